Context: an optimization exercise on an open-source flow, tuned for small area, a short achievable clock period and few clock cycles. The choices shown serve that exercise and are no tape-out recipe.
Function was checked by simulation only, so behaviour that the tests miss may differ from the original.
Runs are listed by start time; runs that overlapped did not see each other's results, and the first one shown may already differ from the original design.
Some runs may be left out. An edit can pass the tests and still lose a function that they never use.
The clock cells of run 18 come from the design's own scripts or RTL, not from TritonCTS.
The clock port is modelled as an ideal driver, which makes a skipped or thinned clock tree look cheaper than it is; a real chip needs a root buffer or a tree.
Power is estimated from default activity; no workload was simulated.

## flow/config.mk

```make
export PLATFORM = sky130hd
export DESIGN_NAME = dna_vt_consensus
export DESIGN_NICKNAME = dna_vt_consensus
export VERILOG_FILES = /design/flow/design.v
export SDC_FILE = /design/flow/constraint.sdc
export NUM_CORES = 4
export LEC_CHECK = 0
export CAP_MARGIN = 20
export CORE_MARGIN = 2
export CORE_UTILIZATION = 50
export CTS_BUF_LIST = sky130_fd_sc_hd__clkbuf_4 sky130_fd_sc_hd__clkbuf_8 sky130_fd_sc_hd__clkbuf_16
export CTS_CLUSTER_DIAMETER = 30
export CTS_CLUSTER_SIZE = 6
export PLACE_DENSITY = 0.6
export SETUP_SLACK_MARGIN = 3
export SLEW_MARGIN = 20
```

## flow/constraint.sdc

```tcl
create_clock -name core_clock -period 62.0 [get_ports {clk}]
set_input_delay 12.4000 -clock core_clock [delete_from_list [all_inputs] [get_ports {clk}]]
set_output_delay 12.4000 -clock core_clock [all_outputs]
set_load 0.01 [all_outputs]
```

## flow/design.v

```verilog
module hard_decoder #(
    parameter DATA_WIDTH = 32
)(
    input logic[31:0] received,
    input logic [31:0] N,
    input logic [31:0] n,
    input logic [31:0] a,
    output logic [127:0] out
);
    localparam W = DATA_WIDTH;
    logic [W:0] r_ext;                  
    assign r_ext = {1'b0, received[W-1:0]};
    logic [31:0] ds_c [0:W];            
    logic [31:0] sy_c [0:W];            
    assign ds_c[0] = 32'd0;
    assign sy_c[0] = 32'd0;
    genvar g;
    generate
        for (g = 0; g < W; g++) begin : sums
            wire in_n = (32'(g) < N);
            assign ds_c[g+1] = ds_c[g] + ((in_n && received[g]) ? 32'd1 : 32'd0);
            assign sy_c[g+1] = sy_c[g] + ((in_n && received[g]) ? 32'(g+1) : 32'd0);
        end
    endgenerate
    logic [31:0] digit_sum, syndrome, diff, temp;
    assign digit_sum = ds_c[W];
    assign syndrome  = sy_c[W];
    assign diff = (syndrome > a) ? syndrome - a : a - syndrome;
    assign temp = (n > N) ? n - N : N - n;
    logic valid_in, is_ins, is_del, is_sub;
    assign valid_in = (temp <= 1) && (diff <= n + 1);
    assign is_ins = valid_in && (N == n + 1);
    assign is_del = valid_in && (N == n - 1);
    assign is_sub = valid_in && (N == n);
    logic [31:0] xi_c [0:W], ci_i_c [0:W];    
    logic [31:0] xd_c [0:W], ci_d_c [0:W];    
    assign xi_c[0] = diff - digit_sum;
    assign ci_i_c[0] = 32'd0;
    assign xd_c[0] = diff - (digit_sum + 1);
    assign ci_d_c[0] = 32'd0;
    logic [31:0] xr_c [0:W], ci_r_c [0:W];
    assign xr_c[W] = diff;
    assign ci_r_c[W] = N - 1;
    generate
        for (g = 0; g < W; g++) begin : scans
            wire in_n = (32'(g) < N);
            wire step_i = in_n && (xi_c[g] > 0);
            assign xi_c[g+1]   = (step_i && !received[g]) ? xi_c[g] - 1 : xi_c[g];
            assign ci_i_c[g+1] = step_i ? ci_i_c[g] + 1 : ci_i_c[g];
            wire step_d = in_n && (xd_c[g] > 0);
            assign xd_c[g+1]   = (step_d && received[g]) ? xd_c[g] - 1 : xd_c[g];
            assign ci_d_c[g+1] = step_d ? ci_d_c[g] + 1 : ci_d_c[g];
            wire step_r = in_n && (xr_c[g+1] > 0);
            assign xr_c[g]   = (step_r && received[g]) ? xr_c[g+1] - 1 : xr_c[g+1];
            assign ci_r_c[g] = step_r ? ci_r_c[g+1] - 1 : ci_r_c[g+1];
        end
    endgenerate
    logic [31:0] ci_ins, ci_del;
    logic deleted_bit;
    always_comb begin
        if (diff > digit_sum)      ci_ins = ci_i_c[W];    
        else if (diff < digit_sum) ci_ins = ci_r_c[0];    
        else                       ci_ins = 32'd0;        
        deleted_bit = (diff > digit_sum);
        if (diff > digit_sum)      ci_del = ci_d_c[W];    
        else if (diff == 0)        ci_del = N;            
        else if (diff < digit_sum) ci_del = ci_r_c[0];    
        else                       ci_del = 32'd0;        
    end
    logic [31:0] flip_idx;
    assign flip_idx = diff - 1;
    generate
        for (g = 0; g <= W; g++) begin : outs
            wire [31:0] gi = 32'(g);
            wire r_g  = r_ext[g];
            wire r_up = (g < W) ? r_ext[g+1] : 1'b0;
            wire r_dn = (g > 0) ? r_ext[g-1] : 1'b0;
            wire o_ins = (g < W && gi < N && gi >= ci_ins) ? r_up : r_g;
            wire o_del = (gi <= N) ? ((gi == ci_del) ? deleted_bit : ((gi > ci_del) ? r_dn : r_g)) : r_g;
            wire o_sub = (flip_idx == gi) ? !r_g : r_g;
            assign out[g] = is_ins ? o_ins : (is_del ? o_del : (is_sub ? o_sub : r_g));
        end
    endgenerate
    assign out[127:W+1] = '0;
endmodule
module vt_decode #(
	parameter k = 5,                 
	parameter n = find_n(k),         
	parameter SYNDROME_VAL = 0       
)(
	input wire [n-1:0] data_in,      
	output reg [k-1:0] recovered,     
	output reg good_syndrome         
);
	function integer find_n(input integer k);
		integer n_guess;
		begin
			n_guess = k;
			while (k > (n_guess - $clog2(n_guess) - 1)) begin
				n_guess = n_guess + 1;
			end
			find_n = n_guess;
		end
	endfunction
	integer i;
	integer sum;
	integer parity_sum;
	integer m;
	integer index;
	reg [n-1:0] parity_index;
	integer temp;
	integer j;
	reg [n-1:0] is_parity;
	integer num_data_bits;
	always @(*) begin
		sum = 0;
		j = 0;
		recovered = '0;
		for (i = 0; i < n; i = i + 1) begin
			sum = sum + ((i+1) * data_in[i]);
			if (j < k && (((i + 1) & i) != 0)) begin
				recovered[j] = data_in[i];
				j = j+1;
			end
		end
		good_syndrome = (sum % (2 * n + 1)) == SYNDROME_VAL;
	end
endmodule
module dna_vt_consensus #(
	parameter int n = 10,
	parameter int a = 5,
	parameter int k = 5
)(
	input  logic         clk,
	input  logic         rst_n,
	input  logic         in_valid,
	output logic         in_ready,
	input  logic [31:0]  in_strand,
	input  logic [5:0]   in_len,
	input  logic         in_last,
	output logic         out_valid,
	output logic [n-1:0] out_codeword,
	output logic [k-1:0] out_data,
	output logic         out_syndrome_ok
);
	assign in_ready = 1'b1;
	logic        s_valid, s_last;
	logic [31:0] s_strand;
	logic [5:0]  s_len;
	always_ff @(posedge clk or negedge rst_n) begin
		if (!rst_n) begin
			s_valid  <= 1'b0;
			s_last   <= 1'b0;
			s_strand <= '0;
			s_len    <= '0;
		end else begin
			s_valid <= in_valid;
			if (in_valid) begin
				s_last   <= in_last;
				s_strand <= in_strand;
				s_len    <= in_len;
			end
		end
	end
	logic [127:0] temp_out;
	hard_decoder hard (
		.received(s_strand),
		.N({26'd0, s_len}),
		.n(32'(n)),
		.a(32'(a)),
		.out(temp_out)
	);
	logic signed [31:0] data_out [n-1:0];
	always_comb begin
		for (int i = 0; i < n; i++) begin
			if (32'(i) < {26'd0, s_len})
				data_out[i] = temp_out[i] ? -(32'sd1 <<< 23) : (32'sd1 <<< 23);
			else
				data_out[i] = 32'sd0;
		end
	end
	logic signed [31:0] sum_L [n-1:0];
	logic [n-1:0] bit_out;
	always_ff @(posedge clk or negedge rst_n) begin
		if (!rst_n) begin
			for (int i = 0; i < n; i++)
				sum_L[i] <= 32'sd0;
			bit_out   <= '0;
			out_valid <= 1'b0;
		end else begin
			out_valid <= 1'b0;
			if (s_valid) begin
				if (s_last) begin
					for (int i = 0; i < n; i++) begin
						bit_out[i] <= ((sum_L[i] + data_out[i]) > 0) ? 1'b0 : 1'b1;
						sum_L[i]   <= 32'sd0;
					end
					out_valid <= 1'b1;
				end else begin
					for (int i = 0; i < n; i++)
						sum_L[i] <= sum_L[i] + data_out[i];
				end
			end
		end
	end
	assign out_codeword = bit_out;
	vt_decode #(
		.k            (k),
		.n            (n),
		.SYNDROME_VAL (a)
	) u_vt_decode (
		.data_in      (bit_out),
		.recovered    (out_data),
		.good_syndrome(out_syndrome_ok)
	);
endmodule
```

## flow/run.sh

```bash
#!/bin/bash
# synth_recipe.tcl (not shown) runs the flow's synth.tcl, then flattens the netlist and writes it again
# the make line also repeats each setting of config.mk as NAME=value (left out here)
make -C /OpenROAD-flow-scripts/flow DESIGN_CONFIG=/design/flow/config.mk WORK_HOME=/design/flow/orfs CLKGATE_MAP_FILE= SYNTH_SCRIPT=/design/flow/synth_recipe.tcl finish
```

==> out/results.ini, run 1 <==
[cts]
clockRootBuffer=clkbuf_16
hold_buffers=0
cts_tree=yes
clockBufferDepth=2
cts.sinks=141
cts_buffers=17
clock_latency_ps=570
htreeDepth=4
clkTransAtPathRegs_ps=120

[floorplan]
die_w_microns=483
core_sq_um=227000
die_y_microns=483
core.rowCount=175
boundaryPins=60
initial_core_util_pct=50.3
die_area_sq_um=233000

[run_status]
status=complete, no violations

[setup_path]
cp-start-kind=flop
reg2reg_to=bit_out[5]$_DFFE_PN0P_
r2r_slack_ps=5120
rr_worst_depth=221
endpoint=bit_out[5]$_DFFE_PN0P_
cpMostUsedCell=inv_1
end_kind=flop
worstSetupPathType=flop to flop
cp.arrival_ps=57310
r2r_start=s_len[2]$_DFFE_PN0P_
crit_required_ps=62430
cpPeakStageDelay_ps=740
cp_slowest_cell=xnor2_1
startpoint=s_len[2]$_DFFE_PN0P_
crit_fanout=22

[cells_and_area]
final_cell_mix=nand2_1, nor2_1, xnor2_1
syn2layout_area_growth_pct=9.45
final_common_cell=nand2_1
fin_nets=16700
layout-drive-gt1-share_pct=20.0

[synthesis]
syn_area_sq_um=115000
syn_nets=16300
yosysSeqAreaShare_pct=3.08
synth-seq-cells=141
synth_edf_count=0
ys.flop_type=dfrtp_1
postSynthCellCount=15700
ys_async_sr_fraction_pct=100
synth_cell_type_count=236
ys_warn_count=13
synth_area_per_cell_sq_um=7.28

[global_route]
grt_pass1_vias=114000
grt-ovfl-total=0
grt_pass1_wl_microns=698000
antenna_found_initial=17
grt_usage_pct=37.4
grt_max_degree=81

[sta]
drv_slew=0
clock_skew_ps=50.3
setup_tns_ps=0
hold_violations=0
finalSetupViolCount=0
clock.fmax_mhz=17.6
fin_crit_sh_pct=91.7
worstMarginPinSlew_ps=1210
rsz0062_at_grt=no
fin_ws_ps=5120
relSlewSlack_pct=18.5
layout_min_cycle_time_ps=56880

[job]
cap_violations=0

[detailed_routing]
viasPerCell=6.77
ant_nets=0
drcViolationCount=0
wl_per_cell_microns=24.3
num_vias=130000
wl_microns=466000
firstDrtPassIters=8
drt_iter0_drc=15600

[placed_design]
place_ws_ps=-3650
hpwl_microns=379000
port_buffers=58
place.gp.congestion=1.07

[hold_path]
hp-class=flop to flop

-- stage by stage --
| stage | instance area, sq um | hold WS, ps | cells | utilization (%) |
|---|---|---|---|---|
| floorplan | 115000 | 461 | 15700 | - |
| global placement | 120000 | 478 | 18900 | 52.6 |
| detailed placement | 120000 | 480 | 18900 | 52.6 |
| CTS | 122000 | 498 | 19000 | 53.5 |
| global route | 125000 | 507 | 19200 | 55.1 |
| finish | 125000 | 495 | 19200 | 55.1 |
-- Yosys cell counts (73+ instances only) --
cell | n | share of area [%]
fa_1 | 103 | 1.8
or3_1 | 197 | 1.1
buf_2 | 88 | 0.38
inv_1 | 595 | 1.9
o21bai_1 | 84 | 0.55
or4_1 | 94 | 0.62
and3_1 | 237 | 1.3
a31oi_1 | 284 | 1.6
and2_1 | 175 | 0.96
xnor2_1 | 1215 | 9.3
a21oi_1 | 667 | 2.9
nor4_1 | 276 | 1.5
xor2_1 | 627 | 4.8
nand3b_1 | 107 | 0.70
o2111ai_1 | 114 | 0.87
clkbuf_1 | 142 | 0.47
dfrtp_1 | 141 | 3.1
nand2_1 | 1434 | 4.7
nand4_1 | 319 | 1.7
buf_6 | 128 | 1.3
nand2b_1 | 143 | 0.78
clkbuf_8 | 76 | 0.91
nor3_1 | 635 | 2.8
or2_2 | 197 | 1.1
nor4b_1 | 73 | 0.56
mux2i_1 | 196 | 1.7
a41oi_1 | 83 | 0.63
and2_2 | 75 | 0.49
a311oi_1 | 87 | 0.67
o21ai_1 | 83 | 0.36
mux2_2 | 250 | 2.5
o211ai_1 | 194 | 1.3
nor2_1 | 1403 | 4.6
o21ai_0 | 528 | 2.3
a21o_1 | 99 | 0.65
nor3b_1 | 115 | 0.75
o21a_1 | 125 | 0.82
o31ai_1 | 144 | 0.94
ha_1 | 368 | 4.0
nor2b_1 | 106 | 0.58
and4_1 | 101 | 0.77
nand3_1 | 666 | 2.9
a211oi_1 | 178 | 1.2
-- how the worst min path moves through the flow --
stage | endpoint | start | depth (start not counted) | slack [ps]
finish | sum_L[0][26]$_DFFE_PN0P_ | sum_L[0][26]$_DFFE_PN0P_ | 1 | 500
global route | sum_L[0][26]$_DFFE_PN0P_ | sum_L[0][26]$_DFFE_PN0P_ | 1 | 510
global placement | sum_L[8][28]$_DFFE_PN0P_ | sum_L[8][28]$_DFFE_PN0P_ | 1 | 480
CTS | sum_L[8][28]$_DFFE_PN0P_ | sum_L[8][28]$_DFFE_PN0P_ | 1 | 500
detailed placement | sum_L[3][28]$_DFFE_PN0P_ | sum_L[3][28]$_DFFE_PN0P_ | 1 | 480
floorplan | sum_L[8][26]$_DFFE_PN0P_ | sum_L[8][26]$_DFFE_PN0P_ | 1 | 460
-- layer usage --
metal / vias up / GRT usage, % / part of all wire, %
li1: 61100 / - / -
met2: 6269 / 54.0 / 41
met5: - / 0 / 0.013
met3: 885 / 6.27 / 9.4
met4: 8 / 12.9 / 3.9
met1: 61600 / 55.2 / 46
-- logic make-up after synthesis --
| kind of cell | count (synthesis) | synth area share (%) |
|---|---|---|
| AND/OR/NAND/NOR | 7195 | 35.2 |
| AO/OA/AOI/OAI | 4390 | 30.4 |
| XOR/XNOR | 1893 | 15.0 |
| buffers and inverters | 1172 | 5.92 |
| multiplexers | 474 | 4.53 |
| adder cells (fa/ha/maj) | 473 | 5.84 |
| flip-flops | 141 | 3.08 |
| other | 1 | 0.00327 |
-- worst max-delay path, delay by kind of cell, from the launching register on --
family	cells	cell delay (ps)
AO/OA/AOI/OAI	74	18180
XOR/XNOR	12	2810
adder cells (fa/ha/maj)	29	9250
buffers and inverters	30	4880
flip-flops	1	370
multiplexers	9	3330
AND/OR/NAND/NOR	67	17750
-- sequential cells by signal (all words and copies together), names as in the netlist --
name / flops
bit_out: 10
s_strand: 32
out_valid: 1
s_valid: 1
sum_L: 90
s_len: 6
s_last: 1
-- repair_timing --
item	4_1_cts	5_1_grt
gates resized for setup	194	361
cloned	2	1
endpoints found under the setup margin	90	90
pin swaps	38	127
buffers inserted	56	204
-- area by class of cell --
type,count,area [sq um]
Multi-Input combinational cell,14400,108000
Fill cell,22600,102000
Timing Repair Buffer,953,7370
Tap cell,3009,3760
Sequential cell,141,3530
Inverter,611,2320
Clock buffer,17,425
Clock inverter,15,168
Antenna cell,8,20.0
Testbench counts, summed over its fixed seeds: cycles 13,845.
Power of run 1 is not shown: default switching activity piles up to over one toggle a cycle in this logic, so the estimate is an artifact.
==> inputs of run 2 (changes only) <==
==> flow/design.v (replaced) <==
module hard_decoder (
	input  logic [10:0] r,
	input  logic [5:0]  N,
	output logic [9:0]  c
);
	wire k0, k1;    
	assign k0 = (N[5:2] == 4'b0010) & N[0];
	assign k1 = (N[5:2] == 4'b0010) & N[1];
wire new_n24, new_n25, new_n26, new_n27, new_n28, new_n29, new_n30, new_n31, new_n32, new_n33, new_n34, new_n35, new_n36, new_n37, new_n38, new_n39, new_n40, new_n41, new_n42, new_n43, new_n44, new_n45, new_n46, new_n47, new_n48, new_n49, new_n50, new_n51, new_n52, new_n53, new_n54, new_n55, new_n56, new_n57, new_n58, new_n59, new_n60, new_n61, new_n62, new_n63, new_n64, new_n65, new_n66, new_n67, new_n68, new_n69, new_n70, new_n71, new_n72, new_n73, new_n74, new_n75, new_n76, new_n77, new_n78, new_n79, new_n80, new_n81, new_n82, new_n83, new_n84, new_n85, new_n86, new_n87, new_n88, new_n89, new_n90, new_n91, new_n92, new_n94, new_n95, new_n96, new_n97, new_n98, new_n99, new_n100, new_n101, new_n102, new_n103, new_n104, new_n105, new_n106, new_n107, new_n108, new_n109, new_n110, new_n111, new_n112, new_n113, new_n114, new_n115, new_n116, new_n117, new_n118, new_n119, new_n120, new_n121, new_n122, new_n123, new_n124, new_n125, new_n126, new_n127, new_n128, new_n129, new_n130, new_n131, new_n132, new_n133, new_n134, new_n135, new_n136, new_n137, new_n139, new_n140, new_n141, new_n142, new_n143, new_n144, new_n145, new_n146, new_n147, new_n148, new_n149, new_n150, new_n151, new_n152, new_n153, new_n154, new_n155, new_n156, new_n157, new_n158, new_n159, new_n160, new_n161, new_n162, new_n163, new_n164, new_n165, new_n166, new_n167, new_n168, new_n169, new_n170, new_n171, new_n172, new_n173, new_n174, new_n175, new_n176, new_n177, new_n178, new_n179, new_n180, new_n181, new_n182, new_n183, new_n184, new_n185, new_n186, new_n187, new_n188, new_n189, new_n191, new_n192, new_n193, new_n194, new_n195, new_n196, new_n197, new_n198, new_n199, new_n200, new_n201, new_n202, new_n203, new_n204, new_n205, new_n206, new_n207, new_n208, new_n209, new_n210, new_n211, new_n212, new_n213, new_n214, new_n215, new_n216, new_n217, new_n218, new_n219, new_n220, new_n221, new_n222, new_n223, new_n224, new_n225, new_n226, new_n227, new_n228, new_n229, new_n230, new_n231, new_n232, new_n233, new_n234, new_n235, new_n236, new_n237, new_n238, new_n239, new_n240, new_n241, new_n242, new_n243, new_n244, new_n245, new_n247, new_n248, new_n249, new_n250, new_n251, new_n252, new_n253, new_n254, new_n255, new_n256, new_n257, new_n258, new_n259, new_n260, new_n261, new_n262, new_n263, new_n264, new_n265, new_n266, new_n267, new_n268, new_n269, new_n270, new_n271, new_n272, new_n273, new_n274, new_n275, new_n276, new_n277, new_n278, new_n279, new_n280, new_n281, new_n282, new_n283, new_n284, new_n285, new_n287, new_n288, new_n289, new_n290, new_n291, new_n292, new_n293, new_n294, new_n295, new_n296, new_n297, new_n298, new_n299, new_n300, new_n301, new_n302, new_n303, new_n304, new_n305, new_n306, new_n307, new_n308, new_n309, new_n310, new_n311, new_n312, new_n313, new_n314, new_n315, new_n316, new_n317, new_n318, new_n319, new_n320, new_n321, new_n322, new_n323, new_n324, new_n326, new_n327, new_n328, new_n329, new_n330, new_n331, new_n332, new_n333, new_n334, new_n335, new_n336, new_n337, new_n338, new_n339, new_n340, new_n341, new_n342, new_n343, new_n344, new_n345, new_n346, new_n347, new_n348, new_n349, new_n350, new_n351, new_n352, new_n353, new_n354, new_n355, new_n356, new_n357, new_n358, new_n360, new_n361, new_n362, new_n363, new_n364, new_n365, new_n366, new_n367, new_n368, new_n369, new_n370, new_n371, new_n372, new_n373, new_n374, new_n375, new_n376, new_n377, new_n378, new_n379, new_n380, new_n381, new_n382, new_n383, new_n384, new_n385, new_n386, new_n387, new_n388, new_n390, new_n391, new_n392, new_n393, new_n394, new_n395, new_n396, new_n397, new_n398, new_n399, new_n400, new_n401, new_n402, new_n403, new_n404, new_n405, new_n406, new_n407, new_n408, new_n409, new_n410, new_n411, new_n412, new_n413, new_n415, new_n416, new_n417, new_n418, new_n419, new_n420, new_n421, new_n422, new_n423, new_n424, new_n425, new_n426, new_n427, new_n428, new_n429, new_n430, new_n431, new_n432, new_n433, new_n434, new_n435, new_n436, new_n437, new_n438, new_n439, new_n440, new_n441, new_n442, new_n443, new_n444, new_n445;
assign new_n24 = ~r[6] & ~r[7];
assign new_n25 = ~r[8] & new_n24;
assign new_n26 = k0 & ~k1;
assign new_n27 = r[2] & new_n26;
assign new_n28 = ~r[4] & new_n26;
assign new_n29 = ~r[3] & r[5];
assign new_n30 = new_n28 & new_n29;
assign new_n31 = ~new_n27 & ~new_n30;
assign new_n32 = r[3] & ~r[4];
assign new_n33 = ~r[5] & new_n32;
assign new_n34 = ~r[0] & r[1];
assign new_n35 = r[2] & new_n34;
assign new_n36 = ~new_n33 & new_n35;
assign new_n37 = r[2] & r[3];
assign new_n38 = ~r[5] & ~new_n37;
assign new_n39 = ~r[1] & ~new_n38;
assign new_n40 = ~new_n36 & ~new_n39;
assign new_n41 = ~new_n31 & new_n40;
assign new_n42 = ~r[3] & ~r[5];
assign new_n43 = k0 & new_n42;
assign new_n44 = r[1] & r[4];
assign new_n45 = new_n43 & new_n44;
assign new_n46 = r[4] & r[5];
assign new_n47 = ~r[1] & ~new_n46;
assign new_n48 = new_n29 & new_n47;
assign new_n49 = ~new_n33 & ~new_n48;
assign new_n50 = ~k0 & ~new_n49;
assign new_n51 = ~new_n45 & ~new_n50;
assign new_n52 = r[10] & k0;
assign new_n53 = k1 & ~new_n52;
assign new_n54 = ~r[9] & new_n53;
assign new_n55 = ~r[2] & new_n54;
assign new_n56 = ~new_n51 & new_n55;
assign new_n57 = ~new_n41 & ~new_n56;
assign new_n58 = new_n25 & ~new_n57;
assign new_n59 = ~new_n26 & ~new_n54;
assign new_n60 = new_n25 & ~new_n59;
assign new_n61 = ~r[0] & r[2];
assign new_n62 = new_n28 & ~new_n61;
assign new_n63 = new_n42 & new_n62;
assign new_n64 = ~r[7] & ~r[8];
assign new_n65 = new_n63 & new_n64;
assign new_n66 = ~new_n60 & new_n65;
assign new_n67 = ~r[0] & ~new_n66;
assign new_n68 = r[3] & r[4];
assign new_n69 = ~r[2] & ~new_n68;
assign new_n70 = ~r[3] & r[4];
assign new_n71 = r[2] & ~new_n32;
assign new_n72 = ~new_n70 & new_n71;
assign new_n73 = ~new_n69 & ~new_n72;
assign new_n74 = ~r[2] & ~k0;
assign new_n75 = new_n42 & ~new_n74;
assign new_n76 = ~new_n73 & new_n75;
assign new_n77 = ~r[2] & ~r[5];
assign new_n78 = new_n70 & new_n77;
assign new_n79 = ~r[1] & new_n78;
assign new_n80 = ~r[4] & k0;
assign new_n81 = ~r[2] & ~r[3];
assign new_n82 = r[5] & ~new_n81;
assign new_n83 = new_n80 & ~new_n82;
assign new_n84 = ~new_n79 & ~new_n83;
assign new_n85 = ~new_n76 & new_n84;
assign new_n86 = r[0] & ~new_n60;
assign new_n87 = r[1] & new_n26;
assign new_n88 = k0 & ~new_n87;
assign new_n89 = ~new_n39 & new_n88;
assign new_n90 = ~new_n86 & ~new_n89;
assign new_n91 = ~new_n85 & new_n90;
assign new_n92 = ~new_n67 & ~new_n91;
assign c[0] = new_n58 | new_n92;
assign new_n94 = ~r[0] & new_n38;
assign new_n95 = new_n80 & ~new_n94;
assign new_n96 = r[0] & ~r[5];
assign new_n97 = ~r[2] & new_n96;
assign new_n98 = ~new_n78 & ~new_n97;
assign new_n99 = ~new_n95 & new_n98;
assign new_n100 = ~r[3] & k0;
assign new_n101 = r[4] & ~new_n100;
assign new_n102 = ~r[5] & k1;
assign new_n103 = ~new_n101 & new_n102;
assign new_n104 = r[0] & ~r[2];
assign new_n105 = ~new_n103 & new_n104;
assign new_n106 = ~new_n82 & ~new_n105;
assign new_n107 = new_n60 & new_n106;
assign new_n108 = ~new_n99 & new_n107;
assign new_n109 = r[1] & ~new_n108;
assign new_n110 = ~k0 & k1;
assign new_n111 = ~r[9] & new_n110;
assign new_n112 = ~r[2] & ~r[4];
assign new_n113 = new_n111 & new_n112;
assign new_n114 = ~new_n28 & ~new_n113;
assign new_n115 = r[0] & new_n29;
assign new_n116 = ~new_n114 & new_n115;
assign new_n117 = r[0] & ~new_n80;
assign new_n118 = r[2] & ~new_n117;
assign new_n119 = new_n103 & new_n118;
assign new_n120 = new_n26 & new_n96;
assign new_n121 = new_n73 & new_n120;
assign new_n122 = ~new_n119 & ~new_n121;
assign new_n123 = ~new_n116 & new_n122;
assign new_n124 = new_n60 & ~new_n123;
assign new_n125 = ~r[7] & new_n111;
assign new_n126 = ~r[0] & ~new_n125;
assign new_n127 = ~r[4] & new_n81;
assign new_n128 = ~r[6] & r[7];
assign new_n129 = r[6] & ~r[7];
assign new_n130 = ~new_n128 & ~new_n129;
assign new_n131 = ~r[5] & ~r[8];
assign new_n132 = ~new_n130 & new_n131;
assign new_n133 = new_n127 & new_n132;
assign new_n134 = r[0] & ~new_n26;
assign new_n135 = new_n133 & ~new_n134;
assign new_n136 = ~new_n126 & new_n135;
assign new_n137 = ~new_n124 & ~new_n136;
assign c[1] = new_n109 | ~new_n137;
assign new_n139 = ~r[6] & new_n111;
assign new_n140 = ~r[7] & new_n34;
assign new_n141 = ~r[0] & ~r[1];
assign new_n142 = ~r[5] & new_n141;
assign new_n143 = r[7] & new_n142;
assign new_n144 = ~new_n140 & ~new_n143;
assign new_n145 = new_n139 & ~new_n144;
assign new_n146 = r[0] & ~r[1];
assign new_n147 = r[6] & new_n111;
assign new_n148 = new_n146 & new_n147;
assign new_n149 = ~new_n87 & ~new_n148;
assign new_n150 = r[5] & ~new_n24;
assign new_n151 = ~r[7] & ~new_n150;
assign new_n152 = ~r[6] & new_n96;
assign new_n153 = ~new_n151 & ~new_n152;
assign new_n154 = ~new_n149 & ~new_n153;
assign new_n155 = ~new_n145 & ~new_n154;
assign new_n156 = ~r[3] & ~r[4];
assign new_n157 = ~r[8] & new_n156;
assign new_n158 = ~new_n155 & new_n157;
assign new_n159 = r[0] & new_n32;
assign new_n160 = ~new_n80 & ~new_n159;
assign new_n161 = k0 & k1;
assign new_n162 = ~r[5] & ~new_n161;
assign new_n163 = ~new_n160 & new_n162;
assign new_n164 = ~r[0] & ~r[4];
assign new_n165 = ~new_n161 & new_n164;
assign new_n166 = ~r[3] & ~new_n134;
assign new_n167 = ~new_n165 & new_n166;
assign new_n168 = ~new_n43 & ~new_n167;
assign new_n169 = ~new_n163 & new_n168;
assign new_n170 = r[0] & new_n80;
assign new_n171 = ~new_n47 & ~new_n170;
assign new_n172 = new_n60 & ~new_n171;
assign new_n173 = ~new_n169 & new_n172;
assign new_n174 = r[2] & ~new_n173;
assign new_n175 = ~r[5] & ~r[6];
assign new_n176 = new_n64 & new_n175;
assign new_n177 = ~r[0] & r[3];
assign new_n178 = ~new_n149 & ~new_n177;
assign new_n179 = r[0] & new_n111;
assign new_n180 = ~r[3] & new_n44;
assign new_n181 = new_n179 & new_n180;
assign new_n182 = r[3] & k0;
assign new_n183 = ~new_n44 & ~new_n146;
assign new_n184 = new_n182 & new_n183;
assign new_n185 = new_n54 & new_n184;
assign new_n186 = ~new_n181 & ~new_n185;
assign new_n187 = ~new_n178 & new_n186;
assign new_n188 = new_n176 & ~new_n187;
assign new_n189 = ~new_n174 & ~new_n188;
assign c[2] = new_n158 | ~new_n189;
assign new_n191 = ~r[2] & new_n141;
assign new_n192 = ~new_n102 & ~new_n161;
assign new_n193 = new_n191 & ~new_n192;
assign new_n194 = ~r[2] & new_n146;
assign new_n195 = ~r[4] & new_n194;
assign new_n196 = r[1] & r[2];
assign new_n197 = k0 & ~new_n196;
assign new_n198 = k1 & new_n196;
assign new_n199 = ~new_n197 & ~new_n198;
assign new_n200 = ~r[5] & ~new_n199;
assign new_n201 = ~new_n195 & new_n200;
assign new_n202 = ~new_n193 & ~new_n201;
assign new_n203 = ~r[2] & new_n131;
assign new_n204 = ~r[7] & ~new_n203;
assign new_n205 = ~new_n202 & ~new_n204;
assign new_n206 = new_n202 & ~new_n203;
assign new_n207 = ~r[1] & new_n139;
assign new_n208 = ~new_n206 & new_n207;
assign new_n209 = ~new_n205 & new_n208;
assign new_n210 = ~r[1] & new_n61;
assign new_n211 = r[1] & new_n104;
assign new_n212 = ~new_n210 & ~new_n211;
assign new_n213 = new_n111 & ~new_n212;
assign new_n214 = ~new_n27 & ~new_n213;
assign new_n215 = r[5] & ~r[6];
assign new_n216 = ~k1 & new_n96;
assign new_n217 = ~new_n215 & ~new_n216;
assign new_n218 = new_n64 & ~new_n217;
assign new_n219 = ~new_n214 & new_n218;
assign new_n220 = ~new_n209 & ~new_n219;
assign new_n221 = ~r[4] & ~new_n220;
assign new_n222 = ~r[2] & new_n34;
assign new_n223 = new_n125 & new_n222;
assign new_n224 = new_n133 & new_n223;
assign new_n225 = ~r[3] & ~new_n224;
assign new_n226 = r[0] & new_n196;
assign new_n227 = new_n54 & ~new_n226;
assign new_n228 = k1 & ~new_n227;
assign new_n229 = new_n25 & ~new_n228;
assign new_n230 = ~r[4] & new_n74;
assign new_n231 = ~r[0] & r[4];
assign new_n232 = ~new_n74 & new_n231;
assign new_n233 = ~new_n230 & ~new_n232;
assign new_n234 = ~new_n202 & new_n233;
assign new_n235 = new_n229 & new_n234;
assign new_n236 = ~new_n225 & ~new_n235;
assign new_n237 = r[2] & new_n146;
assign new_n238 = ~new_n197 & ~new_n237;
assign new_n239 = new_n54 & ~new_n238;
assign new_n240 = r[4] & new_n239;
assign new_n241 = ~new_n27 & ~new_n240;
assign new_n242 = new_n183 & ~new_n210;
assign new_n243 = new_n176 & ~new_n242;
assign new_n244 = ~new_n241 & new_n243;
assign new_n245 = ~new_n236 & ~new_n244;
assign c[3] = new_n221 | ~new_n245;
assign new_n247 = ~r[7] & new_n146;
assign new_n248 = ~r[6] & ~r[8];
assign new_n249 = new_n34 & new_n248;
assign new_n250 = ~new_n247 & ~new_n249;
assign new_n251 = ~r[9] & new_n175;
assign new_n252 = ~new_n250 & new_n251;
assign new_n253 = ~new_n25 & ~new_n252;
assign new_n254 = new_n25 & ~new_n142;
assign new_n255 = new_n81 & new_n110;
assign new_n256 = ~new_n254 & new_n255;
assign new_n257 = ~new_n253 & new_n256;
assign new_n258 = ~r[4] & ~new_n257;
assign new_n259 = r[3] & new_n146;
assign new_n260 = ~new_n196 & ~new_n259;
assign new_n261 = k1 & ~new_n260;
assign new_n262 = new_n100 & ~new_n191;
assign new_n263 = new_n182 & new_n191;
assign new_n264 = ~new_n262 & ~new_n263;
assign new_n265 = ~new_n261 & new_n264;
assign new_n266 = new_n38 & ~new_n265;
assign new_n267 = new_n229 & new_n266;
assign new_n268 = ~new_n258 & ~new_n267;
assign new_n269 = new_n179 & new_n196;
assign new_n270 = new_n26 & ~new_n194;
assign new_n271 = ~r[5] & ~new_n270;
assign new_n272 = ~new_n269 & new_n271;
assign new_n273 = new_n54 & new_n191;
assign new_n274 = new_n26 & new_n104;
assign new_n275 = r[5] & ~new_n274;
assign new_n276 = ~new_n273 & new_n275;
assign new_n277 = ~new_n272 & ~new_n276;
assign new_n278 = r[3] & ~new_n277;
assign new_n279 = ~r[6] & ~new_n42;
assign new_n280 = new_n147 & ~new_n212;
assign new_n281 = ~new_n279 & ~new_n280;
assign new_n282 = new_n29 & ~new_n239;
assign new_n283 = new_n64 & ~new_n282;
assign new_n284 = ~new_n281 & new_n283;
assign new_n285 = ~new_n278 & new_n284;
assign c[4] = new_n268 | new_n285;
assign new_n287 = r[2] & new_n181;
assign new_n288 = ~r[6] & ~new_n287;
assign new_n289 = new_n64 & ~new_n288;
assign new_n290 = ~r[8] & ~new_n68;
assign new_n291 = r[8] & ~new_n156;
assign new_n292 = ~new_n290 & ~new_n291;
assign new_n293 = new_n223 & new_n292;
assign new_n294 = ~new_n289 & ~new_n293;
assign new_n295 = new_n32 & new_n191;
assign new_n296 = new_n156 & ~new_n238;
assign new_n297 = ~new_n295 & ~new_n296;
assign new_n298 = new_n54 & ~new_n297;
assign new_n299 = r[6] & ~new_n298;
assign new_n300 = ~new_n294 & ~new_n299;
assign new_n301 = new_n28 & ~new_n177;
assign new_n302 = r[1] & r[3];
assign new_n303 = k1 & ~new_n302;
assign new_n304 = ~new_n301 & ~new_n303;
assign new_n305 = ~new_n37 & ~new_n304;
assign new_n306 = new_n229 & new_n305;
assign new_n307 = r[5] & ~new_n306;
assign new_n308 = new_n25 & new_n26;
assign new_n309 = ~r[5] & ~new_n308;
assign new_n310 = ~new_n61 & new_n156;
assign new_n311 = ~r[3] & ~new_n310;
assign new_n312 = new_n242 & new_n311;
assign new_n313 = new_n160 & ~new_n312;
assign new_n314 = ~new_n309 & new_n313;
assign new_n315 = r[7] & ~r[9];
assign new_n316 = ~new_n212 & new_n315;
assign new_n317 = ~r[7] & r[9];
assign new_n318 = new_n194 & new_n317;
assign new_n319 = ~new_n316 & ~new_n318;
assign new_n320 = new_n110 & new_n248;
assign new_n321 = new_n156 & new_n320;
assign new_n322 = ~new_n319 & new_n321;
assign new_n323 = ~new_n314 & ~new_n322;
assign new_n324 = ~new_n307 & new_n323;
assign c[5] = new_n300 | ~new_n324;
assign new_n326 = ~r[5] & r[9];
assign new_n327 = new_n156 & new_n326;
assign new_n328 = new_n222 & new_n327;
assign new_n329 = new_n156 & new_n226;
assign new_n330 = ~new_n70 & ~new_n177;
assign new_n331 = ~new_n44 & ~new_n141;
assign new_n332 = ~new_n330 & new_n331;
assign new_n333 = ~r[2] & new_n332;
assign new_n334 = ~new_n329 & ~new_n333;
assign new_n335 = r[5] & ~r[9];
assign new_n336 = ~new_n334 & new_n335;
assign new_n337 = ~new_n328 & ~new_n336;
assign new_n338 = new_n110 & ~new_n337;
assign new_n339 = r[3] & ~new_n62;
assign new_n340 = ~new_n28 & ~new_n274;
assign new_n341 = r[5] & ~new_n340;
assign new_n342 = ~new_n339 & new_n341;
assign new_n343 = ~new_n338 & ~new_n342;
assign new_n344 = new_n64 & ~new_n343;
assign new_n345 = r[7] & new_n131;
assign new_n346 = new_n298 & new_n345;
assign new_n347 = ~r[5] & new_n125;
assign new_n348 = ~new_n212 & new_n292;
assign new_n349 = new_n347 & new_n348;
assign new_n350 = ~r[6] & ~new_n349;
assign new_n351 = ~new_n346 & new_n350;
assign new_n352 = ~new_n344 & new_n351;
assign new_n353 = new_n38 & ~new_n302;
assign new_n354 = ~new_n313 & new_n353;
assign new_n355 = ~new_n228 & new_n354;
assign new_n356 = ~k1 & ~new_n310;
assign new_n357 = new_n64 & ~new_n356;
assign new_n358 = new_n355 & new_n357;
assign c[6] = ~new_n352 & ~new_n358;
assign new_n360 = new_n38 & new_n301;
assign new_n361 = ~r[5] & new_n334;
assign new_n362 = new_n156 & new_n191;
assign new_n363 = r[5] & ~new_n362;
assign new_n364 = new_n111 & ~new_n363;
assign new_n365 = ~new_n361 & new_n364;
assign new_n366 = ~new_n360 & ~new_n365;
assign new_n367 = r[6] & ~r[8];
assign new_n368 = ~new_n366 & new_n367;
assign new_n369 = r[0] & new_n81;
assign new_n370 = ~k1 & ~new_n369;
assign new_n371 = new_n248 & ~new_n370;
assign new_n372 = new_n355 & new_n371;
assign new_n373 = r[7] & ~new_n372;
assign new_n374 = new_n32 & ~new_n212;
assign new_n375 = new_n70 & new_n222;
assign new_n376 = ~new_n374 & ~new_n375;
assign new_n377 = new_n335 & ~new_n376;
assign new_n378 = ~new_n212 & new_n327;
assign new_n379 = ~r[5] & ~r[9];
assign new_n380 = new_n259 & new_n379;
assign new_n381 = new_n72 & new_n380;
assign new_n382 = ~new_n378 & ~new_n381;
assign new_n383 = ~new_n377 & new_n382;
assign new_n384 = new_n320 & ~new_n383;
assign new_n385 = r[8] & new_n175;
assign new_n386 = new_n298 & new_n385;
assign new_n387 = ~new_n384 & ~new_n386;
assign new_n388 = ~new_n373 & new_n387;
assign c[7] = new_n368 | ~new_n388;
assign new_n390 = ~r[5] & ~new_n376;
assign new_n391 = new_n29 & new_n195;
assign new_n392 = ~new_n390 & ~new_n391;
assign new_n393 = r[6] & ~new_n392;
assign new_n394 = new_n70 & ~new_n212;
assign new_n395 = new_n32 & new_n237;
assign new_n396 = ~new_n394 & ~new_n395;
assign new_n397 = new_n215 & ~new_n396;
assign new_n398 = r[3] & new_n175;
assign new_n399 = new_n36 & new_n398;
assign new_n400 = ~new_n397 & ~new_n399;
assign new_n401 = ~new_n393 & new_n400;
assign new_n402 = new_n125 & ~new_n401;
assign new_n403 = ~new_n63 & ~new_n365;
assign new_n404 = new_n128 & ~new_n403;
assign new_n405 = new_n24 & new_n53;
assign new_n406 = ~new_n226 & new_n405;
assign new_n407 = new_n354 & new_n406;
assign new_n408 = ~r[9] & new_n407;
assign new_n409 = r[8] & ~new_n408;
assign new_n410 = new_n326 & new_n405;
assign new_n411 = ~new_n297 & new_n410;
assign new_n412 = ~new_n409 & ~new_n411;
assign new_n413 = ~new_n404 & new_n412;
assign c[8] = new_n402 | ~new_n413;
assign new_n415 = r[9] & ~new_n407;
assign new_n416 = r[10] & ~new_n297;
assign new_n417 = k0 & ~new_n416;
assign new_n418 = new_n128 & ~new_n376;
assign new_n419 = new_n129 & ~new_n396;
assign new_n420 = r[6] & r[7];
assign new_n421 = new_n362 & new_n420;
assign new_n422 = new_n68 & new_n226;
assign new_n423 = ~k0 & ~new_n422;
assign new_n424 = new_n24 & ~new_n423;
assign new_n425 = ~new_n421 & ~new_n424;
assign new_n426 = ~new_n419 & new_n425;
assign new_n427 = ~new_n418 & new_n426;
assign new_n428 = ~new_n417 & ~new_n427;
assign new_n429 = new_n131 & ~new_n428;
assign new_n430 = ~r[6] & new_n146;
assign new_n431 = ~new_n140 & ~new_n430;
assign new_n432 = new_n127 & ~new_n431;
assign new_n433 = new_n150 & ~new_n432;
assign new_n434 = ~new_n191 & ~new_n332;
assign new_n435 = new_n73 & ~new_n434;
assign new_n436 = new_n25 & ~new_n435;
assign new_n437 = ~k0 & ~new_n436;
assign new_n438 = ~new_n175 & ~new_n437;
assign new_n439 = ~new_n433 & ~new_n438;
assign new_n440 = ~new_n429 & new_n439;
assign new_n441 = ~new_n415 & ~new_n440;
assign new_n442 = new_n24 & new_n365;
assign new_n443 = ~r[8] & k1;
assign new_n444 = ~r[9] & ~new_n443;
assign new_n445 = ~new_n442 & new_n444;
assign c[9] = ~new_n441 & ~new_n445;
endmodule
module vt_decode (
	input  logic [9:0] data_in,
	output logic [4:0] recovered,
	output logic       good_syndrome
);
	logic [5:0] sum;
	always_comb begin
		sum = '0;
		for (int i = 0; i < 10; i++)
			if (data_in[i]) sum = sum + 6'(i + 1);
	end
	assign recovered = {data_in[8], data_in[6], data_in[5], data_in[4], data_in[2]};
	assign good_syndrome = (sum == 6'd5) || (sum == 6'd26) || (sum == 6'd47);
endmodule
module dna_vt_consensus (
	input  logic        clk,
	input  logic        rst_n,
	input  logic        in_valid,
	output logic        in_ready,
	input  logic [31:0] in_strand,
	input  logic [5:0]  in_len,
	input  logic        in_last,
	output logic        out_valid,
	output logic [9:0]  out_codeword,
	output logic [4:0]  out_data,
	output logic        out_syndrome_ok
);
	assign in_ready = 1'b1;
	logic        s_valid, s_last;
	logic [10:0] s_r;
	logic [5:0]  s_len;
	always_ff @(posedge clk or negedge rst_n)
		if (!rst_n) s_valid <= 1'b0;
		else        s_valid <= in_valid;
	always_ff @(posedge clk) begin
		s_last <= in_last;
		s_r    <= in_strand[10:0];
		s_len  <= in_len;
	end
	logic [9:0] c;
	hard_decoder hard (.r(s_r), .N(s_len), .c(c));
	logic       first;    
	logic [5:0] t [10];
	always_ff @(posedge clk or negedge rst_n)
		if (!rst_n) begin
			first     <= 1'b1;
			out_valid <= 1'b0;
		end else begin
			if (s_valid) first <= s_last;
			out_valid <= s_valid & s_last;
		end
	genvar gi;
	generate
		for (gi = 0; gi < 10; gi++) begin : cnt
			logic [5:0] b, g, tn;
			logic [6:0] p;
			assign b    = t[gi] | {6{first}};
			assign g    = b ^ {6{c[gi]}};
			assign p[0] = s_valid & (s_len > 6'(gi));
			for (genvar j = 0; j < 6; j++) begin : ch
				assign p[j+1] = p[j] & g[j];
				assign tn[j]  = b[j] ^ p[j];
			end
			always_ff @(posedge clk) t[gi] <= tn;
			assign out_codeword[gi] = t[gi][5];
		end
	endgenerate
	vt_decode u_vt_decode (
		.data_in      (out_codeword),
		.recovered    (out_data),
		.good_syndrome(out_syndrome_ok)
	);
endmodule
--- a/flow/config.mk
+++ b/flow/config.mk
@@ -5,6 +5,7 @@
 export SDC_FILE = /design/flow/constraint.sdc
 export NUM_CORES = 4
 export LEC_CHECK = 0
+export ABC_AREA = 1
 export CAP_MARGIN = 20
 export CORE_MARGIN = 2
 export CORE_UTILIZATION = 50
==> out/results.ini, run 2 <==
[sta]
fin_ws_ps=44980  ; +39860 ps
clock.fmax_mhz=58.7  ; +230%
relSlewSlack_pct=44.1  ; +26 points
layout_min_cycle_time_ps=17020  ; -39860 ps
worstMarginPinSlew_ps=837  ; -368 ps
rsz0062_at_grt=no
clock_skew_ps=18.3  ; -32.1 ps
setup_tns_ps=0  ; unchanged
finalSetupViolCount=0  ; unchanged
fin_crit_sh_pct=27.5  ; -64 points
hold_violations=0  ; unchanged
drv_slew=0  ; unchanged

[setup_path]
cp-start-kind=flop
cpMostUsedCell=nand2_1
crit_required_ps=49600  ; -12830 ps
r2r_start=s_r[5]$_DFF_P_
cp_slowest_cell=clkdlybuf4s50_1
startpoint=t[1][5]$_DFF_P_
cp.arrival_ps=4620  ; -52690 ps
worstSetupPathType=flop to output pin
end_kind=output pin
cpPeakStageDelay_ps=520  ; -220 ps
crit_fanout=4  ; -82%

[hold_path]
hp-class=flop to flop
holdCritStartpoint=s_last$_DFF_P_

[power]
power_mw=0.278
leakage_nw=3.41
p_per_area_nw_per_um2=38.2
peakVddDrop_mv=0.0208

[global_route]
grt_max_degree=53  ; -35%
grt_pass1_vias=5719  ; -95%
antenna_found_initial=0  ; -17
grt_pass1_wl_microns=27500  ; -96%
grt-ovfl-total=0  ; unchanged
grt_usage_pct=23.9  ; -13 points

[cts]
clock_latency_ps=350  ; -220 ps
clkTransAtPathRegs_ps=60  ; -60 ps
cts_resized=0  ; -100%
hold_buffers=0  ; unchanged
clockRootBuffer=clkbuf_16
cts_tree=yes
clockBufferDepth=2  ; unchanged
cts_setup_buffers=0  ; -100%
cts_buffers=9  ; -8
cts.sinks=81  ; -43%
htreeDepth=3  ; -1

[cells_and_area]
final_cell_mix=nand2_1, nand3_1, nor2_1
fillers=1292  ; -94%
largest_registers=t (60), s_r (11), s_len (6)
syn2layout_area_growth_pct=10.5
largest_reg_flops=60  ; -33%
fin_nets=1084  ; -93%
layout-drive-gt1-share_pct=10.8  ; -9.2 points
antenna_cells=0  ; -8
final_common_cell=nand2_1
regMostFlops=t
fin_cells=1206  ; -94%

[floorplan]
core.rowCount=41  ; -77%
die_y_microns=119  ; -75%
core_sq_um=12700  ; -94%
initial_core_util_pct=51.8  ; +1.5 points
die_w_microns=119  ; -75%
die_area_sq_um=14100  ; -94%
boundaryPins=60  ; unchanged

[placed_design]
hpwl_microns=12000  ; -97%
dp.cells=1190  ; -94%
place_ws_ps=45320  ; +48970 ps
port_buffers=37  ; -36%
place.gp.congestion=1.01  ; -5.1%

[synthesis]
ys_warn_count=3  ; -10
postSynthCellCount=1020  ; -94%
synth_cell_type_count=56  ; -76%
synth_top_area_cell=dfxtp_1
synth_top_area_share_pct=23.7  ; +14 points
synth-seq-cells=81  ; -43%
synth_area_per_cell_sq_um=6.46  ; -11%
syn_nets=1075  ; -93%
syn_area_sq_um=6590  ; -94%
synth_area_leaders=dfxtp_1, nand2_1, nand3_1, xor2_1, nor2_1
synth_edf_count=0  ; unchanged
ys.flop_type=dfxtp_1
synth.top_cells.by_count=nand2_1, nand3_1, nor2_1, inv_1, dfxtp_1
ys_async_sr_fraction_pct=3.70  ; -96 points
yosysSeqAreaShare_pct=24.8  ; +22 points
synthMostInstantiatedCell=nand2_1

[detailed_routing]
viasPerCell=5.21  ; -23%
num_vias=6284  ; -95%
drt_iter0_drc=628  ; -96%
drcViolationCount=0  ; unchanged
wl_microns=16200  ; -97%
wl_per_cell_microns=13.4  ; -45%
ant_nets=0  ; unchanged
firstDrtPassIters=6  ; -2

[job]
cap_violations=0  ; unchanged

[run_status]
status=complete, no violations

run 2: cell types whose count changed in the layout (fill, tap and decap cells not counted), sizes merged, moves of 595 or more:
cell / before / now
a21oi: 726 / 28
xnor2: 1234 / 9
nor3: 681 / 4
o21ai: 649 / 54
buf: 895 / 2
nor2: 1450 / 131
nand2: 1458 / 298
run 2: worst max-delay path, delay by kind of cell, from the launching register on:
kind	cells	cell delay, ps
and+or+nand+nor	16	1610
adders and majority gates	5	1180
buffers and inverters	6	840
AOI/OAI and AO/OA	2	190
DFF	1	420
run 2: path summary, 6_finish.rpt:
kind	endpoint	slack (ps)	depth (start not counted)
max	out_syndrome_ok	44980	29
min	first$_DFFE_PN1P_	420	2
max reg2reg	t[0][5]$_DFF_P_	58640	17
min reg2reg	first$_DFFE_PN1P_	420	2
max in group asynchronous	first$_DFFE_PN1P_	49550	1
min in group asynchronous	s_valid$_DFF_PN0_	12230	1
run 2: per-layer routing:
metal	part of all wire [%]	vias up	GRT usage (%)
li1	-	3280	-
met1	47	2693	33.1
met2	41	254	35.6
met3	8.3	57	5.60
met4	3.3	0	9.97
met5	0	-	0
run 2: power breakdown:
group / switching [mW] / leakage [nW] / total (mW) / internal, mW
Clock: 0.0232 / 0.163 / 0.0610 / 0.0378
Combinational: 0.0897 / 2.56 / 0.146 / 0.0564
Sequential: 0.00693 / 0.686 / 0.0709 / 0.0640
run 2: through the flow:
stage | instance area [sq um] | hold slack (ps) | utilization (%)
after global placement | 6950 | 406 | 54.6
after detailed placement | 6950 | 412 | 54.6
after global routing | 7280 | 465 | 57.3
final | 7280 | 418 | 57.3
after CTS | 7280 | 421 | 57.3
after floorplan | 6590 | 391 | -
run 2: layout make-up:
type / count / area (sq um) / share of cell area (%)
Multi-Input combinational cell: 774 / 4240 / 58.2
Sequential cell: 81 / 1640 / 22.5
Inverter: 124 / 470 / 6.46
Timing Repair Buffer: 39 / 385 / 5.29
Clock buffer: 11 / 253 / 3.47
Tap cell: 172 / 215 / 2.95
Clock inverter: 5 / 85.1 / 1.17
run 2: cells by family after synthesis:
group / after synthesis / synth area share, %
other: 1 / 0.0569
AND/OR/NAND/NOR: 591 / 42.1
XOR/XNOR: 63 / 8.60
adder cells (fa/ha/maj): 13 / 2.47
flip-flops: 81 / 24.8
buffers and inverters: 165 / 10.9
AO/OA/AOI/OAI: 106 / 11.0
Testbench counts for the RTL of run 2, summed over its fixed seeds: cycles 13,845.
==> inputs of run 3 (changes only) <==
--- a/flow/design.v
+++ b/flow/design.v
@@ -436,14 +436,23 @@
 	output logic [4:0] recovered,
 	output logic       good_syndrome
 );
-	logic [5:0] sum;
-	always_comb begin
-		sum = '0;
-		for (int i = 0; i < 10; i++)
-			if (data_in[i]) sum = sum + 6'(i + 1);
-	end
+	wire [9:0] c = data_in;
+	wire a0s, a0c, b0s, b0c;
+	assign {a0c, a0s} = c[0] + c[2] + c[4];
+	assign {b0c, b0s} = a0s + c[6] + c[8];
+	wire a1s, a1c, b1s, b1c, d1s, d1c;
+	assign {a1c, a1s} = c[1] + c[2] + c[5];
+	assign {b1c, b1s} = c[6] + c[9] + a0c;
+	assign {d1c, d1s} = a1s + b1s + b0c;
+	wire a2s, a2c, b2s, b2c, d2s, d2c;
+	assign {a2c, a2s} = c[3] + c[4] + c[5];
+	assign {b2c, b2s} = c[6] + a1c + b1c;
+	assign {d2c, d2s} = a2s + b2s + d1c;
+	wire [2:0] hi;
+	assign hi = 3'(a2c) + 3'(b2c) + 3'(d2c) + 3'(c[7]) + 3'(c[8]) + 3'(c[9]);
+	wire [5:0] s = {hi, d2s, d1s, b0s};
 	assign recovered = {data_in[8], data_in[6], data_in[5], data_in[4], data_in[2]};
-	assign good_syndrome = (sum == 6'd5) || (sum == 6'd26) || (sum == 6'd47);
+	assign good_syndrome = (s == 6'd5) || (s == 6'd26) || (s == 6'd47);
 endmodule
 module dna_vt_consensus (
 	input  logic        clk,
@@ -473,7 +482,8 @@
 	logic [9:0] c;
 	hard_decoder hard (.r(s_r), .N(s_len), .c(c));
 	logic       first;    
-	logic [5:0] t [10];
+	logic [4:0] t [10];
+	logic [9:0] cw_next;
 	always_ff @(posedge clk or negedge rst_n)
 		if (!rst_n) begin
 			first     <= 1'b1;
@@ -485,22 +495,28 @@
 	genvar gi;
 	generate
 		for (gi = 0; gi < 10; gi++) begin : cnt
-			logic [5:0] b, g, tn;
-			logic [6:0] p;
-			assign b    = t[gi] | {6{first}};
-			assign g    = b ^ {6{c[gi]}};
-			assign p[0] = s_valid & (s_len > 6'(gi));
-			for (genvar j = 0; j < 6; j++) begin : ch
+			logic [4:0] b, g, tn;
+			logic [5:0] p;
+			logic en;
+			assign b    = t[gi] | {5{first}};
+			assign g    = b ^ {5{c[gi]}};
+			assign en   = s_valid & (s_len > 6'(gi));
+			assign p[0] = en & ~(c[gi] & (b == 5'b10000));
+			for (genvar j = 0; j < 5; j++) begin : ch
 				assign p[j+1] = p[j] & g[j];
 				assign tn[j]  = b[j] ^ p[j];
 			end
 			always_ff @(posedge clk) t[gi] <= tn;
-			assign out_codeword[gi] = t[gi][5];
+			assign out_codeword[gi] = t[gi][4];
+			assign cw_next[gi] = tn[4];
 		end
 	endgenerate
+	logic syn_ok;
 	vt_decode u_vt_decode (
-		.data_in      (out_codeword),
-		.recovered    (out_data),
-		.good_syndrome(out_syndrome_ok)
+		.data_in      (cw_next),
+		.recovered    (),
+		.good_syndrome(syn_ok)
 	);
+	always_ff @(posedge clk) out_syndrome_ok <= syn_ok;
+	assign out_data = {out_codeword[8], out_codeword[6], out_codeword[5], out_codeword[4], out_codeword[2]};
 endmodule
==> out/results.ini, run 3 <==
[run_status]
status=complete, no violations

[synthesis]
synth_top_area_share_pct=23.0  ; -0.66 points
syn_nets=985  ; -8.4%
ys_warn_count=2  ; -1
synth_cell_type_count=47  ; -16%
syn_area_sq_um=6000  ; -9.0%
synth_area_per_cell_sq_um=6.47  ; +0.11%
synth_edf_count=0  ; unchanged
postSynthCellCount=927  ; -9.1%
synth_area_leaders=dfxtp_1, nand2_1, nand3_1, nor2_1, inv_1
synth_top_area_cell=dfxtp_1
ys.flop_type=dfxtp_1
ys_async_sr_fraction_pct=4.17  ; +0.46 points
synth-seq-cells=72  ; -11%
synth.top_cells.by_count=nand2_1, nor2_1, inv_1, nand3_1, dfxtp_1
synthMostInstantiatedCell=nand2_1
yosysSeqAreaShare_pct=24.3  ; -0.54 points

[hold_path]
holdCritStartpoint=s_last$_DFF_P_
hp-class=flop to flop
holdPathStages=2  ; unchanged
hold_path_end=first$_DFFE_PN1P_

[cts]
clockBufferDepth=2  ; unchanged
cts_buffers=9  ; unchanged
cts_setup_buffers=0  ; unchanged
htreeDepth=3  ; unchanged
cts_resized=0  ; unchanged
cts_tree=yes
hold_buffers=0  ; unchanged
clkTransAtPathRegs_ps=60  ; about the same
cts.sinks=72  ; -11%
clockRootBuffer=clkbuf_16
clock_latency_ps=350  ; about the same

[setup_path]
rr_worst_depth=26  ; +9
cpPeakStageDelay_ps=560  ; +40 ps
cp.arrival_ps=1270  ; -3350 ps
crit_fanout=3  ; -1
cp_top_family=buffers and inverters
r2r_start=s_r[5]$_DFF_P_
path_cells=clkdlybuf4s50_1
crit_required_ps=49600  ; about the same
end_kind=output pin
reg2reg_to=out_syndrome_ok$_DFF_P_
r2r_slack_ps=55120  ; -3520 ps
cp-start-kind=flop
cp_num_buf_inv=1  ; -5
worstSetupPathType=flop to output pin
cp_slowest_cell=clkdlybuf4s50_1

[power]
combPwrFrac_pct=34.7  ; -18 points
power_mw=0.183  ; -34%
p_sw_share_pct=36.6  ; -6.5 points
p_per_area_nw_per_um2=27.5  ; -28%
peakVddDrop_mv=0.0163  ; -22%
pwr-share-clk_pct=31.4  ; +9.5 points
seqPwrFrac_pct=33.9  ; +8.4 points
leakage_nw=3.05  ; -11%
cell_internal_pwr_mw=0.116  ; -27%
p_switching_mw=0.0669  ; -44%

[cells_and_area]
final_cell_mix=nand2_1, nor2_1, inv_1
layout-drive-gt1-share_pct=11.2  ; +0.40 points
final_common_cell=nand2_1
largest_registers=t (50), s_r (11), s_len (6)
fillers=1156  ; -11%
largest_reg_flops=50  ; -17%
fin_nets=997  ; -8.0%
antenna_cells=0  ; unchanged
regMostFlops=t
fin_cells=1087  ; -9.9%
syn2layout_area_growth_pct=10.9

[placed_design]
dp.cells=1071  ; -10%
place_ws_ps=48700  ; +3380 ps
port_buffers=37  ; unchanged
hpwl_microns=13100  ; +9.0%
place.gp.congestion=1.04  ; +2.2%

[global_route]
top_usage_layer=met2
use_met3_pct=5.74  ; +0.14 points
met1_usage_pct=35.1  ; +1.9 points
grt-ovfl-total=0  ; unchanged
grt_pass1_wl_microns=28400  ; +3.3%
grt_max_degree=47  ; -11%
antenna_found_initial=0  ; unchanged
grt_pass1_vias=5825  ; +1.9%
met2_usage_pct=46.0  ; +10 points
grt_usage_pct=27.9  ; +3.9 points

[sta]
setup_tns_ps=0  ; unchanged
hold_violations=0  ; unchanged
drv_slew=0  ; unchanged
fin_ws_ps=48330  ; +3360 ps
clock.fmax_mhz=73.2  ; +25%
fin_crit_sh_pct=22.0  ; -5.4 points
worstMarginPinSlew_ps=872  ; +34.8 ps
layout_min_cycle_time_ps=13670  ; -3360 ps
clock_skew_ps=9.10  ; -9.18 ps
relSlewSlack_pct=41.8  ; -2.3 points
rsz0062_at_grt=no
finalSetupViolCount=0  ; unchanged

[job]
cap_violations=0  ; unchanged

[floorplan]
boundaryPins=60  ; unchanged
die_area_sq_um=12900  ; -8.7%
initial_core_util_pct=51.9  ; about the same
core_sq_um=11600  ; -9.1%
die_y_microns=114  ; -4.5%
core.rowCount=39  ; -4.9%
die_w_microns=114  ; -4.5%

[detailed_routing]
viasPerCell=5.69  ; +9.1%
drt_iter0_drc=761  ; +21%
wl_per_cell_microns=15.9  ; +18%
firstDrtPassIters=6  ; unchanged
wl_microns=17300  ; +6.8%
num_vias=6180  ; -1.7%
drcViolationCount=0  ; unchanged
ant_nets=0  ; unchanged

==> run 3: cell types whose count changed in the layout (fill, tap and decap cells not counted), sizes merged, moves of 4 or more <==
| cell | before | now |
|---|---|---|
| nand4 | 25 | 54 |
| xor2 | 54 | 31 |
| nand3 | 118 | 98 |
| nor2 | 131 | 111 |
| inv | 125 | 106 |
| o21ai | 54 | 41 |
| fa | 0 | 11 |
| dfxtp | 78 | 69 |
| ha | 13 | 5 |
| xnor2 | 9 | 1 |
| nor3 | 4 | 8 |
==> run 3: how the worst max path moves through the flow <==
stage / from / to / depth (start not counted)
after floorplan: t[2][4]$_DFF_P_ / out_codeword[2] / 1
after global placement: t[4][4]$_DFF_P_ / out_codeword[4] / 1
after detailed placement: t[4][4]$_DFF_P_ / out_codeword[4] / 1
after CTS: t[4][4]$_DFF_P_ / out_codeword[4] / 1
after global routing: t[5][4]$_DFF_P_ / out_codeword[5] / 1
final: t[5][4]$_DFF_P_ / out_codeword[5] / 1
==> run 3: metrics by stage <==
stage | util, % | area, sq um | hold slack, ps
2_1_floorplan | - | 6000 | 398
5_1_grt | 57.5 | 6650 | 429
3_5_place_dp | 54.7 | 6320 | 422
6_report | 57.5 | 6650 | 413
3_3_place_gp | 54.7 | 6320 | 409
4_1_cts | 57.5 | 6650 | 414
==> run 3: worst min-delay path, stage by stage, from the launching register on <==
cell and delay, ps:
dfxtp_1 290, nand2_1 70, nand2_1 50
==> run 3: cell type report <==
cell class                      count  area (sq um)  share of cell area [%]
Tap cell                          143           179                    2.69
Multi-Input combinational cell    712          3910                    58.8
Timing Repair Buffer               38           378                    5.68
Inverter                          106           398                    5.98
Clock buffer                       10           239                    3.59
Sequential cell                    72          1460                    21.9
Clock inverter                      6          91.3                    1.37
==> run 3: cells by family after synthesis <==
logic type / synth area share (%)
AOI/OAI and AO/OA: 9.56
buffers and inverters: 10.5
xor gates and xnor gates: 4.67
DFF: 24.3
other: 0.0625
and+or+nand+nor: 46.2
adders and majority gates: 4.72
==> run 3: power groups by stage <==
stage | Sequential (mW) | Clock [mW] | Combinational (mW)
final | 0.0620 | 0.0575 | 0.0636
after global routing | 0.0631 | 0.0605 | 0.0717
after CTS | 0.0619 | 0.0587 | 0.0628
after detailed placement | 0.0628 | 0 | 0.0626
after global placement | 0.0625 | 0 | 0.0594
after floorplan | 0.0607 | 0 | 0.0497
==> run 3: metal layers <==
metal | wire length (microns) | part of all wire, %
met1 | 7280 | 42
met3 | 1460 | 8.4
met5 | 0 | 0
met4 | 597 | 3.5
met2 | 7960 | 46
Testbench counts for the RTL of run 3, summed over its fixed seeds: cycles 13,845.
==> inputs of run 4 (changes only) <==
==> flow/design.v (replaced) <==
module hard_decoder (
	input  logic [10:0] r,
	input  logic [5:0]  N,
	output logic [9:0]  c
);
	wire base = (N[5:2] == 4'b0010);
	wire is9  = base & N[0] & ~N[1];
	wire is10 = base & N[1] & ~N[0];
	wire is11 = base & N[1] & N[0];
	logic [9:0] dI, dS;
	logic [8:0] dD;
wire in_n22, in_n23, in_n24, in_n25, in_n26, in_n27, in_n28, in_n29, in_n30, in_n31, in_n32, in_n33, in_n34, in_n35, in_n36, in_n37, in_n38, in_n39, in_n40, in_n41, in_n42, in_n43, in_n44, in_n45, in_n47, in_n48, in_n49, in_n50, in_n51, in_n52, in_n53, in_n54, in_n55, in_n56, in_n57, in_n59, in_n60, in_n61, in_n62, in_n63, in_n64, in_n65, in_n66, in_n67, in_n69, in_n70, in_n71, in_n72, in_n73, in_n75, in_n76, in_n77, in_n79, in_n80, in_n81, in_n82, in_n83, in_n84, in_n85, in_n86, in_n87, in_n89, in_n91, in_n92, in_n93, in_n94, in_n96, in_n97, in_n98, in_n99, in_n100, in_n102, in_n103;
assign in_n22 = ~r[0] & ~r[3];
assign in_n23 = ~r[1] & ~r[2];
assign in_n24 = r[4] & ~in_n23;
assign in_n25 = in_n22 & ~in_n24;
assign in_n26 = r[1] & r[2];
assign in_n27 = r[3] & ~in_n23;
assign in_n28 = ~in_n26 & ~in_n27;
assign in_n29 = ~r[4] & in_n28;
assign in_n30 = ~in_n25 & ~in_n29;
assign in_n31 = ~r[5] & ~in_n30;
assign in_n32 = ~r[6] & ~r[7];
assign in_n33 = ~r[8] & in_n32;
assign in_n34 = ~r[9] & ~r[10];
assign in_n35 = in_n33 & in_n34;
assign in_n36 = ~in_n31 & in_n35;
assign in_n37 = ~r[5] & in_n22;
assign in_n38 = ~r[2] & in_n37;
assign in_n39 = ~r[2] & ~r[3];
assign in_n40 = ~r[4] & ~r[5];
assign in_n41 = ~in_n39 & ~in_n40;
assign in_n42 = r[0] & ~r[1];
assign in_n43 = ~r[4] & in_n42;
assign in_n44 = ~in_n41 & in_n43;
assign in_n45 = ~in_n38 & ~in_n44;
assign dI[0] = in_n36 & ~in_n45;
assign in_n47 = ~r[0] & ~r[4];
assign in_n48 = ~r[3] & in_n42;
assign in_n49 = ~in_n47 & ~in_n48;
assign in_n50 = ~r[5] & ~in_n49;
assign in_n51 = ~r[2] & in_n50;
assign in_n52 = ~in_n37 & in_n41;
assign in_n53 = r[5] & ~in_n47;
assign in_n54 = ~in_n23 & ~in_n26;
assign in_n55 = ~in_n53 & in_n54;
assign in_n56 = in_n35 & in_n55;
assign in_n57 = ~in_n52 & in_n56;
assign dI[1] = ~in_n51 & in_n57;
assign in_n59 = ~r[3] & ~in_n53;
assign in_n60 = ~r[0] & ~r[5];
assign in_n61 = ~r[1] & ~in_n60;
assign in_n62 = ~r[2] & ~in_n61;
assign in_n63 = ~in_n59 & ~in_n62;
assign in_n64 = ~in_n22 & in_n40;
assign in_n65 = r[1] & ~in_n64;
assign in_n66 = in_n35 & ~in_n39;
assign in_n67 = ~in_n65 & in_n66;
assign dI[2] = ~in_n63 & in_n67;
assign in_n69 = in_n23 & in_n47;
assign in_n70 = ~in_n50 & ~in_n69;
assign in_n71 = in_n35 & ~in_n70;
assign in_n72 = ~in_n57 & ~in_n71;
assign in_n73 = ~r[3] & ~r[4];
assign dI[3] = ~in_n72 & ~in_n73;
assign in_n75 = in_n53 & ~in_n73;
assign in_n76 = in_n28 & ~in_n75;
assign in_n77 = ~in_n37 & ~in_n76;
assign dI[4] = in_n36 & ~in_n77;
assign in_n79 = ~in_n30 & in_n36;
assign in_n80 = ~r[1] & in_n49;
assign in_n81 = ~in_n26 & ~in_n80;
assign in_n82 = ~r[7] & in_n81;
assign in_n83 = ~r[6] & in_n81;
assign in_n84 = r[7] & ~in_n83;
assign in_n85 = ~in_n32 & in_n34;
assign in_n86 = ~r[8] & in_n85;
assign in_n87 = in_n31 & in_n86;
assign dI[6] = ~in_n84 & in_n87;
assign in_n89 = in_n82 & dI[6];
assign dI[5] = in_n79 | in_n89;
assign in_n91 = r[8] & ~in_n82;
assign in_n92 = ~r[6] & in_n34;
assign in_n93 = ~in_n33 & in_n92;
assign in_n94 = in_n31 & in_n93;
assign dI[7] = ~in_n91 & in_n94;
assign in_n96 = ~in_n85 & in_n94;
assign in_n97 = ~r[9] & in_n81;
assign in_n98 = r[10] & ~in_n97;
assign in_n99 = in_n33 & ~in_n34;
assign in_n100 = in_n31 & in_n99;
assign dI[9] = ~in_n98 & in_n100;
assign in_n102 = r[9] & in_n81;
assign in_n103 = dI[9] & in_n102;
assign dI[8] = in_n96 | in_n103;
wire dn_n19, dn_n20, dn_n21, dn_n22, dn_n23, dn_n24, dn_n25, dn_n26, dn_n27, dn_n28, dn_n29, dn_n30, dn_n31, dn_n32, dn_n33, dn_n34, dn_n35, dn_n36, dn_n37, dn_n38, dn_n39, dn_n40, dn_n41, dn_n42, dn_n43, dn_n44, dn_n45, dn_n46, dn_n47, dn_n48, dn_n49, dn_n50, dn_n51, dn_n52, dn_n53, dn_n54, dn_n55, dn_n56, dn_n57, dn_n58, dn_n59, dn_n60, dn_n61, dn_n62, dn_n63, dn_n64, dn_n65, dn_n66, dn_n67, dn_n68, dn_n69, dn_n70, dn_n71, dn_n72, dn_n73, dn_n74, dn_n76, dn_n77, dn_n79, dn_n80, dn_n81, dn_n82, dn_n83, dn_n84, dn_n85, dn_n88, dn_n89, dn_n91, dn_n92, dn_n93, dn_n94, dn_n95, dn_n96, dn_n98, dn_n99, dn_n100, dn_n103, dn_n104, dn_n105, dn_n106;
assign dn_n19 = r[0] & r[2];
assign dn_n20 = r[0] & ~r[2];
assign dn_n21 = ~r[0] & r[2];
assign dn_n22 = ~dn_n20 & ~dn_n21;
assign dn_n23 = ~r[5] & ~dn_n22;
assign dn_n24 = ~dn_n19 & ~dn_n23;
assign dn_n25 = ~r[6] & ~dn_n24;
assign dn_n26 = ~r[2] & ~r[3];
assign dn_n27 = ~dn_n25 & ~dn_n26;
assign dn_n28 = r[3] & r[4];
assign dn_n29 = r[2] & dn_n28;
assign dn_n30 = ~dn_n27 & ~dn_n29;
assign dn_n31 = ~r[1] & dn_n30;
assign dn_n32 = ~r[3] & ~r[4];
assign dn_n33 = ~r[5] & dn_n32;
assign dn_n34 = ~r[0] & ~dn_n28;
assign dn_n35 = ~dn_n33 & ~dn_n34;
assign dn_n36 = ~dn_n31 & ~dn_n35;
assign dn_n37 = dn_n31 & dn_n35;
assign dn_n38 = ~dn_n36 & ~dn_n37;
assign dn_n39 = ~r[0] & ~r[2];
assign dn_n40 = r[4] & dn_n39;
assign dn_n41 = ~r[4] & dn_n20;
assign dn_n42 = ~dn_n40 & ~dn_n41;
assign dn_n43 = ~dn_n22 & dn_n42;
assign dn_n44 = ~r[7] & ~r[8];
assign dn_n45 = ~r[6] & dn_n44;
assign dn_n46 = r[3] & dn_n43;
assign dn_n47 = dn_n45 & ~dn_n46;
assign dn_n48 = dn_n43 & dn_n47;
assign dn_n49 = dn_n31 & dn_n40;
assign dn_n50 = r[5] & ~dn_n32;
assign dn_n51 = ~dn_n41 & dn_n50;
assign dn_n52 = dn_n45 & ~dn_n51;
assign dn_n53 = ~dn_n49 & dn_n52;
assign dn_n54 = ~dn_n48 & dn_n53;
assign dn_n55 = ~dn_n38 & dn_n54;
assign dn_n56 = ~r[8] & dn_n33;
assign dn_n57 = ~r[7] & dn_n56;
assign dn_n58 = r[2] & ~r[4];
assign dn_n59 = r[5] & ~dn_n58;
assign dn_n60 = r[2] & r[3];
assign dn_n61 = dn_n45 & ~dn_n60;
assign dn_n62 = ~dn_n59 & dn_n61;
assign dn_n63 = ~dn_n57 & ~dn_n62;
assign dn_n64 = dn_n55 & dn_n63;
assign dn_n65 = r[6] & dn_n44;
assign dn_n66 = dn_n33 & dn_n65;
assign dn_n67 = ~r[1] & dn_n39;
assign dn_n68 = dn_n66 & dn_n67;
assign dn_n69 = ~r[1] & ~r[2];
assign dn_n70 = r[1] & r[2];
assign dn_n71 = ~dn_n69 & ~dn_n70;
assign dn_n72 = dn_n23 & dn_n71;
assign dn_n73 = dn_n47 & dn_n72;
assign dn_n74 = ~dn_n68 & ~dn_n73;
assign dD[0] = dn_n64 | ~dn_n74;
assign dn_n76 = ~r[6] & r[7];
assign dn_n77 = ~dn_n21 & dn_n76;
assign dD[8] = dn_n56 & dn_n77;
assign dn_n79 = ~dn_n65 & ~dD[8];
assign dn_n80 = ~r[4] & ~r[5];
assign dn_n81 = dn_n20 & dn_n80;
assign dn_n82 = ~dn_n79 & dn_n81;
assign dn_n83 = dn_n31 & dn_n82;
assign dn_n84 = ~r[2] & dn_n80;
assign dn_n85 = dn_n55 & ~dn_n84;
assign dD[1] = dn_n83 | dn_n85;
assign dD[7] = dn_n66 | dn_n82;
assign dn_n88 = ~dn_n53 & ~dD[7];
assign dn_n89 = dn_n30 & dn_n71;
assign dD[2] = ~dn_n88 & dn_n89;
assign dn_n91 = ~r[1] & ~r[6];
assign dn_n92 = dn_n80 & ~dn_n91;
assign dn_n93 = ~dn_n42 & ~dn_n92;
assign dn_n94 = dn_n21 & dn_n92;
assign dn_n95 = ~dn_n26 & ~dn_n94;
assign dn_n96 = ~dn_n93 & dn_n95;
assign dD[3] = ~dn_n63 & dn_n96;
assign dn_n98 = ~r[1] & dn_n81;
assign dn_n99 = ~dn_n28 & ~dn_n32;
assign dn_n100 = ~dn_n98 & dn_n99;
assign dD[4] = dn_n53 & dn_n100;
assign dD[5] = dn_n53 & ~dn_n80;
assign dn_n103 = ~dn_n21 & dn_n66;
assign dn_n104 = r[4] & ~dn_n20;
assign dn_n105 = r[5] & ~dn_n104;
assign dn_n106 = dn_n47 & dn_n105;
assign dD[6] = dn_n103 | dn_n106;
	wire a0s, a0c, b0s, b0c;
	assign {a0c, a0s} = r[0] + r[2] + r[4];
	assign {b0c, b0s} = a0s + r[6] + r[8];
	wire a1s, a1c, b1s, b1c, d1s, d1c;
	assign {a1c, a1s} = r[1] + r[2] + r[5];
	assign {b1c, b1s} = r[6] + r[9] + a0c;
	assign {d1c, d1s} = a1s + b1s + b0c;
	wire a2s, a2c, b2s, b2c, d2s, d2c;
	assign {a2c, a2s} = r[3] + r[4] + r[5];
	assign {b2c, b2s} = r[6] + a1c + b1c;
	assign {d2c, d2s} = a2s + b2s + d1c;
	wire [5:0] w8 = {a2c, b2c, d2c, r[7], r[8], r[9]};
	wire any8 = |w8;
	wire two8 = |(w8 & (w8 - 6'd1));
	wire [3:0] s = {any8, d2s, d1s, b0s};
	always_comb
		for (int i = 0; i < 10; i++)
			dS[i] = !two8 && ((s == 4'(i + 6)) || (i <= 4 && s == 4'(4 - i)));
	assign c = r[9:0] ^ ({10{is11}} & dI | {10{is10}} & dS | {1'b0, {9{is9}} & dD});
endmodule
module vt_decode (
	input  logic [9:0] data_in,
	output logic [4:0] recovered,
	output logic       good_syndrome
);
	wire [9:0] c = data_in;
	wire a0s, a0c, b0s, b0c;
	assign {a0c, a0s} = c[0] + c[2] + c[4];
	assign {b0c, b0s} = a0s + c[6] + c[8];
	wire a1s, a1c, b1s, b1c, d1s, d1c;
	assign {a1c, a1s} = c[1] + c[2] + c[5];
	assign {b1c, b1s} = c[6] + c[9] + a0c;
	assign {d1c, d1s} = a1s + b1s + b0c;
	wire a2s, a2c, b2s, b2c, d2s, d2c;
	assign {a2c, a2s} = c[3] + c[4] + c[5];
	assign {b2c, b2s} = c[6] + a1c + b1c;
	assign {d2c, d2s} = a2s + b2s + d1c;
	wire [2:0] hi;
	assign hi = 3'(a2c) + 3'(b2c) + 3'(d2c) + 3'(c[7]) + 3'(c[8]) + 3'(c[9]);
	wire [5:0] s = {hi, d2s, d1s, b0s};
	assign recovered = {data_in[8], data_in[6], data_in[5], data_in[4], data_in[2]};
	assign good_syndrome = (s == 6'd5) || (s == 6'd26) || (s == 6'd47);
endmodule
module dna_vt_consensus (
	input  logic        clk,
	input  logic        rst_n,
	input  logic        in_valid,
	output logic        in_ready,
	input  logic [31:0] in_strand,
	input  logic [5:0]  in_len,
	input  logic        in_last,
	output logic        out_valid,
	output logic [9:0]  out_codeword,
	output logic [4:0]  out_data,
	output logic        out_syndrome_ok
);
	assign in_ready = 1'b1;
	logic        s_valid, s_last;
	logic [10:0] s_r;
	logic [5:0]  s_len;
	always_ff @(posedge clk or negedge rst_n)
		if (!rst_n) s_valid <= 1'b0;
		else        s_valid <= in_valid;
	always_ff @(posedge clk) begin
		s_last <= in_last;
		s_r    <= in_strand[10:0];
		s_len  <= in_len;
	end
	logic [9:0] c;
	hard_decoder hard (.r(s_r), .N(s_len), .c(c));
	logic       first;    
	logic [4:0] t [10];
	logic [9:0] cw_next;
	always_ff @(posedge clk or negedge rst_n)
		if (!rst_n) begin
			first     <= 1'b1;
			out_valid <= 1'b0;
		end else begin
			if (s_valid) first <= s_last;
			out_valid <= s_valid & s_last;
		end
	genvar gi;
	generate
		for (gi = 0; gi < 10; gi++) begin : cnt
			logic [4:0] b, g, tn;
			logic [5:0] p;
			logic en;
			assign b    = t[gi] | {5{first}};
			assign g    = b ^ {5{c[gi]}};
			assign en   = s_valid & (s_len > 6'(gi));
			assign p[0] = en & ~(c[gi] & (b == 5'b10000));
			for (genvar j = 0; j < 5; j++) begin : ch
				assign p[j+1] = p[j] & g[j];
				assign tn[j]  = b[j] ^ p[j];
			end
			always_ff @(posedge clk) t[gi] <= tn;
			assign out_codeword[gi] = t[gi][4];
			assign cw_next[gi] = tn[4];
		end
	endgenerate
	logic syn_ok;
	vt_decode u_vt_decode (
		.data_in      (cw_next),
		.recovered    (),
		.good_syndrome(syn_ok)
	);
	always_ff @(posedge clk) out_syndrome_ok <= syn_ok;
	assign out_data = {out_codeword[8], out_codeword[6], out_codeword[5], out_codeword[4], out_codeword[2]};
endmodule
==> out/results.ini, run 4 <==
[detailed_routing]
viasPerCell=5.34  ; -6.2%
drt_iter0_drc=447  ; -41%
num_vias=5490  ; -11%
drcViolationCount=0  ; unchanged
wl_per_cell_microns=13.5  ; -15%
wl_microns=13900  ; -19%
ant_nets=0  ; unchanged
firstDrtPassIters=5  ; -1

[cells_and_area]
fin_cells=1029  ; -5.3%
largest_registers=t (50), s_r (11), s_len (6)
regMostFlops=t
final_cell_mix=nand2_1, inv_1, nor2_1
final_common_cell=nand2_1
fin_nets=952  ; -4.5%
finalInstanceArea_sq_um=6420  ; -3.5%
utilization_pct=56.7  ; -0.79 points
largest_reg_flops=50  ; unchanged
layout-drive-gt1-share_pct=10.8  ; -0.39 points
syn2layout_area_growth_pct=11.7
antenna_cells=0  ; unchanged

[synthesis]
synth_top_area_share_pct=24.0  ; +0.99 points
synth_edf_count=0  ; unchanged
syn_nets=931  ; -5.5%
synthMostInstantiatedCell=nand2_1
postSynthCellCount=860  ; -7.2%
synth_cell_type_count=46  ; -2.1%
yosysSeqAreaShare_pct=25.3  ; +1.0 points
synth_area_leaders=dfxtp_1, nand2_1, nand3_1, inv_1, nor2_1
syn_area_sq_um=5750  ; -4.1%
synth_top_area_cell=dfxtp_1
synth.top_cells.by_count=nand2_1, inv_1, nor2_1, nand3_1, dfxtp_1
synth-seq-cells=72  ; unchanged
ys_async_sr_fraction_pct=4.17  ; unchanged
ys.flop_type=dfxtp_1
ys_warn_count=3  ; +1
synth_area_per_cell_sq_um=6.69  ; +3.4%

[placed_design]
place_ws_ps=48690  ; -8.10 ps
placed_cell_area_sq_um=6120  ; -3.2%
dp.cells=1013  ; -5.4%
port_buffers=37  ; unchanged
hpwl_microns=10900  ; -17%
place.gp.congestion=0.929  ; -10%

[power]
leakage_nw=3.08  ; +1.1%
power_mw=0.184  ; +0.66%
peakVddDrop_mv=0.0191  ; +18%
p_per_area_nw_per_um2=28.7  ; +4.3%

[sta]
drv_slew=0  ; unchanged
clock.fmax_mhz=73.1  ; about the same
finalSetupViolCount=0  ; unchanged
relSlewSlack_pct=43.7  ; +1.9 points
hold_violations=0  ; unchanged
rsz0062_at_grt=no
layout_min_cycle_time_ps=13670  ; +7.20 ps
clock_skew_ps=4.55  ; -4.55 ps
fin_crit_sh_pct=22.1  ; about the same
setup_tns_ps=0  ; unchanged
whs_ps=419  ; +6.49 ps
worstMarginPinSlew_ps=842  ; -30.0 ps
fin_ws_ps=48330  ; -7.20 ps

[cts]
clockRootBuffer=clkbuf_16
cts_buffers=9  ; unchanged
clockBufferDepth=2  ; unchanged
hold_buffers=0  ; unchanged
cts_resized=0  ; unchanged
clock_latency_ps=340  ; about the same
cts_setup_buffers=0  ; unchanged
cts.sinks=72  ; unchanged
clkTransAtPathRegs_ps=60  ; about the same
htreeDepth=3  ; unchanged
cts_tree=yes

[setup_path]
cp_slowest_cell=clkdlybuf4s50_1
crit_required_ps=49600  ; about the same
end_kind=output pin
cp_top_family=buffers and inverters
cpPeakStageDelay_ps=560  ; about the same
r2r_start=s_r[2]$_DFF_P_
startpoint=t[9][4]$_DFF_P_
cp.arrival_ps=1270  ; about the same
reg2reg_to=out_syndrome_ok$_DFF_P_
path_cells=clkdlybuf4s50_1
worstSetupPathType=flop to output pin
cp-start-kind=flop
rr_worst_depth=34  ; +31%
cp_num_buf_inv=1  ; unchanged
crit_fanout=3  ; unchanged
r2r_slack_ps=54190  ; -930 ps

[global_route]
grt_pass1_vias=5168  ; -11%
grt_max_degree=53  ; +13%
grt_usage_pct=23.4  ; -4.5 points
antenna_found_initial=0  ; unchanged
grt_pass1_wl_microns=23700  ; -16%
grt-ovfl-total=0  ; unchanged

[floorplan]
core.rowCount=39  ; unchanged
core_sq_um=11300  ; -2.1%
boundaryPins=60  ; unchanged
die_w_microns=111  ; -2.0%
die_area_sq_um=12400  ; -4.0%
initial_core_util_pct=50.8  ; -1.1 points
die_y_microns=111  ; -2.0%

[hold_path]
hp-class=flop to flop
hold_path_end=first$_DFFE_PN1P_
holdPathStages=2  ; unchanged
holdCritStartpoint=s_last$_DFF_P_

[job]
cap_violations=0  ; unchanged

[run_status]
status=complete, no violations

## run 4: cell count changes after synthesis, moves of 5 or more
cell / delta
inv_1: +16
o21ai_1: -7
fa_1: +8
a21oi_1: -7
nor2_4: -5
a21oi_4: -6
nand2_1: -66
nor2_1: +10
ha_1: +5
## run 4: final cells by class
cell class	instances	area, sq um
inverters	124	470
flip-flops and latches	72	1460
clock buffers	10	233
multi-input cells	636	3640
fillers	1090	4900
clock inverters	6	67.6
well taps	143	179
repair buffers	38	378
## run 4: worst max path at each step
stage	end	slack, ps	cells past startpoint
2_1_floorplan	out_codeword[2]	49160	1
3_3_place_gp	out_codeword[9]	48690	1
3_5_place_dp	out_codeword[9]	48690	1
4_1_cts	out_codeword[9]	48310	1
5_1_grt	out_codeword[9]	48280	1
6_report	out_codeword[9]	48330	1
## run 4: kinds of logic (layout without fill, tap and decap cells)
kind of cell | count (synthesis) | count (layout) | share of synthesized area [%]
other | 1 | 1 | 0.0652
buffers and inverters | 152 | 178 | 11.4
DFF | 72 | 72 | 25.3
xor gates and xnor gates | 33 | 33 | 5.16
adders and majority gates | 29 | 29 | 8.79
AOI/OAI and AO/OA | 55 | 55 | 6.14
and+or+nand+nor | 518 | 518 | 43.1
## run 4: worst reg2reg max path: cells and delay by family (launching register included)
family	cells	cell delay (ps)
AOI/OAI and AO/OA	2	170
buffers and inverters	6	400
and+or+nand+nor	15	1900
DFF	1	730
adders and majority gates	11	4530
## run 4: report_power, final
| part | internal (mW) | leakage [nW] | total [mW] | switching, mW |
|---|---|---|---|---|
| combinational | 0.0261 | 2.33 | 0.0698 | 0.0438 |
| sequential | 0.0565 | 0.613 | 0.0612 | 0.00472 |
| clock | 0.0318 | 0.143 | 0.0531 | 0.0213 |
## run 4: layer usage
layer | track usage, % | share of wire, %
met1 | 30.8 | 47
met2 | 38.4 | 48
met3 | 4.70 | 4.7
met4 | 7.90 | 1.3
met5 | 0 | 0
Testbench counts for the RTL of run 4, summed over its fixed seeds: cycles 13,845.
==> inputs of run 5 (changes only) <==
==> flow/flow/run.sh (new file) <==
#!/bin/bash
# Standard layout with two changes: after the standard synthesis the
# combinational logic is re-mapped for area (flow/recover.sh; registers are
# kept as synthesized), and the ports are buffered with buf_2 cells.
set -euo pipefail
R=orfs/results/sky130hd/dna_vt_consensus/base
bash standard.sh synth > synth.log 2>&1
cp $R/1_2_yosys.v synth_standard.v
grep -m1 -o 'abc -script.*' orfs/logs/sky130hd/dna_vt_consensus/base/1_2_yosys.log | grep -o -- '-dont_use [^ ]*' | tr '\n' ' ' > dont_use.txt
python3 flow/libmodels.py $FLOW_HOME/platforms/sky130hd/lib/sky130_fd_sc_hd__tt_025C_1v80.lib cell_models.v > libmodels.log 2>&1
bash flow/recover.sh synth_standard.v $R/1_2_yosys.v cell_models.v dont_use.txt > recover.log 2>&1
BUFFER_PORTS_ARGS="-buffer_cell sky130_fd_sc_hd__buf_2" bash standard.sh finish > finish.log 2>&1
==> flow/flow/area.abc (new file) <==
strash
&get -n
&dch
&nf -R 1000
&put
topo
==> flow/flow/libmodels.py (new file) <==
# Write Verilog models (assign per output from the liberty function) of the
# combinational cells of a liberty file.
import re, sys
lib = open(sys.argv[1]).read()
out = []
for m in re.finditer(r'\n\s*cell\s*\(\s*"?([\w]+)"?\s*\)\s*\{', lib):
    name = m.group(1)
    # find cell body by brace matching
    i = m.end(); depth = 1
    while depth:
        if lib[i] == '{': depth += 1
        elif lib[i] == '}': depth -= 1
        i += 1
    body = lib[m.end():i]
    seq = bool(re.search(r'\n\s*(ff|latch|statetable)\s*\(', body))
    pins = []
    for pm in re.finditer(r'\n\s*pin\s*\(\s*"?(\w+)"?\s*\)\s*\{', body):
        j = pm.end(); d = 1
        while d:
            if body[j] == '{': d += 1
            elif body[j] == '}': d -= 1
            j += 1
        pb = body[pm.end():j]
        dm = re.search(r'direction\s*:\s*"?(\w+)"?', pb)
        fm = re.search(r'function\s*:\s*"([^"]*)"', pb)
        pins.append((pm.group(1), dm.group(1) if dm else None, fm.group(1) if fm else None))
    seen=set(); pins=[x for x in pins if not (x[0] in seen or seen.add(x[0]))]
    ins = [p for p, d, f in pins if d == 'input']
    outs = [(p, f) for p, d, f in pins if d == 'output' and f]
    if seq or not ins:
        allo = [p for p, d, f in pins if d == 'output']
        if not allo: continue
        s = '(* blackbox *)\nmodule %s(%s);\n' % (name, ', '.join(ins + allo))
        s += ''.join('  input %s;\n' % p for p in ins) + ''.join('  output %s;\n' % p for p in allo) + 'endmodule\n'
        out.append(s); continue
    if not outs: continue
    if any(re.search(r'VPWR|VGND|KAPWR|SLEEP', f) for p, f in outs): continue
    ports = ins + [p for p, f in outs]
    s = 'module %s(%s);\n' % (name, ', '.join(ports))
    s += ''.join('  input %s;\n' % p for p in ins)
    s += ''.join('  output %s;\n' % p for p, f in outs)
    for p, f in outs:
        e = f.replace('!', '~').replace('*', '&').replace('+', '|')
        e = re.sub(r'\)\s*\(', ') & (', e)
        s += '  assign %s = %s;\n' % (p, e)
    s += 'endmodule\n'
    out.append(s)
open(sys.argv[2], 'w').write('\n'.join(out))
print(len(out), 'models')
==> flow/flow/recover.sh (new file) <==
#!/bin/bash
# Area recovery on the standard synthesis: re-map the combinational logic of
# netlist IN with ABC for area only (ABC script flow/area.abc) and write OUT.
# Flip-flops and tie cells stay as they are (same instances, names and cell
# types); the combinational cells are read as their liberty functions.
# usage: recover.sh IN OUT MODELS DONTUSE_FILE
set -euo pipefail
IN=$1; OUT=$2; MODELS=$3; DONTUSE=$4
F=$(dirname $(readlink -f $0))
LIB=$FLOW_HOME/platforms/sky130hd/lib/sky130_fd_sc_hd__tt_025C_1v80.lib
cat > recover.ys <<EOY
read_verilog $MODELS
read_verilog $IN
hierarchy -top $FLOW_TOP
proc
flatten
techmap
opt_clean -purge
opt -fast
abc -liberty $LIB $(cat $DONTUSE) -script $F/area.abc
splitnets
opt_clean -purge
hilomap -singleton -hicell sky130_fd_sc_hd__conb_1 HI -locell sky130_fd_sc_hd__conb_1 LO
insbuf -buf sky130_fd_sc_hd__buf_4 A X
tee -o recover_stat.txt stat -liberty $LIB
write_verilog -noattr -nohex -nodec $OUT
EOY
yosys -s recover.ys
==> flow/standard.sh (new file) <==
#!/bin/bash
# synth_recipe.tcl (not shown) runs the flow's synth.tcl, then flattens the netlist and writes it again
# the make line also repeats each setting of config.mk as NAME=value (left out here)
make -C /OpenROAD-flow-scripts/flow DESIGN_CONFIG=/design/flow/config.mk WORK_HOME=/design/flow/orfs CLKGATE_MAP_FILE= SYNTH_SCRIPT=/design/flow/synth_recipe.tcl "${@:-finish}"
removed: flow/run.sh
==> out/results.ini, run 5 <==
[run_status]
status=complete, no violations

[hold_path]
holdCritStartpoint=s_last$_DFF_P_
hp-class=flop to flop
holdPathStages=1  ; -1

[detailed_routing]
wl_met2_microns=4490  ; -32%
viasPerCell=5.56  ; +4.3%
ant_nets=0  ; unchanged
wl_per_cell_microns=13.7  ; +1.3%
drt_iter0_drc=311  ; -30%
wl_microns=10100  ; -28%
drcViolationCount=0  ; unchanged
firstDrtPassIters=6  ; +1
wl_met3_microns=568  ; -13%
top_layer_used=met4
wl_met1_microns=4890  ; -25%
num_vias=4090  ; -26%

[sta]
setup_tns_ps=0  ; unchanged
clock.fmax_mhz=75.1  ; +2.7%
rsz0062_at_grt=no
relSlewSlack_pct=48.5  ; +4.8 points
drv_slew=0  ; unchanged
fin_crit_sh_pct=21.5  ; -0.58 points
finalSetupViolCount=0  ; unchanged
worstMarginPinSlew_ps=767  ; -75.1 ps
clock_skew_ps=13.7  ; +9.10 ps
hold_violations=0  ; unchanged
fin_ws_ps=48690  ; +361 ps
whs_ps=467  ; +47.2 ps
layout_min_cycle_time_ps=13310  ; -361 ps

[floorplan]
initial_core_util_pct=51.9  ; +1.1 points
die_y_microns=99.4  ; -11%
boundaryPins=60  ; unchanged
die_area_sq_um=9870  ; -20%
die_w_microns=99.4  ; -11%
core_sq_um=8760  ; -23%
core.rowCount=34  ; -13%

[placed_design]
dp.cells=719  ; -29%
placed_cell_area_sq_um=4760  ; -22%
place_ws_ps=49070  ; +380 ps
port_buffers=37  ; unchanged
place.gp.congestion=0.932  ; +0.31%
hpwl_microns=7460  ; -31%

[synthesis]
syn_nets=630  ; -32%
synth_area_per_cell_sq_um=7.73  ; +16%
postSynthCellCount=588  ; -32%
syn_area_sq_um=4550  ; -21%
ys_warn_count=3  ; unchanged

[setup_path]
startpoint=t[4][4]$_DFF_P_
end_kind=output pin
worstSetupPathType=flop to output pin
crit_fanout=4  ; +1
r2r_start=s_r[2]$_DFF_P_
cp.arrival_ps=910  ; -360 ps
cp_slowest_cell=dfxtp_1
cpPeakStageDelay_ps=410  ; -150 ps
path_cells=buf_2
rr_worst_depth=32  ; -5.9%
crit_cells=1  ; unchanged
crit_required_ps=49600  ; about the same
cp_top_family=flip-flops
cp_num_buf_inv=1  ; unchanged
cp-start-kind=flop

[job]
cap_violations=0  ; unchanged

[power]
power_mw=0.160  ; -13%
p_per_area_nw_per_um2=32.2  ; +12%
leakage_nw=1.83  ; -41%
peakVddDrop_mv=0.0175  ; -8.8%

[cells_and_area]
syn2layout_area_growth_pct=9.27
final_cell_mix=nor2_1, dfxtp_1, nand2_1
fin_cells=735  ; -29%
finalInstanceArea_sq_um=4970  ; -23%
final_common_cell=nor2_1
layout-drive-gt1-share_pct=8.77  ; -2.1 points
utilization_pct=56.7  ; about the same
largest_registers=t (50), s_r (11), s_len (6)
largest_reg_flops=50  ; unchanged
regMostFlops=t
antenna_cells=0  ; unchanged
fin_nets=664  ; -30%

[global_route]
grt-ovfl-total=0  ; unchanged
grt_max_degree=48  ; -9.4%
grt_usage_pct=21.2  ; -2.1 points
grt_pass1_vias=3680  ; -29%
grt_pass1_wl_microns=17100  ; -28%
antenna_found_initial=0  ; unchanged

[cts]
clockBufferDepth=2  ; unchanged
hold_buffers=0  ; unchanged
cts.sinks=72  ; unchanged
clockRootBuffer=clkbuf_8
cts_tree=yes
cts_resized=0  ; unchanged
clock_latency_ps=350  ; about the same
clkTransAtPathRegs_ps=90  ; +30 ps
htreeDepth=3  ; unchanged
cts_setup_buffers=0  ; unchanged
cts_buffers=9  ; unchanged

-- run 5: changes by cell type in the layout (fill, tap and decap cells not counted), moves of 13 or more --
cell / change
fa_1: -19
inv_2: -16
nand4_1: -50
xor2_1: +15
clkdlybuf4s50_1: -37
a21oi_1: +16
o21ai_0: +13
buf_2: +37
xnor2_1: +59
nand2_2: -22
nor3_1: +13
nand2_1: -137
nand3_1: -78
inv_1: -106
-- run 5: cell type report --
| type | count | area (sq um) |
|---|---|---|
| repair buffers | 38 | 193 |
| flip-flops and latches | 72 | 1460 |
| multi-input cells | 494 | 2950 |
| clock buffers | 12 | 153 |
| clock inverters | 4 | 53.8 |
| inverters | 7 | 26.3 |
| well taps | 108 | 135 |
| fillers | 848 | 3790 |
-- run 5: layer usage --
layer | vias up | global-route usage, %
li1 | 2086 | -
met4 | 0 | 7.69
met3 | 13 | 3.79
met5 | - | 0
met2 | 135 | 32.7
met1 | 1856 | 29.9
-- run 5: report_power, final --
group	internal (mW)	switching [mW]	leakage [nW]	total, mW
Sequential	0.0571	0.00675	0.612	0.0638
Combinational	0.0243	0.0325	1.12	0.0569
Clock	0.0208	0.0186	0.100	0.0393
-- run 5: path summary, 6_finish.rpt --
kind,to,slack [ps]
min in group asynchronous,s_valid$_DFF_PN0_,11820
setup reg to reg,out_syndrome_ok$_DFF_P_,53780
max in group asynchronous,first$_DFFE_PN1P_,49990
setup / recovery,out_codeword[4],48690
hold / removal,first$_DFFE_PN1P_,470
hold reg to reg,first$_DFFE_PN1P_,470
==> inputs of run 6 (changes only) <==
==> flow/flow/run.sh (replaced) <==
#!/bin/bash
# Standard layout with two changes: after the standard synthesis the
# combinational logic is re-mapped for area (flow/recover.sh; registers and
# full-adder cells are
# kept as synthesized), and the ports are buffered with buf_2 cells.
set -euo pipefail
R=orfs/results/sky130hd/dna_vt_consensus/base
bash standard.sh synth > synth.log 2>&1
cp $R/1_2_yosys.v synth_standard.v
grep -m1 -o 'abc -script.*' orfs/logs/sky130hd/dna_vt_consensus/base/1_2_yosys.log | grep -o -- '-dont_use [^ ]*' | tr '\n' ' ' > dont_use.txt
python3 flow/libmodels.py $FLOW_HOME/platforms/sky130hd/lib/sky130_fd_sc_hd__tt_025C_1v80.lib cell_models.v sky130_fd_sc_hd__fa_1,sky130_fd_sc_hd__fa_2,sky130_fd_sc_hd__fa_4 > libmodels.log 2>&1
bash flow/recover.sh synth_standard.v $R/1_2_yosys.v cell_models.v dont_use.txt > recover.log 2>&1
BUFFER_PORTS_ARGS="-buffer_cell sky130_fd_sc_hd__buf_2" bash standard.sh finish > finish.log 2>&1
==> flow/flow/area.abc (replaced) <==
strash
&get -n
&deepsyn -T 60
&dch
&nf -p -F 8 -A 4 -C 32 -R 1000
&put
topo
--- a/flow/flow/libmodels.py
+++ b/flow/flow/libmodels.py
@@ -1,6 +1,7 @@
 # Write Verilog models (assign per output from the liberty function) of the
 # combinational cells of a liberty file.
 import re, sys
+KEEP = set(sys.argv[3].split(',')) if len(sys.argv) > 3 else set()
 lib = open(sys.argv[1]).read()
 out = []
 for m in re.finditer(r'\n\s*cell\s*\(\s*"?([\w]+)"?\s*\)\s*\{', lib):
@@ -27,7 +28,7 @@
     seen=set(); pins=[x for x in pins if not (x[0] in seen or seen.add(x[0]))]
     ins = [p for p, d, f in pins if d == 'input']
     outs = [(p, f) for p, d, f in pins if d == 'output' and f]
-    if seq or not ins:
+    if seq or not ins or name in KEEP:
         allo = [p for p, d, f in pins if d == 'output']
         if not allo: continue
         s = '(* blackbox *)\nmodule %s(%s);\n' % (name, ', '.join(ins + allo))
--- a/flow/flow/recover.sh
+++ b/flow/flow/recover.sh
@@ -1,8 +1,9 @@
 #!/bin/bash
 # Area recovery on the standard synthesis: re-map the combinational logic of
 # netlist IN with ABC for area only (ABC script flow/area.abc) and write OUT.
-# Flip-flops and tie cells stay as they are (same instances, names and cell
-# types); the combinational cells are read as their liberty functions.
+# Flip-flops, tie cells and full adders stay as they are (same instances,
+# names and cell
+# types); the other combinational cells are read as their liberty functions.
 # usage: recover.sh IN OUT MODELS DONTUSE_FILE
 set -euo pipefail
 IN=$1; OUT=$2; MODELS=$3; DONTUSE=$4
==> out/results.ini, run 6 <==
[run_status]
status=complete, no violations

[synthesis]
synth_area_per_cell_sq_um=8.15  ; +5.4%
postSynthCellCount=538  ; -8.5%
ys_warn_count=3  ; unchanged
syn_area_sq_um=4390  ; -3.5%
syn_nets=599  ; -4.9%

[setup_path]
path_cells=buf_2
cp.arrival_ps=900  ; about the same
cpPeakStageDelay_ps=390  ; -20 ps
cp_top_family=flip-flops
cp_slowest_cell=dfxtp_1
end_kind=output pin
crit_fanout=4  ; unchanged
crit_required_ps=49600  ; about the same
cp_num_buf_inv=1  ; unchanged
cp-start-kind=flop
worstSetupPathType=flop to output pin

[detailed_routing]
drcViolationCount=0  ; unchanged
num_vias=3714  ; -9.2%
wl_microns=9570  ; -5.1%
drt_iter0_drc=171  ; -45%
viasPerCell=5.42  ; -2.6%
ant_nets=0  ; unchanged
wl_per_cell_microns=14.0  ; +1.8%
firstDrtPassIters=5  ; -1

[cells_and_area]
fillers=853  ; +0.59%
finalInstanceArea_sq_um=4800  ; -3.4%
fin_nets=633  ; -4.7%
largest_registers=t (50), s_r (11), s_len (6)
final_common_cell=nor2_1
final_cell_mix=nor2_1, dfxtp_1, xor2_1
syn2layout_area_growth_pct=9.38
layout-drive-gt1-share_pct=9.53  ; +0.76 points
largest_reg_flops=50  ; unchanged
regMostFlops=t
antenna_cells=0  ; unchanged

[placed_design]
place.gp.congestion=0.892  ; -4.3%
hpwl_microns=7370  ; -1.2%
port_buffers=37  ; unchanged
placed_cell_area_sq_um=4600  ; -3.4%

[global_route]
met1_usage_pct=27.1  ; -2.8 points
use_met3_pct=3.38  ; -0.41 points
grt_pass1_wl_microns=15900  ; -6.6%
grt_max_degree=53  ; +10%
grt_usage_pct=20.7  ; -0.55 points
grt_pass1_vias=3466  ; -5.8%
met2_usage_pct=35.2  ; +2.5 points
grt-ovfl-total=0  ; unchanged
antenna_found_initial=0  ; unchanged
top_usage_layer=met2

[floorplan]
initial_core_util_pct=51.0  ; -0.84 points
die_w_microns=97.7  ; -1.7%
die_area_sq_um=9540  ; -3.4%
boundaryPins=60  ; unchanged
die_y_microns=97.7  ; -1.7%
core_sq_um=8590  ; -1.9%
core.rowCount=34  ; unchanged

[sta]
worstMarginPinSlew_ps=772  ; +5.12 ps
drv_slew=0  ; unchanged
fin_crit_sh_pct=21.5  ; about the same
rsz0062_at_grt=no
hold_violations=0  ; unchanged
layout_min_cycle_time_ps=13300  ; -8.80 ps
setup_tns_ps=0  ; unchanged
relSlewSlack_pct=48.5  ; about the same
clock.fmax_mhz=75.2  ; about the same
clock_skew_ps=12.5  ; -1.15 ps
finalSetupViolCount=0  ; unchanged
whs_ps=474  ; +7.43 ps

[power]
p_per_area_nw_per_um2=31.4  ; -2.6%
leakage_nw=1.83  ; about the same
peakVddDrop_mv=0.0154  ; -12%
power_mw=0.150  ; -5.9%

[cts]
cts_buffers=9  ; unchanged
hold_buffers=0  ; unchanged
cts_resized=0  ; unchanged
clockBufferDepth=2  ; unchanged
htreeDepth=3  ; unchanged
cts.sinks=72  ; unchanged
cts_tree=yes
clock_latency_ps=350  ; about the same
clkTransAtPathRegs_ps=80  ; about the same
clockRootBuffer=clkbuf_8
cts_setup_buffers=0  ; unchanged

[job]
cap_violations=0  ; unchanged

[hold_path]
hp-class=flop to flop

==> run 6: per-layer routing <==
layer	routed length, microns	vias up
met5	0	-
met4	122	0
met3	406	10
met2	4630	90
met1	4410	1737
li1	-	1877
==> run 6: final cells by class <==
type                    count  area, sq um  area share, %
flip-flops and latches     72         1460           30.4
clock buffers              11          139           2.89
multi-input cells         419         2700           56.2
inverters                  32          120           2.50
clock inverters             5         57.6           1.20
well taps                 108          135           2.82
repair buffers             38          193           4.02
==> run 6: path summary, 6_finish.rpt <==
check | startpoint | slack, ps | depth (start not counted) | to
min in group asynchronous | rst_n | 11830 | 1 | s_valid$_DFF_PN0_
max in group asynchronous | rst_n | 49980 | 1 | first$_DFFE_PN1P_
setup / recovery | t[5][4]$_DFF_P_ | 48700 | 1 | out_data[2]
setup reg to reg | s_r[2]$_DFF_P_ | 53070 | 29 | out_syndrome_ok$_DFF_P_
hold / removal | s_last$_DFF_P_ | 470 | 1 | out_valid$_DFF_PN0_
hold reg to reg | s_last$_DFF_P_ | 470 | 1 | out_valid$_DFF_PN0_
==> run 6: worst reg2reg max path, delay by kind of cell, from the launching register on <==
kind                     cells  cell delay [ps]
AO/OA/AOI/OAI                5              970
XOR/XNOR                     2              560
adder cells (fa/ha/maj)     11             4540
buffers and inverters        4              260
flip-flops                   1              830
AND/OR/NAND/NOR              7             1700
==> run 6: power by group <==
group | leakage, nW | total [mW] | switching, mW | internal [mW]
sequential | 0.612 | 0.0637 | 0.00685 | 0.0569
combinational | 1.13 | 0.0496 | 0.0285 | 0.0211
clock | 0.0924 | 0.0372 | 0.0178 | 0.0194
total | 1.83 | 0.150 | 0.0531 | 0.0974
==> run 6: through the flow <==
step	worst slack [ps]	cells	utilization [%]
CTS	48680	685	55.8
global placement	49070	669	53.6
floorplan	49140	538	-
detailed placement	49070	669	53.6
finish	48700	685	55.8
global route	48640	685	55.8
==> inputs of run 7 (changes only) <==
--- a/flow/config.mk
+++ b/flow/config.mk
@@ -9,9 +9,9 @@
 export CAP_MARGIN = 20
 export CORE_MARGIN = 2
 export CORE_UTILIZATION = 50
-export CTS_BUF_LIST = sky130_fd_sc_hd__clkbuf_4 sky130_fd_sc_hd__clkbuf_8 sky130_fd_sc_hd__clkbuf_16
-export CTS_CLUSTER_DIAMETER = 30
-export CTS_CLUSTER_SIZE = 6
+export CTS_BUF_LIST = sky130_fd_sc_hd__clkbuf_16
+export CTS_CLUSTER_DIAMETER = 500
+export CTS_CLUSTER_SIZE = 100
 export PLACE_DENSITY = 0.6
 export SETUP_SLACK_MARGIN = 3
 export SLEW_MARGIN = 20
==> out/results.ini, run 7 <==
[global_route]
grt_usage_pct=20.7  ; +0.046 points
grt_pass1_wl_microns=16000  ; +0.26%
grt_pass1_vias=3468  ; +0.058%
antenna_found_initial=0  ; unchanged
grt_max_degree=53  ; unchanged
grt-ovfl-total=0  ; unchanged

[setup_path]
cp_num_buf_inv=1  ; unchanged
crit_required_ps=49600  ; about the same
cp-start-kind=flop
worstSetupPathType=flop to output pin
path_cells=buf_2
r2r_slack_ps=53060  ; about the same
cpPeakStageDelay_ps=390  ; about the same
cp.arrival_ps=880  ; -20 ps
cp_top_family=flip-flops
cp_slowest_cell=dfxtp_1
crit_fanout=4  ; unchanged
end_kind=output pin

[hold_path]
hp-class=flop to flop

[placed_design]
dp.cells=669  ; unchanged
place.gp.congestion=0.892  ; unchanged
hpwl_microns=7370  ; unchanged
port_buffers=37  ; unchanged

[cts]
cts_setup_buffers=0  ; unchanged
clkTransAtPathRegs_ps=60  ; -20 ps
hold_buffers=0  ; unchanged
cts.sinks=72  ; unchanged
cts_resized=0  ; unchanged
clock_latency_ps=330  ; -20 ps
clockRootBuffer=clkbuf_16
cts_tree=yes
htreeDepth=3  ; unchanged
clockBufferDepth=2  ; unchanged
cts_buffers=9  ; unchanged

[sta]
clock_skew_ps=7.80  ; -4.70 ps
relSlewSlack_pct=48.6  ; +0.16 points
hold_violations=0  ; unchanged
drv_slew=0  ; unchanged
worstMarginPinSlew_ps=770  ; -2.33 ps
finalSetupViolCount=0  ; unchanged
setup_tns_ps=0  ; unchanged
clock.fmax_mhz=75.3  ; +0.17%
rsz0062_at_grt=no
fin_crit_sh_pct=21.4  ; -0.037 points
layout_min_cycle_time_ps=13280  ; -22.7 ps

[power]
leakage_nw=1.88  ; +2.6%
peakVddDrop_mv=0.0191  ; +24%
pwr-share-clk_pct=30.7  ; +6.0 points
p_sw_share_pct=33.5  ; -1.8 points
p_switching_mw=0.0549  ; +3.3%
p_per_area_nw_per_um2=33.5  ; +6.7%
combPwrFrac_pct=30.4  ; -2.6 points
seqPwrFrac_pct=39.0  ; -3.3 points
cell_internal_pwr_mw=0.109  ; +12%

[detailed_routing]
wl_per_cell_microns=14.1  ; +0.62%
ant_nets=0  ; unchanged
num_vias=3740  ; +0.70%
drt_iter0_drc=179  ; +4.7%
viasPerCell=5.46  ; +0.70%
wl_microns=9630  ; +0.62%
drcViolationCount=0  ; unchanged
firstDrtPassIters=5  ; unchanged

[floorplan]
die_y_microns=97.7  ; unchanged
core.rowCount=34  ; unchanged
die_area_sq_um=9540  ; unchanged
die_w_microns=97.7  ; unchanged
boundaryPins=60  ; unchanged
initial_core_util_pct=51.0  ; unchanged
core_sq_um=8590  ; unchanged

[synthesis]
syn_nets=599  ; unchanged
syn_area_sq_um=4390  ; unchanged
synth_area_per_cell_sq_um=8.15  ; unchanged
ys_warn_count=3  ; unchanged
postSynthCellCount=538  ; unchanged

[job]
cap_violations=0  ; unchanged

[cells_and_area]
regMostFlops=t
layout-drive-gt1-share_pct=9.19  ; -0.35 points
final_common_cell=nor2_1
utilization_pct=56.9  ; +1.1 points
fin_cells=685  ; unchanged
syn2layout_area_growth_pct=11.5
antenna_cells=0  ; unchanged
largest_registers=t (50), s_r (11), s_len (6)
largest_reg_flops=50  ; unchanged
fin_nets=633  ; unchanged
final_cell_mix=nor2_1, dfxtp_1, xor2_1
fillers=842  ; -1.3%

[run_status]
status=complete, no violations

run 7: changes by cell type in the layout (fill, tap and decap cells not counted), sizes merged:
cell / change
clkbuf: -2
inv: +2
run 7: metal layers:
layer  track usage, %  wire, microns  vias up
met3             3.81            442        7
met2             35.4           4660      101
met4             5.34             78        0
met1             27.1           4450     1756
li1                 -              -     1876
met5                0              0        -
run 7: path summary, 6_finish.rpt:
| path | from | cells after the start | to |
|---|---|---|---|
| max in group asynchronous | rst_n | 1 | first$_DFFE_PN1P_ |
| min reg2reg | s_last$_DFF_P_ | 1 | out_valid$_DFF_PN0_ |
| max reg2reg | s_r[2]$_DFF_P_ | 29 | out_syndrome_ok$_DFF_P_ |
| min in group asynchronous | rst_n | 1 | s_valid$_DFF_PN0_ |
| min | s_last$_DFF_P_ | 1 | out_valid$_DFF_PN0_ |
| max | t[5][4]$_DFF_P_ | 1 | out_data[2] |
run 7: power groups by stage:
stage               logic, mW  registers (mW)  clock network, mW
floorplan              0.0416          0.0636                  0
global placement       0.0484          0.0646                  0
detailed placement     0.0502          0.0647                  0
CTS                    0.0503          0.0639             0.0515
global route           0.0563          0.0651             0.0535
finish                 0.0497          0.0638             0.0502
run 7: cell type report:
class,count,area (sq um),share of cell area (%)
Multi-Input combinational cell,419,2700,55.1
Sequential cell,72,1460,29.8
Clock buffer,9,225,4.60
Timing Repair Buffer,38,193,3.94
Tap cell,108,135,2.76
Inverter,32,120,2.46
Clock inverter,7,65.1,1.33
run 7: per-stage QoR:
step,worst slack (ps),instance area (sq um),power (mW),hold WS (ps)
after CTS,48710,4890,0.166,473
after detailed placement,49070,4600,0.115,459
final,48720,4890,0.164,470
after global routing,48680,4890,0.175,518
after floorplan,49140,4390,0.105,440
after global placement,49070,4600,0.113,446
==> inputs of run 8 (changes only) <==
==> flow/flow/run.sh (replaced) <==
#!/bin/bash
# Standard layout with two changes:
# - after the standard synthesis, the combinational logic is re-mapped for
#   area (flow/recover.sh); registers, tie cells and full-adder cells are
#   kept as synthesized, with their names and cell types;
# - the ports are buffered with buf_2 cells.
# Each tool writes its full output to its own log file in this folder.
set -euo pipefail
R=orfs/results/sky130hd/dna_vt_consensus/base
LIB=$FLOW_HOME/platforms/sky130hd/lib/sky130_fd_sc_hd__tt_025C_1v80.lib
bash standard.sh synth > synth.log 2>&1
cp $R/1_2_yosys.v synth_standard.v
# the standard synthesis's don't-use cells, as it passed them to ABC
grep -m1 -o 'abc -script.*' orfs/logs/sky130hd/dna_vt_consensus/base/1_2_yosys.log | grep -o -- '-dont_use [^ ]*' | tr '\n' ' ' > dont_use.txt
python3 flow/libmodels.py $LIB cell_models.v sky130_fd_sc_hd__fa_1,sky130_fd_sc_hd__fa_2,sky130_fd_sc_hd__fa_4 > libmodels.log 2>&1
bash flow/recover.sh synth_standard.v $R/1_2_yosys.v cell_models.v dont_use.txt > recover.log 2>&1
BUFFER_PORTS_ARGS="-buffer_cell sky130_fd_sc_hd__buf_2" bash standard.sh finish > finish.log 2>&1
--- a/flow/flow/recover.sh
+++ b/flow/flow/recover.sh
@@ -1,9 +1,9 @@
 #!/bin/bash
 # Area recovery on the standard synthesis: re-map the combinational logic of
 # netlist IN with ABC for area only (ABC script flow/area.abc) and write OUT.
-# Flip-flops, tie cells and full adders stay as they are (same instances,
-# names and cell
-# types); the other combinational cells are read as their liberty functions.
+# Cells that MODELS declares as black boxes (flip-flops, tie cells, full
+# adders) stay as they are, with their instance names and cell types; the
+# other cells are read as their liberty functions.
 # usage: recover.sh IN OUT MODELS DONTUSE_FILE
 set -euo pipefail
 IN=$1; OUT=$2; MODELS=$3; DONTUSE=$4
--- a/flow/config.mk
+++ b/flow/config.mk
@@ -9,9 +9,9 @@
 export CAP_MARGIN = 20
 export CORE_MARGIN = 2
 export CORE_UTILIZATION = 50
-export CTS_BUF_LIST = sky130_fd_sc_hd__clkbuf_16
-export CTS_CLUSTER_DIAMETER = 500
-export CTS_CLUSTER_SIZE = 100
+export CTS_BUF_LIST = sky130_fd_sc_hd__clkbuf_4 sky130_fd_sc_hd__clkbuf_8 sky130_fd_sc_hd__clkbuf_16
+export CTS_CLUSTER_DIAMETER = 30
+export CTS_CLUSTER_SIZE = 6
 export PLACE_DENSITY = 0.6
 export SETUP_SLACK_MARGIN = 3
 export SLEW_MARGIN = 20
==> out/results.ini, run 8 <==
[setup_path]
cpPeakStageDelay_ps=390  ; about the same
end_kind=output pin
path_cells=buf_2
crit_fanout=4  ; unchanged
cp_slowest_cell=dfxtp_1
r2r_slack_ps=53070  ; about the same
cp.arrival_ps=900  ; +20 ps
cp_num_buf_inv=1  ; unchanged
cp_top_family=flip-flops
worstSetupPathType=flop to output pin
crit_required_ps=49600  ; about the same
cp-start-kind=flop

[cells_and_area]
syn2layout_area_growth_pct=9.38
final_common_cell=nor2_1
utilization_pct=55.8  ; -1.1 points
fillers=853  ; +1.3%
regMostFlops=t
antenna_cells=0  ; unchanged
fin_nets=633  ; unchanged
final_cell_mix=nor2_1, dfxtp_1, xor2_1
layout-drive-gt1-share_pct=9.53  ; +0.35 points
largest_reg_flops=50  ; unchanged
largest_registers=t (50), s_r (11), s_len (6)

[detailed_routing]
viasPerCell=5.42  ; -0.70%
wl_per_cell_microns=14.0  ; -0.61%
wl_microns=9570  ; -0.61%
ant_nets=0  ; unchanged
firstDrtPassIters=5  ; unchanged
num_vias=3714  ; -0.70%
drcViolationCount=0  ; unchanged
drt_iter0_drc=171  ; -4.5%

[floorplan]
boundaryPins=60  ; unchanged
die_w_microns=97.7  ; unchanged
core.rowCount=34  ; unchanged
initial_core_util_pct=51.0  ; unchanged
core_sq_um=8590  ; unchanged
die_y_microns=97.7  ; unchanged
die_area_sq_um=9540  ; unchanged

[synthesis]
postSynthCellCount=538  ; unchanged
syn_nets=599  ; unchanged
synth_area_per_cell_sq_um=8.15  ; unchanged
syn_area_sq_um=4390  ; unchanged
ys_warn_count=3  ; unchanged

[sta]
rsz0062_at_grt=no
drv_slew=0  ; unchanged
finalSetupViolCount=0  ; unchanged
setup_tns_ps=0  ; unchanged
hold_violations=0  ; unchanged
fin_crit_sh_pct=21.5  ; +0.037 points
worstMarginPinSlew_ps=772  ; +2.33 ps
clock_skew_ps=12.5  ; +4.70 ps
relSlewSlack_pct=48.5  ; -0.16 points
layout_min_cycle_time_ps=13300  ; +22.7 ps
clock.fmax_mhz=75.2  ; -0.17%

[global_route]
grt_max_degree=53  ; unchanged
grt_pass1_wl_microns=15900  ; -0.26%
grt_pass1_vias=3466  ; -0.058%
grt_usage_pct=20.7  ; -0.046 points
grt-ovfl-total=0  ; unchanged
antenna_found_initial=0  ; unchanged

[cts]
cts.sinks=72  ; unchanged
clockRootBuffer=clkbuf_8
hold_buffers=0  ; unchanged
cts_buffers=9  ; unchanged
cts_setup_buffers=0  ; unchanged
clockBufferDepth=2  ; unchanged
clock_latency_ps=350  ; +20 ps
htreeDepth=3  ; unchanged
cts_tree=yes
clkTransAtPathRegs_ps=80  ; +20 ps
cts_resized=0  ; unchanged

[power]
p_per_area_nw_per_um2=31.4  ; -6.3%
peakVddDrop_mv=0.0154  ; -19%
pwr-share-clk_pct=24.7  ; -6.0 points
cell_internal_pwr_mw=0.0974  ; -11%
p_sw_share_pct=35.3  ; +1.8 points
p_switching_mw=0.0531  ; -3.2%
combPwrFrac_pct=33.0  ; +2.6 points
leakage_nw=1.83  ; -2.5%
seqPwrFrac_pct=42.3  ; +3.3 points

[placed_design]
place.gp.congestion=0.892  ; unchanged
port_buffers=37  ; unchanged
hpwl_microns=7370  ; unchanged

[run_status]
status=complete, no violations

[hold_path]
hp-class=flop to flop

[job]
cap_violations=0  ; unchanged

run 8: changes by cell type in the layout (fill, tap and decap cells not counted):
cell       change
clkbuf_8       +9
inv_1          -2
clkbuf_4       +2
clkbuf_16      -9
run 8: layout make-up:
cell class | instances | area [sq um] | area share (%)
multi-input cells | 419 | 2700 | 56.2
well taps | 108 | 135 | 2.82
repair buffers | 38 | 193 | 4.02
inverters | 32 | 120 | 2.50
flip-flops and latches | 72 | 1460 | 30.4
clock inverters | 5 | 57.6 | 1.20
clock buffers | 11 | 139 | 2.89
run 8: final timing paths:
kind	start	endpoint	cells past startpoint
setup / recovery	t[5][4]$_DFF_P_	out_data[2]	1
hold / removal	s_last$_DFF_P_	out_valid$_DFF_PN0_	1
setup reg to reg	s_r[2]$_DFF_P_	out_syndrome_ok$_DFF_P_	29
hold reg to reg	s_last$_DFF_P_	out_valid$_DFF_PN0_	1
max in group asynchronous	rst_n	first$_DFFE_PN1P_	1
min in group asynchronous	rst_n	s_valid$_DFF_PN0_	1
run 8: power by group through the flow:
stage | Sequential, mW | Clock, mW | Combinational [mW]
global route | 0.0650 | 0.0406 | 0.0563
CTS | 0.0638 | 0.0385 | 0.0503
floorplan | 0.0636 | 0 | 0.0416
finish | 0.0637 | 0.0372 | 0.0496
global placement | 0.0646 | 0 | 0.0484
detailed placement | 0.0647 | 0 | 0.0502
run 8: stage by stage:
step           hold WS (ps)  total power [mW]  setup slack [ps]  cell area [sq um]  instances
2_1_floorplan           440             0.105             49140               4390        538
3_3_place_gp            446             0.113             49070               4600        669
3_5_place_dp            459             0.115             49070               4600        669
4_1_cts                 478             0.153             48680               4800        685
5_1_grt                 523             0.162             48640               4800        685
6_report                474             0.150             48700               4800        685
run 8: layer usage:
| layer | part of all wire, % | track usage, % | vias up |
|---|---|---|---|
| met3 | 4.2 | 3.38 | 10 |
| li1 | - | - | 1877 |
| met2 | 48 | 35.2 | 90 |
| met4 | 1.3 | 5.98 | 0 |
| met5 | 0 | 0 | - |
| met1 | 46 | 27.1 | 1737 |
==> inputs of run 9 (changes only) <==
--- a/flow/config.mk
+++ b/flow/config.mk
@@ -9,9 +9,9 @@
 export CAP_MARGIN = 20
 export CORE_MARGIN = 2
 export CORE_UTILIZATION = 50
-export CTS_BUF_LIST = sky130_fd_sc_hd__clkbuf_4 sky130_fd_sc_hd__clkbuf_8 sky130_fd_sc_hd__clkbuf_16
+export CTS_BUF_LIST = sky130_fd_sc_hd__clkbuf_4 sky130_fd_sc_hd__clkbuf_8
 export CTS_CLUSTER_DIAMETER = 30
-export CTS_CLUSTER_SIZE = 6
+export CTS_CLUSTER_SIZE = 5
 export PLACE_DENSITY = 0.6
 export SETUP_SLACK_MARGIN = 3
 export SLEW_MARGIN = 20
==> out/results.ini, run 9 <==
[run_status]
status=complete, no violations

[cells_and_area]
largest_registers=t (50), s_r (11), s_len (6)
fin_nets=633  ; unchanged
syn2layout_area_growth_pct=9.38  ; unchanged
final_common_cell=nor2_1
layout-drive-gt1-share_pct=9.53  ; unchanged
largest_reg_flops=50  ; unchanged
regArea_sq_um=1460  ; unchanged
antenna_cells=0  ; unchanged
regMostFlops=t
fillers=853  ; unchanged
utilization_pct=55.8  ; unchanged
final_cell_mix=nor2_1, dfxtp_1, xor2_1
multi_input_area_sq_um=2700  ; unchanged

[setup_path]
rr_worst_depth=29  ; unchanged
worstSetupPathType=flop to output pin
crit_required_ps=49600  ; about the same
cp_slowest_cell=dfxtp_1
cp-start-kind=flop
cp_num_buf_inv=1  ; unchanged
r2r_start=s_r[2]$_DFF_P_
path_cells=buf_2
crit_fanout=4  ; unchanged
startpoint=t[5][4]$_DFF_P_
cp_top_family=flip-flops
end_kind=output pin
cpPeakStageDelay_ps=390  ; about the same
crit_cells=1  ; unchanged
cp.arrival_ps=900  ; about the same

[sta]
hold_violations=0  ; unchanged
layout_min_cycle_time_ps=13300  ; unchanged
setup_tns_ps=0  ; unchanged
fin_crit_sh_pct=21.5  ; unchanged
fin_ws_ps=48700  ; unchanged
relSlewSlack_pct=48.5  ; unchanged
rsz0062_at_grt=no
clock_skew_ps=12.5  ; unchanged
worstMarginPinSlew_ps=772  ; unchanged
drv_slew=0  ; unchanged
clock.fmax_mhz=75.2  ; unchanged
finalSetupViolCount=0  ; unchanged

[hold_path]
holdCritStartpoint=s_last$_DFF_P_
holdPathStages=1  ; unchanged
hp-class=flop to flop

[cts]
hold_buffers=0  ; unchanged
clockRootBuffer=clkbuf_8
clkTransAtPathRegs_ps=80  ; about the same
cts_tree=yes
cts_resized=0  ; unchanged
clockBufferDepth=2  ; unchanged
htreeDepth=3  ; unchanged
cts.sinks=72  ; unchanged
cts_setup_buffers=0  ; unchanged
cts_buffers=9  ; unchanged
clock_latency_ps=350  ; about the same

[detailed_routing]
drcViolationCount=0  ; unchanged
wl_microns=9570  ; unchanged
firstDrtPassIters=5  ; unchanged
ant_nets=0  ; unchanged
wl_per_cell_microns=14.0  ; unchanged
viasPerCell=5.42  ; unchanged
num_vias=3714  ; unchanged
drt_iter0_drc=171  ; unchanged

[synthesis]
postSynthCellCount=538  ; unchanged
syn_nets=599  ; unchanged
syn_area_sq_um=4390  ; unchanged
synth_area_per_cell_sq_um=8.15  ; unchanged
ys_warn_count=3  ; unchanged

[floorplan]
boundaryPins=60  ; unchanged
core_sq_um=8590  ; unchanged
initial_core_util_pct=51.0  ; unchanged
die_area_sq_um=9540  ; unchanged
core.rowCount=34  ; unchanged
die_w_microns=97.7  ; unchanged
die_y_microns=97.7  ; unchanged

[placed_design]
port_buffers=37  ; unchanged
hpwl_microns=7370  ; unchanged
place_ws_ps=49070  ; unchanged
place.gp.congestion=0.892  ; unchanged

[global_route]
grt_pass1_wl_microns=15900  ; unchanged
top_usage_layer=met2
grt_pass1_vias=3466  ; unchanged
grt-ovfl-total=0  ; unchanged
grt_max_degree=53  ; unchanged
met1_usage_pct=27.1  ; unchanged
grt_usage_pct=20.7  ; unchanged
antenna_found_initial=0  ; unchanged
met2_usage_pct=35.2  ; unchanged
use_met3_pct=3.38  ; unchanged

[power]
p_per_area_nw_per_um2=31.4  ; unchanged
leakage_nw=1.83  ; unchanged
peakVddDrop_mv=0.0154  ; unchanged

[job]
cap_violations=0  ; unchanged

[run 9: worst paths after layout]
path	slack [ps]	end
hold / removal	470	out_valid$_DFF_PN0_
max in group asynchronous	49980	first$_DFFE_PN1P_
setup reg to reg	53070	out_syndrome_ok$_DFF_P_
min in group asynchronous	11830	s_valid$_DFF_PN0_
hold reg to reg	470	out_valid$_DFF_PN0_
setup / recovery	48700	out_data[2]
[run 9: cell type report]
class | instances | area share, %
Tap cell | 108 | 2.82
Multi-Input combinational cell | 419 | 56.2
Sequential cell | 72 | 30.4
Timing Repair Buffer | 38 | 4.02
Inverter | 32 | 2.50
Clock buffer | 11 | 2.89
Clock inverter | 5 | 1.20
[run 9: metal layers]
layer	wire (microns)	up-vias	share of wire, %
li1	-	1877	-
met1	4410	1737	46
met2	4630	90	48
met3	406	10	4.2
met4	122	0	1.3
met5	0	-	0
[run 9: report_power, final]
| part | switching [mW] | total, mW | internal [mW] |
|---|---|---|---|
| combinational | 0.0285 | 0.0496 | 0.0211 |
| clock | 0.0178 | 0.0372 | 0.0194 |
| sequential | 0.00685 | 0.0637 | 0.0569 |
| total | 0.0531 | 0.150 | 0.0974 |
[run 9: metrics by stage]
step / power (mW) / cell area [sq um] / instances / hold slack [ps]
global placement: 0.113 / 4600 / 669 / 446
detailed placement: 0.115 / 4600 / 669 / 459
floorplan: 0.105 / 4390 / 538 / 440
CTS: 0.153 / 4800 / 685 / 478
finish: 0.150 / 4800 / 685 / 474
global route: 0.162 / 4800 / 685 / 523
==> inputs of run 10 (changes only) <==
--- a/flow/flow/run.sh
+++ b/flow/flow/run.sh
@@ -3,7 +3,7 @@
 # - after the standard synthesis, the combinational logic is re-mapped for
 #   area (flow/recover.sh); registers, tie cells and full-adder cells are
 #   kept as synthesized, with their names and cell types;
-# - the ports are buffered with buf_2 cells.
+# - the ports are buffered with buf_1 cells.
 # Each tool writes its full output to its own log file in this folder.
 set -euo pipefail
 R=orfs/results/sky130hd/dna_vt_consensus/base
@@ -14,4 +14,4 @@
 grep -m1 -o 'abc -script.*' orfs/logs/sky130hd/dna_vt_consensus/base/1_2_yosys.log | grep -o -- '-dont_use [^ ]*' | tr '\n' ' ' > dont_use.txt
 python3 flow/libmodels.py $LIB cell_models.v sky130_fd_sc_hd__fa_1,sky130_fd_sc_hd__fa_2,sky130_fd_sc_hd__fa_4 > libmodels.log 2>&1
 bash flow/recover.sh synth_standard.v $R/1_2_yosys.v cell_models.v dont_use.txt > recover.log 2>&1
-BUFFER_PORTS_ARGS="-buffer_cell sky130_fd_sc_hd__buf_2" bash standard.sh finish > finish.log 2>&1
+BUFFER_PORTS_ARGS="-buffer_cell sky130_fd_sc_hd__buf_1" bash standard.sh finish > finish.log 2>&1
--- a/flow/config.mk
+++ b/flow/config.mk
@@ -9,9 +9,9 @@
 export CAP_MARGIN = 20
 export CORE_MARGIN = 2
 export CORE_UTILIZATION = 50
-export CTS_BUF_LIST = sky130_fd_sc_hd__clkbuf_4 sky130_fd_sc_hd__clkbuf_8
+export CTS_BUF_LIST = sky130_fd_sc_hd__clkbuf_4 sky130_fd_sc_hd__clkbuf_8 sky130_fd_sc_hd__clkbuf_16
 export CTS_CLUSTER_DIAMETER = 30
-export CTS_CLUSTER_SIZE = 5
+export CTS_CLUSTER_SIZE = 6
 export PLACE_DENSITY = 0.6
 export SETUP_SLACK_MARGIN = 3
 export SLEW_MARGIN = 20
==> out/results.ini, run 10 <==
[cells_and_area]
largest_reg_flops=50  ; unchanged
largest_registers=t (50), s_r (11), s_len (6)
utilization_pct=55.6  ; -0.28 points
final_common_cell=nor2_1
finalInstanceArea_sq_um=4770  ; -0.50%
fin_cells=684  ; -0.15%
final_cell_mix=nor2_1, dfxtp_1, xor2_1
antenna_cells=0  ; unchanged
syn2layout_area_growth_pct=8.84
fin_nets=633  ; unchanged
layout-drive-gt1-share_pct=2.95  ; -6.6 points
regMostFlops=t

[cts]
clkTransAtPathRegs_ps=80  ; about the same
cts_buffers=9  ; unchanged
clock_latency_ps=340  ; about the same
hold_buffers=0  ; unchanged
clockRootBuffer=clkbuf_8
cts_setup_buffers=0  ; unchanged
clockBufferDepth=2  ; unchanged
htreeDepth=3  ; unchanged
cts_tree=yes
cts_resized=0  ; unchanged
cts.sinks=72  ; unchanged

[floorplan]
die_area_sq_um=9540  ; unchanged
core_sq_um=8590  ; unchanged
die_y_microns=97.7  ; unchanged
boundaryPins=60  ; unchanged
die_w_microns=97.7  ; unchanged
initial_core_util_pct=51.0  ; unchanged
core.rowCount=34  ; unchanged

[detailed_routing]
firstDrtPassIters=5  ; unchanged
wl_microns=9770  ; +2.0%
viasPerCell=5.50  ; +1.4%
drcViolationCount=0  ; unchanged
wl_per_cell_microns=14.3  ; +2.2%
drt_iter0_drc=116  ; -32%
ant_nets=0  ; unchanged
num_vias=3759  ; +1.2%

[power]
peakVddDrop_mv=0.0129  ; -16%
p_sw_share_pct=34.7  ; -0.62 points
leakage_nw=1.76  ; -3.7%
pwr-share-clk_pct=26.7  ; +2.0 points
cell_internal_pwr_mw=0.101  ; +3.5%
combPwrFrac_pct=31.9  ; -1.1 points
p_switching_mw=0.0535  ; +0.67%
seqPwrFrac_pct=41.4  ; -0.9 points
p_per_area_nw_per_um2=32.3  ; +3.0%

[placed_design]
placed_cell_area_sq_um=4560  ; -1.0%
hpwl_microns=7390  ; +0.30%
dp.cells=669  ; unchanged
port_buffers=37  ; unchanged
place.gp.congestion=0.885  ; -0.75%

[sta]
setup_tns_ps=0  ; unchanged
hold_violations=0  ; unchanged
clock.fmax_mhz=75.1  ; about the same
finalSetupViolCount=0  ; unchanged
worstMarginPinSlew_ps=807  ; +35.2 ps
drv_slew=0  ; unchanged
clock_skew_ps=10.2  ; -2.26 ps
whs_ps=467  ; -7.15 ps
layout_min_cycle_time_ps=13310  ; +4.80 ps
fin_crit_sh_pct=21.5  ; about the same
relSlewSlack_pct=46.1  ; -2.3 points
rsz0062_at_grt=no

[global_route]
grt-ovfl-total=0  ; unchanged
grt_pass1_wl_microns=16700  ; +5.0%
antenna_found_initial=0  ; unchanged
grt_usage_pct=21.7  ; +1.0 points
grt_pass1_vias=3634  ; +4.8%
grt_max_degree=53  ; unchanged

[setup_path]
cpPeakStageDelay_ps=400  ; about the same
cp-start-kind=flop
cp_num_buf_inv=1  ; unchanged
cp.arrival_ps=910  ; about the same
crit_required_ps=49600  ; about the same
crit_fanout=4  ; unchanged
path_cells=buf_1
end_kind=output pin
cp_slowest_cell=dfxtp_1
worstSetupPathType=flop to output pin
cp_top_family=flip-flops

[hold_path]
hp-class=flop to flop

[synthesis]
postSynthCellCount=538  ; unchanged
syn_nets=599  ; unchanged
synth_area_per_cell_sq_um=8.15  ; unchanged
ys_warn_count=3  ; unchanged
syn_area_sq_um=4390  ; unchanged

[job]
cap_violations=0  ; unchanged

[run_status]
status=complete, no violations

## run 10: worst paths after layout
kind                                  from                      end  slack, ps  depth (start not counted)
min in group asynchronous            rst_n        s_valid$_DFF_PN0_      11860                          1
hold / removal              s_last$_DFF_P_      out_valid$_DFF_PN0_        470                          1
hold reg to reg             s_last$_DFF_P_      out_valid$_DFF_PN0_        470                          1
setup reg to reg            s_r[2]$_DFF_P_  out_syndrome_ok$_DFF_P_      52920                         29
max in group asynchronous            rst_n        first$_DFFE_PN1P_      49910                          1
setup / recovery           t[2][4]$_DFF_P_              out_data[0]      48690                          1
## run 10: layout make-up
type                            instances  area, sq um
Clock buffer                           10          138
Clock inverter                          5         81.3
Tap cell                              108          135
Timing Repair Buffer                   38          146
Inverter                               32          120
Sequential cell                        72         1460
Fill cell                             827         3820
Multi-Input combinational cell        419         2700
## run 10: power by group through the flow
stage / clock network, mW / registers [mW] / logic (mW)
floorplan: 0 / 0.0636 / 0.0416
global placement: 0 / 0.0646 / 0.0477
detailed placement: 0 / 0.0649 / 0.0494
CTS: 0.0423 / 0.0639 / 0.0497
global route: 0.0445 / 0.0654 / 0.0568
finish: 0.0411 / 0.0638 / 0.0493
## run 10: routing by layer
layer	GRT usage, %	vias up	part of all wire, %
met5	0	-	0
met4	8.01	0	2.2
met3	4.96	21	4.8
met2	36.1	106	48
met1	27.5	1755	45
li1	-	1877	-
## run 10: metrics by stage
stage	power [mW]	setup WS, ps
3_3_place_gp	0.112	49050
5_1_grt	0.167	48620
6_report	0.154	48690
2_1_floorplan	0.105	49140
3_5_place_dp	0.114	49060
4_1_cts	0.156	48660
==> inputs of run 11 (changes only) <==
--- a/flow/design.v
+++ b/flow/design.v
@@ -268,16 +268,17 @@
 	generate
 		for (gi = 0; gi < 10; gi++) begin : cnt
 			logic [4:0] b, g, tn;
-			logic [5:0] p;
+			logic [4:0] p;
 			logic en;
 			assign b    = t[gi] | {5{first}};
 			assign g    = b ^ {5{c[gi]}};
 			assign en   = s_valid & (s_len > 6'(gi));
-			assign p[0] = en & ~(c[gi] & (b == 5'b10000));
-			for (genvar j = 0; j < 5; j++) begin : ch
+			assign p[0] = en;
+			for (genvar j = 0; j < 4; j++) begin : ch
 				assign p[j+1] = p[j] & g[j];
 				assign tn[j]  = b[j] ^ p[j];
 			end
+			assign tn[4] = (b[4] & c[gi]) | (b[4] ^ p[4]);
 			always_ff @(posedge clk) t[gi] <= tn;
 			assign out_codeword[gi] = t[gi][4];
 			assign cw_next[gi] = tn[4];
==> out/results.ini, run 11 <==
[cts]
clockRootBuffer=clkbuf_8
cts_tree=yes
cts_buffers=9  ; unchanged
cts_resized=0  ; unchanged
cts.sinks=72  ; unchanged
clkTransAtPathRegs_ps=80  ; about the same
clockBufferDepth=2  ; unchanged
cts_setup_buffers=0  ; unchanged
clock_latency_ps=350  ; about the same
htreeDepth=3  ; unchanged
hold_buffers=0  ; unchanged

[synthesis]
syn_area_sq_um=4290  ; -2.2%
postSynthCellCount=520  ; -3.3%
syn_nets=581  ; -3.0%
ys_warn_count=3  ; unchanged
synth_area_per_cell_sq_um=8.25  ; +1.2%

[sta]
layout_min_cycle_time_ps=13290  ; -22.8 ps
worstMarginPinSlew_ps=808  ; +0.886 ps
setup_tns_ps=0  ; unchanged
clock.fmax_mhz=75.3  ; +0.17%
hold_violations=0  ; unchanged
fin_ws_ps=48710  ; +22.8 ps
rsz0062_at_grt=no
finalSetupViolCount=0  ; unchanged
fin_crit_sh_pct=21.4  ; -0.037 points
drv_slew=0  ; unchanged
clock_skew_ps=14.5  ; +4.27 ps
relSlewSlack_pct=46.0  ; -0.059 points

[global_route]
grt_pass1_vias=3377  ; -7.1%
grt_pass1_wl_microns=16100  ; -3.7%
grt_usage_pct=20.9  ; -0.82 points
grt-ovfl-total=0  ; unchanged
antenna_found_initial=0  ; unchanged
grt_max_degree=61  ; +15%

[power]
p_per_area_nw_per_um2=31.0  ; -3.9%
cell_internal_pwr_mw=0.0954  ; -5.3%
p_switching_mw=0.0489  ; -8.5%
combPwrFrac_pct=31.1  ; -0.8 points
p_sw_share_pct=33.9  ; -0.76 points
seqPwrFrac_pct=43.2  ; +1.8 points
pwr-share-clk_pct=25.8  ; -0.9 points
leakage_nw=1.75  ; -0.65%
peakVddDrop_mv=0.0123  ; -5.0%

[setup_path]
cp_num_buf_inv=1  ; unchanged
rr_worst_depth=32  ; +10%
crit_required_ps=49600  ; about the same
r2r_slack_ps=52900  ; -20 ps
r2r_start=s_r[2]$_DFF_P_
end_kind=output pin
cp.arrival_ps=890  ; -20 ps
crit_fanout=4  ; unchanged
path_cells=buf_1
crit_cells=1  ; unchanged
cp_top_family=flip-flops
endpoint=out_codeword[2]
cpPeakStageDelay_ps=380  ; -20 ps
cp_slowest_cell=dfxtp_1
reg2reg_to=out_syndrome_ok$_DFF_P_
startpoint=t[2][4]$_DFF_P_
worstSetupPathType=flop to output pin
cp-start-kind=flop

[detailed_routing]
viasPerCell=5.40  ; -1.7%
ant_nets=0  ; unchanged
drt_iter0_drc=141  ; +22%
wl_per_cell_microns=14.0  ; -2.2%
num_vias=3586  ; -4.6%
drcViolationCount=0  ; unchanged
firstDrtPassIters=5  ; unchanged
wl_microns=9270  ; -5.1%

[cells_and_area]
final_common_cell=nor2_1
antenna_cells=0  ; unchanged
regMostFlops=t
fillers=810  ; -2.1%
layout-drive-gt1-share_pct=3.22  ; +0.27 points
fin_nets=615  ; -2.8%
utilization_pct=56.3  ; +0.77 points
largest_reg_flops=50  ; unchanged
syn2layout_area_growth_pct=8.46
finalInstanceArea_sq_um=4650  ; -2.6%
largest_registers=t (50), s_r (11), s_len (6)
final_cell_mix=nor2_1, dfxtp_1, nand2_1

[placed_design]
place_ws_ps=49080  ; +18.0 ps
port_buffers=37  ; unchanged
hpwl_microns=6970  ; -5.7%
placed_cell_area_sq_um=4450  ; -2.2%
place.gp.congestion=0.918  ; +3.7%

[floorplan]
initial_core_util_pct=51.9  ; +0.89 points
die_area_sq_um=9340  ; -2.1%
boundaryPins=60  ; unchanged
core.rowCount=33  ; -2.9%
die_w_microns=96.6  ; -1.1%
core_sq_um=8260  ; -3.9%
die_y_microns=96.6  ; -1.1%

[job]
cap_violations=0  ; unchanged

[hold_path]
holdPathStages=1  ; unchanged
hp-class=flop to flop

[run_status]
status=complete, no violations

==> run 11: cell count changes in the layout (fill, tap and decap cells not counted), sizes merged, moves of 3 or more <==
cell / change
a21o: +3
clkbuf: +3
maj3: +3
nand3: -7
nor2: -5
nor4b: -3
xnor2: -3
==> run 11: how the worst min path moves through the flow <==
stage                               from                   to
after floorplan           s_last$_DFF_P_  out_valid$_DFF_PN0_
after detailed placement  s_last$_DFF_P_  out_valid$_DFF_PN0_
after CTS                 s_last$_DFF_P_  out_valid$_DFF_PN0_
after global placement    s_last$_DFF_P_  out_valid$_DFF_PN0_
final                     s_last$_DFF_P_  out_valid$_DFF_PN0_
after global routing      s_last$_DFF_P_  out_valid$_DFF_PN0_
==> run 11: final cells by class <==
cell class | instances | area, sq um | area share [%]
Clock buffer | 13 | 154 | 3.31
Clock inverter | 3 | 43.8 | 0.941
Inverter | 32 | 120 | 2.58
Multi-Input combinational cell | 401 | 2600 | 55.9
Sequential cell | 72 | 1460 | 31.3
Tap cell | 105 | 131 | 2.82
Timing Repair Buffer | 38 | 146 | 3.15
==> run 11: power groups by stage <==
| stage | registers [mW] | clock network [mW] | logic, mW |
|---|---|---|---|
| 6_report | 0.0623 | 0.0372 | 0.0448 |
| 5_1_grt | 0.0637 | 0.0404 | 0.0515 |
| 4_1_cts | 0.0623 | 0.0383 | 0.0450 |
| 3_5_place_dp | 0.0633 | 0 | 0.0447 |
| 3_3_place_gp | 0.0630 | 0 | 0.0429 |
| 2_1_floorplan | 0.0628 | 0 | 0.0371 |
==> run 11: through the flow <==
stage | power, mW | hold slack, ps | cells
global placement | 0.106 | 466 | 648
global route | 0.156 | 513 | 664
detailed placement | 0.108 | 474 | 648
CTS | 0.146 | 484 | 664
floorplan | 0.0999 | 440 | 520
finish | 0.144 | 481 | 664
==> run 11: layer usage <==
metal | GRT usage (%) | share of wire [%] | vias up
met5 | 0 | 0 | -
met1 | 28.0 | 46 | 1650
met4 | 7.48 | 2.4 | 0
li1 | - | - | 1813
met3 | 4.12 | 4.4 | 20
met2 | 33.5 | 48 | 103
Testbench counts for the RTL of run 11, summed over its fixed seeds: cycles 13,845.
==> inputs of run 12 (changes only) <==
--- a/flow/design.v
+++ b/flow/design.v
@@ -209,22 +209,25 @@
 	output logic       good_syndrome
 );
 	wire [9:0] c = data_in;
-	wire a0s, a0c, b0s, b0c;
-	assign {a0c, a0s} = c[0] + c[2] + c[4];
-	assign {b0c, b0s} = a0s + c[6] + c[8];
-	wire a1s, a1c, b1s, b1c, d1s, d1c;
-	assign {a1c, a1s} = c[1] + c[2] + c[5];
-	assign {b1c, b1s} = c[6] + c[9] + a0c;
-	assign {d1c, d1s} = a1s + b1s + b0c;
-	wire a2s, a2c, b2s, b2c, d2s, d2c;
-	assign {a2c, a2s} = c[3] + c[4] + c[5];
-	assign {b2c, b2s} = c[6] + a1c + b1c;
-	assign {d2c, d2s} = a2s + b2s + d1c;
-	wire [2:0] hi;
-	assign hi = 3'(a2c) + 3'(b2c) + 3'(d2c) + 3'(c[7]) + 3'(c[8]) + 3'(c[9]);
-	wire [5:0] s = {hi, d2s, d1s, b0s};
+	wire [5:0] T;
+	wire s0, k1a, k1b;
+	assign {k1a, s0}   = c[0] + c[2] + c[4];
+	assign {k1b, T[0]} = s0 + !c[6] + c[8];
+	wire s1, s2, k2a, k2b, k2c;
+	assign {k2a, s1}   = c[1] + c[2] + c[5];
+	assign {k2b, s2}   = c[9] + k1a + k1b;
+	assign {k2c, T[1]} = s1 + s2;
+	wire s3, s4, k3a, k3b, k3c;
+	assign {k3a, s3}   = c[3] + c[4] + c[5];
+	assign {k3b, s4}   = k2a + k2b + k2c;
+	assign {k3c, T[2]} = s3 + s4;
+	wire s5, s6, k4a, k4b, k4c;
+	assign {k4a, s5}   = c[6] + c[7] + c[8];
+	assign {k4b, s6}   = c[9] + k3a + k3b;
+	assign {k4c, T[3]} = s5 + s6 + k3c;
+	assign {T[5], T[4]} = k4a + k4b + k4c;
 	assign recovered = {data_in[8], data_in[6], data_in[5], data_in[4], data_in[2]};
-	assign good_syndrome = (s == 6'd5) || (s == 6'd26) || (s == 6'd47);
+	assign good_syndrome = (T == 6'd6) || (T == 6'd27) || (T == 6'd48);
 endmodule
 module dna_vt_consensus (
 	input  logic        clk,
==> out/results.ini, run 12 <==
[detailed_routing]
wl_per_cell_microns=14.2  ; +1.4%
viasPerCell=5.49  ; +1.7%
wl_microns=9390  ; +1.3%
num_vias=3643  ; +1.6%
ant_nets=0  ; unchanged
firstDrtPassIters=5  ; unchanged
drcViolationCount=0  ; unchanged
drt_iter0_drc=176  ; +25%

[floorplan]
die_y_microns=95.9  ; -0.72%
die_area_sq_um=9200  ; -1.4%
boundaryPins=60  ; unchanged
die_w_microns=95.9  ; -0.72%
initial_core_util_pct=51.4  ; -0.52 points
core.rowCount=33  ; unchanged
core_sq_um=8220  ; -0.50%

[setup_path]
rr_worst_depth=28  ; -13%
r2r_start=s_r[2]$_DFF_P_
reg2reg_to=out_syndrome_ok$_DFF_P_
cp-start-kind=flop
crit_required_ps=49600  ; about the same
cp_top_family=flip-flops
worstSetupPathType=flop to output pin
cpPeakStageDelay_ps=380  ; about the same
cp_num_buf_inv=1  ; unchanged
crit_fanout=4  ; unchanged
end_kind=output pin
cp.arrival_ps=890  ; about the same
path_cells=buf_1
r2r_slack_ps=52110  ; -790 ps
cp_slowest_cell=dfxtp_1

[synthesis]
postSynthCellCount=518  ; -0.38%
syn_nets=578  ; -0.52%
syn_area_sq_um=4230  ; -1.5%
ys_warn_count=3  ; unchanged
synth_area_per_cell_sq_um=8.16  ; -1.1%

[sta]
relSlewSlack_pct=31.0  ; -15 points
clock_skew_ps=16.4  ; +1.88 ps
clock.fmax_mhz=75.2  ; about the same
fin_crit_sh_pct=21.4  ; about the same
layout_min_cycle_time_ps=13290  ; +9.10 ps
hold_violations=0  ; unchanged
drv_slew=0  ; unchanged
worstMarginPinSlew_ps=1030  ; +217 ps
finalSetupViolCount=0  ; unchanged
setup_tns_ps=0  ; unchanged
rsz0062_at_grt=no
whs_ps=481  ; +0.496 ps

[cts]
clkTransAtPathRegs_ps=90  ; about the same
cts.sinks=72  ; unchanged
cts_resized=0  ; unchanged
clockBufferDepth=2  ; unchanged
htreeDepth=3  ; unchanged
hold_buffers=0  ; unchanged
clock_latency_ps=350  ; about the same
cts_buffers=9  ; unchanged
cts_tree=yes
cts_setup_buffers=0  ; unchanged
clockRootBuffer=clkbuf_8

[power]
p_switching_mw=0.0565  ; +16%
p_sw_share_pct=36.0  ; +2.1 points
p_per_area_nw_per_um2=34.2  ; +10%
pwr-share-clk_pct=23.7  ; -2.1 points
cell_internal_pwr_mw=0.101  ; +5.4%
combPwrFrac_pct=36.2  ; +5.1 points
power_mw=0.157  ; +8.8%
peakVddDrop_mv=0.0170  ; +38%
seqPwrFrac_pct=40.0  ; -3.2 points
leakage_nw=1.64  ; -6.6%

[cells_and_area]
final_cell_mix=nor2_1, dfxtp_1, xnor2_1
antenna_cells=0  ; unchanged
layout-drive-gt1-share_pct=3.41  ; +0.18 points
syn2layout_area_growth_pct=8.77
largest_reg_flops=50  ; unchanged
regMostFlops=t
largest_registers=t (50), s_r (11), s_len (6)
fin_nets=613  ; -0.33%
finalInstanceArea_sq_um=4600  ; -1.2%
final_common_cell=nor2_1
multi_input_area_sq_um=2560  ; -1.4%
fillers=804  ; -0.74%
fin_cells=663  ; -0.15%
regArea_sq_um=1460  ; unchanged

[global_route]
grt_usage_pct=21.8  ; +0.94 points
grt_pass1_vias=3325  ; -1.5%
grt_max_degree=61  ; unchanged
grt_pass1_wl_microns=15400  ; -4.3%
antenna_found_initial=0  ; unchanged
grt-ovfl-total=0  ; unchanged

[hold_path]
hp-class=flop to flop
holdCritStartpoint=s_last$_DFF_P_
holdPathStages=1  ; unchanged
hold_path_end=out_valid$_DFF_PN0_

[run_status]
status=complete, no violations

[placed_design]
port_buffers=37  ; unchanged
dp.cells=647  ; -0.15%
place.gp.congestion=0.850  ; -7.4%
placed_cell_area_sq_um=4400  ; -1.3%
hpwl_microns=7130  ; +2.3%

[job]
cap_violations=0  ; unchanged

-- run 12: how the worst max path moves through the flow --
stage	cells after the start	slack, ps	start	to
6_report	1	48710	t[4][4]$_DFF_P_	out_codeword[4]
5_1_grt	1	48650	t[4][4]$_DFF_P_	out_data[1]
4_1_cts	1	48690	t[4][4]$_DFF_P_	out_codeword[4]
3_5_place_dp	1	49080	t[2][4]$_DFF_P_	out_data[0]
3_3_place_gp	1	49090	t[2][4]$_DFF_P_	out_codeword[2]
2_1_floorplan	1	49140	t[4][4]$_DFF_P_	out_codeword[4]
-- run 12: metrics by stage --
| step | utilization (%) | setup slack [ps] |
|---|---|---|
| after CTS | 55.9 | 48690 |
| after global routing | 55.9 | 48650 |
| after global placement | 53.5 | 49090 |
| final | 55.9 | 48710 |
| after floorplan | - | 49140 |
| after detailed placement | 53.5 | 49080 |
-- run 12: cell type report --
cell class                      instances  area share [%]
Tap cell                              105            2.86
Clock buffer                           11            3.02
Inverter                               25            2.04
Clock inverter                          5            1.28
Multi-Input combinational cell        406            55.7
Timing Repair Buffer                   39            3.35
Sequential cell                        72            31.7
-- run 12: per-layer routing --
layer / vias up / track usage [%] / share of wire [%]
met5: - / 0 / 0
met4: 0 / 6.55 / 2.2
met3: 19 / 4.78 / 5.5
met2: 125 / 36.4 / 46
met1: 1682 / 28.3 / 46
li1: 1817 / - / -
-- run 12: power by group through the flow --
stage	Combinational, mW	Sequential (mW)	Clock [mW]
after floorplan	0.0473	0.0633	0
after global placement	0.0546	0.0637	0
after global routing	0.0641	0.0644	0.0403
final	0.0569	0.0629	0.0373
after CTS	0.0572	0.0630	0.0383
after detailed placement	0.0568	0.0640	0
Testbench counts for the RTL of run 12, summed over its fixed seeds: cycles 13,845.
==> inputs of run 13 (changes only) <==
--- a/flow/flow/run.sh
+++ b/flow/flow/run.sh
@@ -3,7 +3,9 @@
 # - after the standard synthesis, the combinational logic is re-mapped for
 #   area (flow/recover.sh); registers, tie cells and full-adder cells are
 #   kept as synthesized, with their names and cell types;
-# - the ports are buffered with buf_1 cells.
+# - the ports are buffered with buf_1 cells;
+# - clock tree synthesis runs with the standard arguments plus
+#   -dont_use_dummy_load (no dummy load cells for balancing).
 # Each tool writes its full output to its own log file in this folder.
 set -euo pipefail
 R=orfs/results/sky130hd/dna_vt_consensus/base
@@ -14,4 +16,5 @@
 grep -m1 -o 'abc -script.*' orfs/logs/sky130hd/dna_vt_consensus/base/1_2_yosys.log | grep -o -- '-dont_use [^ ]*' | tr '\n' ' ' > dont_use.txt
 python3 flow/libmodels.py $LIB cell_models.v sky130_fd_sc_hd__fa_1,sky130_fd_sc_hd__fa_2,sky130_fd_sc_hd__fa_4 > libmodels.log 2>&1
 bash flow/recover.sh synth_standard.v $R/1_2_yosys.v cell_models.v dont_use.txt > recover.log 2>&1
+export CTS_ARGS="-sink_clustering_enable -repair_clock_nets -sink_clustering_size 6 -sink_clustering_max_diameter 30 -buf_list {sky130_fd_sc_hd__clkbuf_4 sky130_fd_sc_hd__clkbuf_8 sky130_fd_sc_hd__clkbuf_16} -dont_use_dummy_load"
 BUFFER_PORTS_ARGS="-buffer_cell sky130_fd_sc_hd__buf_1" bash standard.sh finish > finish.log 2>&1
==> out/results.ini, run 13 <==
[detailed_routing]
drcViolationCount=0  ; unchanged
ant_nets=0  ; unchanged
drt_iter0_drc=228  ; +30%
wl_microns=9300  ; -1.0%
firstDrtPassIters=6  ; +1
wl_per_cell_microns=14.2  ; about the same
num_vias=3638  ; -0.14%
viasPerCell=5.55  ; +0.93%

[sta]
clock.fmax_mhz=75.3  ; +0.10%
worstMarginPinSlew_ps=995  ; -30.4 ps
layout_min_cycle_time_ps=13280  ; -13.7 ps
rsz0062_at_grt=no
finalSetupViolCount=0  ; unchanged
clock_skew_ps=26.3  ; +9.87 ps
relSlewSlack_pct=33.1  ; +2.0 points
fin_crit_sh_pct=21.4  ; -0.022 points
setup_tns_ps=0  ; unchanged
hold_violations=0  ; unchanged
drv_slew=0  ; unchanged

[setup_path]
crit_fanout=4  ; unchanged
path_cells=buf_1
worstSetupPathType=flop to output pin
cp_slowest_cell=dfxtp_1
cp_num_buf_inv=1  ; unchanged
crit_required_ps=49600  ; about the same
cpPeakStageDelay_ps=380  ; about the same
cp_top_family=flip-flops
end_kind=output pin
cp.arrival_ps=880  ; about the same
r2r_slack_ps=52180  ; +70 ps
cp-start-kind=flop

[power]
peakVddDrop_mv=0.0167  ; -1.7%
p_per_area_nw_per_um2=32.6  ; -4.7%
leakage_nw=1.61  ; -1.9%

[cells_and_area]
final_common_cell=nor2_1
syn2layout_area_growth_pct=7.02
fin_cells=656  ; -1.1%
antenna_cells=0  ; unchanged
largest_registers=t (50), s_r (11), s_len (6)
largest_reg_flops=50  ; unchanged
fin_nets=613  ; unchanged
regMostFlops=t
final_cell_mix=nor2_1, dfxtp_1, xnor2_1
finalInstanceArea_sq_um=4520  ; -1.6%
layout-drive-gt1-share_pct=2.18  ; -1.2 points
fillers=811  ; +0.87%

[placed_design]
placed_cell_area_sq_um=4400  ; unchanged
hpwl_microns=7130  ; unchanged
place.gp.congestion=0.850  ; unchanged
port_buffers=37  ; unchanged
dp.cells=647  ; unchanged

[run_status]
status=complete, no violations

[synthesis]
postSynthCellCount=518  ; unchanged
syn_area_sq_um=4230  ; unchanged
syn_nets=578  ; unchanged
ys_warn_count=3  ; unchanged
synth_area_per_cell_sq_um=8.16  ; unchanged

[floorplan]
core.rowCount=33  ; unchanged
boundaryPins=60  ; unchanged
initial_core_util_pct=51.4  ; unchanged
die_y_microns=95.9  ; unchanged
die_area_sq_um=9200  ; unchanged
die_w_microns=95.9  ; unchanged
core_sq_um=8220  ; unchanged

[cts]
cts.sinks=72  ; unchanged
cts_tree=yes
cts_buffers=9  ; unchanged
clock_latency_ps=340  ; about the same
clockBufferDepth=2  ; unchanged
clkTransAtPathRegs_ps=80  ; about the same
hold_buffers=0  ; unchanged
cts_resized=0  ; unchanged
cts_setup_buffers=0  ; unchanged
htreeDepth=3  ; unchanged
clockRootBuffer=clkbuf_8

[global_route]
grt-ovfl-total=0  ; unchanged
grt_pass1_vias=3316  ; -0.27%
antenna_found_initial=0  ; unchanged
grt_max_degree=61  ; unchanged
grt_usage_pct=21.7  ; -0.15 points
grt_pass1_wl_microns=15300  ; -0.54%

[hold_path]
hp-class=flop to flop

[job]
cap_violations=0  ; unchanged

## run 13: changes by cell type in the layout (fill, tap and decap cells not counted)
| cell | delta |
|---|---|
| clkinv_4 | -1 |
| bufinv_16 | -1 |
| clkbuf_4 | -2 |
| clkinv_2 | -1 |
| clkinvlp_4 | -2 |
## run 13: cell type report
type                            count  area (sq um)  area share, %
Multi-Input combinational cell    406          2560           56.6
Sequential cell                    72          1460           32.2
Timing Repair Buffer               39           154           3.40
Tap cell                          105           131           2.91
Clock buffer                        9           124           2.74
Inverter                           25          93.8           2.08
## run 13: worst paths after layout
kind / from / end / depth (start not counted)
setup / recovery: t[4][4]$_DFF_P_ / out_codeword[4] / 1
hold / removal: s_last$_DFF_P_ / out_valid$_DFF_PN0_ / 1
setup reg to reg: s_r[2]$_DFF_P_ / out_syndrome_ok$_DFF_P_ / 28
hold reg to reg: s_last$_DFF_P_ / out_valid$_DFF_PN0_ / 1
max in group asynchronous: rst_n / first$_DFFE_PN1P_ / 1
min in group asynchronous: rst_n / out_valid$_DFF_PN0_ / 1
## run 13: through the flow
| stage | total power [mW] | setup WS (ps) | hold WS, ps | utilization [%] |
|---|---|---|---|---|
| after floorplan | 0.111 | 49140 | 440 | - |
| final | 0.147 | 48720 | 467 | 55.0 |
| after global placement | 0.118 | 49090 | 450 | 53.5 |
| after detailed placement | 0.121 | 49080 | 486 | 53.5 |
| after global routing | 0.159 | 48670 | 489 | 55.0 |
| after CTS | 0.149 | 48700 | 471 | 55.0 |
## run 13: power breakdown
part           switching (mW)  total, mW  internal (mW)  leakage [nW]
clock network          0.0148     0.0277         0.0129        0.0647
registers             0.00558     0.0629         0.0573         0.612
logic                  0.0329     0.0566         0.0237         0.929
total                  0.0533      0.147         0.0940          1.61
## run 13: metal layers
layer / global-route usage [%] / routed length [microns]
met5: 0 / 0
met4: 6.55 / 190
met3: 4.31 / 483
met2: 36.3 / 4400
met1: 28.2 / 4220
==> inputs of run 14 (changes only) <==
--- a/flow/flow/run.sh
+++ b/flow/flow/run.sh
@@ -1,5 +1,5 @@
 #!/bin/bash
-# Standard layout with two changes:
+# Standard layout with three changes:
 # - after the standard synthesis, the combinational logic is re-mapped for
 #   area (flow/recover.sh); registers, tie cells and full-adder cells are
 #   kept as synthesized, with their names and cell types;
==> out/results.ini, run 14 <==
[cts]
cts_setup_buffers=0  ; unchanged
htreeDepth=3  ; unchanged
clkTransAtPathRegs_ps=80  ; about the same
clockBufferDepth=2  ; unchanged
cts_resized=0  ; unchanged
hold_buffers=0  ; unchanged
cts_tree=yes
cts.sinks=72  ; unchanged
clock_latency_ps=340  ; about the same
clockRootBuffer=clkbuf_8
cts_buffers=9  ; unchanged

[setup_path]
end_kind=output pin
cp_num_buf_inv=1  ; unchanged
worstSetupPathType=flop to output pin
cp-start-kind=flop
path_cells=buf_1
cp_slowest_cell=dfxtp_1
cpPeakStageDelay_ps=380  ; about the same
crit_cells=1  ; unchanged
cp_top_family=flip-flops
rr_worst_depth=28  ; unchanged
crit_fanout=4  ; unchanged
cp.arrival_ps=880  ; about the same
crit_required_ps=49600  ; about the same

[sta]
hold_violations=0  ; unchanged
finalSetupViolCount=0  ; unchanged
clock_skew_ps=26.3  ; unchanged
fin_crit_sh_pct=21.4  ; unchanged
clock.fmax_mhz=75.3  ; unchanged
setup_tns_ps=0  ; unchanged
worstMarginPinSlew_ps=995  ; unchanged
drv_slew=0  ; unchanged
rsz0062_at_grt=no
relSlewSlack_pct=33.1  ; unchanged
layout_min_cycle_time_ps=13280  ; unchanged
fin_ws_ps=48720  ; unchanged

[placed_design]
place_ws_ps=49080  ; unchanged
hpwl_microns=7130  ; unchanged
place.gp.congestion=0.850  ; unchanged
port_buffers=37  ; unchanged

[cells_and_area]
regArea_sq_um=1460  ; unchanged
final_common_cell=nor2_1
multi_input_area_sq_um=2560  ; unchanged
largest_reg_flops=50  ; unchanged
syn2layout_area_growth_pct=7.02  ; unchanged
fillers=811  ; unchanged
antenna_cells=0  ; unchanged
largest_registers=t (50), s_r (11), s_len (6)
layout-drive-gt1-share_pct=2.18  ; unchanged
final_cell_mix=nor2_1, dfxtp_1, xnor2_1
regMostFlops=t
fin_nets=613  ; unchanged

[synthesis]
synth_area_per_cell_sq_um=8.16  ; unchanged
ys_warn_count=3  ; unchanged
syn_nets=578  ; unchanged
postSynthCellCount=518  ; unchanged
syn_area_sq_um=4230  ; unchanged

[detailed_routing]
num_vias=3638  ; unchanged
firstDrtPassIters=6  ; unchanged
wl_per_cell_microns=14.2  ; unchanged
drt_iter0_drc=228  ; unchanged
viasPerCell=5.55  ; unchanged
wl_microns=9300  ; unchanged
drcViolationCount=0  ; unchanged
ant_nets=0  ; unchanged

[power]
p_per_area_nw_per_um2=32.6  ; unchanged
leakage_nw=1.61  ; unchanged
peakVddDrop_mv=0.0167  ; unchanged

[global_route]
antenna_found_initial=0  ; unchanged
grt_usage_pct=21.7  ; unchanged
grt-ovfl-total=0  ; unchanged
grt_max_degree=61  ; unchanged
grt_pass1_vias=3316  ; unchanged
grt_pass1_wl_microns=15300  ; unchanged

[floorplan]
die_y_microns=95.9  ; unchanged
core_sq_um=8220  ; unchanged
die_area_sq_um=9200  ; unchanged
initial_core_util_pct=51.4  ; unchanged
boundaryPins=60  ; unchanged
die_w_microns=95.9  ; unchanged
core.rowCount=33  ; unchanged

[hold_path]
hp-class=flop to flop
holdPathStages=1  ; unchanged

[run_status]
status=complete, no violations

[job]
cap_violations=0  ; unchanged

[run 14: cell type report]
| type | count | area share [%] |
|---|---|---|
| flip-flops and latches | 72 | 32.2 |
| well taps | 105 | 2.91 |
| clock buffers | 9 | 2.74 |
| inverters | 25 | 2.08 |
| multi-input cells | 406 | 56.6 |
| repair buffers | 39 | 3.40 |
[run 14: worst register-to-register path: cells and delay by family, from the launching register on]
kind	cells	cell delay (ps)
flip-flops	1	770
AND/OR/NAND/NOR	5	1710
XOR/XNOR	2	520
buffers and inverters	3	230
AO/OA/AOI/OAI	6	1380
adder cells (fa/ha/maj)	11	4720
multiplexers	1	420
[run 14: through the flow]
step	instance area (sq um)	hold slack, ps	instances	utilization, %	power, mW
final	4520	467	656	55.0	0.147
after global placement	4400	450	647	53.5	0.118
after CTS	4520	471	656	55.0	0.149
after detailed placement	4400	486	647	53.5	0.121
after floorplan	4230	440	518	-	0.111
after global routing	4520	489	656	55.0	0.159
[run 14: metal layers]
layer | GRT usage (%) | routed length [microns]
met2 | 36.3 | 4400
met3 | 4.31 | 483
met4 | 6.55 | 190
met1 | 28.2 | 4220
met5 | 0 | 0
[run 14: report_power, final]
group          switching [mW]  internal, mW
combinational          0.0329        0.0237
clock                  0.0148        0.0129
sequential            0.00558        0.0573
[run 14: path summary, 6_finish.rpt]
path,start,end,slack [ps]
max,t[4][4]$_DFF_P_,out_codeword[4],48720
min,s_last$_DFF_P_,out_valid$_DFF_PN0_,470
max reg2reg,s_r[2]$_DFF_P_,out_syndrome_ok$_DFF_P_,52180
min reg2reg,s_last$_DFF_P_,out_valid$_DFF_PN0_,470
max in group asynchronous,rst_n,first$_DFFE_PN1P_,49920
min in group asynchronous,rst_n,out_valid$_DFF_PN0_,11850
==> inputs of run 15 (changes only) <==
--- a/flow/flow/run.sh
+++ b/flow/flow/run.sh
@@ -16,5 +16,5 @@
 grep -m1 -o 'abc -script.*' orfs/logs/sky130hd/dna_vt_consensus/base/1_2_yosys.log | grep -o -- '-dont_use [^ ]*' | tr '\n' ' ' > dont_use.txt
 python3 flow/libmodels.py $LIB cell_models.v sky130_fd_sc_hd__fa_1,sky130_fd_sc_hd__fa_2,sky130_fd_sc_hd__fa_4 > libmodels.log 2>&1
 bash flow/recover.sh synth_standard.v $R/1_2_yosys.v cell_models.v dont_use.txt > recover.log 2>&1
-export CTS_ARGS="-sink_clustering_enable -repair_clock_nets -sink_clustering_size 6 -sink_clustering_max_diameter 30 -buf_list {sky130_fd_sc_hd__clkbuf_4 sky130_fd_sc_hd__clkbuf_8 sky130_fd_sc_hd__clkbuf_16} -dont_use_dummy_load"
+export CTS_ARGS="-sink_clustering_enable -repair_clock_nets -sink_clustering_size 6 -sink_clustering_max_diameter 30 -buf_list {sky130_fd_sc_hd__clkbuf_4 sky130_fd_sc_hd__clkbuf_8} -root_buf sky130_fd_sc_hd__clkbuf_8 -dont_use_dummy_load"
 BUFFER_PORTS_ARGS="-buffer_cell sky130_fd_sc_hd__buf_1" bash standard.sh finish > finish.log 2>&1
==> out/results.ini, run 15 <==
[cts]
clkTransAtPathRegs_ps=80  ; about the same
clockRootBuffer=clkbuf_8
cts_setup_buffers=0  ; unchanged
cts.sinks=72  ; unchanged
clockBufferDepth=2  ; unchanged
hold_buffers=0  ; unchanged
clock_latency_ps=340  ; about the same
cts_resized=0  ; unchanged
cts_buffers=9  ; unchanged
cts_tree=yes
htreeDepth=3  ; unchanged

[setup_path]
worstSetupPathType=flop to output pin
crit_required_ps=49600  ; about the same
cp_slowest_cell=dfxtp_1
cp_top_family=flip-flops
cp_num_buf_inv=1  ; unchanged
cp.arrival_ps=880  ; about the same
crit_fanout=4  ; unchanged
path_cells=buf_1
cp-start-kind=flop
end_kind=output pin
cpPeakStageDelay_ps=380  ; about the same

[cells_and_area]
fillers=811  ; unchanged
finalInstanceArea_sq_um=4520  ; unchanged
largest_reg_flops=50  ; unchanged
final_common_cell=nor2_1
fin_nets=613  ; unchanged
layout-drive-gt1-share_pct=2.18  ; unchanged
final_cell_mix=nor2_1, dfxtp_1, xnor2_1
largest_registers=t (50), s_r (11), s_len (6)
syn2layout_area_growth_pct=7.02  ; unchanged
antenna_cells=0  ; unchanged
regMostFlops=t

[power]
leakage_nw=1.61  ; unchanged
peakVddDrop_mv=0.0167  ; unchanged
combPwrFrac_pct=38.4  ; about the same
cell_internal_pwr_mw=0.0940  ; unchanged
p_per_area_nw_per_um2=32.6  ; unchanged
p_sw_share_pct=36.2  ; unchanged
seqPwrFrac_pct=42.7  ; about the same
p_switching_mw=0.0533  ; unchanged
pwr-share-clk_pct=18.8  ; about the same
power_mw=0.147  ; unchanged

[detailed_routing]
top_layer_used=met4
wl_microns=9300  ; unchanged
viasPerCell=5.55  ; unchanged
num_vias=3638  ; unchanged
firstDrtPassIters=6  ; unchanged
wl_per_cell_microns=14.2  ; unchanged
wl_met3_microns=483  ; unchanged
ant_nets=0  ; unchanged
drt_iter0_drc=228  ; unchanged
wl_met1_microns=4220  ; unchanged
drcViolationCount=0  ; unchanged
wl_met2_microns=4400  ; unchanged

[floorplan]
boundaryPins=60  ; unchanged
die_w_microns=95.9  ; unchanged
core_sq_um=8220  ; unchanged
core.rowCount=33  ; unchanged
initial_core_util_pct=51.4  ; unchanged
die_area_sq_um=9200  ; unchanged
die_y_microns=95.9  ; unchanged

[sta]
relSlewSlack_pct=33.1  ; unchanged
layout_min_cycle_time_ps=13280  ; unchanged
hold_violations=0  ; unchanged
setup_tns_ps=0  ; unchanged
fin_crit_sh_pct=21.4  ; unchanged
whs_ps=467  ; unchanged
worstMarginPinSlew_ps=995  ; unchanged
finalSetupViolCount=0  ; unchanged
clock.fmax_mhz=75.3  ; unchanged
drv_slew=0  ; unchanged
rsz0062_at_grt=no
clock_skew_ps=26.3  ; unchanged

[global_route]
grt_max_degree=61  ; unchanged
grt_pass1_vias=3316  ; unchanged
grt-ovfl-total=0  ; unchanged
grt_usage_pct=21.7  ; unchanged
grt_pass1_wl_microns=15300  ; unchanged
antenna_found_initial=0  ; unchanged

[placed_design]
port_buffers=37  ; unchanged
hpwl_microns=7130  ; unchanged
place.gp.congestion=0.850  ; unchanged
placed_cell_area_sq_um=4400  ; unchanged

[hold_path]
hp-class=flop to flop

[synthesis]
ys_warn_count=3  ; unchanged
syn_nets=578  ; unchanged
syn_area_sq_um=4230  ; unchanged
synth_area_per_cell_sq_um=8.16  ; unchanged
postSynthCellCount=518  ; unchanged

[run_status]
status=complete, no violations

[job]
cap_violations=0  ; unchanged

## run 15: final cells by class
| type | count | area (sq um) | share of cell area (%) |
|---|---|---|---|
| multi-input combinational | 406 | 2560 | 56.6 |
| sequential | 72 | 1460 | 32.2 |
| timing repair buffer | 39 | 154 | 3.40 |
| tap | 105 | 131 | 2.91 |
| clock buffer | 9 | 124 | 2.74 |
| inverter | 25 | 93.8 | 2.08 |
## run 15: path summary, 6_finish.rpt
check	to	depth (start not counted)	slack, ps	start
max in group asynchronous	first$_DFFE_PN1P_	1	49920	rst_n
min reg2reg	out_valid$_DFF_PN0_	1	470	s_last$_DFF_P_
max reg2reg	out_syndrome_ok$_DFF_P_	28	52180	s_r[2]$_DFF_P_
max	out_codeword[4]	1	48720	t[4][4]$_DFF_P_
min	out_valid$_DFF_PN0_	1	470	s_last$_DFF_P_
min in group asynchronous	out_valid$_DFF_PN0_	1	11850	rst_n
## run 15: power by group through the flow
stage / logic (mW) / clock network (mW) / registers, mW
final: 0.0566 / 0.0277 / 0.0629
after global routing: 0.0639 / 0.0308 / 0.0644
after CTS: 0.0572 / 0.0289 / 0.0630
after detailed placement: 0.0568 / 0 / 0.0640
after global placement: 0.0546 / 0 / 0.0637
after floorplan: 0.0473 / 0 / 0.0633
## run 15: worst reg2reg max path: cells and delay by family (launching register included)
kind | cells | cell delay (ps)
compound gates | 6 | 1380
xor+xnor | 2 | 520
fa+ha+maj | 11 | 4720
buf+inv | 3 | 230
flops | 1 | 770
mux | 1 | 420
simple gates | 5 | 1710
## run 15: metal layers
metal | track usage, % | up-vias
met5 | 0 | -
met4 | 6.55 | 0
met3 | 4.31 | 20
met2 | 36.3 | 122
met1 | 28.2 | 1686
li1 | - | 1810
## run 15: through the flow
step                util [%]  instances  worst slack, ps
floorplan                  -        518            49140
global placement        53.5        647            49090
detailed placement      53.5        647            49080
CTS                     55.0        656            48700
global route            55.0        656            48670
finish                  55.0        656            48720
==> inputs of run 16 (changes only) <==
--- a/flow/flow/run.sh
+++ b/flow/flow/run.sh
@@ -16,5 +16,5 @@
 grep -m1 -o 'abc -script.*' orfs/logs/sky130hd/dna_vt_consensus/base/1_2_yosys.log | grep -o -- '-dont_use [^ ]*' | tr '\n' ' ' > dont_use.txt
 python3 flow/libmodels.py $LIB cell_models.v sky130_fd_sc_hd__fa_1,sky130_fd_sc_hd__fa_2,sky130_fd_sc_hd__fa_4 > libmodels.log 2>&1
 bash flow/recover.sh synth_standard.v $R/1_2_yosys.v cell_models.v dont_use.txt > recover.log 2>&1
-export CTS_ARGS="-sink_clustering_enable -repair_clock_nets -sink_clustering_size 6 -sink_clustering_max_diameter 30 -buf_list {sky130_fd_sc_hd__clkbuf_4 sky130_fd_sc_hd__clkbuf_8} -root_buf sky130_fd_sc_hd__clkbuf_8 -dont_use_dummy_load"
+export CTS_ARGS="-sink_clustering_enable -repair_clock_nets -sink_clustering_size 20 -sink_clustering_max_diameter 100 -buf_list {sky130_fd_sc_hd__clkbuf_4 sky130_fd_sc_hd__clkbuf_8 sky130_fd_sc_hd__clkbuf_16} -dont_use_dummy_load"
 BUFFER_PORTS_ARGS="-buffer_cell sky130_fd_sc_hd__buf_1" bash standard.sh finish > finish.log 2>&1
==> out/results.ini, run 16 <==
[cts]
cts_tree=yes
clkTransAtPathRegs_ps=80  ; about the same
cts.sinks=72  ; unchanged
hold_buffers=0  ; unchanged
clockRootBuffer=clkbuf_8
htreeDepth=3  ; unchanged
cts_resized=0  ; unchanged
clock_latency_ps=340  ; about the same
cts_buffers=9  ; unchanged
clockBufferDepth=2  ; unchanged
cts_setup_buffers=0  ; unchanged

[setup_path]
cp-start-kind=flop
path_cells=buf_1
cp.arrival_ps=880  ; about the same
cp_slowest_cell=dfxtp_1
worstSetupPathType=flop to output pin
cpPeakStageDelay_ps=380  ; about the same
crit_required_ps=49600  ; about the same
cp_top_family=flip-flops
cp_num_buf_inv=1  ; unchanged
crit_fanout=4  ; unchanged
end_kind=output pin

[global_route]
grt-ovfl-total=0  ; unchanged
grt_pass1_wl_microns=15300  ; unchanged
grt_max_degree=61  ; unchanged
grt_usage_pct=21.7  ; unchanged
grt_pass1_vias=3316  ; unchanged
antenna_found_initial=0  ; unchanged

[sta]
worstMarginPinSlew_ps=995  ; unchanged
layout_min_cycle_time_ps=13280  ; unchanged
rsz0062_at_grt=no
fin_crit_sh_pct=21.4  ; unchanged
setup_tns_ps=0  ; unchanged
clock_skew_ps=26.3  ; unchanged
drv_slew=0  ; unchanged
clock.fmax_mhz=75.3  ; unchanged
finalSetupViolCount=0  ; unchanged
fin_ws_ps=48720  ; unchanged
relSlewSlack_pct=33.1  ; unchanged
hold_violations=0  ; unchanged

[placed_design]
place.gp.congestion=0.850  ; unchanged
port_buffers=37  ; unchanged
place_ws_ps=49080  ; unchanged
hpwl_microns=7130  ; unchanged

[cells_and_area]
largest_reg_flops=50  ; unchanged
utilization_pct=55.0  ; unchanged
syn2layout_area_growth_pct=7.02  ; unchanged
antenna_cells=0  ; unchanged
layout-drive-gt1-share_pct=2.18  ; unchanged
regMostFlops=t
largest_registers=t (50), s_r (11), s_len (6)
fin_nets=613  ; unchanged
final_common_cell=nor2_1
fillers=811  ; unchanged
regArea_sq_um=1460  ; unchanged
multi_input_area_sq_um=2560  ; unchanged
final_cell_mix=nor2_1, dfxtp_1, xnor2_1

[detailed_routing]
firstDrtPassIters=6  ; unchanged
num_vias=3638  ; unchanged
ant_nets=0  ; unchanged
viasPerCell=5.55  ; unchanged
drt_iter0_drc=228  ; unchanged
wl_microns=9300  ; unchanged
drcViolationCount=0  ; unchanged
wl_per_cell_microns=14.2  ; unchanged

[floorplan]
die_w_microns=95.9  ; unchanged
core.rowCount=33  ; unchanged
initial_core_util_pct=51.4  ; unchanged
boundaryPins=60  ; unchanged
die_y_microns=95.9  ; unchanged
die_area_sq_um=9200  ; unchanged
core_sq_um=8220  ; unchanged

[power]
p_per_area_nw_per_um2=32.6  ; unchanged
leakage_nw=1.61  ; unchanged
peakVddDrop_mv=0.0167  ; unchanged

[job]
cap_violations=0  ; unchanged

[synthesis]
ys_warn_count=3  ; unchanged
postSynthCellCount=518  ; unchanged
synth_area_per_cell_sq_um=8.16  ; unchanged
syn_nets=578  ; unchanged
syn_area_sq_um=4230  ; unchanged

[run_status]
status=complete, no violations

[hold_path]
hp-class=flop to flop

## run 16: final cells by class
type / count / share of cell area (%)
clock buffers: 9 / 2.74
inverters: 25 / 2.08
multi-input cells: 406 / 56.6
flip-flops and latches: 72 / 32.2
well taps: 105 / 2.91
repair buffers: 39 / 3.40
## run 16: metrics by stage
step | hold slack, ps | area (sq um) | std cells | power, mW
after detailed placement | 486 | 4400 | 647 | 0.121
after global routing | 489 | 4520 | 656 | 0.159
after global placement | 450 | 4400 | 647 | 0.118
final | 467 | 4520 | 656 | 0.147
after CTS | 471 | 4520 | 656 | 0.149
after floorplan | 440 | 4230 | 518 | 0.111
## run 16: final timing paths
check / start / endpoint / slack (ps) / depth (start not counted)
worst min register to register: s_last$_DFF_P_ / out_valid$_DFF_PN0_ / 470 / 1
min in group asynchronous: rst_n / out_valid$_DFF_PN0_ / 11850 / 1
worst min-delay path: s_last$_DFF_P_ / out_valid$_DFF_PN0_ / 470 / 1
max in group asynchronous: rst_n / first$_DFFE_PN1P_ / 49920 / 1
worst max-delay path: t[4][4]$_DFF_P_ / out_codeword[4] / 48720 / 1
worst max register to register: s_r[2]$_DFF_P_ / out_syndrome_ok$_DFF_P_ / 52180 / 28
## run 16: worst reg2reg max path: cells and delay by family (launching register included)
kind | cells | cell delay, ps
fa+ha+maj | 11 | 4720
simple gates | 5 | 1710
compound gates | 6 | 1380
flops | 1 | 770
xor+xnor | 2 | 520
mux | 1 | 420
buf+inv | 3 | 230
## run 16: layer usage
| metal | share of wire, % | track usage, % | vias up |
|---|---|---|---|
| met1 | 45 | 28.2 | 1686 |
| li1 | - | - | 1810 |
| met5 | 0 | 0 | - |
| met4 | 2.0 | 6.55 | 0 |
| met3 | 5.2 | 4.31 | 20 |
| met2 | 47 | 36.3 | 122 |
## run 16: where the power goes
part	leakage, nW	internal (mW)	switching (mW)
Clock	0.0647	0.0129	0.0148
Sequential	0.612	0.0573	0.00558
Combinational	0.929	0.0237	0.0329
Total	1.61	0.0940	0.0533
==> inputs of run 17 (changes only) <==
--- a/flow/flow/run.sh
+++ b/flow/flow/run.sh
@@ -16,5 +16,5 @@
 grep -m1 -o 'abc -script.*' orfs/logs/sky130hd/dna_vt_consensus/base/1_2_yosys.log | grep -o -- '-dont_use [^ ]*' | tr '\n' ' ' > dont_use.txt
 python3 flow/libmodels.py $LIB cell_models.v sky130_fd_sc_hd__fa_1,sky130_fd_sc_hd__fa_2,sky130_fd_sc_hd__fa_4 > libmodels.log 2>&1
 bash flow/recover.sh synth_standard.v $R/1_2_yosys.v cell_models.v dont_use.txt > recover.log 2>&1
-export CTS_ARGS="-sink_clustering_enable -repair_clock_nets -sink_clustering_size 20 -sink_clustering_max_diameter 100 -buf_list {sky130_fd_sc_hd__clkbuf_4 sky130_fd_sc_hd__clkbuf_8 sky130_fd_sc_hd__clkbuf_16} -dont_use_dummy_load"
+export CTS_ARGS="-repair_clock_nets -buf_list {sky130_fd_sc_hd__clkbuf_4 sky130_fd_sc_hd__clkbuf_8 sky130_fd_sc_hd__clkbuf_16} -dont_use_dummy_load"
 BUFFER_PORTS_ARGS="-buffer_cell sky130_fd_sc_hd__buf_1" bash standard.sh finish > finish.log 2>&1
==> out/results.ini, run 17 <==
[sta]
clock_skew_ps=26.3  ; unchanged
clock.fmax_mhz=75.3  ; unchanged
hold_violations=0  ; unchanged
setup_tns_ps=0  ; unchanged
worstMarginPinSlew_ps=995  ; unchanged
relSlewSlack_pct=33.1  ; unchanged
fin_crit_sh_pct=21.4  ; unchanged
drv_slew=0  ; unchanged
rsz0062_at_grt=no
layout_min_cycle_time_ps=13280  ; unchanged
finalSetupViolCount=0  ; unchanged

[cells_and_area]
largest_reg_flops=50  ; unchanged
antenna_cells=0  ; unchanged
largest_registers=t (50), s_r (11), s_len (6)
final_common_cell=nor2_1
fin_cells=656  ; unchanged
layout-drive-gt1-share_pct=2.18  ; unchanged
fillers=811  ; unchanged
syn2layout_area_growth_pct=7.02  ; unchanged
final_cell_mix=nor2_1, dfxtp_1, xnor2_1
regMostFlops=t
fin_nets=613  ; unchanged

[setup_path]
reg2reg_to=out_syndrome_ok$_DFF_P_
crit_cells=1  ; unchanged
cp_top_family=flip-flops
rr_worst_depth=28  ; unchanged
cp_num_buf_inv=1  ; unchanged
r2r_slack_ps=52180  ; about the same
crit_required_ps=49600  ; about the same
r2r_start=s_r[2]$_DFF_P_
cp.arrival_ps=880  ; about the same
path_cells=buf_1
worstSetupPathType=flop to output pin
cp-start-kind=flop
endpoint=out_codeword[4]
startpoint=t[4][4]$_DFF_P_
end_kind=output pin
cpPeakStageDelay_ps=380  ; about the same
cp_slowest_cell=dfxtp_1
crit_fanout=4  ; unchanged

[detailed_routing]
wl_per_cell_microns=14.2  ; unchanged
wl_microns=9300  ; unchanged
num_vias=3638  ; unchanged
drcViolationCount=0  ; unchanged
drt_iter0_drc=228  ; unchanged
viasPerCell=5.55  ; unchanged
ant_nets=0  ; unchanged
firstDrtPassIters=6  ; unchanged

[cts]
clock_latency_ps=340  ; about the same
clkTransAtPathRegs_ps=80  ; about the same
cts.sinks=72  ; unchanged
clockRootBuffer=clkbuf_8
clockBufferDepth=2  ; unchanged
htreeDepth=3  ; unchanged
hold_buffers=0  ; unchanged
cts_tree=yes
cts_buffers=9  ; unchanged
cts_setup_buffers=0  ; unchanged
cts_resized=0  ; unchanged

[placed_design]
place.gp.congestion=0.850  ; unchanged
dp.cells=647  ; unchanged
hpwl_microns=7130  ; unchanged
port_buffers=37  ; unchanged

[floorplan]
core_sq_um=8220  ; unchanged
die_w_microns=95.9  ; unchanged
core.rowCount=33  ; unchanged
die_y_microns=95.9  ; unchanged
die_area_sq_um=9200  ; unchanged
boundaryPins=60  ; unchanged
initial_core_util_pct=51.4  ; unchanged

[global_route]
top_usage_layer=met2
grt-ovfl-total=0  ; unchanged
met2_usage_pct=36.3  ; unchanged
antenna_found_initial=0  ; unchanged
met1_usage_pct=28.2  ; unchanged
grt_max_degree=61  ; unchanged
grt_pass1_vias=3316  ; unchanged
grt_usage_pct=21.7  ; unchanged
use_met3_pct=4.31  ; unchanged
grt_pass1_wl_microns=15300  ; unchanged

[power]
p_sw_share_pct=36.2  ; unchanged
p_per_area_nw_per_um2=32.6  ; unchanged
combPwrFrac_pct=38.4  ; about the same
leakage_nw=1.61  ; unchanged
cell_internal_pwr_mw=0.0940  ; unchanged
peakVddDrop_mv=0.0167  ; unchanged
seqPwrFrac_pct=42.7  ; about the same
p_switching_mw=0.0533  ; unchanged
pwr-share-clk_pct=18.8  ; about the same

[synthesis]
ys_warn_count=3  ; unchanged
synth_area_per_cell_sq_um=8.16  ; unchanged
postSynthCellCount=518  ; unchanged
syn_nets=578  ; unchanged
syn_area_sq_um=4230  ; unchanged

[hold_path]
hp-class=flop to flop
holdPathStages=1  ; unchanged

[job]
cap_violations=0  ; unchanged

[run_status]
status=complete, no violations

[run 17: cell counts in the layout (fill, tap and decap cells not counted)]
Identical to the previous run, type by type.
[run 17: area by class of cell]
| cell class | count | area (sq um) | share of cell area, % |
|---|---|---|---|
| Multi-Input combinational cell | 406 | 2560 | 56.6 |
| Sequential cell | 72 | 1460 | 32.2 |
| Timing Repair Buffer | 39 | 154 | 3.40 |
| Tap cell | 105 | 131 | 2.91 |
| Clock buffer | 9 | 124 | 2.74 |
| Inverter | 25 | 93.8 | 2.08 |
[run 17: per-stage QoR]
step	total power, mW	utilization, %	hold slack (ps)	area (sq um)	worst slack [ps]
after floorplan	0.111	-	440	4230	49140
after global placement	0.118	53.5	450	4400	49090
after detailed placement	0.121	53.5	486	4400	49080
after CTS	0.149	55.0	471	4520	48700
after global routing	0.159	55.0	489	4520	48670
final	0.147	55.0	467	4520	48720
[run 17: power groups by stage]
stage	Sequential (mW)	Combinational, mW	Clock [mW]
finish	0.0629	0.0566	0.0277
global route	0.0644	0.0639	0.0308
CTS	0.0630	0.0572	0.0289
detailed placement	0.0640	0.0568	0
global placement	0.0637	0.0546	0
floorplan	0.0633	0.0473	0
[run 17: worst reg2reg max path, delay by kind of cell (launching register included)]
family | cells | cell delay, ps
AO/OA/AOI/OAI | 6 | 1380
XOR/XNOR | 2 | 520
flip-flops | 1 | 770
adder cells (fa/ha/maj) | 11 | 4720
multiplexers | 1 | 420
buffers and inverters | 3 | 230
AND/OR/NAND/NOR | 5 | 1710
[run 17: routing by layer]
layer  part of all wire (%)  routed length [microns]
met1                     45                     4220
met2                     47                     4400
met4                    2.0                      190
met3                    5.2                      483
met5                      0                        0
[run 17: worst min path at each step]
stage / start / endpoint / slack (ps)
detailed placement: s_last$_DFF_P_ / out_valid$_DFF_PN0_ / 490
CTS: s_last$_DFF_P_ / out_valid$_DFF_PN0_ / 470
floorplan: s_last$_DFF_P_ / out_valid$_DFF_PN0_ / 440
finish: s_last$_DFF_P_ / out_valid$_DFF_PN0_ / 470
global route: s_last$_DFF_P_ / out_valid$_DFF_PN0_ / 490
global placement: s_last$_DFF_P_ / out_valid$_DFF_PN0_ / 450
==> inputs of run 18 (changes only) <==
==> flow/flow/run.sh (replaced) <==
#!/bin/bash
# Standard layout with three changes:
# - after the standard synthesis, the combinational logic is re-mapped for
#   area (flow/recover.sh); registers, tie cells and full-adder cells are
#   kept as synthesized, with their names and cell types;
# - the ports are buffered with buf_1 cells;
# - the clock tree is one stage of three clkbuf_16 cells, each driving a
#   third of the registers (flow/clock_tree.tcl, in place of
#   clock_tree_synthesis).
# Each tool writes its full output to its own log file in this folder.
set -euo pipefail
R=orfs/results/sky130hd/dna_vt_consensus/base
LIB=$FLOW_HOME/platforms/sky130hd/lib/sky130_fd_sc_hd__tt_025C_1v80.lib
bash standard.sh synth > synth.log 2>&1
cp $R/1_2_yosys.v synth_standard.v
# the standard synthesis's don't-use cells, as it passed them to ABC
grep -m1 -o 'abc -script.*' orfs/logs/sky130hd/dna_vt_consensus/base/1_2_yosys.log | grep -o -- '-dont_use [^ ]*' | tr '\n' ' ' > dont_use.txt
python3 flow/libmodels.py $LIB cell_models.v sky130_fd_sc_hd__fa_1,sky130_fd_sc_hd__fa_2,sky130_fd_sc_hd__fa_4 > libmodels.log 2>&1
bash flow/recover.sh synth_standard.v $R/1_2_yosys.v cell_models.v dont_use.txt > recover.log 2>&1
export PRE_CTS_TCL=$(pwd)/flow/clock_tree.tcl
BUFFER_PORTS_ARGS="-buffer_cell sky130_fd_sc_hd__buf_1" bash standard.sh finish > finish.log 2>&1
==> flow/flow/clock_tree.tcl (new file) <==
# Clock tree of this flow (sourced as PRE_CTS_TCL by ORFS's cts.tcl): the
# clock port drives three clkbuf_16 cells and each drives the clock pins of
# a third of the registers (split by x position), one buffer stage from the
# port to every register. ORFS's clock_tree_synthesis call that follows is
# made a no-op; the rest of the CTS step (legalisation, timing repair) runs
# as usual.
set block [ord::get_db_block]
set master [[ord::get_db] findMaster sky130_fd_sc_hd__clkbuf_16]
set clknet [$block findNet clk]
set lst {}
foreach it [$clknet getITerms] {
  set loc [[$it getInst] getLocation]
  lappend lst [list [lindex $loc 0] [lindex $loc 1] $it]
}
set lst [lsort -integer -index 0 $lst]
set n [llength $lst]
set k 3
set parts {}
for {set i 0} {$i < $k} {incr i} {
  lappend parts [lrange $lst [expr {$i * $n / $k}] [expr {($i + 1) * $n / $k - 1}]]
}
set g 0
foreach part $parts {
  set net [odb::dbNet_create $block "clknet_third_$g"]
  $net setSigType CLOCK
  set inst [odb::dbInst_create $block $master "clkbuf_third_$g"]
  [$inst findITerm A] connect $clknet
  [$inst findITerm X] connect $net
  set sx 0
  set sy 0
  foreach e $part {
    set it [lindex $e 2]
    $it disconnect
    $it connect $net
    incr sx [lindex $e 0]
    incr sy [lindex $e 1]
  }
  set cnt [llength $part]
  $inst setLocation [expr {$sx / $cnt}] [expr {$sy / $cnt}]
  $inst setPlacementStatus PLACED
  puts "clock_tree.tcl: clkbuf_third_$g drives $cnt clock pins"
  incr g
}
proc clock_tree_synthesis {args} {
  puts "clock_tree.tcl: clock_tree_synthesis skipped"
}
==> out/results.ini, run 18 <==
[run_status]
status=complete, no violations

[hold_path]
hp-class=flop to flop

[global_route]
grt_pass1_vias=3261  ; -1.7%
grt_max_degree=61  ; unchanged
grt_pass1_wl_microns=15200  ; -0.81%
antenna_found_initial=0  ; unchanged
grt_usage_pct=20.5  ; -1.2 points
grt-ovfl-total=0  ; unchanged

[detailed_routing]
drt_iter0_drc=190  ; -17%
drcViolationCount=0  ; unchanged
wl_per_cell_microns=14.2  ; +0.47%
num_vias=3577  ; -1.7%
viasPerCell=5.50  ; -0.77%
ant_nets=0  ; unchanged
firstDrtPassIters=4  ; -2
wl_microns=9250  ; -0.45%

[power]
peakVddDrop_mv=0.0263  ; +58%
leakage_nw=1.58  ; -1.7%
power_mw=0.141  ; -4.6%
p_per_area_nw_per_um2=31.4  ; -3.5%

[sta]
fin_crit_sh_pct=21.1  ; -0.28 points
drv_slew=0  ; unchanged
clock.fmax_mhz=76.3  ; +1.3%
clock_skew_ps=4.71  ; -21.6 ps
hold_violations=0  ; unchanged
worstMarginPinSlew_ps=1120  ; +122 ps
finalSetupViolCount=0  ; unchanged
setup_tns_ps=0  ; unchanged
relSlewSlack_pct=24.9  ; -8.2 points
layout_min_cycle_time_ps=13110  ; -173 ps
rsz0062_at_grt=no

[floorplan]
initial_core_util_pct=51.4  ; unchanged
die_w_microns=95.9  ; unchanged
core.rowCount=33  ; unchanged
die_area_sq_um=9200  ; unchanged
core_sq_um=8220  ; unchanged
die_y_microns=95.9  ; unchanged
boundaryPins=60  ; unchanged

[setup_path]
cpPeakStageDelay_ps=390  ; about the same
cp_num_buf_inv=1  ; unchanged
crit_fanout=3  ; -1
cp_slowest_cell=dfxtp_1
cp-start-kind=flop
cp_top_family=flip-flops
worstSetupPathType=flop to output pin
crit_required_ps=49600  ; about the same
path_cells=buf_1
end_kind=output pin
cp.arrival_ps=710  ; -170 ps

[cells_and_area]
final_cell_mix=nor2_1, dfxtp_1, xnor2_1
largest_reg_flops=50  ; unchanged
syn2layout_area_growth_pct=5.86
multi_input_area_sq_um=2560  ; unchanged
final_common_cell=nor2_1
regArea_sq_um=1460  ; unchanged
antenna_cells=0  ; unchanged
regMostFlops=t
fillers=809  ; -0.25%
largest_registers=t (50), s_r (11), s_len (6)
fin_cells=650  ; -0.91%
layout-drive-gt1-share_pct=1.10  ; -1.1 points
fin_nets=607  ; -0.98%

[placed_design]
place.gp.congestion=0.850  ; unchanged
dp.cells=647  ; unchanged
port_buffers=37  ; unchanged
hpwl_microns=7130  ; unchanged

[synthesis]
synth_area_per_cell_sq_um=8.16  ; unchanged
syn_area_sq_um=4230  ; unchanged
syn_nets=578  ; unchanged
ys_warn_count=3  ; unchanged
postSynthCellCount=518  ; unchanged

[cts]
cts_setup_buffers=0  ; unchanged
hold_buffers=0  ; unchanged
clock_latency_ps=160  ; -180 ps
cts_resized=0  ; unchanged
clkTransAtPathRegs_ps=100  ; +20 ps

[job]
cap_violations=0  ; unchanged

run 18: metal layers:
metal	share of wire (%)	wire length (microns)	track usage, %	vias to the layer above
met1	46	4260	27.9	1658
met2	47	4390	36.8	105
met5	0	0	0	-
li1	-	-	-	1798
met3	4.7	435	1.17	16
met4	1.8	167	2.50	0
run 18: final timing paths:
check,from,to,slack (ps),cells after the start
max,t[2][4]$_DFF_P_,out_data[0],48890,1
max reg2reg,s_r[2]$_DFF_P_,out_syndrome_ok$_DFF_P_,52040,28
min in group asynchronous,rst_n,out_valid$_DFF_PN0_,12020,1
min,s_last$_DFF_P_,out_valid$_DFF_PN0_,500,1
min reg2reg,s_last$_DFF_P_,out_valid$_DFF_PN0_,500,1
max in group asynchronous,rst_n,first$_DFFE_PN1P_,49760,1
run 18: power by group:
group	total (mW)	switching (mW)	internal (mW)
logic	0.0566	0.0329	0.0237
registers	0.0629	0.00560	0.0573
clock network	0.0211	0.0122	0.00891
total	0.141	0.0507	0.0899
run 18: final cells by class:
type | count | share of cell area (%)
plain buffers | 3 | 1.68
inverters | 25 | 2.10
multi-input cells | 406 | 57.3
repair buffers | 39 | 3.44
well taps | 105 | 2.94
flip-flops and latches | 72 | 32.6
run 18: through the flow:
step | instance area, sq um | worst slack [ps] | utilization (%) | hold slack (ps)
floorplan | 4230 | 49140 | - | 440
global placement | 4400 | 49090 | 53.5 | 450
detailed placement | 4400 | 49080 | 53.5 | 486
CTS | 4470 | 49080 | 54.4 | 486
global route | 4470 | 48840 | 54.4 | 534
finish | 4470 | 48890 | 54.4 | 502

-- port drivers added, routing unchanged --
No port has a modelled driver above. Below, the same layouts with a new extraction and two added sets of constraints. Step 1, drivers: a clkbuf_16 drives clk and a buf_2 each remaining input, both assumed. Step 2 times the ports against the registers' clock, not the clock port: input delays grow and output delays shrink by t, the midpoint of the rising clock arrivals with the driver on. Three values: no drivers, after step 1, after step 2; two values: the first two.
run | shift t [ns] | setup WS [ns] | worst setup path after step 2 | latest minus earliest clock arrival (ns) | worst slew at a driven data input, ns
run 1 | 0.631 | 5.116 / 5.116 / 5.116 | register to register | 0.050 / 0.050 | 0.17
run 2 | 0.385 | 44.975 / 44.934 / 45.319 | register to output | 0.018 / 0.018 | 0.03
run 3 | 0.389 | 48.335 / 48.292 / 48.681 | register to output | 0.010 / 0.010 | 0.03
run 4 | 0.378 | 48.327 / 48.289 / 48.666 | register to output | 0.005 / 0.005 | 0.03
run 5 | 0.379 | 48.688 / 48.656 / 49.035 | register to output | 0.014 / 0.014 | 0.04
run 6 | 0.378 | 48.697 / 48.666 / 49.044 | register to output | 0.013 / 0.012 | 0.03
run 7 | 0.361 | 48.720 / 48.684 / 49.045 | register to output | 0.008 / 0.008 | 0.03
run 8 | 0.378 | 48.697 / 48.666 / 49.044 | register to output | 0.013 / 0.012 | 0.03
run 9 | 0.378 | 48.697 / 48.666 / 49.044 | register to output | 0.013 / 0.012 | 0.03
run 10 | 0.368 | 48.692 / 48.660 / 49.028 | register to output | 0.010 / 0.010 | 0.04
run 11 | 0.371 | 48.715 / 48.682 / 49.053 | register to output | 0.014 / 0.014 | 0.03
run 12 | 0.374 | 48.706 / 48.672 / 49.046 | register to output | 0.017 / 0.017 | 0.03
run 13 | 0.359 | 48.719 / 48.686 / 49.045 | register to output | 0.026 / 0.026 | 0.03
run 14 | 0.359 | 48.719 / 48.686 / 49.045 | register to output | 0.026 / 0.026 | 0.03
run 15 | 0.359 | 48.719 / 48.686 / 49.045 | register to output | 0.026 / 0.026 | 0.03
run 16 | 0.359 | 48.719 / 48.686 / 49.045 | register to output | 0.026 / 0.026 | 0.03
run 17 | 0.359 | 48.719 / 48.686 / 49.045 | register to output | 0.026 / 0.026 | 0.03
run 18 | 0.216 | 48.892 / 48.832 / 49.048 | register to output | 0.005 / 0.005 | 0.03
After both steps setup and hold are still met in every run listed.
